This is an optimization exercise on Yosys and OpenROAD, whose aim is a short achievable clock period and few clock cycles, not a production implementation. In this exercise RTL edits were held to simulation tests only and were not proved equivalent to the original. Runs are listed by start time; runs that overlapped did not see each other's results, and the first one shown may already differ from the original design. Not every run is shown, and edits may drop behaviour that the tests do not exercise. Power is estimated from default activity; no workload was simulated.

==> flow/design.v <==
module opc6cpu(
    input[15:0] din,             
    input clk,                  
    input reset_b,              
    input[1:0] int_b,            
    input clken,                 
    output vpa,
    output vda,
    output vio,
    output[15:0] dout,           
    output[15:0] address,        
    output rnw);                 
    parameter MOV=5'h0,AND=5'h1,OR=5'h2,XOR=5'h3,ADD=5'h4,ADC=5'h5,STO=5'h6,LD=5'h7,ROR=5'h8,JSR=5'h9,SUB=5'hA,SBC=5'hB,INC=5'hC,LSR=5'hD,DEC=5'hE,ASR=5'hF;
    parameter HLT=5'h10,BSWP=5'h11,PPSR=5'h12,GPSR=5'h13,RTI=5'h14,NOT=5'h15,OUT=5'h16,IN=5'h17,PUSH=5'h18,POP=5'h19,CMP=5'h1A,CMPC=5'h1B;    
    parameter FET0=3'h0,FET1=3'h1,EAD=3'h2,RDM=3'h3,EXEC=3'h4,WRM=3'h5,INT=3'h6;     
    parameter EI=3,S=2,C=1,Z=0,IRLEN=12,IRLD=16,IRSTO=17,IRNPRED=18,IRWBK=19,INT_VECTOR0=16'h0002,INT_VECTOR1=16'h0004;
    parameter P0=15,P1=14,P2=13;     
    reg [15:0] OR_q;            
    reg [15:0] PC_q;             
    reg [15:0] PCI_q;           
    reg [15:0] result;           
    reg [19:0] IR_q;            
    reg [15:0] RF_q[15:0];       
    reg [2:0]  FSM_q;            
    reg [3:0]  swiid;            
    reg [3:0]  PSRI_q;           
    reg [7:0]  PSR_q ;           
    reg        zero,carry,sign,enable_int;       
    reg        reset_s0_b,reset_s1_b,pred_q;    
    wire [4:0]  op            = {IR_q[IRNPRED],IR_q[11:8]};          
    wire [4:0]  op_d          = { (din[15:13]==3'b001),din[11:8] };  
    wire        pred_d        = (din[15:13]==3'b001) || (din[P2] ^ (din[P1] ? (din[P0] ? sign : zero): (din[P0] ? carry : 1)));  
    wire        pred_din      = (din[15:13]==3'b001) || (din[P2] ^ (din[P1] ? (din[P0] ? PSR_q[S]:PSR_q[Z]):(din[P0] ? PSR_q[C]:1)));  
    wire [15:0] RF_w_p2       = (IR_q[7:4]==4'hF) ? PC_q: {16{(IR_q[7:4]!=4'h0)}} & RF_q[IR_q[7:4]];                           
    wire [15:0] RF_dout       = (IR_q[3:0]==4'hF) ? PC_q: {16{(IR_q[3:0]!=4'h0)}} & RF_q[IR_q[3:0]];                           
    wire [15:0] operand       = (IR_q[IRLEN]||IR_q[IRLD]||(op==INC)||(op==DEC)||(IR_q[IRWBK]))?OR_q:RF_w_p2;      
    assign rnw                = !(FSM_q==WRM);
    assign dout               = RF_w_p2;
    assign address            = (FSM_q==WRM||FSM_q==RDM)? ((op==POP)? RF_dout: OR_q)  : PC_q;
    assign vpa                = (FSM_q==FET0)||(FSM_q==FET1)||(FSM_q==EXEC);             
    assign vda                = ((FSM_q==RDM)||(FSM_q==WRM)) & !((op==IN)||(op==OUT));   
    assign vio                = ((FSM_q==RDM)||(FSM_q==WRM)) & ((op==IN)||(op==OUT));    
    always @( * ) begin
        case (op)
            AND,OR               :{carry,result} = {PSR_q[C],(IR_q[8])?(RF_dout & operand):(RF_dout | operand)};
            ADD,ADC,INC          :{carry,result} = RF_dout + operand + (IR_q[8] & PSR_q[C]);
            SUB,SBC,CMP,CMPC,DEC :{carry,result} = RF_dout + (operand ^ 16'hFFFF) + ((IR_q[8])?PSR_q[C]:1);
            XOR,GPSR             :{carry,result} = (IR_q[IRNPRED])?{PSR_q[C],8'b0,PSR_q}:{PSR_q[C],RF_dout ^ operand};
            NOT,BSWP             :{result,carry} = (IR_q[10])? {~operand,PSR_q[C]} : {operand[7:0],operand[15:8],PSR_q[C]};
            ROR,ASR,LSR          :{result,carry} = {(IR_q[10]==0)?PSR_q[C]:(IR_q[8]==1)?operand[15]:1'b0,operand};
            default              :{carry,result} = {PSR_q[C],operand} ;  
        endcase  
        {swiid,enable_int,sign,carry,zero} = (op==PPSR)?operand[7:0]:(IR_q[3:0]!=4'hF)?{PSR_q[7:3],result[15],carry,!(|result)}:PSR_q;
    end  
    always @(posedge clk)
        if (clken) begin
            {reset_s0_b,reset_s1_b,pred_q} <= {reset_b,reset_s0_b,(FSM_q==FET0)?pred_din:pred_d};
            if (!reset_s1_b)
                {PC_q,PCI_q,PSRI_q,PSR_q,FSM_q} <= 0;
            else begin
                case (FSM_q)
                    FET0   : FSM_q <= (din[IRLEN]) ? FET1 : (!pred_din) ? FET0 : ((din[11:8]==LD)||(din[11:8]==STO)||(op_d==PUSH)||(op_d==POP)) ? EAD : EXEC;
                    FET1   : FSM_q <= (!pred_q )? FET0: ((IR_q[3:0]!=0) || (IR_q[IRLD]) || IR_q[IRSTO])?EAD:EXEC;
                    EAD    : FSM_q <= (IR_q[IRLD]) ? RDM : (IR_q[IRSTO]) ? WRM : EXEC;
                    EXEC   : FSM_q <= ((!(&int_b) & PSR_q[EI])||((op==PPSR) && (|swiid)))?INT:((IR_q[3:0]==4'hF)||(op==JSR))?FET0:
                                      (din[IRLEN]) ? FET1 : (!pred_d) ? FET0 : ((din[11:8]==LD)||(din[11:8]==STO)||(op_d==POP)||(op_d==PUSH))?EAD:EXEC;
                    WRM    : FSM_q <= (!(&int_b) & PSR_q[EI])?INT:FET0;
                    default: FSM_q <= (FSM_q==RDM)? EXEC : FET0;   
                endcase  
                OR_q <= ((FSM_q==FET0)||(FSM_q==EXEC))?({16{op_d==PUSH}}^({12'b0,(op_d==DEC)||(op_d==INC)?din[7:4]:{3'b0,(op_d==POP)}})):(FSM_q==EAD)?RF_w_p2+OR_q:din;
                if ( FSM_q == INT )
                    {PC_q,PCI_q,PSRI_q,PSR_q[EI]} <= {(!int_b[1])?INT_VECTOR1:INT_VECTOR0,PC_q,PSR_q[3:0],1'b0}; 
                else if ((FSM_q==FET0)||(FSM_q==FET1)) 
                    PC_q  <= PC_q + 1;
                else if ( FSM_q == EXEC) begin
                    PC_q <= (op==RTI)?PCI_q: ((IR_q[3:0]==4'hF)||(op==JSR))?result:(((!(&int_b)) && PSR_q[EI])||((op==PPSR)&&(|swiid)))?PC_q:PC_q + 1;
                    PSR_q <= (op==RTI)?{4'b0,PSRI_q}:{swiid,enable_int,sign,carry,zero};  
                end
                if (((FSM_q==EXEC) && !((op==CMP)||(op==CMPC))) || (((FSM_q==WRM)||(FSM_q==RDM)) && IR_q[IRWBK]))
                    RF_q[IR_q[3:0]] <= (op==JSR)? PC_q : result ;
                if ((FSM_q==FET0)||(FSM_q==EXEC))
                    IR_q <= {(op_d==PUSH)||(op_d==POP),(din[15:13]==3'b001),(din[11:8]==STO)||(op_d==PUSH),(din[11:8]==LD)||(op_d==POP),din};
                else if ((FSM_q==EAD && (IR_q[IRLD]||IR_q[IRSTO]))||(FSM_q==RDM))
                    IR_q[7:0] <= {IR_q[3:0],IR_q[7:4]};  
            end 
        end
endmodule
==> flow/run.sh <==
#!/bin/bash
# synth_recipe.tcl (not shown) runs the flow's synth.tcl, then flattens the netlist and writes it again
# the make line also repeats each setting of config.mk as NAME=value (left out here)
make -C /OpenROAD-flow-scripts/flow DESIGN_CONFIG=/design/flow/config.mk WORK_HOME=/design/flow/orfs CLKGATE_MAP_FILE= SYNTH_SCRIPT=/design/flow/synth_recipe.tcl finish
==> flow/config.mk <==
export PLATFORM = sky130hd
export DESIGN_NAME = opc6cpu
export DESIGN_NICKNAME = opc6cpu
export VERILOG_FILES = /design/flow/design.v
export SDC_FILE = /design/flow/constraint.sdc
export NUM_CORES = 4
export LEC_CHECK = 0
export CAP_MARGIN = 20
export CORE_MARGIN = 2
export CORE_UTILIZATION = 40
export SLEW_MARGIN = 20
==> flow/constraint.sdc <==
create_clock -name core_clock -period 8.0 [get_ports {clk}]
set_input_delay 1.6000 -clock core_clock [delete_from_list [all_inputs] [get_ports {clk}]]
set_output_delay 1.6000 -clock core_clock [all_outputs]
set_load 0.01 [all_outputs]
==> results of run 1 <==
-- metrics by stage --
step,power [mW],hold WS (ns)
floorplan,2.96,0.400
detailed placement,3.40,0.413
global placement,3.39,0.408
finish,5.06,0.423
CTS,5.05,0.427
global route,5.22,0.441
-- where the power goes --
group,internal (mW),total (mW),switching [mW],leakage (nW)
clock network,0.916,1.66,0.749,0.549
registers,2.10,2.18,0.0812,3.18
logic,0.474,1.21,0.737,4.90
-- critical path: cells and delay by family (launching register included) --
family	cells	cell delay, ns
and+or+nand+nor	11	2.46
AOI/OAI and AO/OA	7	1.66
adders and majority gates	2	0.97
buffers and inverters	3	0.79
DFF	1	0.46
muxes	1	0.27
-- state kept, by name, summed over array words and instances, names as in the netlist, named ones only --
register,cells
RF_q,256
IR_q,17
OR_q,16
PCI_q,16
PC_q,16
PSR_q,8
PSRI_q,4
FSM_q,3
pred_q,1
reset_s0_b,1
reset_s1_b,1
-- cell usage after synthesis (all sizes together), types with 16 or more instances --
library cell	n	area share
nand2	158	0.027
nor4	17	0.0063
and3	16	0.0046
nor3	27	0.0067
o211ai	17	0.0059
a22oi	72	0.025
ha	63	0.037
xnor2	31	0.013
clkbuf	92	0.016
mux4	112	0.12
a221o	18	0.0083
a21oi	83	0.019
nand2b	21	0.0061
inv	65	0.011
buf	43	0.013
nor2	115	0.020
mux2i	83	0.038
edfxtp	339	0.47
mux2	18	0.0094
o21ai	88	0.020
o221ai	17	0.0072
o22ai	17	0.0049
nand3	39	0.0090
and2	37	0.011
-- area by class of cell --
type | instances | area (sq um) | area share
Antenna cell | 2 | 5.00 | 0.000206
Clock buffer | 47 | 1030 | 0.0423
Clock inverter | 19 | 125 | 0.00515
Inverter | 67 | 253 | 0.0104
Multi-Input combinational cell | 1254 | 10500 | 0.432
Sequential cell | 347 | 10300 | 0.426
Tap cell | 696 | 871 | 0.0359
Timing Repair Buffer | 133 | 1160 | 0.0479
-- cells by family (layout without fill, tap and decap cells) --
logic type,count (synthesis),in the layout,share of synthesized area
and+or+nand+nor,489,489,0.112
AOI/OAI and AO/OA,442,442,0.143
DFF,347,347,0.479
muxes,213,213,0.168
buffers and inverters,202,266,0.0404
adders and majority gates,68,68,0.0411
xor gates and xnor gates,42,42,0.0170
other,0,2,0
-- worst min path at each step --
stage,endpoint,cells past startpoint,slack [ns]
finish,reset_s1_b,0,0.42
floorplan,reset_s1_b,0,0.40
global placement,reset_s1_b,0,0.41
global route,reset_s1_b,0,0.44
CTS,reset_s1_b,0,0.43
detailed placement,reset_s1_b,0,0.41
-- per-layer routing --
metal	track usage	up-vias	part of all wire
met5	0	-	0
li1	-	7128	-
met2	0.416	900	0.46
met4	0.144	0	0.058
met3	0.0417	198	0.081
met1	0.348	8272	0.40
==> reports/results.ini, run 1 <==
[status]
outcome=no timing/DRC/antenna violations

[layout]
areaGrowthSynthToFinish_pct=12.4
layout-drive-gt1-share=0.158
fin_nets=1932
final_common_cell=edfxtp_1
fillerInstances=4935
utilization=0.453
final_cells=2565
final_cell_mix=339 x edfxtp_1, 158 x nand2_1, 102 x nor2_1
design_area_sq_um=24300

[critical_path]
cpMostUsedCell=nand3_1
rrSetupSlack_ns=1.22
worstPathCellList=and4_1 -> buf_4 -> nor4b_4 -> buf_4 -> a22oi_1 -> nand3_1 -> nor2_1 -> nor2_1 -> inv_1 -> fa_1 -> fa_1 -> nor2b_1 -> o2111ai_1 -> and3_1 -> nand3_1 -> o211ai_1 -> a21oi_1 -> a2bb2oi_1 -> nand4b_1 -> or4b_1 -> o31a_1 -> mux2i_1 -> nand3_1 -> a21oi_1
crit_fanout=19
endpoint=FSM_q[2]
cp.arrival_ns=7.20
startpoint_type=flip-flop
max_stage_delay_ns=0.49
ff2ff_path_depth=24
cpMaxStageDelayCell=fa_1
required_ns=8.42
crit_type=flip-flop to flip-flop
crit_path_end_kind=flip-flop
worstReg2RegStart=IR_q[4]
r2r-end=FSM_q[2]
cp-startpoint=IR_q[4]

[power]
leakage_nw=8.63
power_per_cell_area_nw_per_um2=208
vdd_drop_max_uv=163

[floorplan]
start_util=0.403
row_count=85
coreArea_sq_um=53600
io_pins=57
die-area_sq_um=55900
die_y_microns=236
die_w_microns=236

[logic_synthesis]
synth-async-reset-ratio=0
ys.flop_type=edfxtp_1
ys_seq_elements=347
synthCells=1803
netlist_area_sq_um=21600
yosysSeqAreaShare=0.479
yosysWarnings=1
synth_cell_types=92
synth_edf_count=339
synth.avg_cell_area_sq_um=12.0

[job]
drv_cap=0

[clocking]
cts_tree=built
ctsHoldBuffers=0
cts_setup_buffers=0
insertion_delay_ns=0.58
clk_pin_slew_ns=0.06
cts_made_buffers=40
h-tree-depth=2
cts_resized=0
clock_path_buffers=3
cts_sinks=347
cts_root_buffer=clkbuf_16

[placed_design]
port_buffers=56
placed_area_sq_um=23100
dp_cells=2497
dp_hpwl_mm=52.6
dpl_worst_slack_ns=1.33
globalplace.congestion=0.948

[timing]
finalSetupViolations=0
rsz0062_at_grt=false
hold_viol=0
fin_crit_sh=0.848
timing.slew.headroom=0.195
final.setup.tns_ns=0
finClkSkew_ns=0.0296
min_period_ns=6.78
max_freq_ghz=0.147
setup_slack_ns=1.22
final-max-slew-violation-count=0
worst_slew_pin_slew_ns=1.20

[route]
drc=0
drt.antenna.violating_nets=0
wl_mm=74.5
wl_per_cell_microns=29.1
drt_iter0_markers=1958
viasPerCell=6.43
via_count=16500
first_pass_iters=6

[global_route]
grt_max_degree=60
grt_use_total=0.263
antenna_found_initial=2
grt_pass1_wl_mm=109
grt.overflow.total=0
grt_pass1_vias=15900

[min_path]
worstHoldStart=reset_s0_b
min_path_type=flip-flop to flip-flop

Testbench counts, summed over its fixed seeds: cycles 160,398.
==> inputs of run 2 (changes only) <==
==> flow/design.v (replaced) <==
module opc6cpu(
    input[15:0] din,             
    input clk,
    input reset_b,
    input[1:0] int_b,            
    input clken,                 
    output vpa,
    output vda,
    output vio,
    output[15:0] dout,           
    output[15:0] address,        
    output rnw);                 
    parameter MOV=5'h0,AND=5'h1,OR=5'h2,XOR=5'h3,ADD=5'h4,ADC=5'h5,STO=5'h6,LD=5'h7,ROR=5'h8,JSR=5'h9,SUB=5'hA,SBC=5'hB,INC=5'hC,LSR=5'hD,DEC=5'hE,ASR=5'hF;
    parameter HLT=5'h10,BSWP=5'h11,PPSR=5'h12,GPSR=5'h13,RTI=5'h14,NOT=5'h15,OUT=5'h16,IN=5'h17,PUSH=5'h18,POP=5'h19,CMP=5'h1A,CMPC=5'h1B;
    parameter FET0=3'h0,FET1=3'h1,EAD=3'h2,RDM=3'h3,EXEC=3'h4,WRM=3'h5,INT=3'h6;
    parameter EI=3,S=2,C=1,Z=0,IRLEN=12,IRLD=16,IRSTO=17,IRNPRED=18,IRWBK=19,INT_VECTOR0=16'h0002,INT_VECTOR1=16'h0004;
    parameter P0=15,P1=14,P2=13;
    reg [15:0] OR_q;
    reg [15:0] PC_q;
    reg [15:0] PCI_q;
    reg [15:0] result;
    reg [19:0] IR_q;
    reg [15:0] RF_q[14:1];
    reg [2:0]  FSM_q;
    reg [3:0]  swiid;
    reg [3:0]  PSRI_q;
    reg [7:0]  PSR_q;
    reg        zero,carry,sign,enable_int;
    reg        pred_q;
    wire [4:0]  op            = {IR_q[IRNPRED],IR_q[11:8]};
    wire [4:0]  op_d          = { (din[15:13]==3'b001),din[11:8] };
    wire        pred_d        = (din[15:13]==3'b001) || (din[P2] ^ (din[P1] ? (din[P0] ? sign : zero): (din[P0] ? carry : 1)));
    wire        pred_din      = (din[15:13]==3'b001) || (din[P2] ^ (din[P1] ? (din[P0] ? PSR_q[S]:PSR_q[Z]):(din[P0] ? PSR_q[C]:1)));
    wire [15:0] PC_p1         = PC_q + 16'd1;
    wire [15:0] PC_p2         = PC_q + 16'd2;
    wire [15:0] RF_src        = ((IR_q[7:4]==4'h0)||(IR_q[7:4]==4'hF)) ? 16'h0 : RF_q[IR_q[7:4]];
    wire [15:0] RF_w_p2       = (IR_q[7:4]==4'hF) ? PC_q : RF_src;
    wire [15:0] RF_dout       = (IR_q[3:0]==4'hF) ? PC_q : ((IR_q[3:0]==4'h0) ? 16'h0 : RF_q[IR_q[3:0]]);
    wire [15:0] operand       = (IR_q[IRLEN]||IR_q[IRLD]||(op==INC)||(op==DEC)||(IR_q[IRWBK]))?OR_q:RF_w_p2;
    wire        d_long        = din[IRLEN];
    wire        d_mem         = (din[11:8]==LD[3:0])||(din[11:8]==STO[3:0])||(op_d==PUSH)||(op_d==POP);
    wire [19:0] d_ir          = {(op_d==PUSH)||(op_d==POP),(din[15:13]==3'b001),(din[11:8]==STO[3:0])||(op_d==PUSH),(din[11:8]==LD[3:0])||(op_d==POP),din};
    wire [15:0] d_or          = {16{op_d==PUSH}}^({12'b0,(op_d==DEC)||(op_d==INC)?din[7:4]:{3'b0,(op_d==POP)}});
    wire [15:0] f1_src        = (IR_q[7:4]==4'hF) ? PC_p1 : RF_src;
    wire        f1_mem        = IR_q[IRLD] || IR_q[IRSTO];
    wire [15:0] f1_ea         = ((IR_q[3:0]==4'h0) && !f1_mem) ? din : f1_src + din;
    wire        f1_jsr        = (op==JSR);
    wire        f1_jmp        = f1_jsr || ((op==MOV) && (IR_q[3:0]==4'hF));
    wire        hw_int        = !(&int_b) & PSR_q[EI];
    assign rnw                = !(FSM_q==WRM);
    assign dout               = RF_w_p2;
    assign address            = (FSM_q==WRM||FSM_q==RDM)? ((op==POP)? RF_dout: OR_q)  : PC_q;
    assign vpa                = (FSM_q==FET0)||(FSM_q==FET1)||(FSM_q==EXEC);
    assign vda                = ((FSM_q==RDM)||(FSM_q==WRM)) & !((op==IN)||(op==OUT));
    assign vio                = ((FSM_q==RDM)||(FSM_q==WRM)) & ((op==IN)||(op==OUT));
    always @( * ) begin
        case (op)
            AND,OR               :{carry,result} = {PSR_q[C],(IR_q[8])?(RF_dout & operand):(RF_dout | operand)};
            ADD,ADC,INC          :{carry,result} = RF_dout + operand + (IR_q[8] & PSR_q[C]);
            SUB,SBC,CMP,CMPC,DEC :{carry,result} = RF_dout + (operand ^ 16'hFFFF) + ((IR_q[8])?PSR_q[C]:1);
            XOR,GPSR             :{carry,result} = (IR_q[IRNPRED])?{PSR_q[C],8'b0,PSR_q}:{PSR_q[C],RF_dout ^ operand};
            NOT,BSWP             :{result,carry} = (IR_q[10])? {~operand,PSR_q[C]} : {operand[7:0],operand[15:8],PSR_q[C]};
            ROR,ASR,LSR          :{result,carry} = {(IR_q[10]==0)?PSR_q[C]:(IR_q[8]==1)?operand[15]:1'b0,operand};
            default              :{carry,result} = {PSR_q[C],operand} ;
        endcase
        {swiid,enable_int,sign,carry,zero} = (op==PPSR)?operand[7:0]:(IR_q[3:0]!=4'hF)?{PSR_q[7:3],result[15],carry,!(|result)}:PSR_q;
    end
    always @(posedge clk)
        if (clken) begin
            if (!reset_b)
                {PC_q,PCI_q,PSRI_q,PSR_q,FSM_q} <= 0;
            else begin
                case (FSM_q)
                    FET0: begin
                        IR_q <= d_ir;
                        OR_q <= d_or;
                        pred_q <= pred_din;
                        if (d_long && !pred_din) begin
                            PC_q  <= PC_p2;
                            FSM_q <= FET0;
                        end else begin
                            PC_q  <= PC_p1;
                            FSM_q <= d_long ? FET1 : (!pred_din) ? FET0 : d_mem ? EAD : EXEC;
                        end
                    end
                    FET1: begin
                        OR_q <= f1_ea;
                        PC_q <= PC_p1;
                        if (!pred_q)
                            FSM_q <= FET0;
                        else if (IR_q[IRLD]) begin
                            FSM_q <= RDM;
                            IR_q[7:0] <= {IR_q[3:0],IR_q[7:4]};
                        end else if (IR_q[IRSTO]) begin
                            FSM_q <= WRM;
                            IR_q[7:0] <= {IR_q[3:0],IR_q[7:4]};
                        end else if (f1_jmp) begin
                            PC_q  <= f1_ea;
                            FSM_q <= hw_int ? INT : FET0;
                            if (f1_jsr) begin
                                if ((IR_q[3:0]!=4'h0) && (IR_q[3:0]!=4'hF))
                                    RF_q[IR_q[3:0]] <= PC_p1;
                                if (IR_q[3:0]!=4'hF)
                                    PSR_q[S:Z] <= {f1_ea[15],PSR_q[C],!(|f1_ea)};
                            end
                        end else
                            FSM_q <= EXEC;
                    end
                    EAD: begin
                        OR_q <= RF_w_p2 + OR_q;
                        FSM_q <= (IR_q[IRLD]) ? RDM : (IR_q[IRSTO]) ? WRM : EXEC;
                        if (IR_q[IRLD]||IR_q[IRSTO])
                            IR_q[7:0] <= {IR_q[3:0],IR_q[7:4]};
                    end
                    RDM: begin
                        OR_q <= din;
                        FSM_q <= EXEC;
                        if (IR_q[IRWBK] && (IR_q[3:0]!=4'h0) && (IR_q[3:0]!=4'hF))
                            RF_q[IR_q[3:0]] <= result;
                        IR_q[7:0] <= {IR_q[3:0],IR_q[7:4]};
                    end
                    EXEC: begin
                        IR_q <= d_ir;
                        OR_q <= d_or;
                        pred_q <= pred_d;
                        PSR_q <= (op==RTI)?{4'b0,PSRI_q}:{swiid,enable_int,sign,carry,zero};
                        if (!((op==CMP)||(op==CMPC)) && (IR_q[3:0]!=4'h0) && (IR_q[3:0]!=4'hF))
                            RF_q[IR_q[3:0]] <= (op==JSR)? PC_q : result;
                        if (hw_int || ((op==PPSR) && (|swiid))) begin
                            FSM_q <= INT;
                            PC_q <= (op==RTI)?PCI_q: ((IR_q[3:0]==4'hF)||(op==JSR))?result:PC_q;
                        end else if ((IR_q[3:0]==4'hF)||(op==JSR)) begin
                            FSM_q <= FET0;
                            PC_q <= (op==RTI)?PCI_q:result;
                        end else if (op==RTI) begin
                            PC_q <= PCI_q;
                            FSM_q <= d_long ? FET1 : (!pred_d) ? FET0 : d_mem ? EAD : EXEC;
                        end else if (d_long && !pred_d) begin
                            PC_q <= PC_p2;
                            FSM_q <= FET0;
                        end else begin
                            PC_q <= PC_p1;
                            FSM_q <= d_long ? FET1 : (!pred_d) ? FET0 : d_mem ? EAD : EXEC;
                        end
                    end
                    WRM: begin
                        FSM_q <= hw_int ? INT : FET0;
                        if (IR_q[IRWBK] && (IR_q[3:0]!=4'h0) && (IR_q[3:0]!=4'hF))
                            RF_q[IR_q[3:0]] <= result;
                    end
                    INT: begin
                        {PC_q,PCI_q,PSRI_q,PSR_q[EI]} <= {(!int_b[1])?INT_VECTOR1:INT_VECTOR0,PC_q,PSR_q[3:0],1'b0};
                        FSM_q <= FET0;
                    end
                    default: FSM_q <= FET0;
                endcase
            end
        end
endmodule
==> reports/results.ini, run 2 <==
[global_route]
use_met1=0.424  ; was 0.348
met3_usage=0.0709  ; was 0.0417
grt_use_total=0.352  ; was 0.263
grt.overflow.total=0  ; unchanged
grtUsageMet2=0.570  ; was 0.416
grt-busiest-layer=met2  ; unchanged
grt_max_degree=53  ; was 60
grt_pass1_vias=21000  ; was 15900
grt_pass1_wl_mm=153  ; was 109 mm
antenna_found_initial=5  ; was 2

[placed_design]
port_buffers=56  ; unchanged
globalplace.congestion=1.02  ; was 0.948
dp_hpwl_mm=81.3  ; was 52.6 mm
dp_cells=3267  ; was 2497

[status]
outcome=no timing/DRC/antenna violations  ; unchanged

[layout]
areaGrowthSynthToFinish_pct=12.8  ; was 12.4%
fin_nets=2641  ; was 1932
area.sequential_sq_um=9340  ; was 10300 sq um
final_cells=3336  ; was 2565
fillerInstances=5709  ; was 4935
final_cell_mix=305 x edfxtp_1, 240 x nand2_1, 205 x nor2_1  ; was 339 x edfxtp_1, 158 x nand2_1, 102 x nor2_1
layout-drive-gt1-share=0.138  ; was 0.158
final_common_cell=edfxtp_1  ; unchanged
multiInputGateArea_sq_um=13200  ; was 10500 sq um
largest_reg_flops=224  ; was 256

[route]
drt_iter0_markers=2414  ; was 1958
wl_per_cell_microns=32.4  ; was 29.1 microns
wl_mm=108  ; was 74.5 mm
via_count=22000  ; was 16500
viasPerCell=6.60  ; was 6.43
first_pass_iters=6  ; unchanged
drt.antenna.violating_nets=0  ; unchanged
drc=0  ; unchanged

[min_path]
worstHoldStart=PSRI_q[3]  ; was reset_s0_b
min_path_cells=2  ; was 0
min_path_type=flip-flop to flip-flop  ; unchanged
holdPathEnd=PSR_q[3]  ; was reset_s1_b

[clocking]
cts_sinks=313  ; was 347
cts_setup_buffers=0  ; unchanged
h-tree-depth=2  ; unchanged
cts_made_buffers=36  ; was 40
clock_path_buffers=3  ; unchanged
cts_tree=built  ; unchanged
insertion_delay_ns=0.57  ; was 0.58 ns
clk_pin_slew_ns=0.07  ; was 0.06 ns
cts_root_buffer=clkbuf_16  ; unchanged

[critical_path]
ff2ff_path_depth=21  ; was 24
startpoint_type=flip-flop  ; unchanged
cpMaxStageDelayCell=dfxtp_4  ; was fa_1
max_stage_delay_ns=0.75  ; was 0.49 ns
crit_fanout=39  ; was 19
crit_type=flip-flop to flip-flop  ; unchanged
crit_path_end_kind=flip-flop  ; unchanged
worstPathCellList=buf_4 -> mux2_1 -> o211a_1 -> o21ai_1 -> o211ai_2 -> o21bai_2 -> inv_1 -> ha_1 -> or3_1 -> or2_2 -> o32ai_1 -> o21ba_2 -> mux2i_1 -> o21ai_0 -> o32a_1 -> nor3_2 -> nand4b_2 -> nor2_2 -> mux4_2 -> o21a_1 -> o221a_1  ; was and4_1 -> buf_4 -> nor4b_4 -> buf_4 -> a22oi_1 -> nand3_1 -> nor2_1 -> nor2_1 -> inv_1 -> fa_1 -> fa_1 -> nor2b_1 -> o2111ai_1 -> and3_1 -> nand3_1 -> o211ai_1 -> a21oi_1 -> a2bb2oi_1 -> nand4b_1 -> or4b_1 -> o31a_1 -> mux2i_1 -> nand3_1 -> a21oi_1
required_ns=8.33  ; was 8.42 ns
r2r-end=PC_q[0]  ; was FSM_q[2]
rrSetupSlack_ns=0.44  ; was 1.22 ns
cp.arrival_ns=7.89  ; was 7.20 ns

[timing]
min_period_ns=7.56  ; was 6.78 ns
finClkSkew_ns=0.0328  ; was 0.0296 ns
final.setup.tns_ns=0  ; unchanged
max_freq_ghz=0.132  ; was 0.147 GHz
finalSetupViolations=0  ; unchanged
final-max-slew-violation-count=0  ; unchanged
rsz0062_at_grt=false  ; unchanged
fin_crit_sh=0.945  ; was 0.848
hold_viol=0  ; unchanged
timing.slew.headroom=0.224  ; was 0.195
worst_slew_pin_slew_ns=1.16  ; was 1.20 ns

[logic_synthesis]
synthCells=2483  ; was 1803
yosysTopAreaCellShare=0.388  ; was 0.471
yosysMostFrequentCell=edfxtp_1  ; unchanged
yosys-top-cells-count=305 x edfxtp_1, 240 x nand2_1, 217 x nor2_1, 193 x o21ai_0, 175 x a21oi_1  ; was 339 x edfxtp_1, 158 x nand2_1, 115 x nor2_1, 95 x mux4_2, 92 x clkbuf_1
synth-async-reset-ratio=0  ; unchanged
netlist_area_sq_um=23600  ; was 21600 sq um
yosysSeqAreaShare=0.395  ; was 0.479
yosys.area.top_type=edfxtp_1  ; unchanged
synth_area_leaders=edfxtp_1 39%, mux4_2 5.3%, mux2i_1 5.0%  ; was edfxtp_1 47%, mux4_2 9.9%, mux2i_1 3.8%
ys.flop_type=edfxtp_1  ; unchanged
synth_cell_types=100  ; was 92
ys_seq_elements=313  ; was 347
synth_edf_count=305  ; was 339
synth.avg_cell_area_sq_um=9.50  ; was 12.0 sq um
yosysWarnings=1  ; unchanged

[floorplan]
coreArea_sq_um=58700  ; was 53600 sq um
die_y_microns=247  ; was 236 microns
row_count=89  ; was 85
die_w_microns=247  ; was 236 microns
die-area_sq_um=61000  ; was 55900 sq um
start_util=0.402  ; was 0.403
io_pins=57  ; unchanged

[power]
power_per_cell_area_nw_per_um2=206  ; was 208 nW/um^2
leakage_nw=9.79  ; was 8.63 nW
vdd_drop_max_uv=183  ; was 163 uV

[job]
drv_cap=0  ; unchanged

==> run 2: cell types whose count changed in the layout (fill, tap and decap cells not counted), moves of 35 or more <==
cell / previous run / this run
a21oi_1: 81 / 175
a22oi_1: 71 / 28
buf_4: 75 / 140
mux2i_1: 83 / 119
mux4_2: 95 / 56
nand2_1: 158 / 240
nor2_1: 102 / 205
nor3_1: 19 / 58
o21ai_0: 86 / 192
o22ai_1: 17 / 52
==> run 2: through the flow <==
step	total power, mW	worst slack, ns	instance area (sq um)	hold slack (ns)	util
after global routing	5.67	0.239	26600	0.636	0.453
after CTS	5.42	0.481	26600	0.598	0.453
after global placement	3.82	0.564	25500	0.567	0.434
final	5.49	0.442	26600	0.601	0.454
after detailed placement	3.82	0.504	25500	0.582	0.434
after floorplan	3.06	1.30	23600	0.538	-
==> run 2: area by class of cell <==
cell class / count / area share
antenna: 3 / 0.000282
clock buffer: 41 / 0.0353
clock inverter: 23 / 0.00658
inverter: 87 / 0.0123
multi-input combinational: 1897 / 0.496
sequential: 313 / 0.351
tap: 773 / 0.0363
timing repair buffer: 199 / 0.0622
==> run 2: repair_timing <==
item / in CTS / in global routing
hold buffers: 0 / 0
setup endpoints to repair: 0 / 1
resized for setup: 0 / 1
==> run 2: worst max-delay path by stage <==
stage / endpoint / cells past startpoint
6_report: PC_q[0] / 21
3_3_place_gp: PC_q[0] / 22
3_5_place_dp: PC_q[0] / 22
2_1_floorplan: PC_q[0] / 22
5_1_grt: PC_q[0] / 20
4_1_cts: PC_q[0] / 22
==> run 2: cells by family after synthesis <==
kind of cell / Yosys count / synth area share
multiplexers: 205 / 0.118
XOR/XNOR: 62 / 0.0230
adder cells (fa/ha/maj): 86 / 0.0472
flip-flops: 313 / 0.395
buffers and inverters: 273 / 0.0488
AO/OA/AOI/OAI: 743 / 0.205
AND/OR/NAND/NOR: 801 / 0.163
==> run 2: worst max-delay path, delay by kind of cell (launching register included) <==
family / cells / cell delay [ns]
AND/OR/NAND/NOR: 5 / 1.45
multiplexers: 3 / 1.11
flip-flops: 1 / 0.75
AO/OA/AOI/OAI: 10 / 3.03
adder cells (fa/ha/maj): 1 / 0.45
buffers and inverters: 2 / 0.50
==> run 2: layer usage <==
metal | vias up | part of all wire
li1 | 9505 | -
met4 | 2 | 0.083
met2 | 1330 | 0.46
met5 | - | 0.00013
met1 | 10800 | 0.37
met3 | 384 | 0.088
==> run 2: report_power, final <==
group	switching [mW]	internal, mW
Clock	0.698	0.911
Combinational	1.24	0.662
Sequential	0.0969	1.89
Testbench counts for the RTL of run 2, summed over its fixed seeds: cycles 116,086.
==> inputs of run 3 (changes only) <==
--- a/flow/config.mk
+++ b/flow/config.mk
@@ -9,3 +9,4 @@
 export CORE_MARGIN = 2
 export CORE_UTILIZATION = 40
+export SETUP_SLACK_MARGIN = 3.5
 export SLEW_MARGIN = 20
==> reports/results.ini, run 3 <==
[timing]
timing.slew.headroom=0.190  ; was 0.224
setup_slack_ns=1.73  ; was 0.442 ns
hold-worst-slack_ns=0.597  ; was 0.601 ns
worst_slew_pin_slew_ns=1.21  ; was 1.16 ns
fin_crit_sh=0.784  ; was 0.945
finalSetupViolations=0  ; unchanged
final.setup.tns_ns=0  ; unchanged
min_period_ns=6.27  ; was 7.56 ns
max_freq_ghz=0.159  ; was 0.132 GHz
rsz0062_at_grt=true  ; was false
hold_viol=0  ; unchanged
finClkSkew_ns=0.0221  ; was 0.0328 ns
final-max-slew-violation-count=0  ; unchanged

[global_route]
antenna_found_initial=9  ; was 5
grt_use_total=0.385  ; was 0.352
grt_pass1_wl_mm=167  ; was 153 mm
grt.overflow.total=0  ; unchanged
grt_max_degree=54  ; was 53
grt_pass1_vias=22900  ; was 21000

[power]
leakage_nw=12.2  ; was 9.79 nW
vdd_drop_max_uv=278  ; was 183 uV
power_per_cell_area_nw_per_um2=206  ; about the same
finalPower_mw=6.68  ; was 5.49 mW

[layout]
final_cell_mix=305 x edfxtp_1, 280 x buf_4, 228 x nand2_1  ; was 305 x edfxtp_1, 240 x nand2_1, 205 x nor2_1
fillerInstances=4980  ; was 5709
final_common_cell=edfxtp_1  ; unchanged
areaGrowthSynthToFinish_pct=37.7  ; was 12.8%
utilization=0.554  ; was 0.454
fin_nets=2939  ; was 2641
layout-drive-gt1-share=0.355  ; was 0.138
largest_reg_flops=224  ; unchanged

[floorplan]
coreArea_sq_um=58700  ; unchanged
row_count=89  ; unchanged
io_pins=57  ; unchanged
die-area_sq_um=61000  ; unchanged
start_util=0.402  ; unchanged
die_y_microns=247  ; unchanged
die_w_microns=247  ; unchanged

[clocking]
cts_tree=built  ; unchanged
clock_path_buffers=3  ; unchanged
clk_pin_slew_ns=0.06  ; was 0.07 ns
h-tree-depth=2  ; unchanged
cts_sinks=313  ; unchanged
ctsHoldBuffers=0  ; unchanged
cts_made_buffers=37  ; was 36
cts_root_buffer=clkbuf_16  ; unchanged
insertion_delay_ns=0.59  ; was 0.57 ns

[route]
via_count=24700  ; was 22000
drt_iter0_markers=3551  ; was 2414
drc=0  ; unchanged
viasPerCell=6.80  ; was 6.60
first_pass_iters=8  ; was 6
drt.antenna.violating_nets=0  ; unchanged
wl_mm=121  ; was 108 mm
wl_per_cell_microns=33.2  ; was 32.4 microns

[logic_synthesis]
yosysSeqAreaShare=0.395  ; unchanged
yosysTopAreaCellShare=0.388  ; unchanged
yosys-top-cells-count=305 x edfxtp_1, 240 x nand2_1, 217 x nor2_1, 193 x o21ai_0, 175 x a21oi_1  ; unchanged
ys_seq_elements=313  ; unchanged
synth-async-reset-ratio=0  ; unchanged
synth_area_leaders=edfxtp_1 39%, mux4_2 5.3%, mux2i_1 5.0%  ; unchanged
ys.flop_type=edfxtp_1  ; unchanged
netlist_area_sq_um=23600  ; unchanged
yosysMostFrequentCell=edfxtp_1  ; unchanged
synthCells=2483  ; unchanged
synth_cell_types=100  ; unchanged
yosysWarnings=1  ; unchanged
synth.avg_cell_area_sq_um=9.50  ; unchanged
synth_edf_count=305  ; unchanged
yosys.area.top_type=edfxtp_1  ; unchanged

[critical_path]
cp-startpoint=IR_q[6]
crit_type=flip-flop to flip-flop  ; unchanged
startpoint_type=flip-flop  ; unchanged
worstReg2RegStart=IR_q[6]
crit_family=compound AO/OA/AOI/OAI gates  ; unchanged
cp.arrival_ns=6.60  ; was 7.89 ns
crit_fanout=23  ; was 39
rrSetupSlack_ns=1.73  ; was 0.44 ns
required_ns=8.33  ; about the same
crit_path_end_kind=flip-flop  ; unchanged
critPathBufInv=4  ; was 2
max_stage_delay_ns=0.57  ; was 0.75 ns
cpMaxStageDelayCell=o31ai_4  ; was dfxtp_4
worstPathCellList=buf_4 -> and4_4 -> buf_6 -> nor2_1 -> nand2_1 -> o31ai_4 -> inv_1 -> ha_1 -> a221oi_2 -> o21ai_4 -> a211oi_2 -> buf_4 -> o21ai_2 -> and3_1 -> or4_1 -> o211ai_1 -> and3_4 -> nand2_1 -> mux4_2 -> o21a_1 -> o221a_1  ; was buf_4 -> mux2_1 -> o211a_1 -> o21ai_1 -> o211ai_2 -> o21bai_2 -> inv_1 -> ha_1 -> or3_1 -> or2_2 -> o32ai_1 -> o21ba_2 -> mux2i_1 -> o21ai_0 -> o32a_1 -> nor3_2 -> nand4b_2 -> nor2_2 -> mux4_2 -> o21a_1 -> o221a_1

[placed_design]
globalplace.congestion=1.11  ; was 1.02
dpl_worst_slack_ns=0.394  ; was 0.504 ns
port_buffers=56  ; unchanged
dp_hpwl_mm=78.5  ; was 81.3 mm

[status]
outcome=no timing/DRC/antenna violations  ; unchanged

[job]
drv_cap=0  ; unchanged

[min_path]
min_path_type=flip-flop to flip-flop  ; unchanged
worstHoldStart=PSRI_q[3]  ; unchanged

## run 3: cell counts after synthesis
No cell type changed its count.
## run 3: timing repair
action,in CTS,in global routing
buffers inserted,198,106
endpoints found under the setup margin,516,476
gates cloned,15,6
resized for setup,547,252
hold endpoints to repair,0,0
pin swaps,122,130
## run 3: area by class of cell
class                           instances  area (sq um)  area share
Tap cell                              773           967      0.0298
Sequential cell                       313          9340       0.288
Clock buffer                           41           951      0.0293
Inverter                               87           349      0.0107
Multi-Input combinational cell       1900         15700       0.483
Clock inverter                         24           299     0.00920
Antenna cell                            5          12.5    0.000385
Timing Repair Buffer                  493          4870       0.150
## run 3: path summary, 6_finish.rpt
kind,cells after the start,endpoint
setup / recovery,21,PC_q[0]
hold / removal,2,PSR_q[3]
setup reg to reg,21,PC_q[0]
hold reg to reg,2,PSR_q[3]
## run 3: routing by layer
layer | routed length (microns) | track usage
met3 | 15000 | 0.129
met4 | 12400 | 0.326
met2 | 51600 | 0.565
met1 | 41900 | 0.454
met5 | 35 | 0
## run 3: logic make-up (layout without fill, tap and decap cells)
| kind of cell | after synthesis | count (layout) | synth area share |
|---|---|---|---|
| xor+xnor | 62 | 62 | 0.0230 |
| compound gates | 743 | 745 | 0.205 |
| mux | 205 | 206 | 0.118 |
| simple gates | 801 | 801 | 0.163 |
| other cells | 0 | 5 | 0 |
| fa+ha+maj | 86 | 86 | 0.0472 |
| flops | 313 | 313 | 0.395 |
| buf+inv | 273 | 645 | 0.0488 |
## run 3: through the flow
stage	instance area, sq um	std cells
after floorplan	23900	2483
after global placement	25500	3241
after detailed placement	25500	3241
after CTS	30500	3519
after global routing	32500	3634
final	32500	3636
## run 3: where the power goes
group | internal (mW) | total [mW] | switching [mW]
clock | 1.03 | 1.77 | 0.741
sequential | 1.88 | 1.95 | 0.0604
combinational | 1.26 | 2.97 | 1.71
total | 4.17 | 6.68 | 2.51
## run 3: worst register-to-register path, delay by kind of cell, from the launching register on
kind,cells,cell delay (ns)
adders and majority gates,1,0.32
buffers and inverters,4,0.88
DFF,1,0.49
muxes,1,0.46
AOI/OAI and AO/OA,8,2.05
and+or+nand+nor,7,1.82
==> inputs of run 4 (changes only) <==
==> flow/design.v (replaced) <==
module opc6cpu(
    input[15:0] din,             
    input clk,
    input reset_b,
    input[1:0] int_b,            
    input clken,                 
    output vpa,
    output vda,
    output vio,
    output[15:0] dout,           
    output[15:0] address,        
    output rnw);                 
    localparam MOV=5'h0,AND=5'h1,OR=5'h2,XOR=5'h3,ADD=5'h4,ADC=5'h5,STO=5'h6,LD=5'h7,ROR=5'h8,JSR=5'h9,SUB=5'hA,SBC=5'hB,INC=5'hC,LSR=5'hD,DEC=5'hE,ASR=5'hF;
    localparam HLT=5'h10,BSWP=5'h11,PPSR=5'h12,GPSR=5'h13,RTI=5'h14,NOT=5'h15,OUT=5'h16,IN=5'h17,PUSH=5'h18,POP=5'h19,CMP=5'h1A,CMPC=5'h1B;
    localparam EI=3,S=2,C=1,Z=0,INT_VECTOR0=16'h0002,INT_VECTOR1=16'h0004;
    reg s_fet0, s_fet1, s_ead, s_rdm, s_exec, s_wrm, s_int;
    reg [15:0] RF_q[14:1];
    reg [15:0] PC_q, PCI_q;
    reg [3:0]  PSRI_q;
    reg [7:0]  PSR_q;
    reg [4:0]  op_q;
    reg [3:0]  src_q, dst_q;
    reg        ld_q, sto_q, wbk_q, io_q, useor_q, src15_q, dst15_q, pred_q, direct_q;
    reg [15:0] OR_q, A_q, B_q;
    reg [15:0] addr_q, dout_q;
    reg        vpa_q, vda_q, vio_q, rnw_q;
    assign address = addr_q;
    assign dout    = dout_q;
    assign vpa     = vpa_q;
    assign vda     = vda_q;
    assign vio     = vio_q;
    assign rnw     = rnw_q;
    wire [15:0] Ad      = dst15_q ? PC_q : A_q;       
    wire [15:0] Bs      = src15_q ? PC_q : B_q;       
    wire [15:0] operand = useor_q ? OR_q : Bs;
    reg  [15:0] result;
    reg         zero, carry, sign, enable_int;
    reg  [3:0]  swiid;
    always @( * ) begin
        case (op_q)
            AND,OR               :{carry,result} = {PSR_q[C],(op_q[0])?(Ad & operand):(Ad | operand)};
            ADD,ADC,INC          :{carry,result} = Ad + operand + (op_q[0] & PSR_q[C]);
            SUB,SBC,CMP,CMPC,DEC :{carry,result} = Ad + (operand ^ 16'hFFFF) + ((op_q[0])?PSR_q[C]:1);
            XOR,GPSR             :{carry,result} = (op_q[4])?{PSR_q[C],8'b0,PSR_q}:{PSR_q[C],Ad ^ operand};
            NOT,BSWP             :{result,carry} = (op_q[2])? {~operand,PSR_q[C]} : {operand[7:0],operand[15:8],PSR_q[C]};
            ROR,ASR,LSR          :{result,carry} = {(op_q[2]==0)?PSR_q[C]:(op_q[0]==1)?operand[15]:1'b0,operand};
            default              :{carry,result} = {PSR_q[C],operand} ;
        endcase
        {swiid,enable_int,sign,carry,zero} = (op_q==PPSR)?operand[7:0]:(!dst15_q)?{PSR_q[7:3],result[15],carry,!(|result)}:PSR_q;
    end
    wire        x_jsr   = (op_q==JSR);
    wire        x_rti   = (op_q==RTI);
    wire        x_we    = s_exec && !((op_q==CMP)||(op_q==CMPC)) && !dst15_q && (dst_q!=4'h0);
    wire [15:0] x_wdata = x_jsr ? PC_q : result;
    wire        hw_int  = !(&int_b) && PSR_q[EI];
    wire        x_toint = hw_int || ((op_q==PPSR) && (|swiid));
    wire        x_jump  = dst15_q || x_jsr;
    wire        d_page2 = (din[15:13]==3'b001);
    wire [4:0]  d_op    = {d_page2,din[11:8]};
    wire        d_long  = din[12];
    wire        d_ld    = (din[11:8]==4'h7) || (d_op==POP);
    wire        d_sto   = (din[11:8]==4'h6) || (d_op==PUSH);
    wire        d_wbk   = (d_op==PUSH) || (d_op==POP);
    wire        d_io    = (d_op==IN) || (d_op==OUT);
    wire        d_useor = d_long || d_ld || (d_op==INC) || (d_op==DEC) || d_wbk;
    wire [15:0] d_or    = {16{d_op==PUSH}}^({12'b0,(d_op==DEC)||(d_op==INC)?din[7:4]:{3'b0,(d_op==POP)}});
    wire [3:0]  d_src   = din[7:4];
    wire [3:0]  d_dst   = din[3:0];
    wire        pred_old = d_page2 || (din[13] ^ (din[14] ? (din[15] ? PSR_q[S] : PSR_q[Z]) : (din[15] ? PSR_q[C] : 1'b1)));
    wire        pred_new = d_page2 || (din[13] ^ (din[14] ? (din[15] ? sign : zero) : (din[15] ? carry : 1'b1)));
    wire        p       = s_exec ? pred_new : pred_old;
    wire [15:0] rf_s    = ((d_src==4'h0)||(d_src==4'hF)) ? 16'h0 : RF_q[d_src];
    wire [15:0] rf_d    = ((d_dst==4'h0)||(d_dst==4'hF)) ? 16'h0 : RF_q[d_dst];
    wire [15:0] src_f   = (x_we && (d_src==dst_q)) ? x_wdata : rf_s;
    wire [15:0] dst_f   = (x_we && (d_dst==dst_q)) ? x_wdata : rf_d;
    wire [15:0] PC_p1   = PC_q + 16'd1;
    wire [15:0] PC_p2   = PC_q + 16'd2;
    wire [15:0] PCI_p1  = PCI_q + 16'd1;
    wire        rti_d   = s_exec && x_rti;
    wire [15:0] nb1     = rti_d ? PCI_q  : PC_p1;
    wire [15:0] nb2     = rti_d ? PCI_p1 : PC_p2;
    wire [15:0] val_src = (d_src==4'hF) ? PC_p1 : src_f;    
    wire [15:0] val_dst = (d_dst==4'hF) ? PC_p1 : dst_f;
    wire        d_smem  = !d_long && (d_ld || d_sto);
    wire        d_sjmp  = !d_long && !d_page2 && (din[11:8]==4'h0) && (d_dst==4'hF) && !hw_int && !rti_d;
    wire        d_direct= d_smem && (d_op!=PUSH) && !rti_d;
    wire [15:0] f1_src  = src15_q ? PC_p1 : B_q;
    wire        f1_mem  = ld_q || sto_q;
    wire [15:0] f1_ea   = ((dst_q==4'h0) && !f1_mem) ? din : f1_src + din;
    wire        f1_jmp  = x_jsr || ((op_q==MOV) && dst15_q);
    wire [15:0] e_ea    = Bs + OR_q;
    always @(posedge clk)
        if (clken) begin
            if (!reset_b) begin
                {s_fet0,s_fet1,s_ead,s_rdm,s_exec,s_wrm,s_int} <= 7'b1000000;
                {PC_q,PCI_q,PSRI_q,PSR_q} <= 0;
                addr_q <= 16'h0;
                {vpa_q,vda_q,vio_q,rnw_q} <= 4'b1001;
            end else begin
                {s_fet0,s_fet1,s_ead,s_rdm,s_exec,s_wrm,s_int} <= 7'b0;
                {vpa_q,vda_q,vio_q,rnw_q} <= 4'b0001;
                if (s_fet0 || (s_exec && !x_toint && !x_jump)) begin
                    op_q    <= d_op;
                    src_q   <= d_src;
                    dst_q   <= d_dst;
                    ld_q    <= d_ld;
                    sto_q   <= d_sto;
                    wbk_q   <= d_wbk;
                    io_q    <= d_io;
                    useor_q <= d_useor;
                    src15_q <= (d_src==4'hF);
                    dst15_q <= (d_dst==4'hF);
                    OR_q    <= d_or;
                    A_q     <= dst_f;
                    B_q     <= src_f;
                    dout_q  <= val_dst;
                    pred_q  <= p;
                    direct_q<= d_direct;
                    if (!p) begin
                        s_fet0 <= 1'b1;
                        PC_q   <= d_long ? nb2 : nb1;
                        addr_q <= d_long ? nb2 : nb1;
                        vpa_q  <= 1'b1;
                    end else if (d_long) begin
                        s_fet1 <= 1'b1;
                        PC_q   <= nb1;
                        addr_q <= nb1;
                        vpa_q  <= 1'b1;
                    end else if (d_sjmp) begin
                        s_fet0 <= 1'b1;
                        PC_q   <= val_src;
                        addr_q <= val_src;
                        vpa_q  <= 1'b1;
                    end else if (d_direct) begin
                        s_rdm  <= d_ld;
                        s_wrm  <= d_sto;
                        PC_q   <= nb1;
                        addr_q <= val_src;
                        vda_q  <= !d_io;
                        vio_q  <= d_io;
                        rnw_q  <= !d_sto;
                    end else if (d_smem) begin
                        s_ead  <= 1'b1;
                        PC_q   <= nb1;
                    end else begin
                        s_exec <= 1'b1;
                        PC_q   <= nb1;
                        addr_q <= nb1;
                        vpa_q  <= 1'b1;
                    end
                end
                if (s_exec) begin
                    PSR_q <= x_rti ? {4'b0,PSRI_q} : {swiid,enable_int,sign,carry,zero};
                    if (x_we)
                        RF_q[dst_q] <= x_wdata;
                    if (x_toint) begin
                        s_int <= 1'b1;
                        PC_q  <= x_rti ? PCI_q : x_jump ? result : PC_q;
                    end else if (x_jump) begin
                        s_fet0 <= 1'b1;
                        PC_q   <= x_rti ? PCI_q : result;
                        addr_q <= x_rti ? PCI_q : result;
                        vpa_q  <= 1'b1;
                    end
                end
                if (s_fet1) begin
                    if (!pred_q) begin
                        s_fet0 <= 1'b1;
                        PC_q   <= PC_p1;
                        addr_q <= PC_p1;
                        vpa_q  <= 1'b1;
                    end else if (ld_q) begin
                        s_rdm  <= 1'b1;
                        OR_q   <= f1_ea;
                        PC_q   <= PC_p1;
                        addr_q <= (op_q==POP) ? f1_src : f1_ea;
                        vda_q  <= !io_q;
                        vio_q  <= io_q;
                    end else if (sto_q) begin
                        s_wrm  <= 1'b1;
                        OR_q   <= f1_ea;
                        PC_q   <= PC_p1;
                        addr_q <= f1_ea;
                        dout_q <= dst15_q ? PC_p1 : A_q;
                        vda_q  <= !io_q;
                        vio_q  <= io_q;
                        rnw_q  <= 1'b0;
                    end else if (f1_jmp) begin
                        PC_q   <= f1_ea;
                        addr_q <= f1_ea;
                        if (hw_int)
                            s_int <= 1'b1;
                        else begin
                            s_fet0 <= 1'b1;
                            vpa_q  <= 1'b1;
                        end
                        if (x_jsr) begin
                            if (!dst15_q && (dst_q!=4'h0))
                                RF_q[dst_q] <= PC_p1;
                            if (!dst15_q)
                                PSR_q[S:Z] <= {f1_ea[15],PSR_q[C],!(|f1_ea)};
                        end
                    end else begin
                        s_exec <= 1'b1;
                        OR_q   <= f1_ea;
                        PC_q   <= PC_p1;
                        addr_q <= PC_p1;
                        vpa_q  <= 1'b1;
                    end
                end
                if (s_ead) begin
                    OR_q <= e_ea;
                    if (ld_q) begin
                        s_rdm  <= 1'b1;
                        addr_q <= (op_q==POP) ? Bs : e_ea;
                        vda_q  <= !io_q;
                        vio_q  <= io_q;
                    end else if (sto_q) begin
                        s_wrm  <= 1'b1;
                        addr_q <= e_ea;
                        dout_q <= dst15_q ? PC_q : A_q;
                        vda_q  <= !io_q;
                        vio_q  <= io_q;
                        rnw_q  <= 1'b0;
                    end else begin
                        s_exec <= 1'b1;
                        addr_q <= PC_q;
                        vpa_q  <= 1'b1;
                    end
                end
                if (s_rdm) begin
                    OR_q   <= din;
                    s_exec <= 1'b1;
                    addr_q <= PC_q;
                    vpa_q  <= 1'b1;
                    if (wbk_q && !src15_q && (src_q!=4'h0))
                        RF_q[src_q] <= direct_q ? B_q + 16'd1 : OR_q;
                end
                if (s_wrm) begin
                    addr_q <= PC_q;
                    if (hw_int)
                        s_int <= 1'b1;
                    else begin
                        s_fet0 <= 1'b1;
                        vpa_q  <= 1'b1;
                    end
                    if (wbk_q && !src15_q && (src_q!=4'h0))
                        RF_q[src_q] <= OR_q;
                end
                if (s_int) begin
                    {PC_q,PCI_q,PSRI_q,PSR_q[EI]} <= {(!int_b[1])?INT_VECTOR1:INT_VECTOR0,PC_q,PSR_q[3:0],1'b0};
                    addr_q <= (!int_b[1])?INT_VECTOR1:INT_VECTOR0;
                    s_fet0 <= 1'b1;
                    vpa_q  <= 1'b1;
                end
                if (!(s_fet0|s_fet1|s_ead|s_rdm|s_exec|s_wrm|s_int)) begin
                    s_fet0 <= 1'b1;
                    addr_q <= PC_q;
                    vpa_q  <= 1'b1;
                end
            end
        end
endmodule
--- a/flow/config.mk
+++ b/flow/config.mk
@@ -9,4 +9,3 @@
 export CORE_MARGIN = 2
 export CORE_UTILIZATION = 40
-export SETUP_SLACK_MARGIN = 3.5
 export SLEW_MARGIN = 20
==> reports/results.ini, run 4 <==
[power]
p_int_mw=4.24  ; was 4.17 mW
clockPowerShare=0.331  ; was 0.265
vdd_drop_max_uv=173  ; was 278 uV
p_switching_mw=2.53  ; was 2.51 mW
pwr-share-seq=0.358  ; was 0.291
p_sw_frac=0.374  ; was 0.375
leakage_nw=13.7  ; was 12.2 nW
p_comb_frac=0.310  ; was 0.444
finalPower_mw=6.77  ; was 6.68 mW
power_per_cell_area_nw_per_um2=189  ; was 206 nW/um^2

[route]
via_count=32400  ; was 24700
first_pass_iters=10  ; was 8
drt.antenna.violating_nets=0  ; unchanged
wl_per_cell_microns=32.9  ; was 33.2 microns
drt_iter0_markers=5156  ; was 3551
wl_mm=158  ; was 121 mm
viasPerCell=6.76  ; was 6.80
drc=0  ; unchanged

[logic_synthesis]
synth.avg_cell_area_sq_um=8.65  ; was 9.50 sq um
yosys.area.top_type=edfxtp_1  ; unchanged
yosysWarnings=1  ; unchanged
yosys-top-cells-count=451 x nor2_1, 422 x nand2_1, 400 x a21oi_1, 381 x edfxtp_1, 319 x o21ai_0  ; was 305 x edfxtp_1, 240 x nand2_1, 217 x nor2_1, 193 x o21ai_0, 175 x a21oi_1
yosysSeqAreaShare=0.355  ; was 0.395
ys_seq_elements=381  ; was 313
ys.flop_type=edfxtp_1  ; unchanged
yosysMostFrequentCell=nor2_1  ; was edfxtp_1
synth_area_leaders=edfxtp_1 36%, mux2i_1 6.2%, a21oi_1 6.2%  ; was edfxtp_1 39%, mux4_2 5.3%, mux2i_1 5.0%
netlist_area_sq_um=32200  ; was 23600 sq um
synthCells=3724  ; was 2483
synth_cell_types=98  ; was 100
synth_edf_count=381  ; was 305
yosysTopAreaCellShare=0.355  ; was 0.388
synth-async-reset-ratio=0  ; unchanged

[clocking]
cts_resized=0  ; was 547
cts_made_buffers=48  ; was 37
cts_sinks=381  ; was 313
clock_path_buffers=3  ; unchanged
cts_setup_buffers=0  ; was 198
cts_root_buffer=clkbuf_16  ; unchanged
clk_pin_slew_ns=0.07  ; was 0.06 ns
h-tree-depth=2  ; unchanged
cts_tree=built  ; unchanged
ctsHoldBuffers=0  ; unchanged
insertion_delay_ns=0.65  ; was 0.59 ns

[timing]
final.setup.tns_ns=0  ; unchanged
timing.slew.headroom=0.141  ; was 0.190
hold-worst-slack_ns=0.590  ; was 0.597 ns
min_period_ns=7.18  ; was 6.27 ns
setup_slack_ns=0.815  ; was 1.73 ns
final-max-slew-violation-count=0  ; unchanged
finalSetupViolations=0  ; unchanged
worst_slew_pin_slew_ns=1.25  ; was 1.21 ns
finClkSkew_ns=0.0574  ; was 0.0221 ns
hold_viol=0  ; unchanged
rsz0062_at_grt=false  ; was true
max_freq_ghz=0.139  ; was 0.159 GHz
fin_crit_sh=0.898  ; was 0.784

[layout]
fin_nets=3805  ; was 2939
areaGrowthSynthToFinish_pct=11.5  ; was 37.7%
largest_reg_flops=224  ; unchanged
design_area_sq_um=35900  ; was 32500 sq um
final_cells=4793  ; was 3636
final_cell_mix=449 x nor2_1, 422 x nand2_1, 395 x a21oi_1  ; was 305 x edfxtp_1, 280 x buf_4, 228 x nand2_1
final_common_cell=nor2_1  ; was edfxtp_1
layout-drive-gt1-share=0.122  ; was 0.355
utilization=0.448  ; was 0.554

[job]
drv_cap=0  ; unchanged

[critical_path]
crit_fanout=16  ; was 23
required_ns=8.40  ; was 8.33 ns
rrSetupSlack_ns=0.82  ; was 1.73 ns
startpoint_type=flip-flop  ; unchanged
crit_path_end_kind=flip-flop  ; unchanged
cp.arrival_ns=7.58  ; was 6.60 ns
crit_type=flip-flop to flip-flop  ; unchanged

[global_route]
grt_use_total=0.373  ; was 0.385
grt_pass1_wl_mm=222  ; was 167 mm
grt_pass1_vias=29800  ; was 22900
grt_max_degree=72  ; was 54
antenna_found_initial=10  ; was 9
grt.overflow.total=0  ; unchanged

[floorplan]
row_count=104  ; was 89
coreArea_sq_um=80200  ; was 58700 sq um
die-area_sq_um=82800  ; was 61000 sq um
die_w_microns=288  ; was 247 microns
die_y_microns=288  ; was 247 microns
start_util=0.402  ; about the same
io_pins=57  ; unchanged

[placed_design]
dp_cells=4699  ; was 3241
globalplace.congestion=1.14  ; was 1.11
placed_area_sq_um=34300  ; was 25500 sq um
port_buffers=56  ; unchanged
dpl_worst_slack_ns=1.17  ; was 0.394 ns
dp_hpwl_mm=113  ; was 78.5 mm

[status]
outcome=no timing/DRC/antenna violations  ; unchanged

[min_path]
min_path_type=flip-flop to flip-flop  ; unchanged

run 4: cell count changes in the layout (fill, tap and decap cells not counted), moves of 69 or more:
cell / change
nor2_1: +259
nand2_1: +194
mux2i_1: +87
buf_6: -108
a21oi_1: +263
edfxtp_1: +76
buf_4: -108
o21ai_0: +175
a211oi_1: +69
run 4: worst paths after layout:
path / start / end / depth (start not counted)
setup reg to reg: src15_q / addr_q[15] / 16
hold reg to reg: PSR_q[5] / PSR_q[5] / 2
hold / removal: PSR_q[5] / PSR_q[5] / 2
setup / recovery: src15_q / addr_q[15] / 16
run 4: cells by family (layout without fill, tap and decap cells):
kind of cell / Yosys count / in the layout / share of synthesized area
AO/OA/AOI/OAI: 1180 / 1180 / 0.224
other: 0 / 4 / 0
flip-flops: 381 / 381 / 0.355
multiplexers: 335 / 335 / 0.140
adder cells (fa/ha/maj): 94 / 94 / 0.0379
AND/OR/NAND/NOR: 1238 / 1238 / 0.170
buffers and inverters: 412 / 417 / 0.0500
XOR/XNOR: 84 / 84 / 0.0229
run 4: power groups by stage:
stage / Sequential [mW] / Combinational, mW / Clock (mW)
6_report: 2.43 / 2.10 / 2.24
3_3_place_gp: 2.46 / 1.97 / 0
2_1_floorplan: 2.41 / 1.21 / 0
3_5_place_dp: 2.46 / 1.97 / 0
5_1_grt: 2.43 / 2.18 / 2.31
4_1_cts: 2.42 / 1.98 / 2.25
run 4: layout make-up:
| class | instances | area [sq um] |
|---|---|---|
| well taps | 1060 | 1330 |
| repair buffers | 226 | 1820 |
| flip-flops and latches | 381 | 11400 |
| diodes | 4 | 10.0 |
| fillers | 7984 | 44300 |
| multi-input cells | 2931 | 19300 |
| clock inverters | 29 | 329 |
| clock buffers | 60 | 1250 |
| inverters | 102 | 388 |
run 4: layer usage:
layer,global-route usage,share of wire,up-vias
li1,-,-,13800
met1,0.489,0.38,15500
met2,0.537,0.41,2423
met3,0.112,0.13,640
met4,0.226,0.077,14
met5,0.0110,0.0017,-
run 4: critical path, stage by stage, from the launching register on:
cell	delay [ns]
edfxtp_1	0.94
mux2_2	0.45
mux2i_2	0.52
ha_1	0.47
inv_1	0.13
a21o_1	0.23
a211oi_1	0.59
and3_1	0.24
o21ai_0	0.09
a32oi_1	1.03
or4_4	0.32
nor4b_4	0.05
and4_1	0.32
nor4_1	0.80
o21ai_0	0.47
o211ai_1	0.21
nand3_1	0.10
Testbench counts for the RTL of run 4, summed over its fixed seeds: cycles 110,430.
==> inputs of run 5 (changes only) <==
==> flow/design.v (replaced) <==
module opc6cpu(
    input[15:0] din,             
    input clk,
    input reset_b,
    input[1:0] int_b,            
    input clken,                 
    output vpa,
    output vda,
    output vio,
    output[15:0] dout,           
    output[15:0] address,        
    output rnw);                 
    localparam MOV=5'h0,AND=5'h1,OR=5'h2,XOR=5'h3,ADD=5'h4,ADC=5'h5,STO=5'h6,LD=5'h7,ROR=5'h8,JSR=5'h9,SUB=5'hA,SBC=5'hB,INC=5'hC,LSR=5'hD,DEC=5'hE,ASR=5'hF;
    localparam HLT=5'h10,BSWP=5'h11,PPSR=5'h12,GPSR=5'h13,RTI=5'h14,NOT=5'h15,OUT=5'h16,IN=5'h17,PUSH=5'h18,POP=5'h19,CMP=5'h1A,CMPC=5'h1B;
    localparam EI=3,S=2,C=1,Z=0,INT_VECTOR0=16'h0002,INT_VECTOR1=16'h0004;
    function [16:0] add16(input [15:0] a, input [15:0] b, input ci);
        reg [15:0] g, p, gg, pp, gn, pn;
        reg [16:0] c;
        integer i, d;
        begin
            g = a & b;
            p = a ^ b;
            gg = g; pp = p;
            for (d = 1; d < 16; d = d * 2) begin
                gn = gg; pn = pp;
                for (i = d; i < 16; i = i + 1) begin
                    gn[i] = gg[i] | (pp[i] & gg[i-d]);
                    pn[i] = pp[i] & pp[i-d];
                end
                gg = gn; pp = pn;
            end
            c[0] = ci;
            for (i = 1; i < 17; i = i + 1) c[i] = gg[i-1] | (pp[i-1] & ci);
            add16 = {c[16], p ^ c[15:0]};
        end
    endfunction
    function zero16(input [15:0] a, input [15:0] b, input ci);
        reg [15:0] k;
        begin
            k = {a[14:0] | b[14:0], ci};
            zero16 = ~|(a ^ b ^ k);
        end
    endfunction
    reg s_fet0, s_fet1, s_ead, s_rdm, s_exec, s_wrm, s_int;
    reg [15:0] RF_q[14:1];
    reg [15:0] PC_q, PCI_q;
    reg [3:0]  PSRI_q;
    reg [7:0]  PSR_q;
    reg [4:0]  op_q;
    reg [3:0]  src_q, dst_q;
    reg        ld_q, sto_q, wbk_q, io_q, src15_q, dst15_q, pred_q, direct_q;
    reg        c_log, c_add, c_sub, c_xor, c_gpsr, c_not, c_bswp, c_shr, c_def, c_ppsr, c_cmp, c_jsr, c_rti, c_wr;
    reg [15:0] OR_q, A_q, B_q, OPD_q, OPX_q;
    reg        cin_q;
    reg [15:0] addr_q, dout_q;
    reg        vpa_q, vda_q, vio_q, rnw_q;
    assign address = addr_q;
    assign dout    = dout_q;
    assign vpa     = vpa_q;
    assign vda     = vda_q;
    assign vio     = vio_q;
    assign rnw     = rnw_q;
    wire        cin     = cin_q;
    wire [16:0] sum     = add16(A_q, OPX_q, cin);
    wire        sum_z   = zero16(A_q, OPX_q, cin);
    wire [15:0] r_log   = op_q[0] ? (A_q & OPD_q) : (A_q | OPD_q);
    wire [15:0] r_xor   = A_q ^ OPD_q;
    wire [15:0] r_gpsr  = {8'b0,PSR_q};
    wire [15:0] r_not   = ~OPD_q;
    wire [15:0] r_bswp  = {OPD_q[7:0],OPD_q[15:8]};
    wire [15:0] r_shr   = {(op_q[2]==0)?PSR_q[C]:(op_q[0]==1)?OPD_q[15]:1'b0,OPD_q[15:1]};
    wire [15:0] result  = ({16{c_add|c_sub}} & sum[15:0]) | ({16{c_log}} & r_log) | ({16{c_xor}} & r_xor) |
                          ({16{c_gpsr}} & r_gpsr) | ({16{c_not}} & r_not) | ({16{c_bswp}} & r_bswp) |
                          ({16{c_shr}} & r_shr) | ({16{c_def}} & OPD_q);
    wire        r_zero  = ((c_add|c_sub) & sum_z) | (c_log & ~|r_log) | (c_xor & ~|r_xor) | (c_gpsr & ~|r_gpsr) |
                          (c_not & ~|r_not) | (c_bswp & ~|OPD_q) | (c_shr & ~|r_shr) | (c_def & ~|OPD_q);
    wire        r_carry = ((c_add|c_sub) & sum[16]) | (c_shr & OPD_q[0]) | (!(c_add|c_sub|c_shr) & PSR_q[C]);
    wire [7:0]  psr_x   = c_ppsr ? OPD_q[7:0] : (!dst15_q) ? {PSR_q[7:3],result[15],r_carry,r_zero} : PSR_q;
    wire [3:0]  swiid   = psr_x[7:4];
    wire        x_we    = s_exec && c_wr;
    wire [15:0] x_wdata = c_jsr ? PC_q : result;
    wire        hw_int  = !(&int_b) && PSR_q[EI];
    wire        x_toint = hw_int || (c_ppsr && (|swiid));
    wire        x_jump  = dst15_q || c_jsr;
    wire        d_page2 = (din[15:13]==3'b001);
    wire [4:0]  d_op    = {d_page2,din[11:8]};
    wire        d_long  = din[12];
    wire        d_ld    = (din[11:8]==4'h7) || (d_op==POP);
    wire        d_sto   = (din[11:8]==4'h6) || (d_op==PUSH);
    wire        d_wbk   = (d_op==PUSH) || (d_op==POP);
    wire        d_io    = (d_op==IN) || (d_op==OUT);
    wire        d_useor = d_long || d_ld || (d_op==INC) || (d_op==DEC) || d_wbk;
    wire [15:0] d_or    = {16{d_op==PUSH}}^({12'b0,(d_op==DEC)||(d_op==INC)?din[7:4]:{3'b0,(d_op==POP)}});
    wire [3:0]  d_src   = din[7:4];
    wire [3:0]  d_dst   = din[3:0];
    wire        d_log   = (d_op==AND)||(d_op==OR);
    wire        d_add   = (d_op==ADD)||(d_op==ADC)||(d_op==INC);
    wire        d_sub   = (d_op==SUB)||(d_op==SBC)||(d_op==CMP)||(d_op==CMPC)||(d_op==DEC);
    wire        d_xor   = (d_op==XOR);
    wire        d_gpsr  = (d_op==GPSR);
    wire        d_not   = (d_op==NOT);
    wire        d_bswp  = (d_op==BSWP);
    wire        d_shr   = (d_op==ROR)||(d_op==ASR)||(d_op==LSR);
    wire        d_def   = !(d_log|d_add|d_sub|d_xor|d_gpsr|d_not|d_bswp|d_shr);
    wire        d_cmp   = (d_op==CMP)||(d_op==CMPC);
    wire        d_wr    = !d_cmp && (d_dst!=4'h0) && (d_dst!=4'hF);
    wire        pred_old = d_page2 || (din[13] ^ (din[14] ? (din[15] ? PSR_q[S] : PSR_q[Z]) : (din[15] ? PSR_q[C] : 1'b1)));
    wire        pred_new = d_page2 || (din[13] ^ (din[14] ? (din[15] ? psr_x[S] : psr_x[Z]) : (din[15] ? psr_x[C] : 1'b1)));
    wire        p       = s_exec ? pred_new : pred_old;
    wire [15:0] rf_s    = ((d_src==4'h0)||(d_src==4'hF)) ? 16'h0 : RF_q[d_src];
    wire [15:0] rf_d    = ((d_dst==4'h0)||(d_dst==4'hF)) ? 16'h0 : RF_q[d_dst];
    wire [15:0] src_f   = (x_we && (d_src==dst_q)) ? x_wdata : rf_s;
    wire [15:0] dst_f   = (x_we && (d_dst==dst_q)) ? x_wdata : rf_d;
    wire [15:0] PC_p1   = PC_q + 16'd1;
    wire [15:0] PC_p2   = PC_q + 16'd2;
    wire [15:0] PCI_p1  = PCI_q + 16'd1;
    wire        rti_d   = s_exec && c_rti;
    wire [15:0] nb1     = rti_d ? PCI_q  : PC_p1;       
    wire [15:0] nb2     = rti_d ? PCI_p1 : PC_p2;       
    wire [15:0] val_src = (d_src==4'hF) ? PC_p1 : src_f;    
    wire [15:0] val_dst = (d_dst==4'hF) ? PC_p1 : dst_f;
    wire [15:0] ex_src  = (d_src==4'hF) ? nb1 : src_f;      
    wire [15:0] ex_dst  = (d_dst==4'hF) ? nb1 : dst_f;
    wire [15:0] d_opd   = d_useor ? d_or : ex_src;
    wire        d_smem  = !d_long && (d_ld || d_sto);
    wire        d_sjmp  = !d_long && !d_page2 && (din[11:8]==4'h0) && (d_dst==4'hF) && !hw_int && !rti_d;
    wire        d_direct= d_smem && (d_op!=PUSH) && !rti_d;
    wire [15:0] f1_src  = src15_q ? PC_p1 : B_q;
    wire        f1_mem  = ld_q || sto_q;
    wire [16:0] f1_add  = add16(f1_src, din, 1'b0);
    wire [15:0] f1_sum  = f1_add[15:0];
    wire [15:0] f1_ea   = ((dst_q==4'h0) && !f1_mem) ? din : f1_sum;
    wire        f1_z    = zero16(f1_src, din, 1'b0);
    wire        f1_jmp  = c_jsr || ((op_q==MOV) && dst15_q);
    wire [15:0] e_src   = src15_q ? PC_q : B_q;
    wire [15:0] e_ea    = e_src + OR_q;
    wire        disp    = s_fet0 || (s_exec && !x_toint && !x_jump);    
    wire        ld_d    = s_fet0 || s_exec;                               
    wire        C_next  = s_exec ? (c_rti ? PSRI_q[C] : psr_x[C]) : PSR_q[C];
    wire [15:0] vec     = (!int_b[1]) ? INT_VECTOR1 : INT_VECTOR0;
    always @(posedge clk)
        if (clken) begin
            if (ld_d) begin
                op_q    <= d_op;
                src_q   <= d_src;
                dst_q   <= d_dst;
                ld_q    <= d_ld;
                sto_q   <= d_sto;
                wbk_q   <= d_wbk;
                io_q    <= d_io;
                src15_q <= (d_src==4'hF);
                dst15_q <= (d_dst==4'hF);
                {c_log,c_add,c_sub,c_xor,c_gpsr,c_not,c_bswp,c_shr,c_def} <= {d_log,d_add,d_sub,d_xor,d_gpsr,d_not,d_bswp,d_shr,d_def};
                c_ppsr  <= (d_op==PPSR);
                c_cmp   <= d_cmp;
                c_jsr   <= (d_op==JSR);
                c_rti   <= (d_op==RTI);
                c_wr    <= d_wr;
                cin_q   <= d_sub ? (din[8] ? C_next : 1'b1) : (din[8] & C_next);
                OR_q    <= d_or;
                A_q     <= ex_dst;
                B_q     <= src_f;
                OPD_q   <= d_opd;
                OPX_q   <= d_opd ^ {16{d_sub}};
                dout_q  <= val_dst;
                pred_q  <= p;
                direct_q<= d_direct;
            end
            if (s_fet1) begin
                OR_q   <= f1_ea;
                OPD_q  <= f1_ea;
                OPX_q  <= f1_ea ^ {16{c_sub}};
                if (dst15_q)
                    A_q <= PC_p1;
                dout_q <= dst15_q ? PC_p1 : A_q;
            end
            if (s_ead) begin
                OR_q   <= e_ea;
                OPD_q  <= e_ea;
                OPX_q  <= e_ea ^ {16{c_sub}};
                dout_q <= dst15_q ? PC_q : A_q;
            end
            if (s_rdm) begin
                OR_q   <= din;
                OPD_q  <= din;
                OPX_q  <= din ^ {16{c_sub}};
            end
            if (x_we)
                RF_q[dst_q] <= x_wdata;
            if (s_fet1 && pred_q && !ld_q && !sto_q && c_jsr && !dst15_q && (dst_q!=4'h0))
                RF_q[dst_q] <= PC_p1;
            if ((s_rdm || s_wrm) && wbk_q && !src15_q && (src_q!=4'h0))
                RF_q[src_q] <= (s_rdm && direct_q) ? B_q + 16'd1 : OR_q;
        end
    always @(posedge clk)
        if (clken) begin
            if (!reset_b) begin
                {s_fet0,s_fet1,s_ead,s_rdm,s_exec,s_wrm,s_int} <= 7'b1000000;
                {PC_q,PCI_q,PSRI_q,PSR_q} <= 0;
                addr_q <= 16'h0;
                {vpa_q,vda_q,vio_q,rnw_q} <= 4'b1001;
            end else begin
                {s_fet0,s_fet1,s_ead,s_rdm,s_exec,s_wrm,s_int} <= 7'b0;
                {vpa_q,vda_q,vio_q,rnw_q} <= 4'b0001;
                if (disp) begin
                    if (!p) begin
                        s_fet0 <= 1'b1;
                        PC_q   <= d_long ? nb2 : nb1;
                        addr_q <= d_long ? nb2 : nb1;
                        vpa_q  <= 1'b1;
                    end else if (d_long) begin
                        s_fet1 <= 1'b1;
                        PC_q   <= nb1;
                        addr_q <= nb1;
                        vpa_q  <= 1'b1;
                    end else if (d_sjmp) begin
                        s_fet0 <= 1'b1;
                        PC_q   <= val_src;
                        addr_q <= val_src;
                        vpa_q  <= 1'b1;
                    end else if (d_direct) begin
                        s_rdm  <= d_ld;
                        s_wrm  <= d_sto;
                        PC_q   <= nb1;
                        addr_q <= val_src;
                        vda_q  <= !d_io;
                        vio_q  <= d_io;
                        rnw_q  <= !d_sto;
                    end else if (d_smem) begin
                        s_ead  <= 1'b1;
                        PC_q   <= nb1;
                    end else begin
                        s_exec <= 1'b1;
                        PC_q   <= nb1;
                        addr_q <= nb1;
                        vpa_q  <= 1'b1;
                    end
                end
                if (s_exec) begin
                    PSR_q <= c_rti ? {4'b0,PSRI_q} : psr_x;
                    if (x_toint) begin
                        s_int <= 1'b1;
                        PC_q  <= c_rti ? PCI_q : x_jump ? result : PC_q;
                    end else if (x_jump) begin
                        s_fet0 <= 1'b1;
                        PC_q   <= c_rti ? PCI_q : result;
                        addr_q <= c_rti ? PCI_q : result;
                        vpa_q  <= 1'b1;
                    end
                end
                if (s_fet1) begin
                    if (!pred_q) begin
                        s_fet0 <= 1'b1;
                        PC_q   <= PC_p1;
                        addr_q <= PC_p1;
                        vpa_q  <= 1'b1;
                    end else if (ld_q) begin
                        s_rdm  <= 1'b1;
                        PC_q   <= PC_p1;
                        addr_q <= (op_q==POP) ? f1_src : f1_ea;
                        vda_q  <= !io_q;
                        vio_q  <= io_q;
                    end else if (sto_q) begin
                        s_wrm  <= 1'b1;
                        PC_q   <= PC_p1;
                        addr_q <= f1_ea;
                        vda_q  <= !io_q;
                        vio_q  <= io_q;
                        rnw_q  <= 1'b0;
                    end else if (f1_jmp) begin
                        PC_q   <= f1_ea;
                        addr_q <= f1_ea;
                        if (hw_int)
                            s_int <= 1'b1;
                        else begin
                            s_fet0 <= 1'b1;
                            vpa_q  <= 1'b1;
                        end
                        if (c_jsr && !dst15_q)
                            PSR_q[S:Z] <= {f1_ea[15],PSR_q[C],(dst_q==4'h0) ? !(|din) : f1_z};
                    end else begin
                        s_exec <= 1'b1;
                        PC_q   <= PC_p1;
                        addr_q <= PC_p1;
                        vpa_q  <= 1'b1;
                    end
                end
                if (s_ead) begin
                    if (ld_q) begin
                        s_rdm  <= 1'b1;
                        addr_q <= (op_q==POP) ? e_src : e_ea;
                        vda_q  <= !io_q;
                        vio_q  <= io_q;
                    end else if (sto_q) begin
                        s_wrm  <= 1'b1;
                        addr_q <= e_ea;
                        vda_q  <= !io_q;
                        vio_q  <= io_q;
                        rnw_q  <= 1'b0;
                    end else begin
                        s_exec <= 1'b1;
                        addr_q <= PC_q;
                        vpa_q  <= 1'b1;
                    end
                end
                if (s_rdm) begin
                    s_exec <= 1'b1;
                    addr_q <= PC_q;
                    vpa_q  <= 1'b1;
                end
                if (s_wrm) begin
                    addr_q <= PC_q;
                    if (hw_int)
                        s_int <= 1'b1;
                    else begin
                        s_fet0 <= 1'b1;
                        vpa_q  <= 1'b1;
                    end
                end
                if (s_int) begin
                    {PC_q,PCI_q,PSRI_q,PSR_q[EI]} <= {vec,PC_q,PSR_q[3:0],1'b0};
                    addr_q <= vec;
                    s_fet0 <= 1'b1;
                    vpa_q  <= 1'b1;
                end
                if (!(s_fet0|s_fet1|s_ead|s_rdm|s_exec|s_wrm|s_int)) begin
                    s_fet0 <= 1'b1;
                    addr_q <= PC_q;
                    vpa_q  <= 1'b1;
                end
            end
        end
endmodule
--- a/flow/config.mk
+++ b/flow/config.mk
@@ -9,3 +9,4 @@
 export CORE_MARGIN = 2
 export CORE_UTILIZATION = 40
+export SETUP_SLACK_MARGIN = 4
 export SLEW_MARGIN = 20
==> reports/results.ini, run 5 <==
[status]
outcome=no timing/DRC/antenna violations  ; unchanged

[floorplan]
start_util=0.403  ; was 0.402
io_pins=57  ; unchanged
coreArea_sq_um=86500  ; was 80200 sq um
row_count=108  ; was 104
die-area_sq_um=89500  ; was 82800 sq um
die_w_microns=299  ; was 288 microns
die_y_microns=299  ; was 288 microns

[placed_design]
dp_cells=4997  ; was 4699
port_buffers=56  ; unchanged
dpl_worst_slack_ns=1.71  ; was 1.17 ns
dp_hpwl_mm=131  ; was 113 mm
placed_area_sq_um=37200  ; was 34300 sq um
globalplace.congestion=1.09  ; was 1.14

[timing]
setup_slack_ns=3.62  ; was 0.815 ns
min_period_ns=4.38  ; was 7.18 ns
fin_crit_sh=0.548  ; was 0.898
rsz0062_at_grt=true  ; was false
final.setup.tns_ns=0  ; unchanged
max_freq_ghz=0.228  ; was 0.139 GHz
timing.slew.headroom=0.132  ; was 0.141
final-max-slew-violation-count=0  ; unchanged
hold-worst-slack_ns=0.625  ; was 0.590 ns
finClkSkew_ns=0.0577  ; was 0.0574 ns
finalSetupViolations=0  ; unchanged
hold_viol=0  ; unchanged
worst_slew_pin_slew_ns=1.29  ; was 1.25 ns

[route]
wl_mm=188  ; was 158 mm
via_count=35800  ; was 32400
viasPerCell=6.72  ; was 6.76
drc=0  ; unchanged
drt.antenna.violating_nets=0  ; unchanged
wl_per_cell_microns=35.4  ; was 32.9 microns
drt_iter0_markers=4999  ; was 5156
first_pass_iters=9  ; was 10

[power]
vdd_drop_max_uv=183  ; was 173 uV
finalPower_mw=9.12  ; was 6.77 mW
power_per_cell_area_nw_per_um2=210  ; was 189 nW/um^2
p_int_mw=5.46  ; was 4.24 mW
p_switching_mw=3.66  ; was 2.53 mW
leakage_nw=16.2  ; was 13.7 nW
p_comb_frac=0.410  ; was 0.310
clockPowerShare=0.279  ; was 0.331
pwr-share-seq=0.311  ; was 0.358
p_sw_frac=0.401  ; was 0.374

[global_route]
antenna_found_initial=6  ; was 10
grt_use_total=0.407  ; was 0.373
grt_pass1_wl_mm=259  ; was 222 mm
grt_max_degree=57  ; was 72
grt.overflow.total=0  ; unchanged
grt_pass1_vias=32900  ; was 29800

[layout]
fin_nets=4250  ; was 3805
fillerInstances=8132  ; was 7984
layout-drive-gt1-share=0.230  ; was 0.122
final_cell_mix=495 x nor2_1, 426 x edfxtp_1, 404 x a21oi_1  ; was 449 x nor2_1, 422 x nand2_1, 395 x a21oi_1
design_area_sq_um=43400  ; was 35900 sq um
largest_reg_flops=224  ; unchanged
multiInputGateArea_sq_um=22600  ; was 19300 sq um
final_cells=5319  ; was 4793
areaGrowthSynthToFinish_pct=24.7  ; was 11.5%
area.sequential_sq_um=12800  ; was 11400 sq um
utilization=0.502  ; was 0.448
final_common_cell=nor2_1  ; unchanged

[min_path]
min_path_type=flip-flop to flip-flop  ; unchanged

[clocking]
ctsHoldBuffers=0  ; unchanged
cts_root_buffer=clkbuf_16  ; unchanged
h-tree-depth=2  ; unchanged
cts_sinks=426  ; was 381
cts_tree=built  ; unchanged
clock_path_buffers=3  ; unchanged
clk_pin_slew_ns=0.07  ; about the same
insertion_delay_ns=0.67  ; was 0.65 ns
cts_made_buffers=54  ; was 48

[logic_synthesis]
yosys-top-cells-count=509 x nor2_1, 459 x a21oi_1, 426 x edfxtp_1, 339 x nand2_1, 307 x clkbuf_1  ; was 451 x nor2_1, 422 x nand2_1, 400 x a21oi_1, 381 x edfxtp_1, 319 x o21ai_0
yosysWarnings=1  ; unchanged
netlist_area_sq_um=34800  ; was 32200 sq um
synth_edf_count=426  ; was 381
synth-async-reset-ratio=0  ; unchanged
yosysSeqAreaShare=0.367  ; was 0.355
synthCells=3957  ; was 3724
ys.flop_type=edfxtp_1  ; unchanged
synth_cell_types=88  ; was 98
synth_area_leaders=edfxtp_1 37%, a21oi_1 6.6%, mux2i_1 5.8%  ; was edfxtp_1 36%, mux2i_1 6.2%, a21oi_1 6.2%
ys_seq_elements=426  ; was 381
synth.avg_cell_area_sq_um=8.80  ; was 8.65 sq um
yosys.area.top_type=edfxtp_1  ; unchanged
yosysTopAreaCellShare=0.367  ; was 0.355
yosysMostFrequentCell=nor2_1  ; unchanged

[critical_path]
cp.arrival_ns=4.79  ; was 7.58 ns
worstPathCellList=buf_12 -> ha_4 -> and4_4 -> and3_4 -> buf_4 -> nand3_4 -> xnor2_4 -> a21oi_4 -> buf_12 -> ha_4 -> nand3_1 -> o211ai_1 -> nand2_1 -> xor2_2 -> buf_4 -> buf_4 -> nand2_1 -> a31o_2 -> a32o_1  ; was mux2_2 -> mux2i_2 -> ha_1 -> inv_1 -> a21o_1 -> a211oi_1 -> and3_1 -> o21ai_0 -> a32oi_1 -> or4_4 -> nor4b_4 -> and4_1 -> nor4_1 -> o21ai_0 -> o211ai_1 -> nand3_1
max_stage_delay_ns=0.40  ; was 1.03 ns
cpMostUsedCell=buf_4  ; was o21ai_0
crit_type=flip-flop to flip-flop  ; unchanged
crit_fanout=8  ; was 16
startpoint_type=flip-flop  ; unchanged
required_ns=8.41  ; was 8.40 ns
crit_path_end_kind=flip-flop  ; unchanged
cpMaxStageDelayCell=edfxtp_1  ; was a32oi_1

[job]
drv_cap=0  ; unchanged

==> run 5: cell count changes after synthesis, moves of 22 or more <==
| cell | before | now |
|---|---|---|
| a21oi_1 | 400 | 459 |
| clkbuf_1 | 254 | 307 |
| edfxtp_1 | 381 | 426 |
| ha_1 | 88 | 112 |
| nand2_1 | 422 | 339 |
| nor2_1 | 451 | 509 |
| nor4_1 | 13 | 35 |
| o21ai_0 | 319 | 251 |
| xnor2_1 | 45 | 106 |
| xor2_1 | 39 | 69 |
==> run 5: power by group through the flow <==
stage | registers [mW] | clock network [mW] | logic [mW]
after floorplan | 2.78 | 0 | 1.72
after global placement | 2.90 | 0 | 2.83
after detailed placement | 2.90 | 0 | 2.84
after CTS | 2.84 | 2.56 | 3.27
after global routing | 2.84 | 2.63 | 3.83
final | 2.84 | 2.54 | 3.73
==> run 5: final timing paths <==
check / cells past startpoint / start / end / slack, ns
setup / recovery: 19 / PC_q[1] / addr_q[14] / 3.62
hold / removal: 2 / PSRI_q[3] / PSR_q[3] / 0.63
setup reg to reg: 19 / PC_q[1] / addr_q[14] / 3.62
hold reg to reg: 2 / PSRI_q[3] / PSR_q[3] / 0.63
==> run 5: final cells by class <==
cell class | count | area share
sequential | 426 | 0.294
clock inverter | 37 | 0.00907
timing repair buffer | 457 | 0.0997
multi-input combinational | 3066 | 0.521
antenna | 5 | 0.000288
tap | 1155 | 0.0333
inverter | 109 | 0.0107
clock buffer | 64 | 0.0320
==> run 5: repair_timing <==
item                       4_1_cts  5_1_grt
setup buffers                  130       81
gates resized for setup        325      194
setup endpoints to repair      429      159
cloned                           4        1
pin swaps                       72       94
==> run 5: logic make-up (layout without fill, tap and decap cells) <==
kind of cell | count (synthesis) | count (layout) | synth area share
AO/OA/AOI/OAI | 1249 | 1249 | 0.227
AND/OR/NAND/NOR | 1230 | 1231 | 0.158
buffers and inverters | 466 | 667 | 0.0515
flip-flops | 426 | 426 | 0.367
multiplexers | 296 | 296 | 0.111
XOR/XNOR | 175 | 175 | 0.0440
adder cells (fa/ha/maj) | 115 | 115 | 0.0419
other | 0 | 5 | 0
==> run 5: layer usage <==
metal  wire length, microns  GRT usage  part of all wire  vias up
li1                       -          -                 -    15100
met2                  81400      0.619              0.43     2653
met1                  67900      0.507              0.36    17300
met5                     10          0          0.000053        -
met4                  17900      0.302             0.095        2
met3                  21100     0.0919              0.11      731
==> run 5: critical path, delay by kind of cell, from the launching register on <==
family	cells	cell delay, ns
AOI/OAI and AO/OA	4	0.94
DFF	1	0.40
and+or+nand+nor	6	1.04
buffers and inverters	5	0.66
adders and majority gates	2	0.54
xor gates and xnor gates	2	0.58
Testbench counts for the RTL of run 5, summed over its fixed seeds: cycles 110,430.
==> inputs of run 6 (changes only) <==
--- a/flow/design.v
+++ b/flow/design.v
@@ -15,15 +15,14 @@
     localparam EI=3,S=2,C=1,Z=0,INT_VECTOR0=16'h0002,INT_VECTOR1=16'h0004;
     function [16:0] add16(input [15:0] a, input [15:0] b, input ci);
-        reg [15:0] g, p, gg, pp, gn, pn;
+        reg [15:0] p, gg, pp, gn, pn;
         reg [16:0] c;
         integer i, d;
         begin
-            g = a & b;
             p = a ^ b;
-            gg = g; pp = p;
+            gg = a; pp = p;
             for (d = 1; d < 16; d = d * 2) begin
                 gn = gg; pn = pp;
                 for (i = d; i < 16; i = i + 1) begin
-                    gn[i] = gg[i] | (pp[i] & gg[i-d]);
+                    gn[i] = pp[i] ? gg[i-d] : gg[i];
                     pn[i] = pp[i] & pp[i-d];
                 end
@@ -31,5 +30,5 @@
             end
             c[0] = ci;
-            for (i = 1; i < 17; i = i + 1) c[i] = gg[i-1] | (pp[i-1] & ci);
+            for (i = 1; i < 17; i = i + 1) c[i] = pp[i-1] ? ci : gg[i-1];
             add16 = {c[16], p ^ c[15:0]};
         end
@@ -53,4 +52,6 @@
     reg [15:0] OR_q, A_q, B_q, OPD_q, OPX_q;
     reg        cin_q;
+    reg        rst_q;
+    reg [1:0]  intb_q;
     reg [15:0] addr_q, dout_q;
     reg        vpa_q, vda_q, vio_q, rnw_q;
@@ -80,5 +81,5 @@
     wire        x_we    = s_exec && c_wr;
     wire [15:0] x_wdata = c_jsr ? PC_q : result;
-    wire        hw_int  = !(&int_b) && PSR_q[EI];
+    wire        hw_int  = !(&intb_q) && PSR_q[EI];
     wire        x_toint = hw_int || (c_ppsr && (|swiid));
     wire        x_jump  = dst15_q || c_jsr;
@@ -112,7 +113,10 @@
     wire [15:0] src_f   = (x_we && (d_src==dst_q)) ? x_wdata : rf_s;
     wire [15:0] dst_f   = (x_we && (d_dst==dst_q)) ? x_wdata : rf_d;
-    wire [15:0] PC_p1   = PC_q + 16'd1;
-    wire [15:0] PC_p2   = PC_q + 16'd2;
-    wire [15:0] PCI_p1  = PCI_q + 16'd1;
+    wire [16:0] PC_a1   = add16(PC_q, 16'd1, 1'b0);
+    wire [15:0] PC_p1   = PC_a1[15:0];
+    wire [16:0] PC_a2   = add16(PC_q, 16'd2, 1'b0);
+    wire [15:0] PC_p2   = PC_a2[15:0];
+    wire [16:0] PCI_a1  = add16(PCI_q, 16'd1, 1'b0);
+    wire [15:0] PCI_p1  = PCI_a1[15:0];
     wire        rti_d   = s_exec && c_rti;
     wire [15:0] nb1     = rti_d ? PCI_q  : PC_p1;       
@@ -134,9 +138,11 @@
     wire        f1_jmp  = c_jsr || ((op_q==MOV) && dst15_q);
     wire [15:0] e_src   = src15_q ? PC_q : B_q;
-    wire [15:0] e_ea    = e_src + OR_q;
+    wire [16:0] e_add   = add16(e_src, OR_q, 1'b0);
+    wire [15:0] e_ea    = e_add[15:0];
+    wire [16:0] B_a1    = add16(B_q, 16'd1, 1'b0);
     wire        disp    = s_fet0 || (s_exec && !x_toint && !x_jump);    
     wire        ld_d    = s_fet0 || s_exec;                               
     wire        C_next  = s_exec ? (c_rti ? PSRI_q[C] : psr_x[C]) : PSR_q[C];
-    wire [15:0] vec     = (!int_b[1]) ? INT_VECTOR1 : INT_VECTOR0;
+    wire [15:0] vec     = (!intb_q[1]) ? INT_VECTOR1 : INT_VECTOR0;
     always @(posedge clk)
         if (clken) begin
@@ -191,9 +197,11 @@
                 RF_q[dst_q] <= PC_p1;
             if ((s_rdm || s_wrm) && wbk_q && !src15_q && (src_q!=4'h0))
-                RF_q[src_q] <= (s_rdm && direct_q) ? B_q + 16'd1 : OR_q;
+                RF_q[src_q] <= (s_rdm && direct_q) ? B_a1[15:0] : OR_q;
         end
     always @(posedge clk)
         if (clken) begin
-            if (!reset_b) begin
+            rst_q  <= !reset_b;
+            intb_q <= int_b;
+            if (rst_q) begin
                 {s_fet0,s_fet1,s_ead,s_rdm,s_exec,s_wrm,s_int} <= 7'b1000000;
                 {PC_q,PCI_q,PSRI_q,PSR_q} <= 0;
--- a/flow/config.mk
+++ b/flow/config.mk
@@ -6,7 +6,7 @@
 export NUM_CORES = 4
 export LEC_CHECK = 0
-export CAP_MARGIN = 20
+export CAP_MARGIN = 40
 export CORE_MARGIN = 2
 export CORE_UTILIZATION = 40
 export SETUP_SLACK_MARGIN = 4
-export SLEW_MARGIN = 20
+export SLEW_MARGIN = 40
==> reports/results.ini, run 6 <==
[status]
outcome=no timing/DRC/antenna violations  ; unchanged

[power]
vdd_drop_max_uv=191  ; was 183 uV
pwr-share-seq=0.303  ; was 0.311
p_switching_mw=3.90  ; was 3.66 mW
p_int_mw=5.68  ; was 5.46 mW
leakage_nw=16.1  ; was 16.2 nW
clockPowerShare=0.263  ; was 0.279
p_sw_frac=0.407  ; was 0.401
p_comb_frac=0.433  ; was 0.410
power_per_cell_area_nw_per_um2=213  ; was 210 nW/um^2

[route]
wl_mm=201  ; was 188 mm
first_pass_iters=9  ; unchanged
drt.antenna.violating_nets=0  ; unchanged
drc=0  ; unchanged
via_count=38000  ; was 35800
wl_per_cell_microns=36.4  ; was 35.4 microns
drt_iter0_markers=6338  ; was 4999
viasPerCell=6.90  ; was 6.72

[floorplan]
row_count=109  ; was 108
start_util=0.402  ; was 0.403
die-area_sq_um=90700  ; was 89500 sq um
die_w_microns=301  ; was 299 microns
io_pins=57  ; unchanged
coreArea_sq_um=88000  ; was 86500 sq um
die_y_microns=301  ; was 299 microns

[layout]
final_cell_mix=485 x nor2_1, 429 x edfxtp_1, 372 x a21oi_1  ; was 495 x nor2_1, 426 x edfxtp_1, 404 x a21oi_1
fin_nets=4399  ; was 4250
final_common_cell=nor2_1  ; unchanged
layout-drive-gt1-share=0.257  ; was 0.230
largest_reg_flops=224  ; unchanged
areaGrowthSynthToFinish_pct=27.4  ; was 24.7%

[min_path]
min_path_cells=2  ; unchanged
min_path_type=flip-flop to flip-flop  ; unchanged
worstHoldStart=PSRI_q[3]  ; unchanged
holdPathEnd=PSR_q[3]  ; unchanged

[clocking]
clk_pin_slew_ns=0.07  ; about the same
cts_made_buffers=52  ; was 54
cts_tree=built  ; unchanged
clock_path_buffers=3  ; unchanged
h-tree-depth=2  ; unchanged
cts_root_buffer=clkbuf_16  ; unchanged
cts_sinks=429  ; was 426
insertion_delay_ns=0.69  ; was 0.67 ns

[logic_synthesis]
synth_cell_types=98  ; was 88
netlist_area_sq_um=35300  ; was 34800 sq um
yosysSeqAreaShare=0.365  ; was 0.367
yosysMostFrequentCell=nor2_1  ; unchanged
synthCells=4108  ; was 3957
yosys.area.top_type=edfxtp_1  ; unchanged
ys_seq_elements=429  ; was 426
synth-async-reset-ratio=0  ; unchanged
yosys-top-cells-count=508 x nor2_1, 435 x a21oi_1, 429 x edfxtp_1, 373 x nand2_1, 307 x clkbuf_1  ; was 509 x nor2_1, 459 x a21oi_1, 426 x edfxtp_1, 339 x nand2_1, 307 x clkbuf_1
yosysTopAreaCellShare=0.365  ; was 0.367
synth_edf_count=429  ; was 426
ys.flop_type=edfxtp_1  ; unchanged
yosysWarnings=1  ; unchanged
synth_area_leaders=edfxtp_1 36%, a21oi_1 6.2%, nor2_1 5.4%  ; was edfxtp_1 37%, a21oi_1 6.6%, mux2i_1 5.8%
synth.avg_cell_area_sq_um=8.60  ; was 8.80 sq um

[critical_path]
worstPathCellList=buf_12 -> ha_4 -> buf_12 -> and4_4 -> xnor2_4 -> a21oi_2 -> inv_2 -> ha_4 -> buf_8 -> clkinvlp_4 -> a21oi_4 -> o311ai_4 -> buf_4 -> a311o_1 -> o211ai_1 -> o41ai_4 -> xnor2_2 -> buf_4 -> nor2_4 -> a211oi_2 -> nor4_2 -> nor4_1  ; was buf_12 -> ha_4 -> and4_4 -> and3_4 -> buf_4 -> nand3_4 -> xnor2_4 -> a21oi_4 -> buf_12 -> ha_4 -> nand3_1 -> o211ai_1 -> nand2_1 -> xor2_2 -> buf_4 -> buf_4 -> nand2_1 -> a31o_2 -> a32o_1
worstReg2RegStart=PC_q[1]  ; unchanged
r2r-end=addr_q[13]  ; was addr_q[14]
cp.arrival_ns=4.98  ; was 4.79 ns
required_ns=8.32  ; was 8.41 ns
crit_path_end_kind=flip-flop  ; unchanged
startpoint_type=flip-flop  ; unchanged
cpMaxStageDelayCell=edfxtp_1  ; unchanged
crit_type=flip-flop to flip-flop  ; unchanged
crit_fanout=7  ; was 8
rrSetupSlack_ns=3.34  ; was 3.62 ns
ff2ff_path_depth=22  ; was 19
max_stage_delay_ns=0.42  ; was 0.40 ns

[timing]
final.setup.tns_ns=0  ; unchanged
rsz0062_at_grt=true  ; unchanged
max_freq_ghz=0.215  ; was 0.228 GHz
timing.slew.headroom=0.317  ; was 0.132
min_period_ns=4.66  ; was 4.38 ns
worst_slew_pin_slew_ns=1.02  ; was 1.29 ns
fin_crit_sh=0.582  ; was 0.548
finClkSkew_ns=0.0846  ; was 0.0577 ns
hold-worst-slack_ns=0.577  ; was 0.625 ns
finalSetupViolations=0  ; unchanged
hold_viol=0  ; unchanged
final-max-slew-violation-count=0  ; unchanged

[placed_design]
dp_hpwl_mm=142  ; was 131 mm
port_buffers=56  ; unchanged
globalplace.congestion=1.10  ; was 1.09

[global_route]
grt_max_degree=49  ; was 57
grt_pass1_vias=34700  ; was 32900
antenna_found_initial=10  ; was 6
grt_pass1_wl_mm=275  ; was 259 mm
grt_use_total=0.430  ; was 0.407
grt.overflow.total=0  ; unchanged

[job]
drv_cap=0  ; unchanged

[run 6: changes by cell type in the layout (fill, tap and decap cells not counted), sizes merged, moves of 15 or more]
cell,delta
buf,+50
a221oi,+15
a22oi,+18
o211ai,+30
mux2,+16
nand2,+35
nor3,+44
mux2i,-65
ha,-35
o21ai,+47
xor2,-24
a21oi,-23
[run 6: cell families after synthesis]
family          Yosys count  synth area share
flops                   429             0.365
xor+xnor                162            0.0405
mux                     243            0.0939
compound gates         1319             0.237
buf+inv                 492            0.0547
simple gates           1374             0.179
fa+ha+maj                89            0.0307
[run 6: critical path, delay by kind of cell, from the launching register on]
| family | cells | cell delay [ns] |
|---|---|---|
| AOI/OAI and AO/OA | 7 | 1.32 |
| buffers and inverters | 7 | 0.93 |
| and+or+nand+nor | 4 | 0.82 |
| adders and majority gates | 2 | 0.49 |
| DFF | 1 | 0.42 |
| xor gates and xnor gates | 2 | 0.32 |
[run 6: final cells by class]
| type | count | area (sq um) |
|---|---|---|
| Sequential cell | 429 | 12900 |
| Multi-Input combinational cell | 3187 | 23500 |
| Inverter | 120 | 534 |
| Clock buffer | 62 | 1340 |
| Clock inverter | 34 | 413 |
| Timing Repair inverter | 2 | 37.5 |
| Timing Repair Buffer | 509 | 4800 |
| Antenna cell | 3 | 7.51 |
| Tap cell | 1165 | 1460 |
| Fill cell | 8260 | 42900 |
[run 6: power groups by stage]
| stage | clock (mW) | sequential (mW) | combinational (mW) |
|---|---|---|---|
| 2_1_floorplan | 0 | 2.82 | 1.87 |
| 3_3_place_gp | 0 | 2.95 | 3.03 |
| 3_5_place_dp | 0 | 2.95 | 3.05 |
| 4_1_cts | 2.53 | 2.89 | 3.61 |
| 5_1_grt | 2.60 | 2.90 | 4.25 |
| 6_report | 2.52 | 2.90 | 4.15 |
[run 6: metal layers]
layer  part of all wire  GRT usage  vias up
met3               0.13      0.132      882
li1                   -          -    15800
met2               0.42      0.639     3114
met5            0.00027          0        -
met4              0.098      0.315        8
met1               0.35      0.526    18200
[run 6: how the worst max path moves through the flow]
stage / slack (ns) / start / end
finish: 3.34 / PC_q[1] / addr_q[13]
global route: 3.25 / PC_q[1] / addr_q[13]
CTS: 3.32 / PC_q[0] / OPX_q[15]
detailed placement: 1.80 / din[13] / addr_q[1]
global placement: 1.39 / PC_q[0] / addr_q[14]
floorplan: 3.03 / din[4] / OPX_q[15]
[run 6: metrics by stage]
stage                     worst slack (ns)  total power, mW  area (sq um)  cells   util
final                                 3.34             9.58         45000   5511  0.512
after detailed placement              1.80             6.00         37900   5153  0.431
after global placement                1.39             5.98         37700   5150  0.429
after CTS                             3.32             9.02         43000   5401  0.489
after global routing                  3.25             9.75         45000   5508  0.512
after floorplan                       3.03             4.69         35800   4108      -
[run 6: what timing repair did]
action | in CTS | in global routing
pin swaps | 94 | 143
resized for setup | 429 | 218
gates cloned | 6 | 3
buffers inserted | 146 | 102
setup endpoints to repair | 243 | 196
hold buffers | 0 | 0
Testbench counts for the RTL of run 6, summed over its fixed seeds: cycles 110,478.
==> inputs of run 7 (changes only) <==
--- a/flow/design.v
+++ b/flow/design.v
@@ -52,4 +52,5 @@
     reg [15:0] OR_q, A_q, B_q, OPD_q, OPX_q;
     reg        cin_q;
+    reg [15:0] F1S_q;      
     reg        rst_q;
     reg [1:0]  intb_q;
@@ -130,5 +131,5 @@
     wire        d_sjmp  = !d_long && !d_page2 && (din[11:8]==4'h0) && (d_dst==4'hF) && !hw_int && !rti_d;
     wire        d_direct= d_smem && (d_op!=PUSH) && !rti_d;
-    wire [15:0] f1_src  = src15_q ? PC_p1 : B_q;
+    wire [15:0] f1_src  = F1S_q;
     wire        f1_mem  = ld_q || sto_q;
     wire [16:0] f1_add  = add16(f1_src, din, 1'b0);
@@ -167,4 +168,5 @@
                 A_q     <= ex_dst;
                 B_q     <= src_f;
+                F1S_q   <= (d_src==4'hF) ? nb2 : src_f;
                 OPD_q   <= d_opd;
                 OPX_q   <= d_opd ^ {16{d_sub}};
==> reports/results.ini, run 7 <==
[clocking]
cts_root_buffer=clkbuf_16  ; unchanged
cts_tree=built  ; unchanged
cts_sinks=445  ; was 429
ctsHoldBuffers=0  ; unchanged
cts_made_buffers=54  ; was 52
clock_path_buffers=3  ; unchanged
h-tree-depth=2  ; unchanged
clk_pin_slew_ns=0.07  ; about the same
insertion_delay_ns=0.68  ; was 0.69 ns

[critical_path]
r2r-end=PC_q[3]  ; was addr_q[13]
max_stage_delay_ns=0.50  ; was 0.42 ns
crit_fanout=5  ; was 7
crit_type=flip-flop to flip-flop  ; unchanged
required_ns=8.52  ; was 8.32 ns
worstPathCellList=inv_2 -> ha_4 -> mux2i_4 -> a211oi_4 -> o211ai_2 -> o21ai_4 -> mux2i_2 -> o211ai_1 -> a211oi_4 -> buf_4 -> or2_4 -> buf_4 -> a21oi_2 -> a2111o_1 -> a31oi_1  ; was buf_12 -> ha_4 -> buf_12 -> and4_4 -> xnor2_4 -> a21oi_2 -> inv_2 -> ha_4 -> buf_8 -> clkinvlp_4 -> a21oi_4 -> o311ai_4 -> buf_4 -> a311o_1 -> o211ai_1 -> o41ai_4 -> xnor2_2 -> buf_4 -> nor2_4 -> a211oi_2 -> nor4_2 -> nor4_1
rrSetupSlack_ns=3.83  ; was 3.34 ns
worstReg2RegStart=OPX_q[0]  ; was PC_q[1]
crit_path_end_kind=flip-flop  ; unchanged
critPathBufInv=3  ; was 7
crit_family=compound AO/OA/AOI/OAI gates  ; unchanged
cp.arrival_ns=4.69  ; was 4.98 ns
cpMaxStageDelayCell=edfxtp_1  ; unchanged
startpoint_type=flip-flop  ; unchanged
crit_cells=15  ; was 22
ff2ff_path_depth=15  ; was 22

[logic_synthesis]
yosys.area.top_type=edfxtp_1  ; unchanged
yosysTopAreaCellShare=0.378  ; was 0.365
yosysMostFrequentCell=nand2_1  ; was nor2_1
synthCells=4011  ; was 4108
netlist_area_sq_um=35400  ; was 35300 sq um
synth-async-reset-ratio=0  ; unchanged
yosysSeqAreaShare=0.378  ; was 0.365
synth_edf_count=445  ; was 429
ys_seq_elements=445  ; was 429
ys.flop_type=edfxtp_1  ; unchanged
yosysWarnings=1  ; unchanged
synth_cell_types=94  ; was 98
synth_area_leaders=edfxtp_1 38%, o21ai_0 6.1%, nand2_1 5.5%  ; was edfxtp_1 36%, a21oi_1 6.2%, nor2_1 5.4%
synth.avg_cell_area_sq_um=8.81  ; was 8.60 sq um
yosys-top-cells-count=520 x nand2_1, 445 x edfxtp_1, 432 x o21ai_0, 385 x nor2_1, 311 x a21oi_1  ; was 508 x nor2_1, 435 x a21oi_1, 429 x edfxtp_1, 373 x nand2_1, 307 x clkbuf_1

[power]
power_per_cell_area_nw_per_um2=213  ; about the same
vdd_drop_max_uv=182  ; was 191 uV
leakage_nw=15.9  ; was 16.1 nW

[floorplan]
coreArea_sq_um=88000  ; unchanged
die_y_microns=301  ; about the same
row_count=109  ; unchanged
die-area_sq_um=90800  ; was 90700 sq um
die_w_microns=301  ; about the same
io_pins=57  ; unchanged
start_util=0.402  ; about the same

[timing]
hold-worst-slack_ns=0.669  ; was 0.577 ns
final.setup.tns_ns=0  ; unchanged
final-max-slew-violation-count=0  ; unchanged
worst_slew_pin_slew_ns=1.02  ; about the same
min_period_ns=4.17  ; was 4.66 ns
timing.slew.headroom=0.315  ; was 0.317
hold_viol=0  ; unchanged
rsz0062_at_grt=true  ; unchanged
finalSetupViolations=0  ; unchanged
fin_crit_sh=0.521  ; was 0.582
finClkSkew_ns=0.0765  ; was 0.0846 ns
max_freq_ghz=0.240  ; was 0.215 GHz

[global_route]
grt.overflow.total=0  ; unchanged
grt_pass1_wl_mm=250  ; was 275 mm
grt_max_degree=79  ; was 49
grt_use_total=0.387  ; was 0.430
antenna_found_initial=19  ; was 10
grt_pass1_vias=32600  ; was 34700

[layout]
areaGrowthSynthToFinish_pct=22.8  ; was 27.4%
layout-drive-gt1-share=0.219  ; was 0.257
fillerInstances=8156  ; was 8260
final_cell_mix=515 x nand2_1, 445 x edfxtp_1, 365 x nor2_1  ; was 485 x nor2_1, 429 x edfxtp_1, 372 x a21oi_1
fin_nets=4239  ; was 4399
largest_reg_flops=224  ; unchanged
multiInputGateArea_sq_um=22300  ; was 23500 sq um
final_cells=5355  ; was 5511
final_common_cell=nand2_1  ; was nor2_1
area.sequential_sq_um=13400  ; was 12900 sq um

[route]
drt_iter0_markers=6387  ; was 6338
drc=0  ; unchanged
drt.antenna.violating_nets=0  ; unchanged
first_pass_iters=8  ; was 9
wl_per_cell_microns=33.9  ; was 36.4 microns
viasPerCell=6.81  ; was 6.90
via_count=36500  ; was 38000
wl_mm=182  ; was 201 mm

[min_path]
min_path_cells=2  ; unchanged
worstHoldStart=PSRI_q[3]  ; unchanged
holdPathEnd=PSR_q[3]  ; unchanged
min_path_type=flip-flop to flip-flop  ; unchanged

[placed_design]
dp_hpwl_mm=125  ; was 142 mm
port_buffers=56  ; unchanged
globalplace.congestion=1.10  ; about the same
dp_cells=5054  ; was 5153

[status]
outcome=no timing/DRC/antenna violations  ; unchanged

[job]
drv_cap=0  ; unchanged

-- run 7: cell count changes in the layout (fill, tap and decap cells not counted), moves of 24 or more --
cell      before  now
buf_6         46   17
mux2i_1      125  172
o21ai_0      204  359
nand2_1      360  515
nor3_1        85   57
nor2_1       485  365
buf_4        360  311
a21oi_1      372  273
o211ai_1      81   51
xor2_1        38   62
-- run 7: cell families (layout without fill, tap and decap cells) --
family | after synthesis | in the layout | share of synthesized area
xor+xnor | 193 | 193 | 0.0478
fa+ha+maj | 86 | 86 | 0.0298
mux | 294 | 294 | 0.114
flops | 445 | 445 | 0.378
buf+inv | 464 | 635 | 0.0516
other cells | 0 | 6 | 0
simple gates | 1304 | 1306 | 0.165
compound gates | 1225 | 1225 | 0.214
-- run 7: stage by stage --
stage	total power [mW]	utilization	cell area (sq um)	worst slack, ns
3_3_place_gp	5.91	0.429	37700	1.64
2_1_floorplan	4.74	-	36000	3.57
6_report	9.23	0.494	43400	3.83
3_5_place_dp	5.94	0.432	38000	2.14
4_1_cts	8.77	0.475	41700	3.91
5_1_grt	9.40	0.494	43400	3.83
-- run 7: report_power, final --
group	internal (mW)	switching, mW
Sequential	2.80	0.197
Combinational	1.29	2.37
Clock	1.44	1.14
Total	5.53	3.71
-- run 7: worst max-delay path by stage --
stage / start / to / slack, ns
global route: OPX_q[0] / PC_q[3] / 3.83
finish: OPX_q[0] / PC_q[3] / 3.83
floorplan: clken / RF_q[13][0] / 3.57
global placement: din[10] / addr_q[0] / 1.64
detailed placement: din[10] / addr_q[0] / 2.14
CTS: A_q[5] / dout_q[14] / 3.91
-- run 7: per-layer routing --
layer,vias to the layer above,wire (microns),global-route usage
li1,15100,-,-
met4,24,16300,0.260
met5,-,281,0.00370
met3,868,27500,0.147
met1,17400,65000,0.493
met2,3075,72700,0.541
-- run 7: repair_timing --
action,4_1_cts,5_1_grt
setup endpoints to repair,262,178
pin swaps,51,85
gates resized for setup,256,183
gates cloned,8,4
setup buffers,102,82
-- run 7: worst register-to-register path, cell delays in order (launching register included) --
cell	delay (ns)
edfxtp_1	0.50
inv_2	0.13
ha_4	0.22
mux2i_4	0.22
a211oi_4	0.36
o211ai_2	0.18
o21ai_4	0.24
mux2i_2	0.33
o211ai_1	0.21
a211oi_4	0.41
buf_4	0.20
or2_4	0.24
buf_4	0.16
a21oi_2	0.06
a2111o_1	0.39
a31oi_1	0.17
-- run 7: final cells by class --
type / instances / share of cell area
Clock buffer: 62 / 0.0318
Antenna cell: 6 / 0.000346
Clock inverter: 37 / 0.00951
Tap cell: 1165 / 0.0336
Timing Repair Buffer: 415 / 0.0893
Timing Repair inverter: 3 / 0.000893
Multi-Input combinational cell: 3104 / 0.514
Sequential cell: 445 / 0.308
Inverter: 118 / 0.0125
Testbench counts for the RTL of run 7, summed over its fixed seeds: cycles 110,478.
==> inputs of run 8 (changes only) <==
--- a/flow/design.v
+++ b/flow/design.v
@@ -15,14 +15,15 @@
     localparam EI=3,S=2,C=1,Z=0,INT_VECTOR0=16'h0002,INT_VECTOR1=16'h0004;
     function [16:0] add16(input [15:0] a, input [15:0] b, input ci);
-        reg [15:0] p, gg, pp, gn, pn;
+        reg [15:0] g, p, gg, pp, gn, pn;
         reg [16:0] c;
         integer i, d;
         begin
+            g = a & b;
             p = a ^ b;
-            gg = a; pp = p;
+            gg = g; pp = p;
             for (d = 1; d < 16; d = d * 2) begin
                 gn = gg; pn = pp;
                 for (i = d; i < 16; i = i + 1) begin
-                    gn[i] = pp[i] ? gg[i-d] : gg[i];
+                    gn[i] = gg[i] | (pp[i] & gg[i-d]);
                     pn[i] = pp[i] & pp[i-d];
                 end
@@ -30,5 +31,5 @@
             end
             c[0] = ci;
-            for (i = 1; i < 17; i = i + 1) c[i] = pp[i-1] ? ci : gg[i-1];
+            for (i = 1; i < 17; i = i + 1) c[i] = gg[i-1] | (pp[i-1] & ci);
             add16 = {c[16], p ^ c[15:0]};
         end
@@ -131,4 +132,5 @@
     wire        d_sjmp  = !d_long && !d_page2 && (din[11:8]==4'h0) && (d_dst==4'hF) && !hw_int && !rti_d;
     wire        d_direct= d_smem && (d_op!=PUSH) && !rti_d;
+    wire        d_rtisc = !d_long && (d_op==RTI) && (d_dst==4'hF) && !hw_int && !rti_d;    
     wire [15:0] f1_src  = F1S_q;
     wire        f1_mem  = ld_q || sto_q;
@@ -142,4 +144,6 @@
     wire [15:0] e_ea    = e_add[15:0];
     wire [16:0] B_a1    = add16(B_q, 16'd1, 1'b0);
+    wire [7:0]  psr_n   = c_rti ? {4'b0,PSRI_q} : psr_x;
+    wire [7:0]  f1_psr  = (c_jsr && !dst15_q) ? {PSR_q[7:3],f1_ea[15],PSR_q[C],(dst_q==4'h0) ? !(|din) : f1_z} : PSR_q;
     wire        disp    = s_fet0 || (s_exec && !x_toint && !x_jump);    
     wire        ld_d    = s_fet0 || s_exec;                               
@@ -224,4 +228,9 @@
                         addr_q <= nb1;
                         vpa_q  <= 1'b1;
+                    end else if (d_rtisc) begin
+                        s_fet0 <= 1'b1;
+                        PC_q   <= PCI_q;
+                        addr_q <= PCI_q;
+                        vpa_q  <= 1'b1;
                     end else if (d_sjmp) begin
                         s_fet0 <= 1'b1;
@@ -248,8 +257,13 @@
                 end
                 if (s_exec) begin
-                    PSR_q <= c_rti ? {4'b0,PSRI_q} : psr_x;
+                    PSR_q <= psr_n;
                     if (x_toint) begin
-                        s_int <= 1'b1;
-                        PC_q  <= c_rti ? PCI_q : x_jump ? result : PC_q;
+                        s_fet0 <= 1'b1;
+                        vpa_q  <= 1'b1;
+                        PC_q   <= vec;
+                        addr_q <= vec;
+                        PCI_q  <= c_rti ? PCI_q : x_jump ? result : PC_q;
+                        PSRI_q <= psr_n[3:0];
+                        PSR_q  <= {psr_n[7:4],1'b0,psr_n[2:0]};
                     end else if (x_jump) begin
                         s_fet0 <= 1'b1;
@@ -279,14 +293,17 @@
                         rnw_q  <= 1'b0;
                     end else if (f1_jmp) begin
-                        PC_q   <= f1_ea;
-                        addr_q <= f1_ea;
-                        if (hw_int)
-                            s_int <= 1'b1;
-                        else begin
-                            s_fet0 <= 1'b1;
-                            vpa_q  <= 1'b1;
+                        s_fet0 <= 1'b1;
+                        vpa_q  <= 1'b1;
+                        if (hw_int) begin
+                            PC_q   <= vec;
+                            addr_q <= vec;
+                            PCI_q  <= f1_ea;
+                            PSRI_q <= f1_psr[3:0];
+                            PSR_q  <= {f1_psr[7:4],1'b0,f1_psr[2:0]};
+                        end else begin
+                            PC_q   <= f1_ea;
+                            addr_q <= f1_ea;
+                            PSR_q  <= f1_psr;
                         end
-                        if (c_jsr && !dst15_q)
-                            PSR_q[S:Z] <= {f1_ea[15],PSR_q[C],(dst_q==4'h0) ? !(|din) : f1_z};
                     end else begin
                         s_exec <= 1'b1;
@@ -320,12 +337,17 @@
                 end
                 if (s_wrm) begin
-                    addr_q <= PC_q;
-                    if (hw_int)
-                        s_int <= 1'b1;
-                    else begin
-                        s_fet0 <= 1'b1;
-                        vpa_q  <= 1'b1;
-                    end
+                    s_fet0 <= 1'b1;
+                    vpa_q  <= 1'b1;
+                    if (hw_int) begin
+                        PC_q   <= vec;
+                        addr_q <= vec;
+                        PCI_q  <= PC_q;
+                        PSRI_q <= PSR_q[3:0];
+                        PSR_q[EI] <= 1'b0;
+                    end else
+                        addr_q <= PC_q;
                 end
+                if (disp && p && d_rtisc)
+                    PSR_q <= {4'b0,PSRI_q};
                 if (s_int) begin
                     {PC_q,PCI_q,PSRI_q,PSR_q[EI]} <= {vec,PC_q,PSR_q[3:0],1'b0};
--- a/flow/config.mk
+++ b/flow/config.mk
@@ -6,7 +6,7 @@
 export NUM_CORES = 4
 export LEC_CHECK = 0
-export CAP_MARGIN = 40
+export CAP_MARGIN = 20
 export CORE_MARGIN = 2
 export CORE_UTILIZATION = 40
 export SETUP_SLACK_MARGIN = 4
-export SLEW_MARGIN = 40
+export SLEW_MARGIN = 20
==> reports/results.ini, run 8 <==
[status]
outcome=no timing/DRC/antenna violations  ; unchanged

[timing]
finClkSkew_ns=0.0384  ; was 0.0765 ns
rsz0062_at_grt=true  ; unchanged
max_freq_ghz=0.239  ; was 0.240 GHz
min_period_ns=4.18  ; was 4.17 ns
finalSetupViolations=0  ; unchanged
fin_crit_sh=0.523  ; was 0.521
hold_viol=0  ; unchanged
timing.slew.headroom=0.0914  ; was 0.315
final.setup.tns_ns=0  ; unchanged
worst_slew_pin_slew_ns=1.35  ; was 1.02 ns
final-max-slew-violation-count=0  ; unchanged

[critical_path]
rrSetupSlack_ns=3.88  ; was 3.83 ns
required_ns=8.43  ; was 8.52 ns
cpMostUsedCell=buf_12
startpoint_type=primary input  ; was flip-flop
crit_type=primary input to flip-flop  ; was flip-flop to flip-flop
worstReg2RegStart=OPD_q[7]  ; was OPX_q[0]
crit_path_end_kind=flip-flop  ; unchanged
r2r-end=addr_q[5]  ; was PC_q[3]
cpMaxStageDelayCell=mux2i_4  ; was edfxtp_1
ff2ff_path_depth=9  ; was 15
max_stage_delay_ns=0.44  ; was 0.50 ns
cp.arrival_ns=4.61  ; was 4.69 ns
worstPathCellList=buf_12 -> buf_12 -> clkinvlp_4 -> ha_4 -> a21o_1 -> or3_4 -> a211oi_4 -> o21ai_2 -> a41oi_2 -> mux2i_4 -> xnor2_4 -> nand2_1 -> o2111ai_2 -> o2111a_1 -> a221o_1  ; was inv_2 -> ha_4 -> mux2i_4 -> a211oi_4 -> o211ai_2 -> o21ai_4 -> mux2i_2 -> o211ai_1 -> a211oi_4 -> buf_4 -> or2_4 -> buf_4 -> a21oi_2 -> a2111o_1 -> a31oi_1
crit_fanout=3  ; was 5

[global_route]
grt_pass1_wl_mm=265  ; was 250 mm
grt_max_degree=61  ; was 79
grt_use_total=0.400  ; was 0.387
grt.overflow.total=0  ; unchanged
antenna_found_initial=19  ; unchanged
grt_pass1_vias=34300  ; was 32600

[layout]
areaGrowthSynthToFinish_pct=21.7  ; was 22.8%
final_common_cell=nor2_1  ; was nand2_1
fin_nets=4361  ; was 4239
largest_reg_flops=224  ; unchanged
layout-drive-gt1-share=0.202  ; was 0.219
design_area_sq_um=44100  ; was 43400 sq um
final_cell_mix=467 x nor2_1, 444 x edfxtp_1, 429 x a21oi_1  ; was 515 x nand2_1, 445 x edfxtp_1, 365 x nor2_1

[route]
wl_mm=193  ; was 182 mm
first_pass_iters=10  ; was 8
drc=0  ; unchanged
viasPerCell=7.00  ; was 6.81
wl_per_cell_microns=35.4  ; was 33.9 microns
drt_iter0_markers=7234  ; was 6387
drt.antenna.violating_nets=0  ; unchanged
via_count=38100  ; was 36500

[placed_design]
port_buffers=56  ; unchanged
dp_hpwl_mm=127  ; was 125 mm
globalplace.congestion=1.14  ; was 1.10
placed_area_sq_um=38400  ; was 38000 sq um

[floorplan]
die_w_microns=305  ; was 301 microns
coreArea_sq_um=89900  ; was 88000 sq um
start_util=0.403  ; was 0.402
die-area_sq_um=93000  ; was 90800 sq um
die_y_microns=305  ; was 301 microns
io_pins=57  ; unchanged
row_count=110  ; was 109

[logic_synthesis]
synth_edf_count=444  ; was 445
synth-async-reset-ratio=0  ; unchanged
yosysSeqAreaShare=0.368  ; was 0.378
yosysTopAreaCellShare=0.368  ; was 0.378
synth_xor_area_frac=0.0467  ; was 0.0478
synth_compound_area_frac=0.228  ; was 0.214
yosys-top-cells-count=483 x nor2_1, 466 x a21oi_1, 444 x edfxtp_1, 384 x nand2_1, 317 x clkbuf_1  ; was 520 x nand2_1, 445 x edfxtp_1, 432 x o21ai_0, 385 x nor2_1, 311 x a21oi_1
yosysMostFrequentCell=nor2_1  ; was nand2_1
yosysWarnings=1  ; unchanged
synth_top_family_by_area=compound AO/OA/AOI/OAI gates  ; unchanged
synth_cell_types=80  ; was 94
ys_seq_elements=444  ; was 445
synthCells=4141  ; was 4011
yosys.area.top_type=edfxtp_1  ; unchanged
muxShareOfSynthArea=0.115  ; was 0.114
yosys.area_share.simple=0.149  ; was 0.165
synth_area_leaders=edfxtp_1 37%, a21oi_1 6.4%, mux2i_1 6.4%  ; was edfxtp_1 38%, o21ai_0 6.1%, nand2_1 5.5%
synth.avg_cell_area_sq_um=8.75  ; was 8.81 sq um
synth_fa_ha_area_frac=0.0403  ; was 0.0298
netlist_area_sq_um=36200  ; was 35400 sq um
ys.flop_type=edfxtp_1  ; unchanged

[clocking]
cts_made_buffers=53  ; was 54
cts_sinks=444  ; was 445
ctsHoldBuffers=0  ; unchanged
cts_root_buffer=clkbuf_16  ; unchanged
cts_tree=built  ; unchanged
clock_path_buffers=3  ; unchanged
insertion_delay_ns=0.69  ; was 0.68 ns
clk_pin_slew_ns=0.06  ; was 0.07 ns
h-tree-depth=2  ; unchanged

[job]
drv_cap=0  ; unchanged

[min_path]
worstHoldStart=io_q  ; was PSRI_q[3]
min_path_type=flip-flop to flip-flop  ; unchanged
holdPathEnd=vio_q  ; was PSR_q[3]
min_path_cells=2  ; unchanged

[power]
finalPower_mw=9.28  ; was 9.23 mW
p_int_mw=5.48  ; was 5.53 mW
p_switching_mw=3.79  ; was 3.71 mW
p_sw_frac=0.409  ; was 0.401
p_comb_frac=0.407  ; was 0.396
power_per_cell_area_nw_per_um2=210  ; was 213 nW/um^2
leakage_nw=16.6  ; was 15.9 nW
vdd_drop_max_uv=201  ; was 182 uV
pwr-share-seq=0.324  ; about the same
clockPowerShare=0.269  ; was 0.280

==> run 8: stage by stage <==
step	worst slack, ns	hold slack (ns)	util	cells
finish	3.82	0.621	0.490	5447
global route	3.82	0.693	0.490	5443
CTS	3.74	0.621	0.472	5365
detailed placement	1.79	0.609	0.427	5167
global placement	1.89	0.613	0.427	5167
floorplan	3.54	0.578	-	4141
==> run 8: logic make-up (layout without fill, tap and decap cells) <==
family / Yosys count / in the layout
other cells: 0 / 7
fa+ha+maj: 115 / 115
buf+inv: 497 / 619
mux: 331 / 331
compound gates: 1323 / 1323
simple gates: 1238 / 1239
xor+xnor: 193 / 193
flops: 444 / 444
==> run 8: what timing repair did <==
action | in CTS | in global routing
setup endpoints to repair | 240 | 112
pin swaps | 43 | 57
cloned | 13 | 5
gates resized for setup | 289 | 190
setup buffers | 91 | 69
==> run 8: worst max-delay path by stage <==
stage	cells past startpoint	slack, ns	to	from
floorplan	18	3.54	addr_q[15]	din[4]
global placement	14	1.89	PSR_q[5]	din[15]
detailed placement	14	1.79	PSR_q[7]	din[15]
CTS	15	3.74	addr_q[15]	din[9]
global route	15	3.82	addr_q[15]	din[9]
finish	15	3.82	addr_q[15]	din[9]
==> run 8: cell type report <==
| cell class | count | area, sq um |
|---|---|---|
| well taps | 1176 | 1470 |
| clock inverters | 32 | 335 |
| multi-input cells | 3201 | 23100 |
| clock buffers | 62 | 1360 |
| inverters | 121 | 512 |
| repair buffers | 404 | 3990 |
| diodes | 7 | 17.5 |
| fillers | 8448 | 45800 |
| flip-flops and latches | 444 | 13300 |
==> run 8: routing by layer <==
metal,part of all wire,up-vias,track usage
met5,0.0015,-,0.00207
met4,0.091,24,0.265
met3,0.16,938,0.175
met2,0.40,3545,0.560
met1,0.35,18000,0.496
li1,-,15600,-
==> run 8: critical path, delay by kind of cell <==
family          cells  cell delay, ns
simple gates        2            0.48
fa+ha+maj           1            0.19
mux                 1            0.44
xor+xnor            1            0.13
compound gates      7            1.45
buf+inv             3            0.30
==> run 8: power by group through the flow <==
stage / clock network, mW / logic (mW) / registers [mW]
after floorplan: 0 / 1.83 / 2.93
after global placement: 0 / 2.92 / 3.06
after detailed placement: 0 / 2.94 / 3.06
after CTS: 2.48 / 3.26 / 2.99
after global routing: 2.56 / 3.84 / 3.01
final: 2.50 / 3.77 / 3.01
Testbench counts for the RTL of run 8, summed over its fixed seeds: cycles 109,470.
==> inputs of run 9 (changes only) <==
--- a/flow/design.v
+++ b/flow/design.v
@@ -111,8 +111,4 @@
     wire        pred_new = d_page2 || (din[13] ^ (din[14] ? (din[15] ? psr_x[S] : psr_x[Z]) : (din[15] ? psr_x[C] : 1'b1)));
     wire        p       = s_exec ? pred_new : pred_old;
-    wire [15:0] rf_s    = ((d_src==4'h0)||(d_src==4'hF)) ? 16'h0 : RF_q[d_src];
-    wire [15:0] rf_d    = ((d_dst==4'h0)||(d_dst==4'hF)) ? 16'h0 : RF_q[d_dst];
-    wire [15:0] src_f   = (x_we && (d_src==dst_q)) ? x_wdata : rf_s;
-    wire [15:0] dst_f   = (x_we && (d_dst==dst_q)) ? x_wdata : rf_d;
     wire [16:0] PC_a1   = add16(PC_q, 16'd1, 1'b0);
     wire [15:0] PC_p1   = PC_a1[15:0];
@@ -124,8 +120,22 @@
     wire [15:0] nb1     = rti_d ? PCI_q  : PC_p1;       
     wire [15:0] nb2     = rti_d ? PCI_p1 : PC_p2;       
-    wire [15:0] val_src = (d_src==4'hF) ? PC_p1 : src_f;    
-    wire [15:0] val_dst = (d_dst==4'hF) ? PC_p1 : dst_f;
-    wire [15:0] ex_src  = (d_src==4'hF) ? nb1 : src_f;      
-    wire [15:0] ex_dst  = (d_dst==4'hF) ? nb1 : dst_f;
+    wire [15:0] rfv [0:15];
+    wire [15:0] rfw [0:15];
+    genvar gi;
+    generate for (gi = 1; gi < 15; gi = gi + 1) begin : rfread
+        assign rfv[gi] = RF_q[gi];
+        assign rfw[gi] = RF_q[gi];
+    end endgenerate
+    assign rfv[0] = 16'h0;
+    assign rfw[0] = 16'h0;
+    assign rfv[15] = nb1;
+    assign rfw[15] = nb2;
+    wire        fwd_s   = x_we && (d_src==dst_q);
+    wire        fwd_d   = x_we && (d_dst==dst_q);
+    wire [15:0] ex_src  = fwd_s ? x_wdata : rfv[d_src];
+    wire [15:0] ex_dst  = fwd_d ? x_wdata : rfv[d_dst];
+    wire [15:0] f1s_d   = fwd_s ? x_wdata : rfw[d_src];
+    wire [15:0] val_src = ex_src;    
+    wire [15:0] val_dst = ex_dst;
     wire [15:0] d_opd   = d_useor ? d_or : ex_src;
     wire        d_smem  = !d_long && (d_ld || d_sto);
@@ -140,5 +150,5 @@
     wire        f1_z    = zero16(f1_src, din, 1'b0);
     wire        f1_jmp  = c_jsr || ((op_q==MOV) && dst15_q);
-    wire [15:0] e_src   = src15_q ? PC_q : B_q;
+    wire [15:0] e_src   = B_q;
     wire [16:0] e_add   = add16(e_src, OR_q, 1'b0);
     wire [15:0] e_ea    = e_add[15:0];
@@ -171,6 +181,6 @@
                 OR_q    <= d_or;
                 A_q     <= ex_dst;
-                B_q     <= src_f;
-                F1S_q   <= (d_src==4'hF) ? nb2 : src_f;
+                B_q     <= ex_src;
+                F1S_q   <= f1s_d;
                 OPD_q   <= d_opd;
                 OPX_q   <= d_opd ^ {16{d_sub}};
@@ -249,4 +259,5 @@
                         s_ead  <= 1'b1;
                         PC_q   <= nb1;
+                        addr_q <= nb1;
                     end else begin
                         s_exec <= 1'b1;
@@ -348,5 +359,5 @@
                         addr_q <= PC_q;
                 end
-                if (disp && p && d_rtisc)
+                if (disp && d_rtisc)
                     PSR_q <= {4'b0,PSRI_q};
                 if (s_int) begin
==> reports/results.ini, run 9 <==
[status]
outcome=no timing/DRC/antenna violations  ; unchanged

[timing]
max_freq_ghz=0.237  ; was 0.239 GHz
final.setup.tns_ns=0  ; unchanged
fin_crit_sh=0.528  ; was 0.523
worst_slew_pin_slew_ns=1.19  ; was 1.35 ns
final-max-slew-violation-count=0  ; unchanged
timing.slew.headroom=0.207  ; was 0.0914
hold_viol=0  ; unchanged
finalSetupViolations=0  ; unchanged
finClkSkew_ns=0.0392  ; was 0.0384 ns
rsz0062_at_grt=true  ; unchanged
min_period_ns=4.22  ; was 4.18 ns

[logic_synthesis]
synth-async-reset-ratio=0  ; unchanged
netlist_area_sq_um=35300  ; was 36200 sq um
yosysWarnings=1  ; unchanged
yosysSeqAreaShare=0.378  ; was 0.368
yosysMostFrequentCell=nor2_1  ; unchanged
synth_area_leaders=edfxtp_1 38%, a21oi_1 6.6%, nor2_1 6.3%  ; was edfxtp_1 37%, a21oi_1 6.4%, mux2i_1 6.4%
synth_edf_count=444  ; unchanged
yosys.area.top_type=edfxtp_1  ; unchanged
yosys-top-cells-count=596 x nor2_1, 468 x a21oi_1, 444 x edfxtp_1, 348 x nand2_1, 303 x clkbuf_1  ; was 483 x nor2_1, 466 x a21oi_1, 444 x edfxtp_1, 384 x nand2_1, 317 x clkbuf_1
ys.flop_type=edfxtp_1  ; unchanged
synth_cell_types=96  ; was 80
synthCells=4211  ; was 4141
yosysTopAreaCellShare=0.378  ; was 0.368
ys_seq_elements=444  ; unchanged
synth.avg_cell_area_sq_um=8.39  ; was 8.75 sq um

[critical_path]
worstReg2RegStart=s_ead  ; was OPD_q[7]
required_ns=8.47  ; was 8.43 ns
crit_path_end_kind=flip-flop  ; unchanged
startpoint_type=flip-flop  ; was primary input
ff2ff_path_depth=11  ; was 9
cp.arrival_ns=4.70  ; was 4.61 ns
crit_fanout=24  ; was 3
r2r-end=addr_q[1]  ; was addr_q[5]
crit_type=flip-flop to flip-flop  ; was primary input to flip-flop
rrSetupSlack_ns=3.78  ; was 3.88 ns

[layout]
final_cells=5519  ; was 5447
layout-drive-gt1-share=0.183  ; was 0.202
areaGrowthSynthToFinish_pct=21.8  ; was 21.7%
area.sequential_sq_um=13300  ; unchanged
multiInputGateArea_sq_um=22000  ; was 23100 sq um
final_cell_mix=568 x nor2_1, 444 x edfxtp_1, 442 x a21oi_1  ; was 467 x nor2_1, 444 x edfxtp_1, 429 x a21oi_1
fillerInstances=8448  ; unchanged
largest_reg_flops=224  ; unchanged
final_common_cell=nor2_1  ; unchanged
fin_nets=4456  ; was 4361

[power]
vdd_drop_max_uv=178  ; was 201 uV
p_comb_frac=0.386  ; was 0.407
p_int_mw=5.60  ; was 5.48 mW
power_per_cell_area_nw_per_um2=218  ; was 210 nW/um^2
p_sw_frac=0.402  ; was 0.409
pwr-share-seq=0.320  ; was 0.324
clockPowerShare=0.294  ; was 0.269
leakage_nw=15.7  ; was 16.6 nW
p_switching_mw=3.76  ; was 3.79 mW

[route]
drc=0  ; unchanged
drt_iter0_markers=6662  ; was 7234
viasPerCell=7.07  ; was 7.00
first_pass_iters=8  ; was 10
via_count=39000  ; was 38100
wl_mm=206  ; was 193 mm
wl_per_cell_microns=37.4  ; was 35.4 microns
drt.antenna.violating_nets=0  ; unchanged

[clocking]
insertion_delay_ns=0.68  ; was 0.69 ns
h-tree-depth=2  ; unchanged
cts_made_buffers=55  ; was 53
cts_sinks=444  ; unchanged
clock_path_buffers=3  ; unchanged
ctsHoldBuffers=0  ; unchanged
cts_tree=built  ; unchanged
cts_root_buffer=clkbuf_16  ; unchanged
clk_pin_slew_ns=0.06  ; about the same

[floorplan]
die-area_sq_um=90700  ; was 93000 sq um
row_count=108  ; was 110
die_y_microns=301  ; was 305 microns
coreArea_sq_um=87200  ; was 89900 sq um
start_util=0.405  ; was 0.403
io_pins=57  ; unchanged
die_w_microns=301  ; was 305 microns

[placed_design]
port_buffers=56  ; unchanged
globalplace.congestion=1.09  ; was 1.14
dp_cells=5267  ; was 5167
dp_hpwl_mm=144  ; was 127 mm

[global_route]
grt_max_degree=68  ; was 61
grt.overflow.total=0  ; unchanged
grt_use_total=0.438  ; was 0.400
grt_pass1_vias=35000  ; was 34300
grt_pass1_wl_mm=279  ; was 265 mm
antenna_found_initial=15  ; was 19

[min_path]
min_path_cells=2  ; unchanged
holdPathEnd=PSR_q[3]  ; was vio_q
worstHoldStart=PSRI_q[3]  ; was io_q
min_path_type=flip-flop to flip-flop  ; unchanged

[job]
drv_cap=0  ; unchanged

-- run 9: cell types whose count changed after synthesis, sizes merged, moves of 16 or more --
cell    change
mux2i     -151
a22oi     +150
nor2      +113
mux4       -66
a211oi     -57
nand2      -37
a22o       +20
nor2b      +18
and3       +16
-- run 9: repair_timing --
action	4_1_cts	5_1_grt
gates cloned	6	5
hold endpoints to repair	0	0
pin swaps	42	64
buffers inserted	86	51
gates resized for setup	253	182
setup endpoints to repair	398	300
-- run 9: how the worst max path moves through the flow --
stage            from    endpoint  cells past startpoint
3_3_place_gp   din[2]   addr_q[0]                     11
4_1_cts        A_q[3]  addr_q[13]                     14
6_report        s_ead   addr_q[1]                     11
3_5_place_dp   din[2]   addr_q[0]                     11
5_1_grt        din[7]   addr_q[9]                     15
2_1_floorplan  din[7]   addr_q[9]                     16
-- run 9: cell families (layout without fill, tap and decap cells) --
logic type / count (synthesis) / in the layout / share of synthesized area
AO/OA/AOI/OAI: 1474 / 1474 / 0.269
AND/OR/NAND/NOR: 1396 / 1397 / 0.178
buffers and inverters: 472 / 619 / 0.0519
flip-flops: 444 / 444 / 0.378
XOR/XNOR: 192 / 192 / 0.0476
multiplexers: 118 / 118 / 0.0351
adder cells (fa/ha/maj): 115 / 115 / 0.0414
other: 0 / 5 / 0
-- run 9: cell type report --
class | count | share of cell area
well taps | 1155 | 0.0336
inverters | 117 | 0.0119
repair buffers | 406 | 0.0894
diodes | 5 | 0.000291
multi-input cells | 3296 | 0.510
clock inverters | 36 | 0.0119
flip-flops and latches | 444 | 0.310
clock buffers | 60 | 0.0324
-- run 9: routing by layer --
metal  up-vias  wire (microns)  track usage
li1      15900               -            -
met1     18600           72100        0.531
met2      3483           85800        0.648
met3      1010           26600        0.127
met4        20           21900        0.356
met5         -             158            0
-- run 9: worst max-delay path, cell delays in order, from the launching register on --
cell      delay, ns
edfxtp_1       0.33
buf_4          0.32
or2_2          0.17
buf_4          0.41
nor3_1         0.16
nor2_1         0.44
nand2_1        0.61
nor3_1         0.83
nor2_1         0.20
nand2_1        0.12
a31oi_1        0.07
nor4_1         0.34
-- run 9: stage by stage --
stage                     cell area, sq um  power [mW]   util  hold WS, ns  worst slack, ns
final                                43000        9.36  0.493        0.685             3.78
after CTS                            41500        8.95  0.477        0.680             3.84
after detailed placement             37800        6.01  0.434        0.670             1.68
after floorplan                      35600        4.67      -        0.578             3.41
after global placement               37800        6.00  0.434        0.653             1.85
after global routing                 43000        9.49  0.493        0.741             3.77
-- run 9: power groups by stage --
| stage | sequential (mW) | clock [mW] | combinational [mW] |
|---|---|---|---|
| after detailed placement | 3.05 | 0 | 2.95 |
| after global routing | 3.00 | 2.82 | 3.68 |
| after global placement | 3.06 | 0 | 2.94 |
| after CTS | 2.99 | 2.74 | 3.23 |
| final | 3.00 | 2.75 | 3.61 |
| after floorplan | 2.92 | 0 | 1.75 |
Testbench counts for the RTL of run 9, summed over its fixed seeds: cycles 109,470.
==> inputs of run 10 (changes only) <==
--- a/flow/design.v
+++ b/flow/design.v
@@ -51,13 +51,13 @@
     reg        ld_q, sto_q, wbk_q, io_q, src15_q, dst15_q, pred_q, direct_q;
     reg        c_log, c_add, c_sub, c_xor, c_gpsr, c_not, c_bswp, c_shr, c_def, c_ppsr, c_cmp, c_jsr, c_rti, c_wr;
-    reg [15:0] OR_q, A_q, B_q, OPD_q, OPX_q;
+    reg [15:0] A_q, B_q, OPD_q, OPX_q;
     reg        cin_q;
     reg [15:0] F1S_q;      
     reg        rst_q;
     reg [1:0]  intb_q;
-    reg [15:0] addr_q, dout_q;
+    reg [15:0] daddr_q;    
     reg        vpa_q, vda_q, vio_q, rnw_q;
-    assign address = addr_q;
-    assign dout    = dout_q;
+    assign address = (vda_q | vio_q) ? daddr_q : PC_q;
+    assign dout    = A_q;        
     assign vpa     = vpa_q;
     assign vda     = vda_q;
@@ -93,5 +93,5 @@
     wire        d_wbk   = (d_op==PUSH) || (d_op==POP);
     wire        d_io    = (d_op==IN) || (d_op==OUT);
-    wire        d_useor = d_long || d_ld || (d_op==INC) || (d_op==DEC) || d_wbk;
+    wire        d_useor = d_long || d_ld || d_sto || (d_op==INC) || (d_op==DEC) || d_wbk;    
     wire [15:0] d_or    = {16{d_op==PUSH}}^({12'b0,(d_op==DEC)||(d_op==INC)?din[7:4]:{3'b0,(d_op==POP)}});
     wire [3:0]  d_src   = din[7:4];
@@ -151,5 +151,5 @@
     wire        f1_jmp  = c_jsr || ((op_q==MOV) && dst15_q);
     wire [15:0] e_src   = B_q;
-    wire [16:0] e_add   = add16(e_src, OR_q, 1'b0);
+    wire [16:0] e_add   = add16(e_src, OPD_q, 1'b0);
     wire [15:0] e_ea    = e_add[15:0];
     wire [16:0] B_a1    = add16(B_q, 16'd1, 1'b0);
@@ -179,5 +179,4 @@
                 c_wr    <= d_wr;
                 cin_q   <= d_sub ? (din[8] ? C_next : 1'b1) : (din[8] & C_next);
-                OR_q    <= d_or;
                 A_q     <= ex_dst;
                 B_q     <= ex_src;
@@ -185,24 +184,18 @@
                 OPD_q   <= d_opd;
                 OPX_q   <= d_opd ^ {16{d_sub}};
-                dout_q  <= val_dst;
                 pred_q  <= p;
                 direct_q<= d_direct;
             end
             if (s_fet1) begin
-                OR_q   <= f1_ea;
                 OPD_q  <= f1_ea;
                 OPX_q  <= f1_ea ^ {16{c_sub}};
                 if (dst15_q)
                     A_q <= PC_p1;
-                dout_q <= dst15_q ? PC_p1 : A_q;
             end
             if (s_ead) begin
-                OR_q   <= e_ea;
                 OPD_q  <= e_ea;
                 OPX_q  <= e_ea ^ {16{c_sub}};
-                dout_q <= dst15_q ? PC_q : A_q;
             end
             if (s_rdm) begin
-                OR_q   <= din;
                 OPD_q  <= din;
                 OPX_q  <= din ^ {16{c_sub}};
@@ -213,5 +206,5 @@
                 RF_q[dst_q] <= PC_p1;
             if ((s_rdm || s_wrm) && wbk_q && !src15_q && (src_q!=4'h0))
-                RF_q[src_q] <= (s_rdm && direct_q) ? B_a1[15:0] : OR_q;
+                RF_q[src_q] <= (s_rdm && direct_q) ? B_a1[15:0] : OPD_q;
         end
     always @(posedge clk)
@@ -222,5 +215,4 @@
                 {s_fet0,s_fet1,s_ead,s_rdm,s_exec,s_wrm,s_int} <= 7'b1000000;
                 {PC_q,PCI_q,PSRI_q,PSR_q} <= 0;
-                addr_q <= 16'h0;
                 {vpa_q,vda_q,vio_q,rnw_q} <= 4'b1001;
             end else begin
@@ -231,20 +223,16 @@
                         s_fet0 <= 1'b1;
                         PC_q   <= d_long ? nb2 : nb1;
-                        addr_q <= d_long ? nb2 : nb1;
                         vpa_q  <= 1'b1;
                     end else if (d_long) begin
                         s_fet1 <= 1'b1;
                         PC_q   <= nb1;
-                        addr_q <= nb1;
                         vpa_q  <= 1'b1;
                     end else if (d_rtisc) begin
                         s_fet0 <= 1'b1;
                         PC_q   <= PCI_q;
-                        addr_q <= PCI_q;
                         vpa_q  <= 1'b1;
                     end else if (d_sjmp) begin
                         s_fet0 <= 1'b1;
                         PC_q   <= val_src;
-                        addr_q <= val_src;
                         vpa_q  <= 1'b1;
                     end else if (d_direct) begin
@@ -252,5 +240,5 @@
                         s_wrm  <= d_sto;
                         PC_q   <= nb1;
-                        addr_q <= val_src;
+                        daddr_q<= val_src;
                         vda_q  <= !d_io;
                         vio_q  <= d_io;
@@ -259,9 +247,7 @@
                         s_ead  <= 1'b1;
                         PC_q   <= nb1;
-                        addr_q <= nb1;
                     end else begin
                         s_exec <= 1'b1;
                         PC_q   <= nb1;
-                        addr_q <= nb1;
                         vpa_q  <= 1'b1;
                     end
@@ -273,5 +259,4 @@
                         vpa_q  <= 1'b1;
                         PC_q   <= vec;
-                        addr_q <= vec;
                         PCI_q  <= c_rti ? PCI_q : x_jump ? result : PC_q;
                         PSRI_q <= psr_n[3:0];
@@ -280,5 +265,4 @@
                         s_fet0 <= 1'b1;
                         PC_q   <= c_rti ? PCI_q : result;
-                        addr_q <= c_rti ? PCI_q : result;
                         vpa_q  <= 1'b1;
                     end
@@ -288,10 +272,9 @@
                         s_fet0 <= 1'b1;
                         PC_q   <= PC_p1;
-                        addr_q <= PC_p1;
                         vpa_q  <= 1'b1;
                     end else if (ld_q) begin
                         s_rdm  <= 1'b1;
                         PC_q   <= PC_p1;
-                        addr_q <= (op_q==POP) ? f1_src : f1_ea;
+                        daddr_q<= (op_q==POP) ? f1_src : f1_ea;
                         vda_q  <= !io_q;
                         vio_q  <= io_q;
@@ -299,5 +282,5 @@
                         s_wrm  <= 1'b1;
                         PC_q   <= PC_p1;
-                        addr_q <= f1_ea;
+                        daddr_q<= f1_ea;
                         vda_q  <= !io_q;
                         vio_q  <= io_q;
@@ -308,5 +291,4 @@
                         if (hw_int) begin
                             PC_q   <= vec;
-                            addr_q <= vec;
                             PCI_q  <= f1_ea;
                             PSRI_q <= f1_psr[3:0];
@@ -314,5 +296,4 @@
                         end else begin
                             PC_q   <= f1_ea;
-                            addr_q <= f1_ea;
                             PSR_q  <= f1_psr;
                         end
@@ -320,5 +301,4 @@
                         s_exec <= 1'b1;
                         PC_q   <= PC_p1;
-                        addr_q <= PC_p1;
                         vpa_q  <= 1'b1;
                     end
@@ -327,10 +307,10 @@
                     if (ld_q) begin
                         s_rdm  <= 1'b1;
-                        addr_q <= (op_q==POP) ? e_src : e_ea;
+                        daddr_q<= (op_q==POP) ? e_src : e_ea;
                         vda_q  <= !io_q;
                         vio_q  <= io_q;
                     end else if (sto_q) begin
                         s_wrm  <= 1'b1;
-                        addr_q <= e_ea;
+                        daddr_q<= e_ea;
                         vda_q  <= !io_q;
                         vio_q  <= io_q;
@@ -338,5 +318,4 @@
                     end else begin
                         s_exec <= 1'b1;
-                        addr_q <= PC_q;
                         vpa_q  <= 1'b1;
                     end
@@ -344,5 +323,4 @@
                 if (s_rdm) begin
                     s_exec <= 1'b1;
-                    addr_q <= PC_q;
                     vpa_q  <= 1'b1;
                 end
@@ -352,10 +330,8 @@
                     if (hw_int) begin
                         PC_q   <= vec;
-                        addr_q <= vec;
                         PCI_q  <= PC_q;
                         PSRI_q <= PSR_q[3:0];
                         PSR_q[EI] <= 1'b0;
-                    end else
-                        addr_q <= PC_q;
+                    end
                 end
                 if (disp && d_rtisc)
@@ -363,5 +339,4 @@
                 if (s_int) begin
                     {PC_q,PCI_q,PSRI_q,PSR_q[EI]} <= {vec,PC_q,PSR_q[3:0],1'b0};
-                    addr_q <= vec;
                     s_fet0 <= 1'b1;
                     vpa_q  <= 1'b1;
@@ -369,5 +344,4 @@
                 if (!(s_fet0|s_fet1|s_ead|s_rdm|s_exec|s_wrm|s_int)) begin
                     s_fet0 <= 1'b1;
-                    addr_q <= PC_q;
                     vpa_q  <= 1'b1;
                 end
==> reports/results.ini, run 10 <==
[status]
outcome=no timing/DRC/antenna violations  ; unchanged

[logic_synthesis]
yosysWarnings=1  ; unchanged
synth_fa_ha_area_frac=0.0446  ; was 0.0414
ys.flop_type=edfxtp_1  ; unchanged
synth_top_family_by_area=compound AO/OA/AOI/OAI gates  ; unchanged
yosysMostFrequentCell=nor2_1  ; unchanged
yosysSeqAreaShare=0.377  ; was 0.378
netlist_area_sq_um=32800  ; was 35300 sq um
synth_compound_area_frac=0.256  ; was 0.269
synth_edf_count=412  ; was 444
yosys.area_share.simple=0.172  ; was 0.178
yosys-top-cells-count=458 x nor2_1, 412 x edfxtp_1, 407 x a21oi_1, 286 x nand2_1, 265 x clkbuf_1  ; was 596 x nor2_1, 468 x a21oi_1, 444 x edfxtp_1, 348 x nand2_1, 303 x clkbuf_1
synth-async-reset-ratio=0  ; unchanged
muxShareOfSynthArea=0.0513  ; was 0.0351
synth_cell_types=106  ; was 96
synth.avg_cell_area_sq_um=8.67  ; was 8.39 sq um
yosys.area.top_type=edfxtp_1  ; unchanged
yosysTopAreaCellShare=0.377  ; was 0.378
synthCells=3783  ; was 4211
synth_xor_area_frac=0.0443  ; was 0.0476
synth_area_leaders=edfxtp_1 38%, a21oi_1 6.2%, nor2_1 5.2%  ; was edfxtp_1 38%, a21oi_1 6.6%, nor2_1 6.3%
ys_seq_elements=412  ; was 444

[timing]
finClkSkew_ns=0.0643  ; was 0.0392 ns
hold_viol=0  ; unchanged
max_freq_ghz=0.241  ; was 0.237 GHz
finalSetupViolations=0  ; unchanged
rsz0062_at_grt=true  ; unchanged
setup_slack_ns=3.85  ; was 3.78 ns
fin_crit_sh=0.519  ; was 0.528
worst_slew_pin_slew_ns=1.31  ; was 1.19 ns
final-max-slew-violation-count=0  ; unchanged
min_period_ns=4.15  ; was 4.22 ns
final.setup.tns_ns=0  ; unchanged
timing.slew.headroom=0.123  ; was 0.207

[global_route]
grt_pass1_vias=31500  ; was 35000
grt_use_total=0.391  ; was 0.438
grt.overflow.total=0  ; unchanged
antenna_found_initial=9  ; was 15
grt_pass1_wl_mm=239  ; was 279 mm
grt_max_degree=68  ; unchanged

[placed_design]
globalplace.congestion=1.07  ; was 1.09
port_buffers=56  ; unchanged
dp_cells=4726  ; was 5267
dpl_worst_slack_ns=1.93  ; was 1.68 ns
dp_hpwl_mm=123  ; was 144 mm

[route]
first_pass_iters=9  ; was 8
drt_iter0_markers=6716  ; was 6662
drc=0  ; unchanged
viasPerCell=6.99  ; was 7.07
wl_per_cell_microns=35.0  ; was 37.4 microns
via_count=35000  ; was 39000
wl_mm=175  ; was 206 mm
drt.antenna.violating_nets=0  ; unchanged

[floorplan]
row_count=105  ; was 108
die_w_microns=290  ; was 301 microns
die_y_microns=290  ; was 301 microns
die-area_sq_um=84300  ; was 90700 sq um
io_pins=57  ; unchanged
coreArea_sq_um=81600  ; was 87200 sq um
start_util=0.402  ; was 0.405

[layout]
fin_nets=4018  ; was 4456
largest_reg_flops=224  ; unchanged
utilization=0.486  ; was 0.493
final_cell_mix=444 x nor2_1, 412 x edfxtp_1, 389 x a21oi_1  ; was 568 x nor2_1, 444 x edfxtp_1, 442 x a21oi_1
fillerInstances=7713  ; was 8448
final_common_cell=nor2_1  ; unchanged
final_cells=5000  ; was 5519
layout-drive-gt1-share=0.183  ; about the same
areaGrowthSynthToFinish_pct=20.9  ; was 21.8%

[power]
vdd_drop_max_uv=179  ; was 178 uV
leakage_nw=14.5  ; was 15.7 nW
p_comb_frac=0.371  ; was 0.386
p_sw_frac=0.393  ; was 0.402
p_int_mw=5.03  ; was 5.60 mW
p_switching_mw=3.26  ; was 3.76 mW
clockPowerShare=0.288  ; was 0.294
pwr-share-seq=0.341  ; was 0.320
power_per_cell_area_nw_per_um2=209  ; was 218 nW/um^2

[critical_path]
rrSetupSlack_ns=3.85  ; was 3.78 ns
crit_path_end_kind=flip-flop  ; unchanged
cp.arrival_ns=4.35  ; was 4.70 ns
worstReg2RegStart=OPD_q[4]  ; was s_ead
ff2ff_path_depth=5  ; was 11
r2r-end=vpa_q  ; was addr_q[1]
crit_type=flip-flop to flip-flop  ; unchanged
required_ns=8.20  ; was 8.47 ns
startpoint_type=flip-flop  ; unchanged
crit_fanout=16  ; was 24

[min_path]
min_path_cells=2  ; unchanged
min_path_type=flip-flop to flip-flop  ; unchanged
worstHoldStart=io_q  ; was PSRI_q[3]
holdPathEnd=vio_q  ; was PSR_q[3]

[clocking]
cts_root_buffer=clkbuf_16  ; unchanged
h-tree-depth=2  ; unchanged
cts_sinks=412  ; was 444
clk_pin_slew_ns=0.07  ; was 0.06 ns
cts_tree=built  ; unchanged
insertion_delay_ns=0.67  ; was 0.68 ns
ctsHoldBuffers=0  ; unchanged
cts_made_buffers=50  ; was 55
clock_path_buffers=3  ; unchanged

[job]
drv_cap=0  ; unchanged

## run 10: worst max-delay path by stage
stage / from / endpoint / slack, ns / cells after the start
global route: din[2] / PC_q[14] / 3.79 / 15
global placement: din[15] / PC_q[14] / 1.98 / 13
detailed placement: din[15] / PC_q[14] / 1.93 / 13
floorplan: din[4] / PSRI_q[2] / 3.62 / 14
CTS: din[0] / daddr_q[12] / 3.91 / 15
finish: OPD_q[4] / vpa_q / 3.85 / 5
## run 10: timing repair
action	in CTS	in global routing
setup buffers	57	104
cloned	1	12
endpoints found under the setup margin	201	193
pin swaps	27	56
gates resized for setup	207	176
## run 10: cells by family after synthesis
logic type,after synthesis
buffers and inverters,449
flip-flops,412
AO/OA/AOI/OAI,1276
adder cells (fa/ha/maj),115
XOR/XNOR,163
multiplexers,159
AND/OR/NAND/NOR,1209
## run 10: stage by stage
stage,hold slack (ns),total power [mW],cell area [sq um]
after floorplan,0.575,4.28,33000
after global placement,0.610,5.36,34800
after detailed placement,0.622,5.37,34800
after CTS,0.638,7.88,37700
after global routing,0.678,8.44,39600
final,0.632,8.29,39700
## run 10: power groups by stage
stage | Sequential, mW | Combinational [mW] | Clock [mW]
after global placement | 2.90 | 2.46 | 0
final | 2.82 | 3.08 | 2.39
after CTS | 2.82 | 2.67 | 2.38
after floorplan | 2.69 | 1.59 | 0
after global routing | 2.82 | 3.17 | 2.46
after detailed placement | 2.90 | 2.48 | 0
## run 10: final cells by class
type                       instances  area, sq um  area share
multi-input combinational       2922        20200       0.509
sequential                       412        12400       0.312
timing repair buffer             376         3520      0.0886
tap                             1070         1340      0.0338
clock buffer                      55         1270      0.0320
inverter                         120          562      0.0142
clock inverter                    37          395     0.00997
antenna                            8         20.0    0.000505
## run 10: worst max-delay path: stages, from the launching register on
cell      delay, ns
edfxtp_1       0.67
or4_1          0.73
a21oi_4        0.52
nor2_1         0.29
nor2_1         0.96
nand4_1        0.51
## run 10: routing by layer
layer	GRT usage	routed length (microns)
met3	0.127	25200
met1	0.479	60400
met2	0.580	71900
met4	0.280	17500
met5	0	34
Testbench counts for the RTL of run 10, summed over its fixed seeds: cycles 109,470.
==> inputs of run 11 (changes only) <==
--- a/flow/design.v
+++ b/flow/design.v
@@ -47,4 +47,5 @@
     reg [3:0]  PSRI_q;
     reg [7:0]  PSR_q;
+    reg        jsrf_q;     
     reg [4:0]  op_q;
     reg [3:0]  src_q, dst_q;
@@ -65,5 +66,6 @@
     assign rnw     = rnw_q;
     wire        cin     = cin_q;
-    wire [16:0] sum     = add16(A_q, OPX_q, cin);
+    wire [16:0] sum;
+    opc6add u_add_x (.a(A_q), .b(OPX_q), .ci(cin), .s(sum));
     wire        sum_z   = zero16(A_q, OPX_q, cin);
     wire [15:0] r_log   = op_q[0] ? (A_q & OPD_q) : (A_q | OPD_q);
@@ -108,5 +110,6 @@
     wire        d_cmp   = (d_op==CMP)||(d_op==CMPC);
     wire        d_wr    = !d_cmp && (d_dst!=4'h0) && (d_dst!=4'hF);
-    wire        pred_old = d_page2 || (din[13] ^ (din[14] ? (din[15] ? PSR_q[S] : PSR_q[Z]) : (din[15] ? PSR_q[C] : 1'b1)));
+    wire [7:0]  PSR_f   = jsrf_q ? {PSR_q[7:3],PC_q[15],PSR_q[C],!(|PC_q)} : PSR_q;    
+    wire        pred_old = d_page2 || (din[13] ^ (din[14] ? (din[15] ? PSR_f[S] : PSR_f[Z]) : (din[15] ? PSR_f[C] : 1'b1)));
     wire        pred_new = d_page2 || (din[13] ^ (din[14] ? (din[15] ? psr_x[S] : psr_x[Z]) : (din[15] ? psr_x[C] : 1'b1)));
     wire        p       = s_exec ? pred_new : pred_old;
@@ -140,10 +143,11 @@
     wire [15:0] d_opd   = d_useor ? d_or : ex_src;
     wire        d_smem  = !d_long && (d_ld || d_sto);
-    wire        d_sjmp  = !d_long && !d_page2 && (din[11:8]==4'h0) && (d_dst==4'hF) && !hw_int && !rti_d;
+    wire        d_sjmp  = !d_long && !d_page2 && (din[11:8]==4'h0) && (d_dst==4'hF) && !rti_d;
     wire        d_direct= d_smem && (d_op!=PUSH) && !rti_d;
-    wire        d_rtisc = !d_long && (d_op==RTI) && (d_dst==4'hF) && !hw_int && !rti_d;    
+    wire        d_rtisc = !d_long && (d_op==RTI) && (d_dst==4'hF) && !rti_d;    
     wire [15:0] f1_src  = F1S_q;
     wire        f1_mem  = ld_q || sto_q;
-    wire [16:0] f1_add  = add16(f1_src, din, 1'b0);
+    wire [16:0] f1_add;
+    opc6add u_add_f1 (.a(f1_src), .b(din), .ci(1'b0), .s(f1_add));
     wire [15:0] f1_sum  = f1_add[15:0];
     wire [15:0] f1_ea   = ((dst_q==4'h0) && !f1_mem) ? din : f1_sum;
@@ -155,6 +159,5 @@
     wire [16:0] B_a1    = add16(B_q, 16'd1, 1'b0);
     wire [7:0]  psr_n   = c_rti ? {4'b0,PSRI_q} : psr_x;
-    wire [7:0]  f1_psr  = (c_jsr && !dst15_q) ? {PSR_q[7:3],f1_ea[15],PSR_q[C],(dst_q==4'h0) ? !(|din) : f1_z} : PSR_q;
-    wire        disp    = s_fet0 || (s_exec && !x_toint && !x_jump);    
+    wire        disp    = (s_fet0 && !hw_int) || (s_exec && !x_toint && !x_jump);    
     wire        ld_d    = s_fet0 || s_exec;                               
     wire        C_next  = s_exec ? (c_rti ? PSRI_q[C] : psr_x[C]) : PSR_q[C];
@@ -215,4 +218,5 @@
                 {s_fet0,s_fet1,s_ead,s_rdm,s_exec,s_wrm,s_int} <= 7'b1000000;
                 {PC_q,PCI_q,PSRI_q,PSR_q} <= 0;
+                jsrf_q <= 1'b0;
                 {vpa_q,vda_q,vio_q,rnw_q} <= 4'b1001;
             end else begin
@@ -289,13 +293,6 @@
                         s_fet0 <= 1'b1;
                         vpa_q  <= 1'b1;
-                        if (hw_int) begin
-                            PC_q   <= vec;
-                            PCI_q  <= f1_ea;
-                            PSRI_q <= f1_psr[3:0];
-                            PSR_q  <= {f1_psr[7:4],1'b0,f1_psr[2:0]};
-                        end else begin
-                            PC_q   <= f1_ea;
-                            PSR_q  <= f1_psr;
-                        end
+                        PC_q   <= f1_ea;
+                        jsrf_q <= c_jsr && !dst15_q;
                     end else begin
                         s_exec <= 1'b1;
@@ -328,10 +325,16 @@
                     s_fet0 <= 1'b1;
                     vpa_q  <= 1'b1;
+                end
+                if (s_fet0) begin
+                    jsrf_q <= 1'b0;
                     if (hw_int) begin
+                        s_fet0 <= 1'b1;
+                        vpa_q  <= 1'b1;
                         PC_q   <= vec;
                         PCI_q  <= PC_q;
-                        PSRI_q <= PSR_q[3:0];
-                        PSR_q[EI] <= 1'b0;
-                    end
+                        PSRI_q <= PSR_f[3:0];
+                        PSR_q  <= {PSR_f[7:4],1'b0,PSR_f[2:0]};
+                    end else
+                        PSR_q  <= PSR_f;
                 end
                 if (disp && d_rtisc)
@@ -349,2 +352,23 @@
         end
 endmodule
+module opc6add(input [15:0] a, input [15:0] b, input ci, output [16:0] s);
+    reg [15:0] g, p, gg, pp, gn, pn;
+    reg [16:0] c;
+    integer i, d;
+    always @( * ) begin
+        g = a & b;
+        p = a ^ b;
+        gg = g; pp = p;
+        for (d = 1; d < 16; d = d * 2) begin
+            gn = gg; pn = pp;
+            for (i = d; i < 16; i = i + 1) begin
+                gn[i] = gg[i] | (pp[i] & gg[i-d]);
+                pn[i] = pp[i] & pp[i-d];
+            end
+            gg = gn; pp = pn;
+        end
+        c[0] = ci;
+        for (i = 1; i < 17; i = i + 1) c[i] = gg[i-1] | (pp[i-1] & ci);
+    end
+    assign s = {c[16], p ^ c[15:0]};
+endmodule
--- a/flow/config.mk
+++ b/flow/config.mk
@@ -11,2 +11,3 @@
 export SETUP_SLACK_MARGIN = 4
 export SLEW_MARGIN = 20
+export SYNTH_HIERARCHICAL = 1
==> reports/results.ini, run 11 <==
[status]
outcome=no timing/DRC/antenna violations  ; unchanged

[timing]
fin_crit_sh=0.537  ; was 0.519
hold_viol=0  ; unchanged
final-max-slew-violation-count=0  ; unchanged
max_freq_ghz=0.233  ; was 0.241 GHz
rsz0062_at_grt=true  ; unchanged
finalSetupViolations=0  ; unchanged
timing.slew.headroom=0.261  ; was 0.123
final.setup.tns_ns=0  ; unchanged
worst_slew_pin_slew_ns=1.10  ; was 1.31 ns
min_period_ns=4.30  ; was 4.15 ns
finClkSkew_ns=0.0279  ; was 0.0643 ns

[floorplan]
row_count=103  ; was 105
die-area_sq_um=81800  ; was 84300 sq um
io_pins=57  ; unchanged
die_w_microns=286  ; was 290 microns
die_y_microns=286  ; was 290 microns
start_util=0.404  ; was 0.402
coreArea_sq_um=78900  ; was 81600 sq um

[power]
p_comb_frac=0.349  ; was 0.371
p_sw_frac=0.379  ; was 0.393
pwr-share-seq=0.343  ; was 0.341
power_per_cell_area_nw_per_um2=211  ; was 209 nW/um^2
p_int_mw=4.99  ; was 5.03 mW
leakage_nw=14.3  ; was 14.5 nW
p_switching_mw=3.04  ; was 3.26 mW
finalPower_mw=8.04  ; was 8.29 mW
vdd_drop_max_uv=175  ; was 179 uV
clockPowerShare=0.308  ; was 0.288

[critical_path]
required_ns=8.50  ; was 8.20 ns
ff2ff_path_depth=20  ; was 5
worstPathCellList=ha_4 -> a211oi_4 -> buf_4 -> buf_6 -> o21ai_4 -> a31oi_4 -> o31ai_4 -> o22a_1 -> o21ai_1 -> a21o_1 -> a31oi_4 -> a21oi_2 -> a21oi_2 -> a21oi_2 -> mux2i_2 -> buf_6 -> buf_6 -> or4_1 -> a31oi_1 -> o31a_1  ; was or4_1 -> a21oi_4 -> nor2_1 -> nor2_1 -> nand4_1
cp.arrival_ns=4.80  ; was 4.35 ns
critPathBufInv=4  ; was 0
crit_family=compound AO/OA/AOI/OAI gates  ; was simple AND/OR/NAND/NOR gates
crit_fanout=5  ; was 16
startpoint_type=flip-flop  ; unchanged
crit_path_end_kind=flip-flop  ; unchanged
crit_cells=20  ; was 5
crit_type=flip-flop to flip-flop  ; unchanged
cpMaxStageDelayCell=edfxtp_1  ; was nor2_1
max_stage_delay_ns=0.50  ; was 0.96 ns

[route]
drt.antenna.violating_nets=0  ; unchanged
drc=0  ; unchanged
viasPerCell=6.83  ; was 6.99
wl_mm=164  ; was 175 mm
drt_iter0_markers=5355  ; was 6716
via_count=32500  ; was 35000
wl_per_cell_microns=34.5  ; was 35.0 microns
first_pass_iters=6  ; was 9

[layout]
final_cells=4761  ; was 5000
areaGrowthSynthToFinish_pct=19.8  ; was 20.9%
layout-drive-gt1-share=0.178  ; was 0.183
final_cell_mix=413 x edfxtp_1, 381 x nor2_1, 354 x a21oi_1  ; was 444 x nor2_1, 412 x edfxtp_1, 389 x a21oi_1
fin_nets=3787  ; was 4018
utilization=0.484  ; was 0.486
multiInputGateArea_sq_um=19300  ; was 20200 sq um
largest_reg_flops=224  ; unchanged
fillerInstances=7525  ; was 7713
area.sequential_sq_um=12400  ; about the same
final_common_cell=edfxtp_1  ; was nor2_1

[clocking]
cts_root_buffer=clkbuf_16  ; unchanged
ctsHoldBuffers=0  ; unchanged
cts_sinks=413  ; was 412
cts_made_buffers=52  ; was 50
h-tree-depth=2  ; unchanged
clk_pin_slew_ns=0.06  ; was 0.07 ns
insertion_delay_ns=0.65  ; was 0.67 ns
cts_tree=built  ; unchanged
clock_path_buffers=3  ; unchanged

[global_route]
antenna_found_initial=7  ; was 9
grt_max_degree=53  ; was 68
grt_use_total=0.385  ; was 0.391
grt_pass1_wl_mm=226  ; was 239 mm
grt.overflow.total=0  ; unchanged
grt_pass1_vias=29900  ; was 31500

[logic_synthesis]
netlist_area_sq_um=31800  ; was 32800 sq um
synth.avg_cell_area_sq_um=8.86  ; was 8.67 sq um
synthCells=3594  ; was 3783
yosysWarnings=8  ; was 1

[placed_design]
globalplace.congestion=1.04  ; was 1.07
dp_hpwl_mm=113  ; was 123 mm
dp_cells=4529  ; was 4726
port_buffers=56  ; unchanged

[job]
drv_cap=0  ; unchanged

[min_path]
min_path_cells=2  ; unchanged
min_path_type=flip-flop to flip-flop  ; unchanged

-- run 11: cell count changes in the layout (fill, tap and decap cells not counted), sizes merged, moves of 24 or more --
cell,before,now
o211ai,61,33
xor2,51,75
nor2b,23,50
nor3,77,49
mux2i,120,188
buf,320,272
nand3,103,139
nor2,458,389
nor4,44,20
-- run 11: worst paths after layout --
path | start | to | slack [ns]
max | OPX_q[0] | PC_q[11] | 3.70
min | daddr_q[9] | daddr_q[9] | 0.59
max reg2reg | OPX_q[0] | PC_q[11] | 3.70
min reg2reg | daddr_q[9] | daddr_q[9] | 0.59
-- run 11: metrics by stage --
step | hold slack [ns] | instance area [sq um] | setup WS (ns)
floorplan | 0.537 | 32000 | 3.37
global placement | 0.553 | 33700 | 1.91
detailed placement | 0.574 | 33800 | 2.02
CTS | 0.588 | 36900 | 3.90
global route | 0.622 | 38100 | 3.61
finish | 0.592 | 38100 | 3.70
-- run 11: routing by layer --
| layer | track usage | up-vias | routed length [microns] |
|---|---|---|---|
| met5 | 0.00174 | - | 29 |
| met4 | 0.298 | 4 | 16100 |
| met3 | 0.0986 | 794 | 19200 |
| met2 | 0.585 | 2589 | 70400 |
| met1 | 0.467 | 15500 | 58400 |
| li1 | - | 13600 | - |
-- run 11: tightest hold or removal path: cells and delay by family (launching register included) --
| kind | cells | cell delay (ns) |
|---|---|---|
| flops | 1 | 0.34 |
| simple gates | 2 | 0.14 |
-- run 11: area by class of cell --
type / instances / area share
multi-input combinational: 2774 / 0.506
sequential: 413 / 0.325
timing repair buffer: 328 / 0.0789
clock buffer: 56 / 0.0351
tap: 1050 / 0.0344
inverter: 95 / 0.0101
clock inverter: 40 / 0.0100
antenna: 5 / 0.000328
-- run 11: repair_timing --
| item | 4_1_cts | 5_1_grt |
|---|---|---|
| cloned | 2 | 5 |
| pin swaps | 44 | 69 |
| resized for setup | 194 | 146 |
| setup endpoints to repair | 202 | 133 |
| buffers inserted | 66 | 57 |
-- run 11: power by group through the flow --
stage	clock, mW	sequential, mW	combinational (mW)
finish	2.47	2.76	2.81
global route	2.53	2.76	2.90
CTS	2.46	2.75	2.51
detailed placement	0	2.82	2.28
global placement	0	2.82	2.27
floorplan	0	2.69	1.46
Testbench counts for the RTL of run 11, summed over its fixed seeds: cycles 109,470.
==> inputs of run 12 (changes only) <==
--- a/flow/config.mk
+++ b/flow/config.mk
@@ -11,3 +11,2 @@
 export SETUP_SLACK_MARGIN = 4
 export SLEW_MARGIN = 20
-export SYNTH_HIERARCHICAL = 1
==> reports/results.ini, run 12 <==
[critical_path]
max_stage_delay_ns=0.80  ; was 0.50 ns
crit_path_end_kind=flip-flop  ; unchanged
cpMostUsedCell=a21oi_1
cpMaxStageDelayCell=edfxtp_1  ; unchanged
crit_family=compound AO/OA/AOI/OAI gates  ; unchanged
crit_fanout=10  ; was 5
crit_type=flip-flop to flip-flop  ; unchanged
cp.arrival_ns=4.70  ; was 4.80 ns
startpoint_type=flip-flop  ; unchanged
worstPathCellList=and4_1 -> nand4_1 -> nor4_2 -> xnor2_1 -> a21oi_1 -> a21oi_1 -> o22ai_1 -> buf_4 -> a222oi_1 -> mux2i_1 -> a31oi_2 -> a211oi_2  ; was ha_4 -> a211oi_4 -> buf_4 -> buf_6 -> o21ai_4 -> a31oi_4 -> o31ai_4 -> o22a_1 -> o21ai_1 -> a21o_1 -> a31oi_4 -> a21oi_2 -> a21oi_2 -> a21oi_2 -> mux2i_2 -> buf_6 -> buf_6 -> or4_1 -> a31oi_1 -> o31a_1
required_ns=8.48  ; was 8.50 ns
critPathBufInv=1  ; was 4

[clocking]
insertion_delay_ns=0.66  ; was 0.65 ns
clk_pin_slew_ns=0.06  ; about the same
cts_tree=built  ; unchanged
clock_path_buffers=3  ; unchanged
ctsHoldBuffers=0  ; unchanged
cts_sinks=413  ; unchanged
cts_made_buffers=50  ; was 52
h-tree-depth=2  ; unchanged
cts_root_buffer=clkbuf_16  ; unchanged

[layout]
areaGrowthSynthToFinish_pct=21.1  ; was 19.8%
layout-drive-gt1-share=0.190  ; was 0.178
final_cell_mix=413 x edfxtp_1, 400 x nor2_1, 339 x a21oi_1  ; was 413 x edfxtp_1, 381 x nor2_1, 354 x a21oi_1
largest_reg_flops=224  ; unchanged
multiInputGateArea_sq_um=18900  ; was 19300 sq um
fillerInstances=7380  ; was 7525
final_common_cell=edfxtp_1  ; unchanged
area.sequential_sq_um=12400  ; unchanged
fin_nets=3753  ; was 3787

[route]
viasPerCell=6.94  ; was 6.83
drt_iter0_markers=5471  ; was 5355
via_count=32700  ; was 32500
drc=0  ; unchanged
drt.antenna.violating_nets=0  ; unchanged
wl_per_cell_microns=34.4  ; was 34.5 microns
first_pass_iters=7  ; was 6
wl_mm=162  ; was 164 mm

[timing]
final-max-slew-violation-count=0  ; unchanged
finClkSkew_ns=0.0730  ; was 0.0279 ns
fin_crit_sh=0.527  ; was 0.537
timing.slew.headroom=0.268  ; was 0.261
worst_slew_pin_slew_ns=1.07  ; was 1.10 ns
hold_viol=0  ; unchanged
finalSetupViolations=0  ; unchanged
max_freq_ghz=0.237  ; was 0.233 GHz
final.setup.tns_ns=0  ; unchanged
hold-worst-slack_ns=0.623  ; was 0.592 ns
min_period_ns=4.22  ; was 4.30 ns
rsz0062_at_grt=true  ; unchanged

[logic_synthesis]
synthCells=3530  ; was 3594
yosys.area.top_type=edfxtp_1
yosysTopAreaCellShare=0.394
yosysWarnings=2  ; was 8
synth_area_leaders=edfxtp_1 39%, a21oi_1 5.8%, mux2i_1 4.9%
netlist_area_sq_um=31500  ; was 31800 sq um
synth_cell_types=85
ys.flop_type=edfxtp_1
yosys-top-cells-count=413 x edfxtp_1, 410 x nor2_1, 365 x a21oi_1, 281 x clkbuf_1, 268 x nand2_1
synth_edf_count=413
synth-async-reset-ratio=0
yosysSeqAreaShare=0.394
yosysMostFrequentCell=edfxtp_1
synth.avg_cell_area_sq_um=8.91  ; was 8.86 sq um
ys_seq_elements=413

[floorplan]
row_count=102  ; was 103
die_w_microns=284  ; was 286 microns
io_pins=57  ; unchanged
die-area_sq_um=80900  ; was 81800 sq um
die_y_microns=284  ; was 286 microns
start_util=0.405  ; was 0.404
coreArea_sq_um=77600  ; was 78900 sq um

[status]
outcome=no timing/DRC/antenna violations  ; unchanged

[placed_design]
globalplace.congestion=1.03  ; was 1.04
port_buffers=56  ; unchanged
dp_hpwl_mm=110  ; was 113 mm

[min_path]
min_path_type=flip-flop to flip-flop  ; unchanged

[global_route]
grt.overflow.total=0  ; unchanged
grt_pass1_wl_mm=225  ; was 226 mm
grt_max_degree=68  ; was 53
grt_use_total=0.384  ; was 0.385
grt_pass1_vias=30100  ; was 29900
antenna_found_initial=8  ; was 7

[job]
drv_cap=0  ; unchanged

[power]
leakage_nw=14.1  ; was 14.3 nW
power_per_cell_area_nw_per_um2=210  ; was 211 nW/um^2
vdd_drop_max_uv=182  ; was 175 uV

## run 12: cell families after synthesis
logic type	count (synthesis)	synth area share
AO/OA/AOI/OAI	1180	0.245
XOR/XNOR	173	0.0482
adder cells (fa/ha/maj)	101	0.0409
buffers and inverters	409	0.0500
flip-flops	413	0.394
multiplexers	213	0.0709
AND/OR/NAND/NOR	1041	0.151
## run 12: per-layer routing
layer / track usage / wire [microns] / up-vias
met1: 0.472 / 56900 / 15500
met4: 0.276 / 15700 / 12
met3: 0.109 / 21300 / 873
li1: - / - / 13600
met2: 0.578 / 68100 / 2740
met5: 0 / 86 / -
## run 12: final timing paths
path / to / startpoint / slack (ns) / cells past startpoint
hold reg to reg: PSR_q[1] / PSRI_q[1] / 0.62 / 2
setup reg to reg: PC_q[15] / PC_q[7] / 3.78 / 12
hold / removal: PSR_q[1] / PSRI_q[1] / 0.62 / 2
setup / recovery: PC_q[15] / PC_q[7] / 3.78 / 12
## run 12: where the power goes
| group | leakage, nW | internal [mW] | total [mW] | switching, mW |
|---|---|---|---|---|
| logic | 9.41 | 0.996 | 2.72 | 1.72 |
| registers | 3.86 | 2.58 | 2.76 | 0.178 |
| clock network | 0.858 | 1.48 | 2.53 | 1.05 |
## run 12: repair_timing
action | 4_1_cts | 5_1_grt
pin swaps | 44 | 60
cloned | 5 | 6
endpoints found under the setup margin | 189 | 174
buffers inserted | 74 | 70
gates resized for setup | 200 | 125
## run 12: through the flow
| step | total power [mW] | cells | utilization | worst slack [ns] | area, sq um |
|---|---|---|---|---|---|
| after floorplan | 4.14 | 3530 | - | 3.57 | 31800 |
| after global placement | 5.04 | 4461 | 0.433 | 2.20 | 33600 |
| after detailed placement | 5.05 | 4463 | 0.433 | 2.21 | 33600 |
| after CTS | 7.72 | 4635 | 0.474 | 3.88 | 36800 |
| after global routing | 8.19 | 4712 | 0.491 | 3.81 | 38100 |
| final | 8.01 | 4714 | 0.491 | 3.78 | 38100 |
## run 12: final cells by class
type                       count  area share
clock buffer                  58      0.0336
tap                         1040      0.0342
clock inverter                35      0.0132
multi-input combinational   2711       0.496
timing repair buffer         361      0.0876
inverter                      93     0.00962
antenna                        2    0.000131
timing repair inverter         1    0.000296
sequential                   413       0.326
## run 12: worst min-delay path, cell delays in order, from the launching register on
cell      delay (ns)
edfxtp_1        0.36
mux2i_1         0.07
nor2_1          0.08
==> inputs of run 13 (changes only) <==
--- a/flow/config.mk
+++ b/flow/config.mk
@@ -9,4 +9,4 @@
 export CORE_MARGIN = 2
 export CORE_UTILIZATION = 40
-export SETUP_SLACK_MARGIN = 4
+export SETUP_SLACK_MARGIN = 5
 export SLEW_MARGIN = 20
==> reports/results.ini, run 13 <==
[status]
outcome=no timing/DRC/antenna violations  ; unchanged

[timing]
finalSetupViolations=0  ; unchanged
worst_slew_pin_slew_ns=1.38  ; was 1.07 ns
rsz0062_at_grt=true  ; unchanged
hold-worst-slack_ns=0.634  ; was 0.623 ns
hold_viol=0  ; unchanged
setup_slack_ns=3.39  ; was 3.78 ns
final-max-slew-violation-count=0  ; unchanged
final.setup.tns_ns=0  ; unchanged
fin_crit_sh=0.576  ; was 0.527
timing.slew.headroom=0.0682  ; was 0.268
min_period_ns=4.61  ; was 4.22 ns
finClkSkew_ns=0.0814  ; was 0.0730 ns
max_freq_ghz=0.217  ; was 0.237 GHz

[global_route]
grt_max_degree=68  ; unchanged
grt_pass1_wl_mm=255  ; was 225 mm
grt.overflow.total=0  ; unchanged
grt_pass1_vias=33100  ; was 30100
antenna_found_initial=19  ; was 8
grt_use_total=0.442  ; was 0.384

[critical_path]
required_ns=8.35  ; was 8.48 ns
ff2ff_path_depth=15  ; was 12
crit_path_end_kind=flip-flop  ; unchanged
crit_fanout=7  ; was 10
cp-startpoint=A_q[7]  ; was PC_q[7]
crit_type=flip-flop to flip-flop  ; unchanged
startpoint_type=flip-flop  ; unchanged
cp.arrival_ns=4.95  ; was 4.70 ns
worstReg2RegStart=A_q[7]  ; was PC_q[7]
r2r-end=PC_q[1]  ; was PC_q[15]
rrSetupSlack_ns=3.39  ; was 3.78 ns

[power]
clockPowerShare=0.289  ; was 0.316
p_switching_mw=3.44  ; was 2.95 mW
p_comb_frac=0.406  ; was 0.339
p_int_mw=5.63  ; was 5.06 mW
pwr-share-seq=0.305  ; was 0.344
finalPower_mw=9.07  ; was 8.01 mW
leakage_nw=17.7  ; was 14.1 nW
vdd_drop_max_uv=177  ; was 182 uV
power_per_cell_area_nw_per_um2=195  ; was 210 nW/um^2
p_sw_frac=0.379  ; was 0.368

[logic_synthesis]
synth_area_leaders=edfxtp_1 39%, a21oi_1 5.8%, mux2i_1 4.9%  ; unchanged
netlist_area_sq_um=31500  ; unchanged
synth.avg_cell_area_sq_um=8.91  ; unchanged
yosys-top-cells-count=413 x edfxtp_1, 410 x nor2_1, 365 x a21oi_1, 281 x clkbuf_1, 268 x nand2_1  ; unchanged
yosys.area.top_type=edfxtp_1  ; unchanged
ys.flop_type=edfxtp_1  ; unchanged
synth_cell_types=85  ; unchanged
synth-async-reset-ratio=0  ; unchanged
synthCells=3530  ; unchanged
yosysSeqAreaShare=0.394  ; unchanged
synth_edf_count=413  ; unchanged
yosysTopAreaCellShare=0.394  ; unchanged
yosysMostFrequentCell=edfxtp_1  ; unchanged
ys_seq_elements=413  ; unchanged
yosysWarnings=2  ; unchanged

[route]
first_pass_iters=11  ; was 7
wl_mm=193  ; was 162 mm
viasPerCell=7.20  ; was 6.94
drc=0  ; unchanged
wl_per_cell_microns=37.6  ; was 34.4 microns
via_count=36900  ; was 32700
drt_iter0_markers=7224  ; was 5471
drt.antenna.violating_nets=0  ; unchanged

[layout]
fillerInstances=6382  ; was 7380
layout-drive-gt1-share=0.369  ; was 0.190
final_common_cell=edfxtp_1  ; unchanged
final_cell_mix=413 x edfxtp_1, 389 x buf_4, 366 x nor2_1  ; was 413 x edfxtp_1, 400 x nor2_1, 339 x a21oi_1
fin_nets=4165  ; was 3753
areaGrowthSynthToFinish_pct=47.9  ; was 21.1%
final_cells=5127  ; was 4714
largest_reg_flops=224  ; unchanged

[clocking]
cts_tree=built  ; unchanged
clk_pin_slew_ns=0.07  ; was 0.06 ns
cts_made_buffers=51  ; was 50
cts_root_buffer=clkbuf_16  ; unchanged
clock_path_buffers=3  ; unchanged
insertion_delay_ns=0.66  ; about the same
cts_sinks=413  ; unchanged
h-tree-depth=2  ; unchanged

[min_path]
min_path_type=flip-flop to flip-flop  ; unchanged
worstHoldStart=io_q  ; was PSRI_q[1]
min_path_cells=2  ; unchanged
holdPathEnd=vio_q  ; was PSR_q[1]

[placed_design]
dp_hpwl_mm=111  ; was 110 mm
dp_cells=4419  ; was 4463
dpl_worst_slack_ns=1.97  ; was 2.21 ns
globalplace.congestion=1.05  ; was 1.03
port_buffers=56  ; unchanged

[floorplan]
die-area_sq_um=80900  ; unchanged
die_y_microns=284  ; unchanged
row_count=102  ; unchanged
io_pins=57  ; unchanged
die_w_microns=284  ; unchanged
start_util=0.405  ; unchanged
coreArea_sq_um=77600  ; unchanged

[job]
drv_cap=0  ; unchanged

run 13: changes by cell type in the layout (fill, tap and decap cells not counted), sizes merged, moves of 4 or more:
cell           before  now
diode               2    7
clkbuf             63   68
clkinvlp            5   11
clkinv             26   20
mux2               56   60
bufbuf              2   10
buf               309  737
clkdlybuf4s50      40    3
run 13: worst max-delay path, cell delays in order, from the launching register on:
cell      delay [ns]
edfxtp_1        0.64
inv_2           0.12
ha_4            0.33
and3_4          0.23
a21boi_4        0.25
a21oi_4         0.09
a211oi_2        0.28
a21o_1          0.16
nand2_1         0.10
a211oi_4        0.34
mux2i_4         0.30
buf_12          0.15
buf_6           0.10
inv_4           0.06
o211ai_1        0.94
a311oi_1        0.20
run 13: how the worst max path moves through the flow:
stage | to | slack [ns]
2_1_floorplan | OPX_q[15] | 3.57
3_5_place_dp | OPD_q[14] | 1.97
5_1_grt | PC_q[1] | 3.57
4_1_cts | OPX_q[15] | 3.73
3_3_place_gp | OPD_q[14] | 2.04
6_report | PC_q[1] | 3.39
run 13: power by group through the flow:
stage | logic [mW] | clock network, mW | registers [mW]
2_1_floorplan | 1.55 | 0 | 2.69
3_3_place_gp | 2.24 | 0 | 2.85
3_5_place_dp | 2.25 | 0 | 2.85
4_1_cts | 3.06 | 2.59 | 2.75
5_1_grt | 3.75 | 2.67 | 2.76
6_report | 3.69 | 2.62 | 2.76
run 13: layer usage:
metal | track usage | wire, microns
met1 | 0.509 | 61700
met2 | 0.633 | 75500
met3 | 0.185 | 31500
met4 | 0.377 | 23700
met5 | 0 | 200
run 13: metrics by stage:
step | cell area (sq um) | util
6_report | 46500 | 0.599
3_3_place_gp | 34200 | 0.440
5_1_grt | 46500 | 0.599
3_5_place_dp | 34200 | 0.440
2_1_floorplan | 33300 | -
4_1_cts | 43300 | 0.558
run 13: area by class of cell:
cell class / count / area [sq um] / area share
diodes: 7 / 17.5 / 0.000377
inverters: 93 / 422 / 0.00906
well taps: 1040 / 1300 / 0.0280
clock buffers: 60 / 1310 / 0.0282
repair buffers: 765 / 8640 / 0.186
multi-input cells: 2715 / 21900 / 0.470
flip-flops and latches: 413 / 12400 / 0.267
clock inverters: 30 / 495 / 0.0107
repair inverters: 4 / 46.3 / 0.000995
run 13: cells by family (layout without fill, tap and decap cells):
family	Yosys count	count (layout)	synth area share
xor gates and xnor gates	173	173	0.0482
other	0	7	0
adders and majority gates	101	101	0.0409
AOI/OAI and AO/OA	1180	1180	0.245
DFF	413	413	0.394
and+or+nand+nor	1041	1044	0.151
buffers and inverters	409	952	0.0500
muxes	213	217	0.0709
run 13: repair_timing:
action	in CTS	in global routing
endpoints found under the hold margin	0	0
cloned	31	7
setup endpoints to repair	761	623
hold buffers	0	0
setup buffers	387	186
pin swaps	209	199
resized for setup	897	328

[afterwards: timing with drivers on the ports]
The results above use ideal ports. As a check the final layouts listed here were re-extracted and re-timed, cells and wires unchanged.
Step 1: set_driving_cell puts a clkbuf_16 on clk and a buf_2 on each other input, an assumption about the parent block.
Step 2, shift: input delay + t, output delay - t, t = (earliest + latest rising clock arrival at the registers) / 2. This alone moves slack from input paths to output paths.
Slacks: no drivers / after step 1 / after step 2; pairs: no drivers / after step 1.
run	t (ns)	setup WS [ns]	worst slew at a driven data input, ns	cell pins on the clock port's net
run 1	0.620	1.220 / 1.220 / 1.220	0.04	1
run 2	0.611	0.442 / 0.442 / 0.442	0.04	1
run 3	0.639	1.728 / 1.728 / 1.728	0.05	1
run 4	0.694	0.815 / 0.815 / 0.815	0.03	1
run 5	0.709	3.615 / 3.615 / 2.968	0.20	1
run 6	0.717	3.341 / 3.341 / 2.756	0.16	1
run 7	0.716	3.831 / 3.830 / 3.125	0.20	1
run 8	0.740	3.817 / 3.709 / 2.969	0.23	1
run 9	0.734	3.778 / 3.778 / 3.061	0.21	1
run 10	0.698	3.852 / 3.791 / 3.093	0.29	1
run 11	0.709	3.705 / 3.705 / 3.119	0.26	1
run 12	0.685	3.783 / 3.783 / 3.243	0.22	1
run 13	0.687	3.394 / 3.389 / 2.702	0.37	1
After both steps every run listed still meets setup and hold. The setup slack of run 8, which loses most, moves by -0.108 ns with the drivers and by -0.848 ns with both steps.
